From an optimization exercise on the open Yosys and OpenROAD flow, aimed at a short achievable clock period and few clock cycles; shortcuts taken in it are not production practice.
RTL that was checked went through simulation tests only; none was proved equivalent to the original.
The runs stand in the order in which they began. Some may have run side by side, so a run need not build on the results above it, and the first need not be the original design.
Some runs may be left out. An edit can pass the tests and still lose a function that they never use.
No functional check of the RTL was part of runs 1 to 4 and 7.
Power and IR drop assume default switching activity.

[design/flow/config.mk]
export PLATFORM = sky130hd
export DESIGN_NAME = lc3_datapath
export DESIGN_NICKNAME = lc3_datapath
export VERILOG_FILES = /design/flow/design.v
export SDC_FILE = /design/flow/constraint.sdc
export NUM_CORES = 4
export LEC_CHECK = 0
export CAP_MARGIN = 20
export CORE_MARGIN = 2
export CORE_UTILIZATION = 40
export PLACE_DENSITY = 0.6
export SETUP_SLACK_MARGIN = 4.0
export SLEW_MARGIN = 20
[design/flow/constraint.sdc]
create_clock -name core_clock -period 7.5 [get_ports {clk}]
set_input_delay 1.5000 -clock core_clock [delete_from_list [all_inputs] [get_ports {clk}]]
set_output_delay 1.5000 -clock core_clock [all_outputs]
set_load 0.01 [all_outputs]
[design/flow/design.v]
module lc3_datapath
  (clk,
   rst,
   mem_en,
   mem_we,
   mem_addr,
   mem_wdata,
   mem_ready,
   mem_rdata
   );
  input         clk;
  input         rst;
  output        mem_en;
  output        mem_we;
  output [15:0] mem_addr;
  output [15:0] mem_wdata;
  input         mem_ready;
  input  [15:0] mem_rdata;
  localparam CL = 6;                  
  localparam CN = 1 << CL;
  localparam TW = 16 - CL;            
  localparam [2:0] K_FETCH = 3'd0,
                   K_LOAD  = 3'd1,
                   K_LDI   = 3'd2,
                   K_STI   = 3'd3,
                   K_STORE = 3'd4,
                   K_TRAP  = 3'd5,
                   K_ADDR  = 3'd6;    
  reg [15:0] r0, r1, r2, r3, r4, r5, r6, r7;
  reg        n, z, p;
  reg [15:0] pc;      
  reg [15:0] pc1;     
  reg [15:0] ir;
  reg [2:0]  kind;
  reg        en;      
  reg        we;
  reg [15:0] mar;
  reg [15:0] mdr;
  reg [15:0] sw;      
  reg        ex;
  reg [1:0]  aop;     
  reg [15:0] opa, opb;
  reg [15:0]   c_data  [0:CN-1];
  reg [TW-1:0] c_tag   [0:CN-1];
  reg [CN-1:0] c_valid;
  assign mem_en    = en;
  assign mem_we    = we;
  assign mem_addr  = mar;
  assign mem_wdata = mdr;
  function [15:0] rsel;
    input [2:0] s;
    input [15:0] a0, a1, a2, a3, a4, a5, a6, a7;
    case (s)
      3'd0: rsel = a0;
      3'd1: rsel = a1;
      3'd2: rsel = a2;
      3'd3: rsel = a3;
      3'd4: rsel = a4;
      3'd5: rsel = a5;
      3'd6: rsel = a6;
      default: rsel = a7;
    endcase
  endfunction
  function [15:0] ksadd;
    input [15:0] a, b;
    reg   [15:0] g, p, x;
    integer k, j;
    begin
      x = a ^ b;
      g = a & b;
      p = x;
      for (k = 0; k < 4; k = k + 1)
        for (j = 15; j >= (1 << k); j = j - 1)
          begin
            g[j] = g[j] | (p[j] & g[j - (1 << k)]);
            p[j] = p[j] & p[j - (1 << k)];
          end
      ksadd = x ^ {g[14:0], 1'b0};
    end
  endfunction
  wire [2:0] xdr = ir[11:9];          
  wire [3:0] sop = sw[15:12];
  reg        sdep;
  always @(*)
    case (sop)
      4'b0001, 4'b0101: sdep = (sw[8:6] == xdr) | (~sw[5] & (sw[2:0] == xdr));
      4'b1001:          sdep = (sw[8:6] == xdr);
      4'b0000, 4'b1111: sdep = 1'b1;
      default:          sdep = 1'b0;
    endcase
  wire       hold = ~en & ex & sdep;
  wire        step  = en ? mem_ready : ~hold;
  wire [15:0] d     = en ? mem_rdata : sw;
  wire [3:0]  op    = d[15:12];
  wire        taken = (d[11] & n) | (d[10] & z) | (d[9] & p);
  wire [15:0]   la    = (kind == K_FETCH) ? pc1 : pc;
  wire [CL-1:0] li    = la[CL-1:0];
  wire          lhit  = c_valid[li] & (c_tag[li] == la[15:CL]);
  wire [15:0]   lword = c_data[li];
  wire [15:0] ibase = rsel(ir[8:6], r0, r1, r2, r3, r4, r5, r6, r7);
  wire [15:0] isrc  = rsel(ir[11:9], r0, r1, r2, r3, r4, r5, r6, r7);
  wire [15:0] t9    = ksadd(pc, {{7{ir[8]}}, ir[8:0]});
  wire [15:0] t11   = ksadd(pc, {{5{ir[10]}}, ir[10:0]});
  wire [15:0] t6    = ksadd(ibase, {{10{ir[5]}}, ir[5:0]});
  wire [15:0] jsrt  = ir[11] ? t11 : ((ir[8:6] == 3'd7) ? pc : ibase);
  reg  [15:0] res;
  always @(*)
    case (aop)
      2'd0:    res = ksadd(opa, opb);
      2'd1:    res = opa & opb;
      default: res = ~opa;
    endcase
  wire        link  = step & (kind == K_FETCH) & (op == 4'b1111);
  wire        jlink = (kind == K_ADDR) & (ir[15:12] == 4'b0100);
  wire        ldw   = mem_ready & (kind == K_LOAD);
  wire [15:0] wval  = ex ? res : (ldw ? mem_rdata : (jlink ? pc : pc1));
  wire [2:0]  wsel  = (link | jlink) ? 3'd7 : ir[11:9];
  wire        wen   = ex | ldw | link | jlink;
  always @(posedge clk or negedge rst)
    begin
      if (rst == 1'b0)
        begin
          r0 <= 16'h0; r1 <= 16'h0; r2 <= 16'h0; r3 <= 16'h0;
          r4 <= 16'h0; r5 <= 16'h0; r6 <= 16'h0; r7 <= 16'h0;
        end
      else if (wen)
        case (wsel)
          3'd0: r0 <= wval;
          3'd1: r1 <= wval;
          3'd2: r2 <= wval;
          3'd3: r3 <= wval;
          3'd4: r4 <= wval;
          3'd5: r5 <= wval;
          3'd6: r6 <= wval;
          default: r7 <= wval;
        endcase
    end
  reg         zres;
  always @(*)
    case (aop)
      2'd0:    zres = ((opa ^ opb) == {opa[14:0] | opb[14:0], 1'b0});
      2'd1:    zres = ((opa & opb) == 16'h0);
      default: zres = (opa == 16'hffff);
    endcase
  wire        zv = ex ? zres : (mem_rdata == 16'h0);
  wire        nv = ex ? res[15] : mem_rdata[15];
  always @(posedge clk or negedge rst)
    begin
      if (rst == 1'b0)
        begin
          n <= 1'b0; z <= 1'b0; p <= 1'b0;
        end
      else if (ex | ldw)
        begin
          n <= nv;
          z <= zv;
          p <= ~nv & ~zv;
        end
    end
  wire fill = en & mem_ready & (kind == K_FETCH);
  always @(posedge clk)
    if (fill)
      begin
        c_data[pc[CL-1:0]] <= mem_rdata;
        c_tag[pc[CL-1:0]]  <= pc[15:CL];
      end
  integer i;
  always @(posedge clk or negedge rst)
    begin
      if (rst == 1'b0)
        c_valid <= {CN{1'b0}};
      else
        for (i = 0; i < CN; i = i + 1)
          if (fill & (pc[CL-1:0] == i))
            c_valid[i] <= 1'b1;
          else if ((kind == K_STORE) & (mar[CL-1:0] == i))
            c_valid[i] <= 1'b0;
    end
  always @(posedge clk or negedge rst)
    begin
      if (rst == 1'b0)
        begin
          pc   <= 16'h0200;
          pc1  <= 16'h0201;
          ir   <= 16'h0;
          mar  <= 16'h0200;
          mdr  <= 16'h0;
          en   <= 1'b1;
          we   <= 1'b0;
          sw   <= 16'h0;
          kind <= K_FETCH;
          ex   <= 1'b0;
          aop  <= 2'd0;
          opa  <= 16'h0;
          opb  <= 16'h0;
        end
      else
        begin
          ex  <= 1'b0;
          pc1 <= pc + 16'd1;
          case (kind)
            K_FETCH:
              if (step)
                begin
                  ir  <= d;
                  sw  <= lword;
                  pc  <= pc1;
                  pc1 <= pc1 + 16'd1;
                  opa <= (op == 4'b1110) ? pc1 : rsel(d[8:6], r0, r1, r2, r3, r4, r5, r6, r7);
                  opb <= (op == 4'b1110) ? {{7{d[8]}}, d[8:0]} :
                         (d[5] ? {{11{d[4]}}, d[4:0]} : rsel(d[2:0], r0, r1, r2, r3, r4, r5, r6, r7));
                  case (op)
                    4'b0101: aop <= 2'd1;
                    4'b1001: aop <= 2'd2;
                    default: aop <= 2'd0;
                  endcase
                  case (op)
                    4'b0000:  
                      if (taken)
                        begin
                          kind <= K_ADDR;
                          en   <= 1'b0;
                        end
                      else
                        begin
                          mar <= pc1;
                          en  <= ~lhit;
                        end
                    4'b0001, 4'b0101, 4'b1001, 4'b1110:  
                      begin
                        ex  <= 1'b1;
                        mar <= pc1;
                        en  <= ~lhit;
                      end
                    4'b1111:  
                      begin
                        kind <= K_TRAP;
                        mar  <= {8'h00, d[7:0]};
                        en   <= 1'b1;
                      end
                    4'b1000, 4'b1101:  
                      begin
                        mar <= pc1;
                        en  <= ~lhit;
                      end
                    default:  
                      begin
                        kind <= K_ADDR;
                        en   <= 1'b0;
                      end
                  endcase
                end
            K_ADDR:
              begin
                en  <= 1'b1;
                mdr <= isrc;
                case (ir[15:12])
                  4'b0010: begin kind <= K_LOAD;  mar <= t9; end
                  4'b0011: begin kind <= K_STORE; mar <= t9; we <= 1'b1; end
                  4'b0110: begin kind <= K_LOAD;  mar <= t6; end
                  4'b0111: begin kind <= K_STORE; mar <= t6; we <= 1'b1; end
                  4'b1010: begin kind <= K_LDI;   mar <= t9; end
                  4'b1011: begin kind <= K_STI;   mar <= t9; end
                  4'b0100: begin kind <= K_FETCH; mar <= jsrt; pc <= jsrt; end
                  4'b1100: begin kind <= K_FETCH; mar <= ibase; pc <= ibase; end
                  default: begin kind <= K_FETCH; mar <= t9; pc <= t9; end   
                endcase
              end
            K_LDI:
              if (mem_ready)
                begin
                  kind <= K_LOAD;
                  mar  <= mem_rdata;
                end
            K_STI:
              if (mem_ready)
                begin
                  kind <= K_STORE;
                  we   <= 1'b1;
                  mar  <= mem_rdata;
                end
            K_TRAP:
              if (mem_ready)
                begin
                  kind <= K_FETCH;
                  mar  <= mem_rdata;
                  pc   <= mem_rdata;
                end
            default:  
              if (mem_ready)
                begin
                  kind <= K_FETCH;
                  we   <= 1'b0;
                  mar  <= pc;
                  sw   <= lword;
                  en   <= ~lhit;
                end
          endcase
        end
    end
endmodule
[design/flow/run.sh]
#!/bin/bash
# synth_recipe.tcl (not shown) runs the flow's synth.tcl, then flattens the netlist and writes it again
# the make line also repeats each setting of config.mk as NAME=value (left out here)
make -C /OpenROAD-flow-scripts/flow DESIGN_CONFIG=/design/flow/config.mk WORK_HOME=/design/flow/orfs CLKGATE_MAP_FILE= SYNTH_SCRIPT=/design/flow/synth_recipe.tcl finish
==> results.yml, run 1 <==
sta:
  setup_ws_ns: 3.580
  hold_violations: 0
  finalSetupViolCount: 0
  fmax_ghz: 0.2551
  relSlewSlack_pct: 17.33
  fin_crit_ns: 3.920
  rsz0062_at_grt: "true"
  finClkSkew_ns: 0.08678
  fin_setup_tns_ns: 0
  slew_violations: 0
  tightestPinTransition_ns: 1.240
  fin_crit_sh_pct: 52.27
synth:
  synthesis.nets: 6690
  syn-mean-instance-area_um2: 13.45
  ys_seq_area_share_pct: 65.72
  synth-seq-cells: 1995
  synth_cells: 6592
  ys.warnings.count: 1
  ys.flop_type: "edfxtp_1"
  synth_edf_count: 1664
  syn_area_mm2: 0.08865
  ys_async_sr_fraction_pct: 16.59
  synth_cell_types: 84
worst_setup_path:
  crit_path_end_kind: "flop"
  path_buf_inv: 5
  cp.depth: 15
  required_ns: 8.29
  cp_top_family: "simple AND/OR/NAND/NOR gates"
  crit_top_cell: "buf_12"
  reg2reg_depth: 15
  cp_slowest_cell: "or4b_4"
  worstPathCellList: "buf_4 > or4b_4 > buf_12 > nand2_8 > buf_12 > buf_4 > buf_12 > mux2_2 > o311ai_0 > a211oi_1 > nor3_1 > xnor2_1 > o211ai_1 > nor4_1 > a31oi_1"
  worstPathArrival_ns: 4.71
  startpoint_type: "flop"
  ff2ff_setup_slack_ns: 3.58
  path_max_fanout: 26
  cpPeakStageDelay_ns: 0.53
  crit_type: "reg -> reg"
global_routing:
  antenna_found_initial: 26
  overflow: 0
  grt_pass1_wl_um: 455100
  first_global_vias: 60120
  grt_max_degree: 121
  gr-usage-all-layers_pct: 28.16
power:
  worst_ir_drop_vdd_mv: 0.3344
  leakage_nw: 36.99
  p_per_area_mw_per_mm2: 527.2
floorplanning:
  rows: 172
  core_mm2: 0.2199
  initial_core_util_pct: 40.30
  chipWidth_um: 474.8
  die_height_um: 474.8
  die_area_mm2: 0.2254
  ios: 53
clocking:
  hold_buffers: 0
  h-tree-depth: 4
  clkSlewWorstSetupHoldPaths_ns: 0.07
  cts_tree: "built"
  cts_inserted_buffers: 206
  clockBufferDepth: 3
  numClockSinks: 1995
  clockRootBuffer: "clkbuf_16"
  clock_latency_ns: 0.90
layout:
  ff_latch_area_mm2: 0.05830
  final_common_cell: "edfxtp_1"
  nFillCells: 18630
  fin_cells: 10110
  largest_reg_flops: 1024
  area_delta_synth_final_pct: 21.54
  final_cell_area_mm2: 0.1077
  final_cell_mix: "edfxtp_1 (1,664), nand2_1 (972), o21ai_0 (385)"
  fin_nets: 7065
  final_util_pct: 48.99
  drive_above_1_share_pct: 24.17
  multi_input_area_mm2: 0.03171
drt:
  firstDrtPassIters: 10
  routed_via_density: 6.312
  num_vias: 63840
  dr.first_iter.drc_count: 9687
  drc_errors: 0
  avgRoutedWirePerCell_um: 32.11
  ant_nets: 0
  drt-total-wl_um: 324700
place:
  dpl.hpwl_um: 181500
  io_buffers: 52
  placed_area_mm2: 0.09324
  placed_cells: 9328
  gp_congestion: 0.9505
  dp_slack_ns: 2.134
job:
  drv_cap: 0
worst_hold_path:
  holdCritPathClass: "reg -> reg"
  holdPathStages: 2
run_status:
  status: "timing/DRC/antenna clean"
[final timing paths]
path	from	end
setup reg to reg	kind[0]$_DFFE_PN0P_	en$_DFFE_PN1P_
max in group asynchronous	rst	opa[1]$_DFFE_PN0N_
min in group asynchronous	rst	mar[14]$_DFFE_PN0P_
hold reg to reg	mdr[13]$_DFFE_PN0P_	mdr[13]$_DFFE_PN0P_
setup / recovery	kind[0]$_DFFE_PN0P_	en$_DFFE_PN1P_
hold / removal	mdr[13]$_DFFE_PN0P_	mdr[13]$_DFFE_PN0P_
[power by group]
part	internal [mW]	total, mW	switching (mW)	leakage (nW)
registers	13.5	15.0	1.56	18.7
clock network	5.77	10.3	4.51	3.28
logic	12.2	31.5	19.3	15.0
total	31.5	56.8	25.3	37.0
[tightest hold or removal path: cells and delay by family (launching register included)]
family,cells,cell delay (ns)
compound gates,1,0.06
simple gates,1,0.05
flops,1,0.34
[cells by family after synthesis]
kind of cell,after synthesis,synth area share (%)
AND/OR/NAND/NOR,2054,10.16
flip-flops,1995,65.72
AO/OA/AOI/OAI,1318,9.571
buffers and inverters,542,2.478
multiplexers,501,9.908
XOR/XNOR,102,1.008
adder cells (fa/ha/maj),80,1.152
[layout make-up]
cell class / instances / share of cell area [%]
Multi-Input combinational cell: 4101 / 29.43
Timing Repair Buffer: 591 / 6.488
Tap cell: 2958 / 3.435
Clock buffer: 283 / 5.230
Clock inverter: 96 / 1.010
Sequential cell: 1995 / 54.11
Antenna cell: 18 / 0.04181
Inverter: 72 / 0.2543
[timing repair]
item / in CTS / in global routing
cloned: 69 / 15
pin swaps: 152 / 93
resized for setup: 490 / 212
setup buffers: 246 / 57
setup endpoints to repair: 1479 / 1110
[synthesized netlist by cell type (47+ instances only)]
| cell | n | area (µm²) |
|---|---|---|
| a21oi_1 | 252 | 1261 |
| nand2_1 | 1033 | 3877 |
| xor2_1 | 50 | 437.9 |
| mux2i_1 | 144 | 1441 |
| and3_1 | 130 | 813.3 |
| xnor2_1 | 52 | 455.4 |
| nor3_1 | 53 | 265.3 |
| a211oi_1 | 135 | 1013 |
| nor2_1 | 351 | 1318 |
| inv_1 | 72 | 270.3 |
| edfxtp_1 | 1664 | 49970 |
| mux2_2 | 62 | 698.2 |
| dfrtp_1 | 326 | 8158 |
| o21ai_0 | 404 | 2022 |
| nand4_1 | 47 | 294.0 |
| ha_1 | 76 | 950.9 |
| a31oi_1 | 93 | 581.8 |
| a311oi_1 | 89 | 779.5 |
| clkbuf_1 | 283 | 1062 |
| buf_2 | 103 | 515.5 |
| buf_1 | 76 | 285.3 |
| nand3_1 | 314 | 1572 |
| mux4_2 | 295 | 6644 |
[metrics by stage]
step                hold WS, ns  power, mW
floorplan                0.4538      29.71
global placement         0.4669      38.78
detailed placement       0.4737      39.02
CTS                      0.4900      54.63
global route             0.5194      58.62
finish                   0.4854      56.80
[routing by layer]
layer	GRT usage [%]	share of wire (%)	vias to the layer above
met5	0.4543	0.096	-
met1	39.68	39	32510
met4	11.15	4.7	20
met3	7.800	13	781
li1	-	-	26210
met2	41.19	43	4319
==> run 2: changes to the inputs <==
--- a/design/flow/design.v
+++ b/design/flow/design.v
@@ -97,3 +97,3 @@
   wire [CL-1:0] li    = la[CL-1:0];
-  wire          lhit  = c_valid[li] & (c_tag[li] == la[15:CL]);
+  wire          lhit  = 1'b0;
   wire [15:0]   lword = c_data[li];
--- a/design/flow/config.mk
+++ b/design/flow/config.mk
@@ -11,3 +11,3 @@
 export PLACE_DENSITY = 0.6
-export SETUP_SLACK_MARGIN = 4.0
+export SETUP_SLACK_MARGIN = 4.5
 export SLEW_MARGIN = 20
==> run 2 against run 1 <==
Effect of this change: highest routed layer unchanged; maximum frequency rose by 1.1%; critical path type unchanged; first-iteration DRC count fell by 22%; synthesized cell count fell by 16%; combinational power fell by 31%; clock skew fell by 0.030 ns; wire length fell by 23%; clock power fell by 33%; total power fell by 33%; cell count fell by 21%.
==> results.yml, run 2 <==
drt:
  num_vias: 51650
  drc_errors: 0
  dr.first_iter.drc_count: 7591
  routed_via_density: 6.443
  avgRoutedWirePerCell_um: 31.06
  ant_nets: 0
  firstDrtPassIters: 7
  drt-total-wl_um: 249000
worst_hold_path:
  holdCritPathClass: "reg -> reg"
  holdPathStages: 2
clocking:
  cts_tree: "built"
  numClockSinks: 1291
  cts_inserted_buffers: 139
  clkSlewWorstSetupHoldPaths_ns: 0.07
  clockBufferDepth: 3
  clock_latency_ns: 0.82
  h-tree-depth: 4
  clockRootBuffer: "clkbuf_16"
  hold_buffers: 0
place:
  dpl.hpwl_um: 126500
  placed_cells: 7288
  gp_congestion: 0.9787
  io_buffers: 52
  dp_slack_ns: 2.391
  placed_area_mm2: 0.06431
layout:
  multi_input_area_mm2: 0.02611
  nFillCells: 12740
  final_cell_mix: "nand2_1 (1,119), edfxtp_1 (1,024), buf_4 (277)"
  fin_nets: 5970
  ff_latch_area_mm2: 0.03748
  drive_above_1_share_pct: 26.16
  fin_cells: 8017
  final_common_cell: "nand2_1"
  area_delta_synth_final_pct: 30.16
  largest_reg_flops: 1024
  final_cell_area_mm2: 0.07937
sta:
  finClkSkew_ns: 0.05712
  hold_violations: 0
  fin_crit_sh_pct: 51.70
  relSlewSlack_pct: 34.34
  finalSetupViolCount: 0
  fmax_ghz: 0.2579
  rsz0062_at_grt: "true"
  fin_setup_tns_ns: 0
  setup_ws_ns: 3.622
  fin_crit_ns: 3.878
  slew_violations: 0
  tightestPinTransition_ns: 0.9849
global_routing:
  first_global_vias: 47320
  grt_pass1_wl_um: 340400
  gr-usage-all-layers_pct: 29.72
  overflow: 0
  grt_max_degree: 134
  antenna_found_initial: 13
worst_setup_path:
  ff2ff_setup_slack_ns: 3.62
  reg2reg_depth: 15
  cp_slowest_cell: "dfrtp_4"
  worstPathCellList: "buf_4 > mux2_2 > a221o_1 > a222oi_1 > buf_4 > nor2_1 > ha_1 > nand3b_1 > a211oi_4 > o31ai_4 > o211ai_1 > xor2_1 > o21ai_1 > a221oi_2 > a211o_1"
  startpoint_type: "flop"
  cpPeakStageDelay_ns: 0.55
  required_ns: 8.15
  crit_top_cell: "buf_4"
  path_max_fanout: 6
  crit_path_end_kind: "flop"
  crit_type: "reg -> reg"
  worstPathArrival_ns: 4.53
synth:
  synth_cells: 5510
  synthDominantCellAreaShare_pct: 50.43
  synth_cell_types: 79
  ys_async_sr_fraction_pct: 20.68
  synth_top_area_cell: "edfxtp_1"
  synth.most_common_cell: "nand2_1"
  ys.flop_type: "edfxtp_1"
  syn-mean-instance-area_um2: 11.07
  ys_top_cells_by_count: "nand2_1 (1,136), edfxtp_1 (1,024), nor2_1 (354)"
  ys_seq_area_share_pct: 61.39
  syn_area_mm2: 0.06098
  synth_edf_count: 1024
  synthesis.nets: 5603
  yosys-top-cells-area: "edfxtp_1 (50%), dfrtp_1 (11%), nand2_1 (7.0%)"
  ys.warnings.count: 1
  synth-seq-cells: 1291
floorplanning:
  core_mm2: 0.1517
  ios: 53
  chipWidth_um: 394.4
  die_area_mm2: 0.1556
  die_height_um: 394.4
  rows: 143
  initial_core_util_pct: 40.19
power:
  worst_ir_drop_vdd_mv: 0.3382
  leakage_nw: 28.71
  p_per_area_mw_per_mm2: 483.0
run_status:
  status: "timing/DRC/antenna clean"
job:
  drv_cap: 0
## run 2: cell types whose count changed after synthesis, sizes merged, moves of 44 or more
cell,previous run,this run
o21ai,407,216
nand3,314,222
and3,130,202
a311oi,89,180
edfxtp,1664,1024
mux2i,144,77
clkbuf,286,330
buf,184,98
dfrtp,326,262
mux4,295,19
a211oi,136,225
nand2,1033,1136
## run 2: path summary, 6_finish.rpt
check | start | endpoint
setup / recovery | ir[7]$_DFFE_PN0N_ | mar[14]$_DFFE_PN0P_
hold / removal | mdr[5]$_DFFE_PN0P_ | mdr[5]$_DFFE_PN0P_
setup reg to reg | ir[7]$_DFFE_PN0N_ | mar[14]$_DFFE_PN0P_
hold reg to reg | mdr[5]$_DFFE_PN0P_ | mdr[5]$_DFFE_PN0P_
max in group asynchronous | rst | pc1[1]$_DFF_PN0_
min in group asynchronous | rst | mdr[4]$_DFFE_PN0P_
## run 2: area by class of cell
cell class | count | share of cell area, %
flip-flops and latches | 1291 | 47.22
multi-input cells | 3744 | 32.89
repair buffers | 641 | 10.72
clock buffers | 187 | 4.753
well taps | 2030 | 3.200
clock inverters | 56 | 0.8969
inverters | 60 | 0.2932
diodes | 8 | 0.02522
## run 2: logic make-up (layout without fill, tap and decap cells)
kind of cell	count (synthesis)	in the layout	share of synthesized area [%]
other cells	0	8	0
flops	1291	1291	61.39
xor+xnor	90	90	1.315
mux	148	149	2.926
buf+inv	488	944	3.125
compound gates	1357	1359	15.10
simple gates	2061	2071	14.57
fa+ha+maj	75	75	1.572
## run 2: per-layer routing
layer  global-route usage (%)  share of wire, %
met1                    38.75                37
met2                    45.15                44
met3                    7.052                12
met4                    17.57               7.6
met5                        0             0.034
## run 2: worst max-delay path, delay by kind of cell (launching register included)
family / cells / cell delay [ns]
compound gates: 8 / 1.81
flops: 1 / 0.55
buf+inv: 2 / 0.37
fa+ha+maj: 1 / 0.32
mux: 1 / 0.29
simple gates: 2 / 0.26
xor+xnor: 1 / 0.11
## run 2: timing repair
action                      CTS  global route
resized for setup           649           461
pin swaps                   199           198
buffers inserted            237           147
cloned                       64            30
setup endpoints to repair  1272           698
## run 2: where the power goes
group	switching (mW)	total [mW]	internal [mW]
Sequential	1.44	9.92	8.48
Combinational	13.2	21.6	8.37
Clock	3.05	6.85	3.80
## run 2: stage by stage
stage          hold WS (ns)  power, mW  util [%]
2_1_floorplan        0.4428      19.04         -
3_5_place_dp         0.4596      24.44     42.39
4_1_cts              0.4684      35.54     49.62
3_3_place_gp         0.4511      24.32     42.38
6_report             0.4655      38.33     52.31
5_1_grt              0.4821      39.56     52.30
==> run 3: changes to the inputs <==
--- a/design/flow/design.v
+++ b/design/flow/design.v
@@ -18,5 +18,6 @@
   input  [15:0] mem_rdata;
-  localparam CL = 6;                  
-  localparam CN = 1 << CL;
-  localparam TW = 16 - CL;            
+  localparam STEP_BR  = 1;
+  localparam STEP_JMP = 1;
+  localparam STEP_PCR = 1;
+  localparam STEP_JSR = 1;
   localparam [2:0] K_FETCH = 3'd0,
@@ -32,2 +33,4 @@
   reg [15:0] pc1;     
+  reg [6:0]  h9p, h9m;
+  reg [4:0]  h11p, h11m;
   reg [15:0] ir;
@@ -38,3 +41,2 @@
   reg [15:0] mdr;
-  reg [15:0] sw;      
   reg        ex;
@@ -42,5 +44,2 @@
   reg [15:0] opa, opb;
-  reg [15:0]   c_data  [0:CN-1];
-  reg [TW-1:0] c_tag   [0:CN-1];
-  reg [CN-1:0] c_valid;
   assign mem_en    = en;
@@ -65,3 +64,3 @@
     input [15:0] a, b;
-    reg   [15:0] g, p, x;
+    reg   [15:0] g, q, x;
     integer k, j;
@@ -70,3 +69,3 @@
       g = a & b;
-      p = x;
+      q = x;
       for (k = 0; k < 4; k = k + 1)
@@ -74,4 +73,4 @@
           begin
-            g[j] = g[j] | (p[j] & g[j - (1 << k)]);
-            p[j] = p[j] & p[j - (1 << k)];
+            g[j] = g[j] | (q[j] & g[j - (1 << k)]);
+            q[j] = q[j] & q[j - (1 << k)];
           end
@@ -80,21 +79,12 @@
   endfunction
-  wire [2:0] xdr = ir[11:9];          
-  wire [3:0] sop = sw[15:12];
-  reg        sdep;
-  always @(*)
-    case (sop)
-      4'b0001, 4'b0101: sdep = (sw[8:6] == xdr) | (~sw[5] & (sw[2:0] == xdr));
-      4'b1001:          sdep = (sw[8:6] == xdr);
-      4'b0000, 4'b1111: sdep = 1'b1;
-      default:          sdep = 1'b0;
-    endcase
-  wire       hold = ~en & ex & sdep;
-  wire        step  = en ? mem_ready : ~hold;
-  wire [15:0] d     = en ? mem_rdata : sw;
+  wire [15:0] d     = mem_rdata;
   wire [3:0]  op    = d[15:12];
+  wire        fstep = mem_ready & (kind == K_FETCH);
   wire        taken = (d[11] & n) | (d[10] & z) | (d[9] & p);
-  wire [15:0]   la    = (kind == K_FETCH) ? pc1 : pc;
-  wire [CL-1:0] li    = la[CL-1:0];
-  wire          lhit  = 1'b0;
-  wire [15:0]   lword = c_data[li];
+  wire [9:0]  lo9  = {1'b0, pc1[8:0]} + {1'b0, d[8:0]};
+  wire [15:0] d9   = {(d[8] == lo9[9]) ? pc1[15:9] : (lo9[9] ? h9p : h9m), lo9[8:0]};
+  wire [11:0] lo11 = {1'b0, pc1[10:0]} + {1'b0, d[10:0]};
+  wire [15:0] d11  = {(d[10] == lo11[11]) ? pc1[15:11] : (lo11[11] ? h11p : h11m), lo11[10:0]};
+  wire [15:0] dbase = rsel(d[8:6], r0, r1, r2, r3, r4, r5, r6, r7);
+  wire [15:0] djsr  = d[11] ? d11 : ((d[8:6] == 3'd7) ? pc1 : dbase);
   wire [15:0] ibase = rsel(ir[8:6], r0, r1, r2, r3, r4, r5, r6, r7);
@@ -112,6 +102,6 @@
     endcase
-  wire        link  = step & (kind == K_FETCH) & (op == 4'b1111);
+  wire        link  = fstep & ((op == 4'b1111) | (STEP_JSR & (op == 4'b0100)));
   wire        jlink = (kind == K_ADDR) & (ir[15:12] == 4'b0100);
   wire        ldw   = mem_ready & (kind == K_LOAD);
-  wire [15:0] wval  = ex ? res : (ldw ? mem_rdata : (jlink ? pc : pc1));
+  wire [15:0] wval  = ex ? res : (ldw ? d : (jlink ? pc : pc1));
   wire [2:0]  wsel  = (link | jlink) ? 3'd7 : ir[11:9];
@@ -144,4 +134,4 @@
     endcase
-  wire        zv = ex ? zres : (mem_rdata == 16'h0);
-  wire        nv = ex ? res[15] : mem_rdata[15];
+  wire        zv = ex ? zres : (d == 16'h0);
+  wire        nv = ex ? res[15] : d[15];
   always @(posedge clk or negedge rst)
@@ -159,10 +149,2 @@
     end
-  wire fill = en & mem_ready & (kind == K_FETCH);
-  always @(posedge clk)
-    if (fill)
-      begin
-        c_data[pc[CL-1:0]] <= mem_rdata;
-        c_tag[pc[CL-1:0]]  <= pc[15:CL];
-      end
-  integer i;
   always @(posedge clk or negedge rst)
@@ -170,9 +152,17 @@
       if (rst == 1'b0)
-        c_valid <= {CN{1'b0}};
+        begin
+          pc1  <= 16'h0201;
+          h9p  <= 7'd2;
+          h9m  <= 7'd0;
+          h11p <= 5'd1;
+          h11m <= 5'd31;
+        end
       else
-        for (i = 0; i < CN; i = i + 1)
-          if (fill & (pc[CL-1:0] == i))
-            c_valid[i] <= 1'b1;
-          else if ((kind == K_STORE) & (mar[CL-1:0] == i))
-            c_valid[i] <= 1'b0;
+        begin
+          pc1  <= pc + 16'd1;
+          h9p  <= pc[15:9] + ((pc[8:0] == 9'h1ff) ? 7'd2 : 7'd1);
+          h9m  <= pc[15:9] + ((pc[8:0] == 9'h1ff) ? 7'd0 : 7'h7f);
+          h11p <= pc[15:11] + ((pc[10:0] == 11'h7ff) ? 5'd2 : 5'd1);
+          h11m <= pc[15:11] + ((pc[10:0] == 11'h7ff) ? 5'd0 : 5'h1f);
+        end
     end
@@ -183,3 +173,2 @@
           pc   <= 16'h0200;
-          pc1  <= 16'h0201;
           ir   <= 16'h0;
@@ -189,3 +178,2 @@
           we   <= 1'b0;
-          sw   <= 16'h0;
           kind <= K_FETCH;
@@ -198,13 +186,11 @@
         begin
-          ex  <= 1'b0;
-          pc1 <= pc + 16'd1;
+          ex <= 1'b0;
           case (kind)
             K_FETCH:
-              if (step)
+              if (mem_ready)
                 begin
                   ir  <= d;
-                  sw  <= lword;
                   pc  <= pc1;
-                  pc1 <= pc1 + 16'd1;
-                  opa <= (op == 4'b1110) ? pc1 : rsel(d[8:6], r0, r1, r2, r3, r4, r5, r6, r7);
+                  mdr <= rsel(d[11:9], r0, r1, r2, r3, r4, r5, r6, r7);
+                  opa <= (op == 4'b1110) ? pc1 : dbase;
                   opb <= (op == 4'b1110) ? {{7{d[8]}}, d[8:0]} :
@@ -217,13 +203,2 @@
                   case (op)
-                    4'b0000:  
-                      if (taken)
-                        begin
-                          kind <= K_ADDR;
-                          en   <= 1'b0;
-                        end
-                      else
-                        begin
-                          mar <= pc1;
-                          en  <= ~lhit;
-                        end
                     4'b0001, 4'b0101, 4'b1001, 4'b1110:  
@@ -232,3 +207,2 @@
                         mar <= pc1;
-                        en  <= ~lhit;
                       end
@@ -238,10 +212,84 @@
                         mar  <= {8'h00, d[7:0]};
-                        en   <= 1'b1;
                       end
-                    4'b1000, 4'b1101:  
-                      begin
+                    4'b0000:  
+                      if (~taken)
                         mar <= pc1;
-                        en  <= ~lhit;
-                      end
-                    default:  
+                      else if (STEP_BR)
+                        begin
+                          mar <= d9;
+                          pc  <= d9;
+                        end
+                      else
+                        begin
+                          kind <= K_ADDR;
+                          en   <= 1'b0;
+                        end
+                    4'b1100:  
+                      if (STEP_JMP)
+                        begin
+                          mar <= dbase;
+                          pc  <= dbase;
+                        end
+                      else
+                        begin
+                          kind <= K_ADDR;
+                          en   <= 1'b0;
+                        end
+                    4'b0100:  
+                      if (STEP_JSR)
+                        begin
+                          mar <= djsr;
+                          pc  <= djsr;
+                        end
+                      else
+                        begin
+                          kind <= K_ADDR;
+                          en   <= 1'b0;
+                        end
+                    4'b0010:  
+                      if (STEP_PCR)
+                        begin
+                          kind <= K_LOAD;
+                          mar  <= d9;
+                        end
+                      else
+                        begin
+                          kind <= K_ADDR;
+                          en   <= 1'b0;
+                        end
+                    4'b0011:  
+                      if (STEP_PCR)
+                        begin
+                          kind <= K_STORE;
+                          we   <= 1'b1;
+                          mar  <= d9;
+                        end
+                      else
+                        begin
+                          kind <= K_ADDR;
+                          en   <= 1'b0;
+                        end
+                    4'b1010:  
+                      if (STEP_PCR)
+                        begin
+                          kind <= K_LDI;
+                          mar  <= d9;
+                        end
+                      else
+                        begin
+                          kind <= K_ADDR;
+                          en   <= 1'b0;
+                        end
+                    4'b1011:  
+                      if (STEP_PCR)
+                        begin
+                          kind <= K_STI;
+                          mar  <= d9;
+                        end
+                      else
+                        begin
+                          kind <= K_ADDR;
+                          en   <= 1'b0;
+                        end
+                    4'b0110, 4'b0111:  
                       begin
@@ -250,2 +298,4 @@
                       end
+                    default:  
+                      mar <= pc1;
                   endcase
@@ -272,3 +322,3 @@
                   kind <= K_LOAD;
-                  mar  <= mem_rdata;
+                  mar  <= d;
                 end
@@ -279,3 +329,3 @@
                   we   <= 1'b1;
-                  mar  <= mem_rdata;
+                  mar  <= d;
                 end
@@ -285,4 +335,4 @@
                   kind <= K_FETCH;
-                  mar  <= mem_rdata;
-                  pc   <= mem_rdata;
+                  mar  <= d;
+                  pc   <= d;
                 end
@@ -294,4 +344,2 @@
                   mar  <= pc;
-                  sw   <= lword;
-                  en   <= ~lhit;
                 end
==> run 3 against run 2 <==
Effect of this change: synthesized cell count decreased by 48%; die area decreased by 62%; critical endpoint is now mar[10]$_DFFE_PN0P_; via count decreased by 49%; highest routed layer unchanged.
==> results.yml, run 3 <==
run_status:
  status: "timing/DRC/antenna clean"
sta:
  slew_violations: 0
  fin_setup_tns_ns: 0
  relSlewSlack_pct: 27.39
  tightestPinTransition_ns: 1.059
  fmax_ghz: 0.2631
  finalSetupViolCount: 0
  fin_crit_ns: 3.801
  finClkSkew_ns: 0.03144
  fin_crit_sh_pct: 50.68
  rsz0062_at_grt: "true"
  hold_violations: 0
clocking:
  cts_inserted_buffers: 36
  clockBufferDepth: 3
  clkSlewWorstSetupHoldPaths_ns: 0.06
  clockRootBuffer: "clkbuf_16"
  clock_latency_ns: 0.60
  numClockSinks: 273
  cts_tree: "built"
  h-tree-depth: 2
  hold_buffers: 0
layout:
  fin_nets: 3105
  multi_input_area_mm2: 0.01714
  fin_cells: 3777
  area_delta_synth_final_pct: 29.34
  final_cell_area_mm2: 0.02986
  ff_latch_area_mm2: 0.006864
  final_common_cell: "nor2_1"
  final_cell_mix: "nor2_1 (312), nand2_1 (305), dfrtp_1 (247)"
  nFillCells: 5333
  drive_above_1_share_pct: 24.19
  final_util_pct: 52.06
synth:
  synth-seq-cells: 273
  synthDominantCellAreaShare_pct: 28.39
  synth_top_area_cell: "dfrtp_1"
  ys.flop_type: "dfrtp_1"
  synth_cells: 2881
  syn_area_mm2: 0.02309
  yosys-top-cells-area: "dfrtp_1 (28%), o21ai_0 (6.1%), a21oi_1 (5.8%)"
  ys_top_cells_by_count: "nor2_1 (331), nand2_1 (319), o21ai_0 (281)"
  synth.most_common_cell: "nor2_1"
  synthesis.nets: 3002
  ys_seq_area_share_pct: 29.65
  ys.warnings.count: 1
  ys_async_sr_fraction_pct: 100.0
  synth_cell_types: 84
  syn-mean-instance-area_um2: 8.014
  synth_edf_count: 0
floorplanning:
  chipWidth_um: 244.3
  rows: 88
  initial_core_util_pct: 40.25
  core_mm2: 0.05737
  die_area_mm2: 0.05966
  die_height_um: 244.3
  ios: 53
place:
  dpl.hpwl_um: 74080
  gp_congestion: 1.002
  io_buffers: 52
  placed_area_mm2: 0.02444
  placed_cells: 3535
worst_setup_path:
  path_max_fanout: 2
  required_ns: 7.97
  crit_path_end_kind: "flop"
  startpoint_type: "input port"
  crit_type: "in -> reg"
  worstPathArrival_ns: 4.27
drt:
  ant_nets: 0
  drt-total-wl_um: 116200
  routed_via_density: 6.930
  drc_errors: 0
  firstDrtPassIters: 7
  avgRoutedWirePerCell_um: 30.77
  dr.first_iter.drc_count: 3796
  num_vias: 26180
power:
  worst_ir_drop_vdd_mv: 0.2504
  leakage_nw: 12.16
  p_total_mw: 16.02
  p_per_area_mw_per_mm2: 536.4
global_routing:
  gr-usage-all-layers_pct: 37.24
  grt_max_degree: 131
  first_global_vias: 24510
  antenna_found_initial: 2
  overflow: 0
  grt_pass1_wl_um: 165800
job:
  drv_cap: 0
worst_hold_path:
  holdCritPathClass: "reg -> reg"
## run 3: area by class of cell
type                       count  share of cell area (%)
multi-input combinational   2294                   57.38
sequential                   273                   22.98
timing repair buffer         290                   11.32
clock buffer                  53                   3.503
tap                          765                   3.205
inverter                      89                   1.202
clock inverter                11                  0.3855
antenna                        2                 0.01676
## run 3: power breakdown
group	internal [mW]	switching, mW
sequential	2.20	1.40
clock	1.01	0.752
combinational	4.45	6.22
total	7.66	8.36
## run 3: path summary, 6_finish.rpt
kind	start	endpoint	slack [ns]	cells past startpoint
max in group asynchronous	rst	ir[6]$_DFFE_PN0P_	5.12	2
hold reg to reg	en$_DFFE_PN1P_	en$_DFFE_PN1P_	0.48	2
setup reg to reg	ir[6]$_DFFE_PN0P_	mar[15]$_DFFE_PN0P_	3.80	12
hold / removal	en$_DFFE_PN1P_	en$_DFFE_PN1P_	0.48	2
min in group asynchronous	rst	h9m[3]$_DFF_PN0_	0.94	1
setup / recovery	mem_rdata[0]	mar[10]$_DFFE_PN0P_	3.70	14
## run 3: cells by family after synthesis
family	count (synthesis)	share of synthesized area, %
compound gates	1038	28.52
simple gates	846	15.63
buf+inv	317	5.251
flops	273	29.65
mux	206	11.41
fa+ha+maj	103	5.831
xor+xnor	98	3.717
## run 3: critical path, stage by stage
cell	delay, ns
buf_12	0.10
buf_12	0.13
ha_4	0.16
fa_2	0.37
a21oi_2	0.17
o211ai_1	0.15
or4_4	0.47
a41oi_2	0.17
xor2_1	0.26
o21ai_1	0.12
a31oi_2	0.21
buf_4	0.16
a31oi_4	0.10
o21a_1	0.19
## run 3: repair_timing
| item | 4_1_cts | 5_1_grt |
|---|---|---|
| hold endpoints to repair | 0 | 0 |
| pin swaps | 91 | 86 |
| endpoints found under the setup margin | 263 | 195 |
| cloned | 15 | 7 |
| buffers inserted | 97 | 57 |
| resized for setup | 410 | 168 |
## run 3: through the flow
stage                     hold WS, ns  setup WS (ns)
after floorplan                0.4722          3.569
after global placement         0.4781          2.291
after detailed placement       0.4758          2.320
after CTS                      0.4828          3.687
after global routing           0.4916          3.661
final                          0.4843          3.699
## run 3: layer usage
layer	part of all wire [%]	track usage [%]	up-vias
met5	0.013	0	-
met4	9.1	25.68	2
met3	13	10.63	679
met2	42	55.59	2033
met1	37	46.46	12620
li1	-	-	10840
==> run 4: changes to the inputs <==
==> design/flow/design.v (replaced) <==
module lc3_datapath
  (clk,
   rst,
   mem_en,
   mem_we,
   mem_addr,
   mem_wdata,
   mem_ready,
   mem_rdata
   );
  input         clk;
  input         rst;
  output        mem_en;
  output        mem_we;
  output [15:0] mem_addr;
  output [15:0] mem_wdata;
  input         mem_ready;
  input  [15:0] mem_rdata;
  localparam [2:0] K_FETCH = 3'd0,
                   K_LOAD  = 3'd1,
                   K_LDI   = 3'd2,
                   K_STI   = 3'd3,
                   K_STORE = 3'd4,
                   K_TRAP  = 3'd5,
                   K_ADDR  = 3'd6;    
  reg [15:0] r0, r1, r2, r3, r4, r5, r6, r7;
  reg        n, z, p;
  reg [15:0] pc;      
  reg [15:0] pc1;     
  reg [15:0] ir;
  reg [2:0]  kind;
  reg        en;      
  reg        we;
  reg [15:0] mar;
  reg [15:0] mdr;
  reg        ex;      
  reg [1:0]  aop;     
  reg [15:0] opa, opb;
  assign mem_en    = en;
  assign mem_we    = we;
  assign mem_addr  = mar;
  assign mem_wdata = mdr;
  function [15:0] rsel;
    input [2:0] s;
    input [15:0] a0, a1, a2, a3, a4, a5, a6, a7;
    case (s)
      3'd0: rsel = a0;
      3'd1: rsel = a1;
      3'd2: rsel = a2;
      3'd3: rsel = a3;
      3'd4: rsel = a4;
      3'd5: rsel = a5;
      3'd6: rsel = a6;
      default: rsel = a7;
    endcase
  endfunction
  function [15:0] ksadd;
    input [15:0] a, b;
    reg   [15:0] g, q, x;
    integer k, j;
    begin
      x = a ^ b;
      g = a & b;
      q = x;
      for (k = 0; k < 4; k = k + 1)
        for (j = 15; j >= (1 << k); j = j - 1)
          begin
            g[j] = g[j] | (q[j] & g[j - (1 << k)]);
            q[j] = q[j] & q[j - (1 << k)];
          end
      ksadd = x ^ {g[14:0], 1'b0};
    end
  endfunction
  wire [15:0] d     = mem_rdata;
  wire [3:0]  op    = d[15:12];
  wire        fstep = mem_ready & (kind == K_FETCH);
  wire        taken = (d[11] & n) | (d[10] & z) | (d[9] & p);
  wire [15:0] dbase = rsel(d[8:6], r0, r1, r2, r3, r4, r5, r6, r7);
  wire [15:0] djsrr = (d[8:6] == 3'd7) ? pc1 : dbase;
  wire [15:0] sum = ksadd(opa, opb);
  reg  [15:0] res;
  always @(*)
    case (aop)
      2'd0:    res = sum;
      2'd1:    res = opa & opb;
      default: res = ~opa;
    endcase
  wire        link  = fstep & ((op == 4'b1111) | (op == 4'b0100));
  wire        ldw   = mem_ready & (kind == K_LOAD);
  wire [15:0] wval  = ex ? res : (ldw ? d : pc1);
  wire [2:0]  wsel  = link ? 3'd7 : ir[11:9];
  wire        wen   = ex | ldw | link;
  always @(posedge clk or negedge rst)
    begin
      if (rst == 1'b0)
        begin
          r0 <= 16'h0; r1 <= 16'h0; r2 <= 16'h0; r3 <= 16'h0;
          r4 <= 16'h0; r5 <= 16'h0; r6 <= 16'h0; r7 <= 16'h0;
        end
      else if (wen)
        case (wsel)
          3'd0: r0 <= wval;
          3'd1: r1 <= wval;
          3'd2: r2 <= wval;
          3'd3: r3 <= wval;
          3'd4: r4 <= wval;
          3'd5: r5 <= wval;
          3'd6: r6 <= wval;
          default: r7 <= wval;
        endcase
    end
  reg         zres;
  always @(*)
    case (aop)
      2'd0:    zres = ((opa ^ opb) == {opa[14:0] | opb[14:0], 1'b0});
      2'd1:    zres = ((opa & opb) == 16'h0);
      default: zres = (opa == 16'hffff);
    endcase
  wire        zv = ex ? zres : (d == 16'h0);
  wire        nv = ex ? res[15] : d[15];
  always @(posedge clk or negedge rst)
    begin
      if (rst == 1'b0)
        begin
          n <= 1'b0; z <= 1'b0; p <= 1'b0;
        end
      else if (ex | ldw)
        begin
          n <= nv;
          z <= zv;
          p <= ~nv & ~zv;
        end
    end
  always @(posedge clk or negedge rst)
    begin
      if (rst == 1'b0)
        begin
          pc   <= 16'h0200;
          pc1  <= 16'h0201;
          ir   <= 16'h0;
          mar  <= 16'h0200;
          mdr  <= 16'h0;
          en   <= 1'b1;
          we   <= 1'b0;
          kind <= K_FETCH;
          ex   <= 1'b0;
          aop  <= 2'd0;
          opa  <= 16'h0;
          opb  <= 16'h0;
        end
      else
        begin
          ex  <= 1'b0;
          pc1 <= pc + 16'd1;
          case (kind)
            K_FETCH:
              if (mem_ready)
                begin
                  ir  <= d;
                  pc  <= pc1;
                  mdr <= rsel(d[11:9], r0, r1, r2, r3, r4, r5, r6, r7);
                  case (op)
                    4'b0000, 4'b0010, 4'b0011, 4'b1010, 4'b1011, 4'b1110:
                      begin
                        opa <= pc1;
                        opb <= {{7{d[8]}}, d[8:0]};
                      end
                    4'b0100:
                      begin
                        opa <= pc1;
                        opb <= {{5{d[10]}}, d[10:0]};
                      end
                    4'b0110, 4'b0111:
                      begin
                        opa <= dbase;
                        opb <= {{10{d[5]}}, d[5:0]};
                      end
                    default:
                      begin
                        opa <= dbase;
                        opb <= d[5] ? {{11{d[4]}}, d[4:0]} : rsel(d[2:0], r0, r1, r2, r3, r4, r5, r6, r7);
                      end
                  endcase
                  case (op)
                    4'b0101: aop <= 2'd1;
                    4'b1001: aop <= 2'd2;
                    default: aop <= 2'd0;
                  endcase
                  case (op)
                    4'b0001, 4'b0101, 4'b1001, 4'b1110:  
                      begin
                        ex  <= 1'b1;
                        mar <= pc1;
                      end
                    4'b1111:  
                      begin
                        kind <= K_TRAP;
                        mar  <= {8'h00, d[7:0]};
                      end
                    4'b1100:  
                      begin
                        mar <= dbase;
                        pc  <= dbase;
                      end
                    4'b0100:  
                      if (d[11])
                        begin
                          kind <= K_ADDR;
                          en   <= 1'b0;
                        end
                      else
                        begin
                          mar <= djsrr;
                          pc  <= djsrr;
                        end
                    4'b0000:  
                      if (taken)
                        begin
                          kind <= K_ADDR;
                          en   <= 1'b0;
                        end
                      else
                        mar <= pc1;
                    4'b0010, 4'b0011, 4'b0110, 4'b0111, 4'b1010, 4'b1011:
                      begin  
                        kind <= K_ADDR;
                        en   <= 1'b0;
                      end
                    default:  
                      mar <= pc1;
                  endcase
                end
            K_ADDR:
              begin
                en  <= 1'b1;
                mar <= sum;
                case (ir[15:12])
                  4'b0010, 4'b0110: kind <= K_LOAD;
                  4'b0011, 4'b0111: begin kind <= K_STORE; we <= 1'b1; end
                  4'b1010: kind <= K_LDI;
                  4'b1011: kind <= K_STI;
                  default: begin kind <= K_FETCH; pc <= sum; end   
                endcase
              end
            K_LDI:
              if (mem_ready)
                begin
                  kind <= K_LOAD;
                  mar  <= d;
                end
            K_STI:
              if (mem_ready)
                begin
                  kind <= K_STORE;
                  we   <= 1'b1;
                  mar  <= d;
                end
            K_TRAP:
              if (mem_ready)
                begin
                  kind <= K_FETCH;
                  mar  <= d;
                  pc   <= d;
                end
            default:  
              if (mem_ready)
                begin
                  kind <= K_FETCH;
                  we   <= 1'b0;
                  mar  <= pc;
                end
          endcase
        end
    end
endmodule
==> run 4 against run 3 <==
Effect of this change: still clean on timing, DRC and antenna; die area is 28% lower; combinational power down 56%; clock skew decreased by 0.016 ns; via count fell by 38%; maximum frequency is 24% higher; design area is 34% lower; worst setup slack gained 0.73 ns; critical path type unchanged; global-route usage is 5.5 points lower; cell count down 36%; critical endpoint is now opb[7]$_DFFE_PN0P_; flip-flop and latch count is 31 lower.
==> results.yml, run 4 <==
run_status:
  status: "timing/DRC/antenna clean"
place:
  io_buffers: 52
  dp_slack_ns: 2.662
  dpl.hpwl_um: 47630
  placed_cells: 2332
  gp_congestion: 0.9860
worst_setup_path:
  cp_top_family: "compound AO/OA/AOI/OAI gates"
  path_max_fanout: 44
  rr_endpoint: "r5[7]$_DFFE_PN0P_"
  ff2ff_setup_slack_ns: 4.57
  worstPathCellList: "buf_2 > buf_12 > inv_1 > nand2_1 > o221ai_1 > o211ai_1 > a221oi_2 > o21ai_0"
  cpPeakStageDelay_ns: 0.46
  path_buf_inv: 3
  crit_path_end_kind: "flop"
  r2r_start: "opa[6]$_DFFE_PN0P_"
  cp_slowest_cell: "a221oi_2"
  reg2reg_depth: 9
  startpoint_type: "input port"
  crit_type: "in -> reg"
  required_ns: 7.93
  worstPathArrival_ns: 3.50
synth:
  ys.warnings.count: 1
  synthDominantCellAreaShare_pct: 35.77
  syn-mean-instance-area_um2: 8.925
  ys_async_sr_fraction_pct: 100.0
  ys_top_cells_by_count: "dfrtp_1 (237), nand2_1 (223), o21ai_0 (165)"
  ys.flop_type: "dfrtp_1"
  synth_edf_count: 0
  synth_top_area_cell: "dfrtp_1"
  synth-seq-cells: 242
  synth_cells: 1858
  synth_cell_types: 91
  syn_area_mm2: 0.01658
  synth.most_common_cell: "dfrtp_1"
  synthesis.nets: 1910
  ys_seq_area_share_pct: 36.56
  yosys-top-cells-area: "dfrtp_1 (36%), mux2_2 (7.5%), nand2_1 (5.0%)"
drt:
  dr.first_iter.drc_count: 2238
  num_vias: 16350
  routed_via_density: 6.723
  dr_wl_met3_um: 7371
  highest_layer: "met5"
  avgRoutedWirePerCell_um: 28.85
  ant_nets: 0
  drt-total-wl_um: 70170
  drc_errors: 0
  wl_met2_um: 29870
  met1_length_um: 27660
  firstDrtPassIters: 8
worst_hold_path:
  min_to: "mdr[11]$_DFFE_PN0P_"
  holdCritStartpoint: "mdr[11]$_DFFE_PN0P_"
  holdPathStages: 2
  holdCritPathClass: "reg -> reg"
layout:
  area_delta_synth_final_pct: 19.73
  fin_cells: 2432
  final_util_pct: 48.62
  fin_nets: 1932
  final_cell_mix: "dfrtp_1 (232), nand2_1 (209), o21ai_0 (158)"
  final_common_cell: "dfrtp_1"
  drive_above_1_share_pct: 21.59
floorplanning:
  ios: 53
  initial_core_util_pct: 40.61
  chipWidth_um: 207.6
  core_mm2: 0.04083
  die_height_um: 207.6
  rows: 74
  die_area_mm2: 0.04310
sta:
  tightestPinTransition_ns: 1.187
  whs_ns: 0.4734
  fin_crit_ns: 3.070
  fin_crit_sh_pct: 40.94
  hold_violations: 0
  rsz0062_at_grt: "true"
  slew_violations: 0
  fin_setup_tns_ns: 0
  finClkSkew_ns: 0.01522
  finalSetupViolCount: 0
  setup_ws_ns: 4.430
  relSlewSlack_pct: 20.89
  fmax_ghz: 0.3257
clocking:
  clock_latency_ns: 0.60
  clkSlewWorstSetupHoldPaths_ns: 0.06
  clockBufferDepth: 3
  h-tree-depth: 1
  hold_buffers: 0
  cts_tree: "built"
  clockRootBuffer: "clkbuf_16"
  numClockSinks: 242
  cts_inserted_buffers: 29
global_routing:
  antenna_found_initial: 5
  gr-usage-all-layers_pct: 31.74
  grt_pass1_wl_um: 104000
  overflow: 0
  first_global_vias: 15550
  grt_max_degree: 175
power:
  leakage_nw: 8.249
  worst_ir_drop_vdd_mv: 0.2429
  p_per_area_mw_per_mm2: 452.8
job:
  drv_cap: 0
## run 4: cell count changes after synthesis, moves of 25 or more
cell,previous run,this run
o21ai_0,281,165
ha_1,94,32
buf_2,11,42
xnor2_1,56,13
a21oi_1,269,96
clkbuf_1,185,86
a211oi_1,62,14
mux2_2,46,111
mux2i_1,118,51
a21o_1,35,8
dfrtp_1,262,237
nor2_1,331,134
nand2_1,319,223
inv_1,86,52
## run 4: cells by family (layout without fill, tap and decap cells)
kind of cell / Yosys count / count (layout) / synth area share (%)
AO/OA/AOI/OAI: 607 / 608 / 24.85
multiplexers: 181 / 181 / 13.20
adder cells (fa/ha/maj): 33 / 33 / 2.535
buffers and inverters: 200 / 237 / 4.920
flip-flops: 242 / 242 / 36.56
AND/OR/NAND/NOR: 558 / 561 / 15.99
other: 0 / 1 / 0
XOR/XNOR: 37 / 37 / 1.954
## run 4: final cells by class
class                   count  area (µm²)
multi-input cells        1420       10540
flip-flops and latches    242        6068
inverters                  57       221.5
fillers                  3820       20980
clock inverters             9       135.1
repair buffers            130        1403
clock buffers              41       820.8
well taps                 532       665.6
diodes                      1       2.502
## run 4: tightest hold or removal path, delay by kind of cell, from the launching register on
family / cells / cell delay, ns
compound gates: 1 / 0.06
flops: 1 / 0.34
simple gates: 1 / 0.05
## run 4: power breakdown
part,total [mW],switching (mW),internal [mW]
Clock,1.46,0.600,0.860
Sequential,2.79,0.868,1.93
Combinational,4.74,2.85,1.89
Total,8.99,4.32,4.67
## run 4: stage by stage
stage               power (mW)  cell area (µm²)
floorplan                5.278            16920
global placement         6.902            17640
detailed placement       6.982            17650
CTS                      8.648            19400
global route             9.414            19850
finish                   8.990            19850
## run 4: repair_timing
| action | 4_1_cts | 5_1_grt |
|---|---|---|
| pin swaps | 17 | 16 |
| cloned | 5 | 3 |
| resized for setup | 149 | 75 |
| setup buffers | 26 | 15 |
| setup endpoints to repair | 223 | 158 |
## run 4: how the worst max path moves through the flow
| stage | start | end | slack (ns) | depth (start not counted) |
|---|---|---|---|---|
| final | mem_rdata[1] | opb[7]$_DFFE_PN0P_ | 4.43 | 8 |
| after global routing | mem_rdata[6] | mar[6]$_DFFE_PN0P_ | 4.38 | 7 |
| after CTS | opa[3]$_DFFE_PN0P_ | r7[13]$_DFFE_PN0P_ | 4.43 | 8 |
| after detailed placement | mem_rdata[15] | r1[12]$_DFFE_PN0P_ | 2.66 | 5 |
| after global placement | mem_rdata[15] | r2[2]$_DFFE_PN0P_ | 2.75 | 5 |
| after floorplan | mem_ready | r6[12]$_DFFE_PN0P_ | 4.44 | 7 |
## run 4: routing by layer
| layer | vias to the layer above | GRT usage, % |
|---|---|---|
| li1 | 7008 | - |
| met1 | 7980 | 42.46 |
| met2 | 1082 | 47.43 |
| met3 | 276 | 6.657 |
| met4 | 4 | 18.69 |
| met5 | - | 0 |
==> run 5: changes to the inputs <==
==> design/flow/design.v (replaced) <==
module lc3_datapath
  (clk,
   rst,
   mem_en,
   mem_we,
   mem_addr,
   mem_wdata,
   mem_ready,
   mem_rdata
   );
  input         clk;
  input         rst;
  output        mem_en;
  output        mem_we;
  output [15:0] mem_addr;
  output [15:0] mem_wdata;
  input         mem_ready;
  input  [15:0] mem_rdata;
  localparam [2:0] K_FETCH = 3'd0,
                   K_LOAD  = 3'd1,
                   K_LDI   = 3'd2,
                   K_STI   = 3'd3,
                   K_STORE = 3'd4,
                   K_TRAP  = 3'd5,
                   K_ADDR  = 3'd6,    
                   K_PF    = 3'd7;    
  reg [15:0] r0, r1, r2, r3, r4, r5, r6, r7;
  reg        n, z, p;
  reg [15:0] pc;      
  reg [15:0] pc1;     
  reg [15:0] ir;
  reg [2:0]  kind;
  reg        en;      
  reg        we;
  reg [15:0] mar;
  reg [15:0] mdr;
  reg [15:0] pf;      
  reg        pfv;
  reg        ex;      
  reg        lk;      
  reg [1:0]  aop;     
  reg [15:0] opa, opb;
  assign mem_en    = en;
  assign mem_we    = we;
  assign mem_addr  = mar;
  assign mem_wdata = mdr;
  function [15:0] rsel;
    input [2:0] s;
    input [15:0] a0, a1, a2, a3, a4, a5, a6, a7;
    case (s)
      3'd0: rsel = a0;
      3'd1: rsel = a1;
      3'd2: rsel = a2;
      3'd3: rsel = a3;
      3'd4: rsel = a4;
      3'd5: rsel = a5;
      3'd6: rsel = a6;
      default: rsel = a7;
    endcase
  endfunction
  function [15:0] ksadd;
    input [15:0] a, b;
    reg   [15:0] g, q, x;
    integer k, j;
    begin
      x = a ^ b;
      g = a & b;
      q = x;
      for (k = 0; k < 4; k = k + 1)
        for (j = 15; j >= (1 << k); j = j - 1)
          begin
            g[j] = g[j] | (q[j] & g[j - (1 << k)]);
            q[j] = q[j] & q[j - (1 << k)];
          end
      ksadd = x ^ {g[14:0], 1'b0};
    end
  endfunction
  wire [2:0] ldr  = ir[11:9];         
  wire       fw   = (kind == K_LOAD);
  wire       fwb  = fw & (pf[8:6] == ldr);
  wire       fws  = fw & (pf[11:9] == ldr);
  wire       fw2  = fw & (pf[2:0] == ldr);
  wire       pdep = (pf[15:12] == 4'b0000);
  reg step;
  always @(*)
    case (kind)
      K_FETCH: step = pfv | mem_ready;
      K_LOAD:  step = pfv & mem_ready & ~pdep;
      K_STORE: step = pfv & mem_ready;
      default: step = 1'b0;
    endcase
  wire [15:0] d     = pfv ? pf : mem_rdata;
  wire [3:0]  op    = d[15:12];
  wire        taken = (d[11] & n) | (d[10] & z) | (d[9] & p);
  wire [15:0] dbase = fwb ? mem_rdata : rsel(d[8:6], r0, r1, r2, r3, r4, r5, r6, r7);
  wire [15:0] dsrc  = fws ? mem_rdata : rsel(d[11:9], r0, r1, r2, r3, r4, r5, r6, r7);
  wire [15:0] dsr2  = fw2 ? mem_rdata : rsel(d[2:0], r0, r1, r2, r3, r4, r5, r6, r7);
  wire [15:0] djsrr = (d[8:6] == 3'd7) ? pc1 : dbase;
  wire [15:0] sum = ksadd(opa, opb);
  reg  [15:0] res;
  always @(*)
    case (aop)
      2'd0:    res = sum;
      2'd1:    res = opa & opb;
      default: res = ~opa;
    endcase
  wire        ldw   = mem_ready & (kind == K_LOAD);
  wire [15:0] wval  = ex ? res : (ldw ? mem_rdata : opa);
  wire [2:0]  wsel  = lk ? 3'd7 : ir[11:9];
  wire        wen   = ex | ldw | lk;
  always @(posedge clk or negedge rst)
    begin
      if (rst == 1'b0)
        begin
          r0 <= 16'h0; r1 <= 16'h0; r2 <= 16'h0; r3 <= 16'h0;
          r4 <= 16'h0; r5 <= 16'h0; r6 <= 16'h0; r7 <= 16'h0;
        end
      else if (wen)
        case (wsel)
          3'd0: r0 <= wval;
          3'd1: r1 <= wval;
          3'd2: r2 <= wval;
          3'd3: r3 <= wval;
          3'd4: r4 <= wval;
          3'd5: r5 <= wval;
          3'd6: r6 <= wval;
          default: r7 <= wval;
        endcase
    end
  reg         zres;
  always @(*)
    case (aop)
      2'd0:    zres = ((opa ^ opb) == {opa[14:0] | opb[14:0], 1'b0});
      2'd1:    zres = ((opa & opb) == 16'h0);
      default: zres = (opa == 16'hffff);
    endcase
  wire        zv = ex ? zres : (mem_rdata == 16'h0);
  wire        nv = ex ? res[15] : mem_rdata[15];
  always @(posedge clk or negedge rst)
    begin
      if (rst == 1'b0)
        begin
          n <= 1'b0; z <= 1'b0; p <= 1'b0;
        end
      else if (ex | ldw)
        begin
          n <= nv;
          z <= zv;
          p <= ~nv & ~zv;
        end
    end
  always @(posedge clk or negedge rst)
    begin
      if (rst == 1'b0)
        begin
          pc   <= 16'h0200;
          pc1  <= 16'h0201;
          ir   <= 16'h0;
          mar  <= 16'h0200;
          mdr  <= 16'h0;
          en   <= 1'b1;
          we   <= 1'b0;
          kind <= K_FETCH;
          pf   <= 16'h0;
          pfv  <= 1'b0;
          ex   <= 1'b0;
          lk   <= 1'b0;
          aop  <= 2'd0;
          opa  <= 16'h0;
          opb  <= 16'h0;
        end
      else
        begin
          ex  <= 1'b0;
          lk  <= 1'b0;
          pc1 <= pc + 16'd1;
          if (step)
            begin
              ir  <= d;
              pc  <= pc1;
              pfv <= 1'b0;
              we  <= 1'b0;
              en  <= 1'b1;
              mdr <= dsrc;
              case (op)
                4'b0000, 4'b0010, 4'b0011, 4'b1010, 4'b1011, 4'b1110:
                  begin
                    opa <= pc1;
                    opb <= {{7{d[8]}}, d[8:0]};
                  end
                4'b0100, 4'b1111:
                  begin
                    opa <= pc1;
                    opb <= {{5{d[10]}}, d[10:0]};
                  end
                4'b0110, 4'b0111:
                  begin
                    opa <= dbase;
                    opb <= {{10{d[5]}}, d[5:0]};
                  end
                default:
                  begin
                    opa <= dbase;
                    opb <= d[5] ? {{11{d[4]}}, d[4:0]} : dsr2;
                  end
              endcase
              case (op)
                4'b0101: aop <= 2'd1;
                4'b1001: aop <= 2'd2;
                default: aop <= 2'd0;
              endcase
              case (op)
                4'b0001, 4'b0101, 4'b1001, 4'b1110:  
                  begin
                    ex   <= 1'b1;
                    kind <= K_FETCH;
                    mar  <= pc1;
                  end
                4'b1111:  
                  begin
                    lk   <= 1'b1;
                    kind <= K_TRAP;
                    mar  <= {8'h00, d[7:0]};
                  end
                4'b1100:  
                  begin
                    kind <= K_FETCH;
                    mar  <= dbase;
                    pc   <= dbase;
                  end
                4'b0100:  
                  begin
                    lk <= 1'b1;
                    if (d[11])
                      begin
                        kind <= K_ADDR;
                        en   <= 1'b0;
                      end
                    else
                      begin
                        kind <= K_FETCH;
                        mar  <= djsrr;
                        pc   <= djsrr;
                      end
                  end
                4'b0000:  
                  if (taken)
                    begin
                      kind <= K_ADDR;
                      en   <= 1'b0;
                    end
                  else
                    begin
                      kind <= K_FETCH;
                      mar  <= pc1;
                    end
                4'b0010, 4'b0011, 4'b0110, 4'b0111, 4'b1010, 4'b1011:
                  begin  
                    kind <= K_PF;
                    mar  <= pc1;
                  end
                default:  
                  begin
                    kind <= K_FETCH;
                    mar  <= pc1;
                  end
              endcase
            end
          else
            case (kind)
              K_ADDR:  
                begin
                  en   <= 1'b1;
                  kind <= K_FETCH;
                  mar  <= sum;
                  pc   <= sum;
                end
              K_PF:
                if (mem_ready)
                  begin
                    pf  <= mem_rdata;
                    pfv <= 1'b1;
                    mar <= sum;
                    case (ir[15:12])
                      4'b0010, 4'b0110: kind <= K_LOAD;
                      4'b0011, 4'b0111: begin kind <= K_STORE; we <= 1'b1; end
                      4'b1010: kind <= K_LDI;
                      default: kind <= K_STI;
                    endcase
                  end
              K_LDI:
                if (mem_ready)
                  begin
                    kind <= K_LOAD;
                    mar  <= mem_rdata;
                  end
              K_STI:
                if (mem_ready)
                  begin
                    kind <= K_STORE;
                    we   <= 1'b1;
                    mar  <= mem_rdata;
                  end
              K_TRAP:
                if (mem_ready)
                  begin
                    kind <= K_FETCH;
                    mar  <= mem_rdata;
                    pc   <= mem_rdata;
                  end
              K_LOAD, K_STORE:  
                if (mem_ready)
                  begin
                    kind <= K_FETCH;
                    we   <= 1'b0;
                    en   <= 1'b0;
                  end
              default: ;
            endcase
        end
    end
endmodule
==> run 5 against run 4 <==
Effect of this change: worst setup slack worse by 0.063 ns; design area rose by 13%; die area grew 6.0%; wire length rose by 14%; maximum frequency decreased by 2.0%; area after synthesis up 6.1%; clock power is 9.6% higher; non-clock buffer count up 113; critical path depth increased by 5; worst hold slack lost 0.00098 ns; total power is 8.6% higher; largest cell class unchanged.
==> results.yml, run 5 <==
sta:
  finalSetupViolCount: 0
  tightestPinTransition_ns: 0.9784
  relSlewSlack_pct: 34.33
  hold_violations: 0
  slew_violations: 0
  setup_ws_ns: 4.367
  finClkSkew_ns: 0.02092
  fin_setup_tns_ns: 0
  rsz0062_at_grt: "true"
  fin_crit_sh_pct: 41.77
  fin_crit_ns: 3.133
  whs_ns: 0.4724
  fmax_ghz: 0.3192
power:
  p_total_mw: 9.765
  worst_ir_drop_vdd_mv: 0.2595
  leakage_nw: 9.363
  p_per_area_mw_per_mm2: 434.1
layout:
  area_delta_synth_final_pct: 27.81
  final_cell_mix: "nand2_1 (397), o21ai_0 (251), dfrtp_1 (251)"
  nFillCells: 4017
  num_antenna_cells: 0
  multi_input_area_mm2: 0.01149
  final_util_pct: 51.99
  ff_latch_area_mm2: 0.006518
  fin_cells: 2879
  final_common_cell: "nand2_1"
  final_cell_area_mm2: 0.02249
  drive_above_1_share_pct: 23.89
  fin_nets: 2322
floorplanning:
  core_mm2: 0.04327
  initial_core_util_pct: 40.68
  chipWidth_um: 213.8
  ios: 53
  rows: 76
  die_area_mm2: 0.04569
  die_height_um: 213.8
synth:
  syn-mean-instance-area_um2: 8.216
  ys_seq_area_share_pct: 37.00
  synth-seq-cells: 260
  ys.flop_type: "dfrtp_1"
  synth_top_area_cell: "dfrtp_1"
  ys_top_cells_by_count: "nand2_1 (408), o21ai_0 (272), dfrtp_1 (255)"
  ys_async_sr_fraction_pct: 100.0
  synthDominantCellAreaShare_pct: 36.26
  synth.most_common_cell: "nand2_1"
  yosys-top-cells-area: "dfrtp_1 (36%), nand2_1 (8.7%), o21ai_0 (7.7%)"
  synthesis.nets: 2194
  ys.warnings.count: 1
  synth_cell_types: 102
  syn_area_mm2: 0.01760
  synth_edf_count: 0
  synth_cells: 2142
worst_setup_path:
  rr_endpoint: "opb[1]$_DFFE_PN0N_"
  ff2ff_setup_slack_ns: 4.54
  cpPeakStageDelay_ns: 0.35
  crit_path_end_kind: "flop"
  endpoint: "opb[1]$_DFFE_PN0N_"
  critPathLaunch: "mem_rdata[0]"
  worstPathArrival_ns: 3.58
  worstPathCellList: "buf_6 > buf_8 > mux2i_4 > buf_4 > buf_6 > buf_4 > nand2_2 > nor2_1 > a31oi_1 > a211oi_2 > nor3_2 > a211oi_2 > o22ai_1"
  reg2reg_depth: 12
  startpoint_type: "input port"
  crit_type: "in -> reg"
  cp_slowest_cell: "a211oi_2"
  r2r_start: "pfv$_DFFE_PN0P_"
  path_max_fanout: 5
  required_ns: 7.95
drt:
  num_vias: 18700
  dr.first_iter.drc_count: 2880
  routed_via_density: 6.495
  firstDrtPassIters: 8
  drt-total-wl_um: 80020
  drc_errors: 0
  avgRoutedWirePerCell_um: 27.79
  ant_nets: 0
clocking:
  hold_buffers: 0
  numClockSinks: 260
  clockBufferDepth: 3
  clockRootBuffer: "clkbuf_16"
  cts_tree: "built"
  clkSlewWorstSetupHoldPaths_ns: 0.06
  cts_inserted_buffers: 31
  h-tree-depth: 1
  clock_latency_ns: 0.60
place:
  io_buffers: 52
  placed_cells: 2658
  dpl.hpwl_um: 51550
  gp_congestion: 1.016
  placed_area_mm2: 0.01866
  dp_slack_ns: 2.509
global_routing:
  first_global_vias: 17060
  grt_pass1_wl_um: 114600
  overflow: 0
  gr-usage-all-layers_pct: 34.01
  antenna_found_initial: 3
  grt_max_degree: 137
job:
  drv_cap: 0
run_status:
  status: "timing/DRC/antenna clean"
worst_hold_path:
  holdCritPathClass: "reg -> reg"
## run 5: what timing repair did
item	in CTS	in global routing
pin swaps	36	54
resized for setup	245	137
cloned	12	4
buffers inserted	93	54
endpoints found under the setup margin	268	158
## run 5: kinds of logic (layout without fill, tap and decap cells)
| logic type | Yosys count | count (layout) | share of synthesized area, % |
|---|---|---|---|
| DFF | 260 | 260 | 37.00 |
| xor gates and xnor gates | 49 | 49 | 2.438 |
| AOI/OAI and AO/OA | 713 | 718 | 25.14 |
| and+or+nand+nor | 757 | 757 | 18.26 |
| muxes | 124 | 133 | 9.292 |
| buffers and inverters | 206 | 344 | 5.481 |
| adders and majority gates | 33 | 33 | 2.389 |
## run 5: metal layers
| layer | GRT usage (%) | routed length (µm) | up-vias |
|---|---|---|---|
| li1 | - | - | 8040 |
| met1 | 46.32 | 31290 | 8940 |
| met2 | 50.77 | 34350 | 1357 |
| met3 | 6.957 | 8945 | 357 |
| met4 | 18.41 | 5358 | 4 |
| met5 | 0 | 74 | - |
## run 5: report_power, final
part           total, mW  leakage [nW]  internal (mW)  switching [mW]
clock               1.60         0.529          0.955           0.642
sequential          2.85          3.32           1.99           0.864
combinational       5.32          5.51           2.06            3.25
total               9.76          9.36           5.01            4.76
## run 5: critical path: cells and delay by family
kind | cells | cell delay, ns
compound gates | 4 | 0.82
simple gates | 3 | 0.40
mux | 1 | 0.26
buf+inv | 5 | 0.60
## run 5: cell type report
| class | count | share of cell area [%] |
|---|---|---|
| Clock buffer | 42 | 3.899 |
| Clock inverter | 15 | 0.8566 |
| Inverter | 44 | 0.7509 |
| Multi-Input combinational cell | 1690 | 51.08 |
| Sequential cell | 260 | 28.97 |
| Tap cell | 585 | 3.254 |
| Timing Repair Buffer | 243 | 11.19 |
## run 5: worst min path at each step
stage,slack [ns],endpoint,start,depth (start not counted)
finish,0.47,mdr[1]$_DFFE_PN0N_,mdr[1]$_DFFE_PN0N_,2
global route,0.50,mdr[5]$_DFFE_PN0N_,mdr[5]$_DFFE_PN0N_,2
CTS,0.48,mdr[1]$_DFFE_PN0N_,mdr[1]$_DFFE_PN0N_,2
detailed placement,0.47,mdr[1]$_DFFE_PN0N_,mdr[1]$_DFFE_PN0N_,2
global placement,0.47,mdr[8]$_DFFE_PN0N_,mdr[8]$_DFFE_PN0N_,2
floorplan,0.45,pc1[15]$_DFF_PN0_,pc[15]$_DFFE_PN0P_,1
Testbench counts for the RTL of run 5, summed over its fixed seeds: cycles 125,899.
==> run 6: changes to the inputs <==
--- a/design/flow/design.v
+++ b/design/flow/design.v
@@ -18,2 +18,5 @@
   input  [15:0] mem_rdata;
+  localparam CL = 5;                  
+  localparam CN = 1 << CL;
+  localparam TW = 16 - CL;            
   localparam [2:0] K_FETCH = 3'd0,
@@ -38,2 +41,7 @@
   reg        pfv;
+  reg [15:0]   c_data  [0:CN-1];
+  reg [TW-1:0] c_tag   [0:CN-1];
+  reg [CN-1:0] c_valid;
+  reg          fq;
+  reg [15:0]   fqa, fqd;
   reg        ex;      
@@ -77,2 +85,13 @@
   endfunction
+  function [15:0] inc16;
+    input [15:0] x;
+    reg   [15:0] c;
+    integer k;
+    begin
+      c[0] = 1'b1;
+      for (k = 1; k < 16; k = k + 1)
+        c[k] = c[k - 1] & x[k - 1];
+      inc16 = x ^ c;
+    end
+  endfunction
   wire [2:0] ldr  = ir[11:9];         
@@ -83,2 +102,19 @@
   wire       pdep = (pf[15:12] == 4'b0000);
+  wire [2:0] xdr = ir[11:9];          
+  wire       xb  = (pf[8:6] == xdr);
+  wire       xs  = (pf[11:9] == xdr);
+  reg        xdep;
+  always @(*)
+    case (pf[15:12])
+      4'b0001, 4'b0101: xdep = xb | (~pf[5] & (pf[2:0] == xdr));
+      4'b1001, 4'b0110, 4'b1100: xdep = xb;          
+      4'b0111:          xdep = xb | xs;              
+      4'b0011, 4'b1011: xdep = xs;                   
+      4'b0100:          xdep = ~pf[11] & xb;         
+      4'b0000:          xdep = 1'b1;                 
+      default:          xdep = 1'b0;                 
+    endcase
+  wire [CL-1:0] li    = pc1[CL-1:0];
+  wire          lhit  = c_valid[li] & (c_tag[li] == pc1[15:CL]);
+  wire [15:0]   lword = c_data[li];
   reg step;
@@ -86,3 +122,3 @@
     case (kind)
-      K_FETCH: step = pfv | mem_ready;
+      K_FETCH: step = pfv ? ~(ex & xdep) : mem_ready;
       K_LOAD:  step = pfv & mem_ready & ~pdep;
@@ -154,2 +190,31 @@
       if (rst == 1'b0)
+        fq <= 1'b0;
+      else
+        fq <= mem_ready & (((kind == K_FETCH) & ~pfv) | (kind == K_PF));
+    end
+  always @(posedge clk)
+    begin
+      fqa <= pc;
+      fqd <= mem_rdata;
+      if (fq)
+        begin
+          c_data[fqa[CL-1:0]] <= fqd;
+          c_tag[fqa[CL-1:0]]  <= fqa[15:CL];
+        end
+    end
+  integer i;
+  always @(posedge clk or negedge rst)
+    begin
+      if (rst == 1'b0)
+        c_valid <= {CN{1'b0}};
+      else
+        for (i = 0; i < CN; i = i + 1)
+          if ((kind == K_STORE) & (mar[CL-1:0] == i))
+            c_valid[i] <= 1'b0;
+          else if (fq & (fqa[CL-1:0] == i))
+            c_valid[i] <= 1'b1;
+    end
+  always @(posedge clk or negedge rst)
+    begin
+      if (rst == 1'b0)
         begin
@@ -175,3 +240,3 @@
           lk  <= 1'b0;
-          pc1 <= pc + 16'd1;
+          pc1 <= inc16(pc);
           if (step)
@@ -180,2 +245,4 @@
               pc  <= pc1;
+              pc1 <= inc16(pc1);
+              pf  <= lword;
               pfv <= 1'b0;
@@ -217,2 +284,4 @@
                     mar  <= pc1;
+                    pfv  <= lhit;
+                    en   <= ~lhit;
                   end
@@ -255,2 +324,4 @@
                       mar  <= pc1;
+                      pfv  <= lhit;
+                      en   <= ~lhit;
                     end
@@ -258,4 +329,6 @@
                   begin  
-                    kind <= K_PF;
+                    kind <= lhit ? K_ADDR : K_PF;
                     mar  <= pc1;
+                    pfv  <= lhit;
+                    en   <= ~lhit;
                   end
@@ -265,2 +338,4 @@
                     mar  <= pc1;
+                    pfv  <= lhit;
+                    en   <= ~lhit;
                   end
@@ -270,8 +345,13 @@
             case (kind)
-              K_ADDR:  
+              K_ADDR:
                 begin
-                  en   <= 1'b1;
-                  kind <= K_FETCH;
-                  mar  <= sum;
-                  pc   <= sum;
+                  en  <= 1'b1;
+                  mar <= sum;
+                  case (ir[15:12])
+                    4'b0010, 4'b0110: kind <= K_LOAD;
+                    4'b0011, 4'b0111: begin kind <= K_STORE; we <= 1'b1; end
+                    4'b1010: kind <= K_LDI;
+                    4'b1011: kind <= K_STI;
+                    default: begin kind <= K_FETCH; pc <= sum; end   
+                  endcase
                 end
==> run 6 against run 5 <==
Effect of this change: critical endpoint is now kind[0]$_DFFE_PN0P_; synthesized cell count is 74% higher; total power grew to 2.7 times the previous value; still clean on timing, DRC and antenna; count of clock-buffer cells in the layout is 114 higher; largest power group unchanged; non-clock buffer count is 120 higher; critical path type is now reg -> reg; combinational power is 100% higher; design area grew to 2.9 times the previous value.
==> results.yml, run 6 <==
worst_setup_path:
  required_ns: 8.08
  worstPathArrival_ns: 3.86
  startpoint_type: "flop"
  crit_path_end_kind: "flop"
  rr_endpoint: "kind[0]$_DFFE_PN0P_"
  crit_type: "reg -> reg"
  r2r_start: "pc1[0]$_DFF_PN1_"
  reg2reg_depth: 10
  ff2ff_setup_slack_ns: 4.22
  critPathLaunch: "pc1[0]$_DFF_PN1_"
  path_max_fanout: 5
sta:
  fmax_ghz: 0.3047
  finClkSkew_ns: 0.05972
  fin_crit_ns: 3.282
  hold_violations: 0
  slew_violations: 0
  relSlewSlack_pct: 30.09
  fin_setup_tns_ns: 0
  tightestPinTransition_ns: 1.049
  finalSetupViolCount: 0
  fin_crit_sh_pct: 43.76
  rsz0062_at_grt: "true"
place:
  gp_congestion: 0.9705
  dpl.hpwl_um: 100400
  placed_area_mm2: 0.05633
  io_buffers: 52
floorplanning:
  die_area_mm2: 0.1358
  rows: 133
  initial_core_util_pct: 40.38
  ios: 53
  core_mm2: 0.1316
  die_height_um: 368.5
  chipWidth_um: 368.5
synth:
  synth_cells: 3726
  synth.most_common_cell: "edfxtp_1"
  yosys-top-cells-area: "edfxtp_1 (49%), dfrtp_1 (14%), mux4_2 (11%)"
  ys.flop_type: "edfxtp_1"
  synth_mux_area_share_pct: 13.85
  synth_top_area_cell: "edfxtp_1"
  synth_xor_xnor_area_share_pct: 0.7580
  ys_top_cells_by_count: "edfxtp_1 (864), nand2_1 (474), dfrtp_1 (288)"
  synthDominantCellAreaShare_pct: 48.81
  synth_compound_area_share_pct: 10.12
  ys_async_sr_fraction_pct: 24.64
  synth-seq-cells: 1189
  syn-mean-instance-area_um2: 14.27
  synth_cell_types: 93
  synth-simple-area-share_pct: 7.405
  syn_area_mm2: 0.05315
  ys.warnings.count: 1
  ys_seq_area_share_pct: 63.82
  synth_edf_count: 864
  synth_top_family_by_area: "multiplexers"
  synthesis.nets: 3805
  synthAdderAreaFrac_pct: 1.426
drt:
  dr.first_iter.drc_count: 5579
  drt-total-wl_um: 175800
  firstDrtPassIters: 10
  avgRoutedWirePerCell_um: 30.14
  num_vias: 36340
  drc_errors: 0
  ant_nets: 0
  routed_via_density: 6.230
clocking:
  h-tree-depth: 3
  hold_buffers: 0
  cts_inserted_buffers: 118
  clockRootBuffer: "clkbuf_16"
  clock_latency_ns: 0.77
  cts_tree: "built"
  clockBufferDepth: 3
  numClockSinks: 1189
  clkSlewWorstSetupHoldPaths_ns: 0.06
power:
  switchingPower_mw: 10.28
  power.share.sequential_pct: 36.8
  leakage_nw: 22.48
  pwr-share-comb_pct: 40.3
  pwr-share-clk_pct: 22.8
  swShare_pct: 38.57
  p_per_area_mw_per_mm2: 412.7
  worst_ir_drop_vdd_mv: 0.2118
  internal_power_mw: 16.36
global_routing:
  antenna_found_initial: 6
  overflow: 0
  grt_pass1_wl_um: 252600
  grt_max_degree: 128
  gr-usage-all-layers_pct: 25.48
  first_global_vias: 35260
layout:
  final_common_cell: "edfxtp_1"
  ff_latch_area_mm2: 0.03401
  largest_reg_flops: 512
  nFillCells: 11030
  area_delta_synth_final_pct: 21.43
  fin_nets: 4052
  final_cell_mix: "edfxtp_1 (864), nand2_1 (461), mux4_2 (261)"
  drive_above_1_share_pct: 28.71
  final_cell_area_mm2: 0.06454
  multi_input_area_mm2: 0.02024
job:
  drv_cap: 0
worst_hold_path:
  holdCritStartpoint: "pc[1]$_DFFE_PN0P_"
  holdPathStages: 0
  min_to: "fqa[1]$_DFF_P_"
  holdCritPathClass: "reg -> reg"
run_status:
  status: "timing/DRC/antenna clean"
[run 6: cell count changes after synthesis, sizes merged, moves of 18 or more]
| cell | change |
|---|---|
| nand2 | +65 |
| ha | +27 |
| o22a | +19 |
| dfrtp | +33 |
| buf | +48 |
| a211oi | +18 |
| a31oi | +29 |
| dfxtp | +32 |
| mux4 | +243 |
| mux2i | +28 |
| nor2b | +26 |
| edfxtp | +864 |
| clkbuf | +44 |
[run 6: power by group through the flow]
stage	Sequential [mW]	Combinational [mW]	Clock (mW)
5_1_grt	9.88	11.3	6.42
6_report	9.82	10.7	6.08
4_1_cts	9.72	9.99	6.15
3_3_place_gp	9.99	8.36	0
3_5_place_dp	9.99	8.41	0
2_1_floorplan	9.02	6.22	0
[run 6: through the flow]
stage	worst slack, ns	cells	hold WS, ns	total power, mW	util (%)
finish	4.218	5833	0.4505	26.64	49.03
global route	4.180	5831	0.4453	27.61	49.03
CTS	4.249	5768	0.4259	25.87	48.11
detailed placement	2.407	5380	0.4468	18.40	42.80
global placement	2.492	5379	0.4438	18.35	42.78
floorplan	4.157	3726	0.3700	15.23	-
[run 6: kinds of logic (layout without fill, tap and decap cells)]
family,Yosys count,in the layout
other cells,0,3
flops,1189,1189
mux,398,413
simple gates,891,893
fa+ha+maj,60,60
buf+inv,301,632
xor+xnor,46,46
compound gates,841,842
[run 6: how the worst max path moves through the flow]
stage / end / cells after the start / slack [ns]
after detailed placement: mar[11]$_DFFE_PN0P_ / 10 / 2.41
after floorplan: mar[10]$_DFFE_PN0P_ / 9 / 4.16
after global routing: kind[0]$_DFFE_PN0P_ / 10 / 4.18
after CTS: kind[0]$_DFFE_PN0P_ / 10 / 4.25
final: kind[0]$_DFFE_PN0P_ / 10 / 4.22
after global placement: mar[11]$_DFFE_PN0P_ / 10 / 2.49
[run 6: cell type report]
type,instances,share of cell area [%]
Antenna cell,3,0.01163
Clock buffer,156,4.972
Clock inverter,66,1.150
Inverter,47,0.2753
Multi-Input combinational cell,2254,31.35
Sequential cell,1189,52.69
Tap cell,1755,3.402
Timing Repair Buffer,363,6.147
[run 6: per-layer routing]
metal	part of all wire, %	vias to the layer above	track usage, %
met5	0.056	-	0
met4	5.0	6	10.82
met3	10	582	6.642
met2	45	2185	38.85
met1	40	18530	34.58
li1	-	15040	-
[run 6: timing repair]
item	in CTS	in global routing
endpoints found under the hold margin	0	0
pin swaps	59	53
gates cloned	27	4
gates resized for setup	368	146
endpoints found under the setup margin	293	213
setup buffers	139	58
[run 6: worst max-delay path: stages, from the launching register on]
cell	delay (ns)
dfstp_4	0.67
buf_6	0.16
buf_6	0.15
buf_16	0.14
mux4_2	0.52
a22oi_2	0.32
nand4_1	0.36
xor2_2	0.28
nor4_4	0.22
buf_4	0.19
a41oi_1	0.12
Testbench counts for the RTL of run 6, summed over its fixed seeds: cycles 115,005.
==> run 7: changes to the inputs <==
==> design/flow/design.v (replaced) <==
module lc3_datapath
  (clk,
   rst,
   mem_en,
   mem_we,
   mem_addr,
   mem_wdata,
   mem_ready,
   mem_rdata
   );
  input         clk;
  input         rst;
  output        mem_en;
  output        mem_we;
  output [15:0] mem_addr;
  output [15:0] mem_wdata;
  input         mem_ready;
  input  [15:0] mem_rdata;
  localparam CL = 5;                  
  localparam CN = 1 << CL;
  localparam TW = 16 - CL;            
  localparam [2:0] K_FETCH = 3'd0,
                   K_LOAD  = 3'd1,
                   K_LDI   = 3'd2,
                   K_STI   = 3'd3,
                   K_STORE = 3'd4,
                   K_TRAP  = 3'd5,
                   K_ADDR  = 3'd6,    
                   K_PF    = 3'd7;    
  reg [15:0] r0, r1, r2, r3, r4, r5, r6, r7;
  reg        n, z, p;
  reg [15:0] pc;      
  reg [15:0] pc1;     
  reg [15:0] ir;
  reg [2:0]  kind;
  reg        en;      
  reg        we;
  reg [15:0] mar;
  reg [15:0] mdr;
  reg [15:0] pf;      
  reg        pfv;
  reg [15:0]   c_data  [0:CN-1];
  reg [TW-1:0] c_tag   [0:CN-1];
  reg [CN-1:0] c_valid;
  reg          fq;
  reg [15:0]   fqa, fqd;
  reg        ex;      
  reg        lk;      
  reg [1:0]  aop;     
  reg [15:0] opa, opb;
  assign mem_en    = en;
  assign mem_we    = we;
  assign mem_addr  = mar;
  assign mem_wdata = mdr;
  function [15:0] rsel;
    input [2:0] s;
    input [15:0] a0, a1, a2, a3, a4, a5, a6, a7;
    case (s)
      3'd0: rsel = a0;
      3'd1: rsel = a1;
      3'd2: rsel = a2;
      3'd3: rsel = a3;
      3'd4: rsel = a4;
      3'd5: rsel = a5;
      3'd6: rsel = a6;
      default: rsel = a7;
    endcase
  endfunction
  function [15:0] ksadd;
    input [15:0] a, b;
    reg   [15:0] g, q, x;
    integer k, j;
    begin
      x = a ^ b;
      g = a & b;
      q = x;
      for (k = 0; k < 4; k = k + 1)
        for (j = 15; j >= (1 << k); j = j - 1)
          begin
            g[j] = g[j] | (q[j] & g[j - (1 << k)]);
            q[j] = q[j] & q[j - (1 << k)];
          end
      ksadd = x ^ {g[14:0], 1'b0};
    end
  endfunction
  function [15:0] inc16;
    input [15:0] x;
    reg   [15:0] c;
    integer k;
    begin
      c[0] = 1'b1;
      for (k = 1; k < 16; k = k + 1)
        c[k] = c[k - 1] & x[k - 1];
      inc16 = x ^ c;
    end
  endfunction
  wire [2:0] ldr  = ir[11:9];         
  wire       fw   = (kind == K_LOAD);
  wire       fwb  = fw & (pf[8:6] == ldr);
  wire       fws  = fw & (pf[11:9] == ldr);
  wire       fw2  = fw & (pf[2:0] == ldr);
  wire       pdep = (pf[15:12] == 4'b0000);
  wire [2:0] xdr = ir[11:9];          
  wire       xb  = (pf[8:6] == xdr);
  wire       xs  = (pf[11:9] == xdr);
  reg        xdep;
  always @(*)
    case (pf[15:12])
      4'b0001, 4'b0101: xdep = xb | (~pf[5] & (pf[2:0] == xdr));
      4'b1001, 4'b0110, 4'b1100: xdep = xb;          
      4'b0111:          xdep = xb | xs;              
      4'b0011, 4'b1011: xdep = xs;                   
      4'b0100:          xdep = ~pf[11] & xb;         
      4'b0000:          xdep = 1'b1;                 
      default:          xdep = 1'b0;                 
    endcase
  wire [15:0]   la0   = inc16(pc);
  wire [15:0]   la1   = inc16(pc1);
  wire          hit0  = c_valid[la0[CL-1:0]] & (c_tag[la0[CL-1:0]] == la0[15:CL]);
  wire          hit1  = c_valid[la1[CL-1:0]] & (c_tag[la1[CL-1:0]] == la1[15:CL]);
  reg           lhit;
  reg  [15:0]   lword;
  reg step;
  always @(*)
    case (kind)
      K_FETCH: step = pfv ? ~(ex & xdep) : mem_ready;
      K_LOAD:  step = pfv & mem_ready & ~pdep;
      K_STORE: step = pfv & mem_ready;
      default: step = 1'b0;
    endcase
  wire [15:0] d     = pfv ? pf : mem_rdata;
  wire [3:0]  op    = d[15:12];
  wire        taken = (d[11] & n) | (d[10] & z) | (d[9] & p);
  wire [15:0] dbase = fwb ? mem_rdata : rsel(d[8:6], r0, r1, r2, r3, r4, r5, r6, r7);
  wire [15:0] dsrc  = fws ? mem_rdata : rsel(d[11:9], r0, r1, r2, r3, r4, r5, r6, r7);
  wire [15:0] dsr2  = fw2 ? mem_rdata : rsel(d[2:0], r0, r1, r2, r3, r4, r5, r6, r7);
  wire [15:0] djsrr = (d[8:6] == 3'd7) ? pc1 : dbase;
  wire [15:0] p9  = ksadd(pc1, {{7{pf[8]}}, pf[8:0]});
  wire [15:0] p11 = ksadd(pc1, {{5{pf[10]}}, pf[10:0]});
  wire [15:0] sum = ksadd(opa, opb);
  reg  [15:0] res;
  always @(*)
    case (aop)
      2'd0:    res = sum;
      2'd1:    res = opa & opb;
      default: res = ~opa;
    endcase
  wire        ldw   = mem_ready & (kind == K_LOAD);
  wire [15:0] wval  = ex ? res : (ldw ? mem_rdata : opa);
  wire [2:0]  wsel  = lk ? 3'd7 : ir[11:9];
  wire        wen   = ex | ldw | lk;
  always @(posedge clk or negedge rst)
    begin
      if (rst == 1'b0)
        begin
          r0 <= 16'h0; r1 <= 16'h0; r2 <= 16'h0; r3 <= 16'h0;
          r4 <= 16'h0; r5 <= 16'h0; r6 <= 16'h0; r7 <= 16'h0;
        end
      else if (wen)
        case (wsel)
          3'd0: r0 <= wval;
          3'd1: r1 <= wval;
          3'd2: r2 <= wval;
          3'd3: r3 <= wval;
          3'd4: r4 <= wval;
          3'd5: r5 <= wval;
          3'd6: r6 <= wval;
          default: r7 <= wval;
        endcase
    end
  reg         zres;
  always @(*)
    case (aop)
      2'd0:    zres = ((opa ^ opb) == {opa[14:0] | opb[14:0], 1'b0});
      2'd1:    zres = ((opa & opb) == 16'h0);
      default: zres = (opa == 16'hffff);
    endcase
  wire        zv = ex ? zres : (mem_rdata == 16'h0);
  wire        nv = ex ? res[15] : mem_rdata[15];
  always @(posedge clk or negedge rst)
    begin
      if (rst == 1'b0)
        begin
          n <= 1'b0; z <= 1'b0; p <= 1'b0;
        end
      else if (ex | ldw)
        begin
          n <= nv;
          z <= zv;
          p <= ~nv & ~zv;
        end
    end
  always @(posedge clk or negedge rst)
    begin
      if (rst == 1'b0)
        fq <= 1'b0;
      else
        fq <= mem_ready & (((kind == K_FETCH) & ~pfv) | (kind == K_PF));
    end
  always @(posedge clk)
    begin
      fqa <= pc;
      fqd <= mem_rdata;
      if (fq)
        begin
          c_data[fqa[CL-1:0]] <= fqd;
          c_tag[fqa[CL-1:0]]  <= fqa[15:CL];
        end
    end
  integer i;
  always @(posedge clk or negedge rst)
    begin
      if (rst == 1'b0)
        c_valid <= {CN{1'b0}};
      else
        for (i = 0; i < CN; i = i + 1)
          if ((kind == K_STORE) & (mar[CL-1:0] == i))
            c_valid[i] <= 1'b0;
          else if (fq & (fqa[CL-1:0] == i))
            c_valid[i] <= 1'b1;
    end
  reg [15:0] n_pc, n_pc1, n_ir, n_pf, n_mdr, n_opa, n_opb, n_mar;
  reg [2:0]  n_kind;
  reg [1:0]  n_aop;
  reg        n_pfv, n_we, n_en, n_ex, n_lk;
  always @(*)
    begin
      n_pc   = pc;
      n_ir   = ir;
      n_pf   = pf;
      n_pfv  = pfv;
      n_we   = we;
      n_en   = en;
      n_mdr  = mdr;
      n_opa  = opa;
      n_opb  = opb;
      n_aop  = aop;
      n_kind = kind;
      n_mar  = mar;
      n_ex   = 1'b0;
      n_lk   = 1'b0;
      n_pc1  = inc16(pc);
      if (step)
        begin
          n_ir  = d;
          n_pc  = pc1;
          n_pc1 = inc16(pc1);
          n_pf  = lword;
          n_pfv = 1'b0;
          n_we  = 1'b0;
          n_en  = 1'b1;
          n_mdr = dsrc;
          case (op)
            4'b0000, 4'b0010, 4'b0011, 4'b1010, 4'b1011, 4'b1110:
              begin
                n_opa = pc1;
                n_opb = {{7{d[8]}}, d[8:0]};
              end
            4'b0100, 4'b1111:
              begin
                n_opa = pc1;
                n_opb = {{5{d[10]}}, d[10:0]};
              end
            4'b0110, 4'b0111:
              begin
                n_opa = dbase;
                n_opb = {{10{d[5]}}, d[5:0]};
              end
            default:
              begin
                n_opa = dbase;
                n_opb = d[5] ? {{11{d[4]}}, d[4:0]} : dsr2;
              end
          endcase
          case (op)
            4'b0101: n_aop = 2'd1;
            4'b1001: n_aop = 2'd2;
            default: n_aop = 2'd0;
          endcase
          case (op)
            4'b0001, 4'b0101, 4'b1001, 4'b1110:  
              begin
                n_ex   = 1'b1;
                n_kind = K_FETCH;
                n_mar  = pc1;
                n_pfv  = lhit;
                n_en   = ~lhit;
              end
            4'b1111:  
              begin
                n_lk   = 1'b1;
                n_kind = K_TRAP;
                n_mar  = {8'h00, d[7:0]};
              end
            4'b1100:  
              begin
                n_kind = K_FETCH;
                n_mar  = dbase;
                n_pc   = dbase;
              end
            4'b0100:  
              begin
                n_lk = 1'b1;
                if (d[11] & pfv)
                  begin
                    n_kind = K_FETCH;
                    n_mar  = p11;
                    n_pc   = p11;
                  end
                else if (d[11])
                  begin
                    n_kind = K_ADDR;
                    n_en   = 1'b0;
                  end
                else
                  begin
                    n_kind = K_FETCH;
                    n_mar  = djsrr;
                    n_pc   = djsrr;
                  end
              end
            4'b0000:  
              if (taken & pfv)
                begin
                  n_kind = K_FETCH;
                  n_mar  = p9;
                  n_pc   = p9;
                end
              else if (taken)
                begin
                  n_kind = K_ADDR;
                  n_en   = 1'b0;
                end
              else
                begin
                  n_kind = K_FETCH;
                  n_mar  = pc1;
                  n_pfv  = lhit;
                  n_en   = ~lhit;
                end
            4'b0010, 4'b0011, 4'b0110, 4'b0111, 4'b1010, 4'b1011:
              begin  
                n_kind = lhit ? K_ADDR : K_PF;
                n_mar  = pc1;
                n_pfv  = lhit;
                n_en   = ~lhit;
              end
            default:  
              begin
                n_kind = K_FETCH;
                n_mar  = pc1;
                n_pfv  = lhit;
                n_en   = ~lhit;
              end
          endcase
        end
      else
        case (kind)
          K_ADDR:
            begin
              n_en  = 1'b1;
              n_mar = sum;
              case (ir[15:12])
                4'b0010, 4'b0110: n_kind = K_LOAD;
                4'b0011, 4'b0111: begin n_kind = K_STORE; n_we = 1'b1; end
                4'b1010: n_kind = K_LDI;
                4'b1011: n_kind = K_STI;
                default: begin n_kind = K_FETCH; n_pc = sum; end   
              endcase
            end
          K_PF:
            if (mem_ready)
              begin
                n_pf  = mem_rdata;
                n_pfv = 1'b1;
                n_mar = sum;
                case (ir[15:12])
                  4'b0010, 4'b0110: n_kind = K_LOAD;
                  4'b0011, 4'b0111: begin n_kind = K_STORE; n_we = 1'b1; end
                  4'b1010: n_kind = K_LDI;
                  default: n_kind = K_STI;
                endcase
              end
          K_LDI:
            if (mem_ready)
              begin
                n_kind = K_LOAD;
                n_mar  = mem_rdata;
              end
          K_STI:
            if (mem_ready)
              begin
                n_kind = K_STORE;
                n_we   = 1'b1;
                n_mar  = mem_rdata;
              end
          K_TRAP:
            if (mem_ready)
              begin
                n_kind = K_FETCH;
                n_mar  = mem_rdata;
                n_pc   = mem_rdata;
              end
          K_LOAD, K_STORE:  
            if (mem_ready)
              begin
                n_kind = K_FETCH;
                n_we   = 1'b0;
                n_en   = 1'b0;
              end
          default: ;
        endcase
      if ((kind == K_FETCH) & ~pfv & ~en)
        begin
          n_en  = 1'b1;
          n_we  = 1'b0;
          n_mar = pc;
        end
    end
  always @(posedge clk or negedge rst)
    begin
      if (rst == 1'b0)
        begin
          pc   <= 16'h0200;
          en   <= 1'b0;
          kind <= K_FETCH;
          pfv  <= 1'b0;
          ex   <= 1'b0;
          lk   <= 1'b0;
        end
      else
        begin
          pc   <= n_pc;
          en   <= n_en;
          kind <= n_kind;
          pfv  <= n_pfv;
          ex   <= n_ex;
          lk   <= n_lk;
        end
    end
  always @(posedge clk)
    begin
      pc1   <= n_pc1;
      ir    <= n_ir;
      pf    <= n_pf;
      we    <= n_we;
      mdr   <= n_mdr;
      opa   <= n_opa;
      opb   <= n_opb;
      aop   <= n_aop;
      mar   <= n_mar;
      lhit  <= step ? hit1 : hit0;
      lword <= step ? c_data[la1[CL-1:0]] : c_data[la0[CL-1:0]];
    end
endmodule
==> run 7 against run 6 <==
Effect of this change: maximum frequency decreased by 8.4%; non-clock buffer count grew 199; cell count is 21% higher; critical path depth is 1 lower; total power grew 59%; flip-flop and latch count grew 17; critical endpoint is now lhit$_DFF_P_; highest routed layer unchanged; worst setup slack got worse by 0.30 ns.
==> results.yml, run 7 <==
synth:
  synth_edf_count: 953
  synth_cells: 4530
  synthDominantCellAreaShare_pct: 45.96
  synth_top_area_cell: "edfxtp_1"
  ys_seq_area_share_pct: 55.59
  synth_cell_types: 86
  yosys-top-cells-area: "edfxtp_1 (46%), mux4_2 (18%), dfrtp_1 (7.5%)"
  ys.warnings.count: 1
  ys.flop_type: "edfxtp_1"
  synth-seq-cells: 1206
  syn-mean-instance-area_um2: 13.75
  syn_area_mm2: 0.06227
  synth.most_common_cell: "edfxtp_1"
  synthesis.nets: 4631
  ys_async_sr_fraction_pct: 15.51
  ys_top_cells_by_count: "edfxtp_1 (953), nand2_1 (620), mux4_2 (500)"
global_routing:
  grt_pass1_wl_um: 338600
  overflow: 0
  gr-usage-all-layers_pct: 30.10
  grt_max_degree: 97
  first_global_vias: 45250
  antenna_found_initial: 14
sta:
  finalSetupViolCount: 0
  fin_crit_sh_pct: 47.76
  whs_ns: 0.4913
  setup_ws_ns: 3.918
  fin_setup_tns_ns: 0
  tightestPinTransition_ns: 1.223
  rsz0062_at_grt: "true"
  fin_crit_ns: 3.582
  finClkSkew_ns: 0.05525
  relSlewSlack_pct: 18.30
  fmax_ghz: 0.2792
  slew_violations: 0
  hold_violations: 0
drt:
  drt-total-wl_um: 243200
  routed_via_density: 6.627
  num_vias: 46910
  ant_nets: 0
  drc_errors: 0
  avgRoutedWirePerCell_um: 34.35
  dr.first_iter.drc_count: 6665
  firstDrtPassIters: 13
floorplanning:
  die_area_mm2: 0.1589
  initial_core_util_pct: 40.33
  chipWidth_um: 398.6
  die_height_um: 398.6
  core_mm2: 0.1544
  rows: 144
  ios: 53
layout:
  drive_above_1_share_pct: 34.91
  multi_input_area_mm2: 0.02947
  final_common_cell: "edfxtp_1"
  fin_nets: 5014
  area_delta_synth_final_pct: 24.74
  final_cell_mix: "edfxtp_1 (953), nand2_1 (595), mux4_2 (501)"
  fin_cells: 7079
  nFillCells: 12780
  ff_latch_area_mm2: 0.03465
  largest_reg_flops: 512
worst_hold_path:
  min_to: "pf[5]$_DFFE_PP_"
  holdCritPathClass: "reg -> reg"
  holdPathStages: 2
  holdCritStartpoint: "lword[5]$_DFF_P_"
clocking:
  h-tree-depth: 4
  clkSlewWorstSetupHoldPaths_ns: 0.06
  clockBufferDepth: 3
  clock_latency_ns: 0.79
  hold_buffers: 0
  cts_inserted_buffers: 134
  cts_tree: "built"
  numClockSinks: 1206
  clockRootBuffer: "clkbuf_16"
worst_setup_path:
  worstPathCellList: "ha_4 > buf_6 > mux4_2 > mux4_2 > mux2i_2 > xor2_1 > nand2_1 > nor4_2 > a41o_1"
  crit_path_end_kind: "flop"
  path_max_fanout: 30
  crit_top_cell: "mux4_2"
  cp_slowest_cell: "ha_4"
  required_ns: 8.23
  worstPathArrival_ns: 4.31
  rr_endpoint: "lhit$_DFF_P_"
  ff2ff_setup_slack_ns: 3.92
  reg2reg_depth: 9
  path_buf_inv: 1
  r2r_start: "pc[0]$_DFFE_PN0P_"
  cp_top_family: "multiplexers"
  cpPeakStageDelay_ns: 0.58
  startpoint_type: "flop"
  crit_type: "reg -> reg"
run_status:
  status: "timing/DRC/antenna clean"
place:
  io_buffers: 52
  gp_congestion: 1.006
  placed_cells: 6418
  dp_slack_ns: 2.319
  dpl.hpwl_um: 137600
power:
  p_total_mw: 42.45
  worst_ir_drop_vdd_mv: 0.3468
  leakage_nw: 27.16
  p_per_area_mw_per_mm2: 546.5
job:
  drv_cap: 0
## run 7: changes by cell type in the layout (fill, tap and decap cells not counted), moves of 28 or more
cell and change:
dfxtp_1 +42, buf_4 +96, edfxtp_1 +89, nor2_1 +49, a21oi_1 +46, mux4_2 +240
mux2i_1 +97, nand2_1 +134, o21ai_0 -67, buf_6 +74, dfrtp_1 -78, o21ai_2 +28
## run 7: logic make-up (layout without fill, tap and decap cells)
logic type      Yosys count  count (layout)  share of synthesized area (%)
flops                  1206            1206                          55.59
mux                     710             719                          21.60
buf+inv                 388             870                          2.704
fa+ha+maj                82              82                          1.672
simple gates           1140            1146                          7.836
xor+xnor                 79              79                          1.111
compound gates          925             925                          9.486
other cells               0               8                              0
## run 7: repair_timing
item                       4_1_cts  5_1_grt
pin swaps                      138      145
setup endpoints to repair      390      242
setup buffers                  256      105
gates cloned                    31       10
resized for setup              633      255
## run 7: layer usage
| metal | global-route usage [%] | up-vias | routed length [µm] |
|---|---|---|---|
| li1 | - | 18750 | - |
| met5 | 0.2421 | - | 384 |
| met4 | 15.64 | 20 | 16510 |
| met1 | 38.82 | 23870 | 88230 |
| met2 | 45.59 | 3336 | 107600 |
| met3 | 9.494 | 929 | 30500 |
## run 7: area by class of cell
class | instances | area share (%)
flip-flops and latches | 1206 | 44.61
multi-input cells | 2951 | 37.94
repair buffers | 562 | 7.949
clock buffers | 177 | 4.695
well taps | 2044 | 3.292
clock inverters | 73 | 1.150
inverters | 56 | 0.3109
diodes | 8 | 0.02577
repair inverters | 2 | 0.02255
## run 7: worst max path at each step
| stage | slack (ns) | startpoint | depth (start not counted) | to |
|---|---|---|---|---|
| finish | 3.92 | pc[0]$_DFFE_PN0P_ | 9 | lhit$_DFF_P_ |
| detailed placement | 2.32 | mem_rdata[11] | 8 | mar[4]$_DFFE_PP_ |
| global route | 3.80 | pc1[0]$_DFF_P_ | 14 | mar[12]$_DFFE_PP_ |
| global placement | 2.35 | mem_rdata[11] | 8 | mar[0]$_DFFE_PP_ |
| CTS | 3.90 | pc[0]$_DFFE_PN0P_ | 19 | lhit$_DFF_P_ |
| floorplan | 3.89 | mem_rdata[7] | 10 | mar[10]$_DFFE_PP_ |
## run 7: power by group
part           internal, mW  total [mW]  switching, mW  leakage, nW
Sequential             8.71        10.4           1.64         11.6
Clock                  3.90        6.77           2.87         2.19
Combinational          11.1        25.3           14.2         13.4
## run 7: metrics by stage
step	instance area, µm²	util, %
global route	77660	50.29
finish	77680	50.31
detailed placement	65800	42.61
global placement	65790	42.61
CTS	75450	48.86
floorplan	63120	-
## run 7: worst min-delay path: stages, from the launching register on
cell and delay (ns):
dfxtp_1 0.30, nand2_1 0.04, nand2_1 0.04
==> run 8: changes to the inputs <==
==> design/flow/design.v: back to that of run 5 <==
--- a/design/flow/config.mk
+++ b/design/flow/config.mk
@@ -11,3 +11,3 @@
 export PLACE_DENSITY = 0.6
-export SETUP_SLACK_MARGIN = 4.5
+export SETUP_SLACK_MARGIN = 4.7
 export SLEW_MARGIN = 20
==> run 8 against run 7 <==
Effect of this change: critical path depth grew 3; wire length fell by 64%; design area down 67%; largest cell class is now multi-input gates.
==> results.yml, run 8 <==
run_status:
  status: "timing/DRC/antenna clean"
sta:
  fin_setup_tns_ns: 0
  whs_ns: 0.4820
  hold_violations: 0
  finClkSkew_ns: 0.01742
  fin_crit_ns: 3.059
  rsz0062_at_grt: "true"
  finalSetupViolCount: 0
  relSlewSlack_pct: 33.14
  slew_violations: 0
  setup_ws_ns: 4.441
  tightestPinTransition_ns: 1.000
  fmax_ghz: 0.3269
  fin_crit_sh_pct: 40.79
worst_setup_path:
  crit_path_end_kind: "flop"
  path_buf_inv: 4
  worstPathCellList: "buf_16 > mux2i_4 > buf_6 > buf_12 > buf_12 > nor2_4 > a221o_1 > a22oi_2 > nand2_1 > mux2_4 > mux2i_1 > a221oi_1"
  cpPeakStageDelay_ns: 0.33
  cp_slowest_cell: "a221o_1"
  worstPathArrival_ns: 3.47
  crit_type: "in -> reg"
  cp_top_family: "compound AO/OA/AOI/OAI gates"
  required_ns: 7.91
  path_max_fanout: 6
  startpoint_type: "input port"
  crit_top_cell: "buf_12"
clocking:
  clkSlewWorstSetupHoldPaths_ns: 0.06
  h-tree-depth: 2
  cts_tree: "built"
  clockRootBuffer: "clkbuf_16"
  numClockSinks: 260
  cts_inserted_buffers: 34
  clock_latency_ns: 0.57
  clockBufferDepth: 3
place:
  io_buffers: 52
  gp_congestion: 0.9743
  dpl.hpwl_um: 51240
  placed_cells: 2655
  dp_slack_ns: 2.266
layout:
  final_cell_mix: "nand2_1 (376), dfrtp_1 (245), buf_4 (213)"
  drive_above_1_share_pct: 36.17
  fin_nets: 2470
  fin_cells: 3029
  final_common_cell: "nand2_1"
  num_antenna_cells: 0
  area_delta_synth_final_pct: 46.54
drt:
  avgRoutedWirePerCell_um: 29.06
  ant_nets: 0
  dr.first_iter.drc_count: 3516
  routed_via_density: 6.725
  drt-total-wl_um: 88010
  firstDrtPassIters: 7
  num_vias: 20370
  drc_errors: 0
global_routing:
  grt_max_degree: 104
  grt_pass1_wl_um: 124200
  first_global_vias: 18450
  gr-usage-all-layers_pct: 37.10
  overflow: 0
  antenna_found_initial: 1
power:
  switchingPower_mw: 5.392
  power.share.sequential_pct: 25.7
  swShare_pct: 48.05
  pwr-share-clk_pct: 16.2
  pwr-share-comb_pct: 58.1
  worst_ir_drop_vdd_mv: 0.2209
  internal_power_mw: 5.829
  leakage_nw: 10.76
  p_per_area_mw_per_mm2: 435.1
floorplanning:
  core_mm2: 0.04327
  chipWidth_um: 213.8
  die_area_mm2: 0.04569
  die_height_um: 213.8
  ios: 53
  rows: 76
  initial_core_util_pct: 40.68
synth:
  ys.flop_type: "dfrtp_1"
  synth-seq-cells: 260
  synth_top_area_cell: "dfrtp_1"
  synth_cells: 2142
  synthesis.nets: 2194
  ys.warnings.count: 1
  synthDominantCellAreaShare_pct: 36.26
  syn-mean-instance-area_um2: 8.216
  ys_seq_area_share_pct: 37.00
  synth.most_common_cell: "nand2_1"
  yosys-top-cells-area: "dfrtp_1 (36%), nand2_1 (8.7%), o21ai_0 (7.7%)"
  ys_async_sr_fraction_pct: 100.0
  syn_area_mm2: 0.01760
  synth_edf_count: 0
  synth_cell_types: 102
  ys_top_cells_by_count: "nand2_1 (408), o21ai_0 (272), dfrtp_1 (255)"
worst_hold_path:
  holdCritPathClass: "reg -> reg"
job:
  drv_cap: 0
## run 8: changes by cell type after synthesis, sizes merged, moves of 55 or more
cell / delta
buf: -71
clkbuf: -99
dfrtp: +69
dfxtp: -66
edfxtp: -953
mux2i: -125
mux4: -483
nand2: -211
nor2: -55
## run 8: kinds of logic (layout without fill, tap and decap cells)
family / count (synthesis) / after routing / share of synthesized area [%]
flops: 260 / 260 / 37.00
xor+xnor: 49 / 49 / 2.438
simple gates: 757 / 758 / 18.26
mux: 124 / 132 / 9.292
fa+ha+maj: 33 / 33 / 2.389
buf+inv: 206 / 496 / 5.481
compound gates: 713 / 716 / 25.14
## run 8: final cells by class
| cell class | count | area [µm²] |
|---|---|---|
| Fill cell | 3621 | 17480 |
| Multi-Input combinational cell | 1688 | 12850 |
| Sequential cell | 260 | 6528 |
| Timing Repair Buffer | 390 | 4289 |
| Clock buffer | 45 | 1006 |
| Tap cell | 585 | 732.0 |
| Clock inverter | 17 | 224.0 |
| Inverter | 44 | 165.2 |
## run 8: power groups by stage
stage          logic (mW)  clock network [mW]  registers, mW
6_report             6.52                1.82           2.88
2_1_floorplan        3.22                   0           2.45
3_5_place_dp         4.50                   0           2.76
3_3_place_gp         4.44                   0           2.75
4_1_cts              5.59                1.82           2.79
5_1_grt              6.85                1.89           2.91
## run 8: tightest hold or removal path: cells and delay by family (launching register included)
family / cells / cell delay [ns]
DFF: 1 / 0.34
AOI/OAI and AO/OA: 1 / 0.06
and+or+nand+nor: 1 / 0.05
## run 8: metal layers
metal  track usage [%]  routed length, µm  vias to the layer above
met4             21.77               7550                        2
met5                 0                 12                        -
met1             48.42              32680                     9767
met2             55.94              36830                     1678
met3             9.139              10940                      541
li1                  -                  -                     8383
## run 8: worst paths after layout
check,slack (ns),to,startpoint,cells after the start
worst max-delay path,4.44,pc[13]$_DFFE_PN0P_,mem_rdata[6],12
worst min-delay path,0.48,mdr[11]$_DFFE_PN0N_,mdr[11]$_DFFE_PN0N_,2
worst max register to register,4.65,opb[5]$_DFFE_PN0N_,kind[0]$_DFFE_PN0P_,8
worst min register to register,0.48,mdr[11]$_DFFE_PN0N_,mdr[11]$_DFFE_PN0N_,2
max in group asynchronous,5.19,mdr[12]$_DFFE_PN0N_,rst,2
min in group asynchronous,0.94,ir[13]$_DFFE_PN0N_,rst,1
## run 8: per-stage QoR
step | power (mW) | area, µm² | utilization (%)
5_1_grt | 11.65 | 25790 | 59.61
2_1_floorplan | 5.662 | 18540 | -
3_5_place_dp | 7.255 | 18880 | 43.63
4_1_cts | 10.20 | 23770 | 54.93
3_3_place_gp | 7.191 | 18860 | 43.60
6_report | 11.22 | 25790 | 59.61
## run 8: timing repair
item / CTS / global route
setup buffers: 187 / 100
hold buffers: 0 / 0
gates resized for setup: 490 / 243
pin swaps: 129 / 168
endpoints found under the hold margin: 0 / 0
gates cloned: 21 / 4
endpoints found under the setup margin: 271 / 200
Testbench counts for the RTL of run 8, summed over its fixed seeds: cycles 125,899.
==> run 9: changes to the inputs <==
--- a/design/flow/design.v
+++ b/design/flow/design.v
@@ -18,2 +18,5 @@
   input  [15:0] mem_rdata;
+  localparam CL = 4;                  
+  localparam CN = 1 << CL;
+  localparam TW = 16 - CL;            
   localparam [2:0] K_FETCH = 3'd0,
@@ -38,2 +41,7 @@
   reg        pfv;
+  reg [15:0]   c_data  [0:CN-1];
+  reg [TW-1:0] c_tag   [0:CN-1];
+  reg [CN-1:0] c_valid;
+  reg          fq;
+  reg [15:0]   fqa, fqd;
   reg        ex;      
@@ -77,2 +85,13 @@
   endfunction
+  function [15:0] inc16;
+    input [15:0] x;
+    reg   [15:0] c;
+    integer k;
+    begin
+      c[0] = 1'b1;
+      for (k = 1; k < 16; k = k + 1)
+        c[k] = c[k - 1] & x[k - 1];
+      inc16 = x ^ c;
+    end
+  endfunction
   wire [2:0] ldr  = ir[11:9];         
@@ -83,2 +102,19 @@
   wire       pdep = (pf[15:12] == 4'b0000);
+  wire [2:0] xdr = ir[11:9];          
+  wire       xb  = (pf[8:6] == xdr);
+  wire       xs  = (pf[11:9] == xdr);
+  reg        xdep;
+  always @(*)
+    case (pf[15:12])
+      4'b0001, 4'b0101: xdep = xb | (~pf[5] & (pf[2:0] == xdr));
+      4'b1001, 4'b0110, 4'b1100: xdep = xb;          
+      4'b0111:          xdep = xb | xs;              
+      4'b0011, 4'b1011: xdep = xs;                   
+      4'b0100:          xdep = ~pf[11] & xb;         
+      4'b0000:          xdep = 1'b1;                 
+      default:          xdep = 1'b0;                 
+    endcase
+  wire [CL-1:0] li    = pc1[CL-1:0];
+  wire          lhit  = c_valid[li] & (c_tag[li] == pc1[15:CL]);
+  wire [15:0]   lword = c_data[li];
   reg step;
@@ -86,3 +122,3 @@
     case (kind)
-      K_FETCH: step = pfv | mem_ready;
+      K_FETCH: step = pfv ? ~(ex & xdep) : mem_ready;
       K_LOAD:  step = pfv & mem_ready & ~pdep;
@@ -154,2 +190,31 @@
       if (rst == 1'b0)
+        fq <= 1'b0;
+      else
+        fq <= mem_ready & (((kind == K_FETCH) & ~pfv) | (kind == K_PF));
+    end
+  always @(posedge clk)
+    begin
+      fqa <= pc;
+      fqd <= mem_rdata;
+      if (fq)
+        begin
+          c_data[fqa[CL-1:0]] <= fqd;
+          c_tag[fqa[CL-1:0]]  <= fqa[15:CL];
+        end
+    end
+  integer i;
+  always @(posedge clk or negedge rst)
+    begin
+      if (rst == 1'b0)
+        c_valid <= {CN{1'b0}};
+      else
+        for (i = 0; i < CN; i = i + 1)
+          if ((kind == K_STORE) & (mar[CL-1:0] == i))
+            c_valid[i] <= 1'b0;
+          else if (fq & (fqa[CL-1:0] == i))
+            c_valid[i] <= 1'b1;
+    end
+  always @(posedge clk or negedge rst)
+    begin
+      if (rst == 1'b0)
         begin
@@ -175,3 +240,3 @@
           lk  <= 1'b0;
-          pc1 <= pc + 16'd1;
+          pc1 <= inc16(pc);
           if (step)
@@ -180,2 +245,4 @@
               pc  <= pc1;
+              pc1 <= inc16(pc1);
+              pf  <= lword;
               pfv <= 1'b0;
@@ -217,2 +284,4 @@
                     mar  <= pc1;
+                    pfv  <= lhit;
+                    en   <= ~lhit;
                   end
@@ -255,2 +324,4 @@
                       mar  <= pc1;
+                      pfv  <= lhit;
+                      en   <= ~lhit;
                     end
@@ -258,4 +329,6 @@
                   begin  
-                    kind <= K_PF;
+                    kind <= lhit ? K_ADDR : K_PF;
                     mar  <= pc1;
+                    pfv  <= lhit;
+                    en   <= ~lhit;
                   end
@@ -265,2 +338,4 @@
                     mar  <= pc1;
+                    pfv  <= lhit;
+                    en   <= ~lhit;
                   end
@@ -270,8 +345,13 @@
             case (kind)
-              K_ADDR:  
+              K_ADDR:
                 begin
-                  en   <= 1'b1;
-                  kind <= K_FETCH;
-                  mar  <= sum;
-                  pc   <= sum;
+                  en  <= 1'b1;
+                  mar <= sum;
+                  case (ir[15:12])
+                    4'b0010, 4'b0110: kind <= K_LOAD;
+                    4'b0011, 4'b0111: begin kind <= K_STORE; we <= 1'b1; end
+                    4'b1010: kind <= K_LDI;
+                    4'b1011: kind <= K_STI;
+                    default: begin kind <= K_FETCH; pc <= sum; end   
+                  endcase
                 end
--- a/design/flow/config.mk
+++ b/design/flow/config.mk
@@ -11,3 +11,3 @@
 export PLACE_DENSITY = 0.6
-export SETUP_SLACK_MARGIN = 4.7
+export SETUP_SLACK_MARGIN = 4.5
 export SLEW_MARGIN = 20
==> run 9 against run 8 <==
Effect of this change: critical endpoint is now pc[8]$_DFFE_PN0P_; non-clock buffer count shrank 26; largest power group unchanged; clock power is 130% higher; sequential share of layout area grew 20 points; synthesized cell count is 44% higher; first-iteration DRC count up 39%; worst hold slack got worse by 0.010 ns; design area rose by 80%; via count up 46%; utilization down 8.8 points.
==> results.yml, run 9 <==
synth:
  ys.flop_type: "edfxtp_1"
  ys_top_cells_by_count: "nand2_1 (471), edfxtp_1 (448), dfrtp_1 (272)"
  yosys-top-cells-area: "edfxtp_1 (37%), dfrtp_1 (18%), mux4_2 (7.8%)"
  synthDominantCellAreaShare_pct: 36.54
  ys.warnings.count: 1
  syn_area_mm2: 0.03682
  synth.most_common_cell: "nand2_1"
  synth_top_area_cell: "edfxtp_1"
  synth-seq-cells: 757
  synth_cell_types: 89
  ys_seq_area_share_pct: 57.12
  syn-mean-instance-area_um2: 11.91
  synth_cells: 3092
  synthesis.nets: 3171
  ys_async_sr_fraction_pct: 36.59
  synth_edf_count: 448
drt:
  avgRoutedWirePerCell_um: 30.05
  drc_errors: 0
  drt-total-wl_um: 137600
  num_vias: 29710
  ant_nets: 0
  routed_via_density: 6.486
  firstDrtPassIters: 14
  dr.first_iter.drc_count: 4889
worst_setup_path:
  critPathLaunch: "mem_rdata[7]"
  r2r_start: "pc1[0]$_DFF_PN1_"
  rr_endpoint: "pfv$_DFFE_PN0P_"
  startpoint_type: "input port"
  required_ns: 8.06
  crit_path_end_kind: "flop"
  endpoint: "pc[8]$_DFFE_PN0P_"
  ff2ff_setup_slack_ns: 4.34
  crit_type: "in -> reg"
  reg2reg_depth: 11
  path_max_fanout: 4
  worstPathArrival_ns: 3.92
power:
  power.share.sequential_pct: 30.3
  swShare_pct: 44.00
  pwr-share-clk_pct: 18.3
  switchingPower_mw: 9.997
  p_per_area_mw_per_mm2: 489.1
  leakage_nw: 17.17
  internal_power_mw: 12.73
  pwr-share-comb_pct: 51.4
  worst_ir_drop_vdd_mv: 0.2586
global_routing:
  grt_pass1_wl_um: 196200
  gr-usage-all-layers_pct: 28.46
  antenna_found_initial: 7
  first_global_vias: 27770
  overflow: 0
  grt_max_degree: 117
sta:
  setup_ws_ns: 4.142
  finClkSkew_ns: 0.05481
  rsz0062_at_grt: "true"
  slew_violations: 0
  relSlewSlack_pct: 37.11
  fin_setup_tns_ns: 0
  finalSetupViolCount: 0
  fin_crit_ns: 3.358
  hold_violations: 0
  fin_crit_sh_pct: 44.77
  tightestPinTransition_ns: 0.9434
  fmax_ghz: 0.2978
layout:
  drive_above_1_share_pct: 28.47
  nFillCells: 7735
  final_util_pct: 50.84
  ff_latch_area_mm2: 0.02108
  fin_nets: 3403
  final_common_cell: "nand2_1"
  multi_input_area_mm2: 0.01707
  final_cell_mix: "nand2_1 (454), edfxtp_1 (448), dfrtp_1 (243)"
  largest_reg_flops: 256
  area_delta_synth_final_pct: 26.19
worst_hold_path:
  holdCritPathClass: "reg -> reg"
  holdPathStages: 2
  holdCritStartpoint: "mdr[0]$_DFFE_PN0N_"
floorplanning:
  ios: 53
  initial_core_util_pct: 40.29
  core_mm2: 0.09139
  rows: 111
  chipWidth_um: 307.4
  die_height_um: 307.4
  die_area_mm2: 0.09449
clocking:
  clockRootBuffer: "clkbuf_16"
  hold_buffers: 0
  cts_inserted_buffers: 80
  clockBufferDepth: 3
  cts_tree: "built"
  h-tree-depth: 3
  numClockSinks: 757
  clock_latency_ns: 0.69
  clkSlewWorstSetupHoldPaths_ns: 0.06
place:
  io_buffers: 52
  dp_slack_ns: 2.364
  dpl.hpwl_um: 79640
  gp_congestion: 0.9967
run_status:
  status: "timing/DRC/antenna clean"
job:
  drv_cap: 0
run 9: how the worst min path moves through the flow:
| stage | end | slack (ns) |
|---|---|---|
| after global routing | fqa[14]$_DFF_P_ | 0.49 |
| after floorplan | fqa[2]$_DFF_P_ | 0.37 |
| after CTS | fqa[15]$_DFF_P_ | 0.47 |
| after detailed placement | fqa[14]$_DFF_P_ | 0.42 |
| final | mdr[0]$_DFFE_PN0N_ | 0.47 |
| after global placement | fqa[14]$_DFF_P_ | 0.42 |
run 9: power by group through the flow:
stage / Sequential, mW / Clock [mW] / Combinational (mW)
global route: 6.92 / 4.38 / 12.2
floorplan: 6.10 / 0 / 6.29
finish: 6.88 / 4.16 / 11.7
detailed placement: 6.93 / 0 / 8.61
CTS: 6.76 / 4.20 / 10.6
global placement: 6.94 / 0 / 8.57
run 9: final cells by class:
type	instances	area share, %
flip-flops and latches	757	45.38
multi-input cells	2062	36.74
repair buffers	364	8.273
clock buffers	111	4.888
well taps	1186	3.194
clock inverters	37	1.029
inverters	59	0.4767
diodes	4	0.02154
run 9: critical path: stages:
cell	delay, ns
buf_12	0.11
mux2i_4	0.36
buf_12	0.18
buf_6	0.09
buf_6	0.09
buf_4	0.11
nor2_2	0.06
a22oi_1	0.36
o22ai_4	0.22
mux2_4	0.35
a22oi_2	0.16
o211a_1	0.22
o21ai_1	0.08
run 9: cells by family (layout without fill, tap and decap cells):
kind of cell               after synthesis  in the layout  synth area share, %
and+or+nand+nor                        852            853                9.926
AOI/OAI and AO/OA                      846            847                14.36
DFF                                    757            757                57.12
buffers and inverters                  285            571                3.589
muxes                                  242            252                11.75
adders and majority gates               60             60                2.059
xor gates and xnor gates                50             50                1.189
other                                    0              4                    0
run 9: repair_timing:
action | CTS | global route
resized for setup | 463 | 145
cloned | 20 | 3
setup endpoints to repair | 282 | 181
setup buffers | 167 | 52
pin swaps | 98 | 80
run 9: stage by stage:
step                hold slack, ns  power, mW  area, µm²  std cells
finish                      0.4717      22.72      46460       4580
global route                0.4862      23.52      46450       4576
CTS                         0.4707      21.58      45320       4520
detailed placement          0.4169      15.54      38880       4185
global placement            0.4159      15.51      38880       4185
floorplan                   0.3737      12.39      37410       3092
run 9: layer usage:
metal | vias to the layer above | global-route usage [%] | part of all wire, % | wire (µm)
met5 | - | 0 | 0.093 | 128
li1 | 12190 | - | - | -
met2 | 2149 | 42.26 | 43 | 58490
met3 | 727 | 9.001 | 12 | 16700
met1 | 14640 | 37.69 | 38 | 52730
met4 | 6 | 14.06 | 7.0 | 9568
Testbench counts for the RTL of run 9, summed over its fixed seeds: cycles 118,839.
==> run 10: changes to the inputs <==
==> design/flow/design.v (replaced) <==
module lc3_datapath
  (clk,
   rst,
   mem_en,
   mem_we,
   mem_addr,
   mem_wdata,
   mem_ready,
   mem_rdata
   );
  input         clk;
  input         rst;
  output        mem_en;
  output        mem_we;
  output [15:0] mem_addr;
  output [15:0] mem_wdata;
  input         mem_ready;
  input  [15:0] mem_rdata;
  localparam [2:0] K_FETCH = 3'd0,
                   K_LOAD  = 3'd1,
                   K_LDI   = 3'd2,
                   K_STI   = 3'd3,
                   K_STORE = 3'd4,
                   K_TRAP  = 3'd5,
                   K_ADDR  = 3'd6,    
                   K_PF    = 3'd7;    
  reg [15:0] r0, r1, r2, r3, r4, r5, r6, r7;
  reg        n, z, p;
  reg [15:0] pc;      
  reg [15:0] pc1;     
  reg [15:0] ir;
  reg [2:0]  kind;
  reg        en;      
  reg        we;
  reg [15:0] mar;
  reg [15:0] mdr;
  reg [15:0] pf;      
  reg        pfv;
  reg        ex;      
  reg        lk;      
  reg [1:0]  aop;     
  reg [15:0] opa, opb;
  assign mem_en    = en;
  assign mem_we    = we;
  assign mem_addr  = mar;
  assign mem_wdata = mdr;
  function [15:0] ksadd;
    input [15:0] a, b;
    reg   [15:0] g, q, x;
    integer k, j;
    begin
      x = a ^ b;
      g = a & b;
      q = x;
      for (k = 0; k < 4; k = k + 1)
        for (j = 15; j >= (1 << k); j = j - 1)
          begin
            g[j] = g[j] | (q[j] & g[j - (1 << k)]);
            q[j] = q[j] & q[j - (1 << k)];
          end
      ksadd = x ^ {g[14:0], 1'b0};
    end
  endfunction
  wire       fw   = (kind == K_LOAD);
  wire       pdep = (pf[15:12] == 4'b0000);
  reg step;
  always @(*)
    case (kind)
      K_FETCH: step = pfv | mem_ready;
      K_LOAD:  step = pfv & mem_ready & ~pdep;
      K_STORE: step = pfv & mem_ready;
      default: step = 1'b0;
    endcase
  wire [2:0]  b_kind, f_kind;
  wire        b_en, f_en, b_ex, f_ex, b_lk, f_lk;
  wire [15:0] b_mar, f_mar, b_pc, f_pc, b_mdr, f_mdr;
  wire [15:0] b_opa, f_opa, b_opb, f_opb;
  wire [1:0]  b_aop, f_aop;
  lc3_step #(.PF(0)) u_bus
    (.d(mem_rdata), .n(n), .z(z), .p(p),
     .r0(r0), .r1(r1), .r2(r2), .r3(r3), .r4(r4), .r5(r5), .r6(r6), .r7(r7),
     .pc1(pc1), .fw(1'b0), .fwd(mem_rdata), .ldr(ir[11:9]),
     .o_kind(b_kind), .o_en(b_en), .o_ex(b_ex), .o_lk(b_lk), .o_mar(b_mar),
     .o_pc(b_pc), .o_mdr(b_mdr), .o_opa(b_opa), .o_opb(b_opb), .o_aop(b_aop));
  lc3_step #(.PF(1)) u_pf
    (.d(pf), .n(n), .z(z), .p(p),
     .r0(r0), .r1(r1), .r2(r2), .r3(r3), .r4(r4), .r5(r5), .r6(r6), .r7(r7),
     .pc1(pc1), .fw(fw), .fwd(mem_rdata), .ldr(ir[11:9]),
     .o_kind(f_kind), .o_en(f_en), .o_ex(f_ex), .o_lk(f_lk), .o_mar(f_mar),
     .o_pc(f_pc), .o_mdr(f_mdr), .o_opa(f_opa), .o_opb(f_opb), .o_aop(f_aop));
  wire [15:0] sum = ksadd(opa, opb);
  reg  [15:0] res;
  always @(*)
    case (aop)
      2'd0:    res = sum;
      2'd1:    res = opa & opb;
      default: res = ~opa;
    endcase
  wire        ldw   = mem_ready & (kind == K_LOAD);
  wire [15:0] wval  = ex ? res : (ldw ? mem_rdata : opa);
  wire [2:0]  wsel  = lk ? 3'd7 : ir[11:9];
  wire        wen   = ex | ldw | lk;
  always @(posedge clk or negedge rst)
    begin
      if (rst == 1'b0)
        begin
          r0 <= 16'h0; r1 <= 16'h0; r2 <= 16'h0; r3 <= 16'h0;
          r4 <= 16'h0; r5 <= 16'h0; r6 <= 16'h0; r7 <= 16'h0;
        end
      else if (wen)
        case (wsel)
          3'd0: r0 <= wval;
          3'd1: r1 <= wval;
          3'd2: r2 <= wval;
          3'd3: r3 <= wval;
          3'd4: r4 <= wval;
          3'd5: r5 <= wval;
          3'd6: r6 <= wval;
          default: r7 <= wval;
        endcase
    end
  reg         zres;
  always @(*)
    case (aop)
      2'd0:    zres = ((opa ^ opb) == {opa[14:0] | opb[14:0], 1'b0});
      2'd1:    zres = ((opa & opb) == 16'h0);
      default: zres = (opa == 16'hffff);
    endcase
  wire        zv = ex ? zres : (mem_rdata == 16'h0);
  wire        nv = ex ? res[15] : mem_rdata[15];
  always @(posedge clk or negedge rst)
    begin
      if (rst == 1'b0)
        begin
          n <= 1'b0; z <= 1'b0; p <= 1'b0;
        end
      else if (ex | ldw)
        begin
          n <= nv;
          z <= zv;
          p <= ~nv & ~zv;
        end
    end
  always @(posedge clk or negedge rst)
    begin
      if (rst == 1'b0)
        begin
          pc   <= 16'h0200;
          pc1  <= 16'h0201;
          ir   <= 16'h0;
          mar  <= 16'h0200;
          mdr  <= 16'h0;
          en   <= 1'b1;
          we   <= 1'b0;
          kind <= K_FETCH;
          pf   <= 16'h0;
          pfv  <= 1'b0;
          ex   <= 1'b0;
          lk   <= 1'b0;
          aop  <= 2'd0;
          opa  <= 16'h0;
          opb  <= 16'h0;
        end
      else
        begin
          ex  <= 1'b0;
          lk  <= 1'b0;
          pc1 <= pc + 16'd1;
          if (step)
            begin
              ir   <= pfv ? pf : mem_rdata;
              pfv  <= 1'b0;
              we   <= 1'b0;
              pc   <= pfv ? f_pc   : b_pc;
              mar  <= pfv ? f_mar  : b_mar;
              mdr  <= pfv ? f_mdr  : b_mdr;
              opa  <= pfv ? f_opa  : b_opa;
              opb  <= pfv ? f_opb  : b_opb;
              aop  <= pfv ? f_aop  : b_aop;
              kind <= pfv ? f_kind : b_kind;
              en   <= pfv ? f_en   : b_en;
              ex   <= pfv ? f_ex   : b_ex;
              lk   <= pfv ? f_lk   : b_lk;
            end
          else
            case (kind)
              K_ADDR:  
                begin
                  en   <= 1'b1;
                  kind <= K_FETCH;
                  mar  <= sum;
                  pc   <= sum;
                end
              K_PF:
                if (mem_ready)
                  begin
                    pf  <= mem_rdata;
                    pfv <= 1'b1;
                    mar <= sum;
                    case (ir[15:12])
                      4'b0010, 4'b0110: kind <= K_LOAD;
                      4'b0011, 4'b0111: begin kind <= K_STORE; we <= 1'b1; end
                      4'b1010: kind <= K_LDI;
                      default: kind <= K_STI;
                    endcase
                  end
              K_LDI:
                if (mem_ready)
                  begin
                    kind <= K_LOAD;
                    mar  <= mem_rdata;
                  end
              K_STI:
                if (mem_ready)
                  begin
                    kind <= K_STORE;
                    we   <= 1'b1;
                    mar  <= mem_rdata;
                  end
              K_TRAP:
                if (mem_ready)
                  begin
                    kind <= K_FETCH;
                    mar  <= mem_rdata;
                    pc   <= mem_rdata;
                  end
              K_LOAD, K_STORE:  
                if (mem_ready)
                  begin
                    kind <= K_FETCH;
                    we   <= 1'b0;
                    en   <= 1'b0;
                  end
              default: ;
            endcase
        end
    end
endmodule
module lc3_step
  #(parameter PF = 0)
  (input      [15:0] d,
   input             n, z, p,
   input      [15:0] r0, r1, r2, r3, r4, r5, r6, r7,
   input      [15:0] pc1,
   input             fw,
   input      [15:0] fwd,
   input      [2:0]  ldr,
   output reg [2:0]  o_kind,
   output reg        o_en,
   output reg        o_ex,
   output reg        o_lk,
   output reg [15:0] o_mar,
   output reg [15:0] o_pc,
   output     [15:0] o_mdr,
   output reg [15:0] o_opa,
   output reg [15:0] o_opb,
   output reg [1:0]  o_aop);
  localparam [2:0] K_FETCH = 3'd0,
                   K_LOAD  = 3'd1,
                   K_LDI   = 3'd2,
                   K_STI   = 3'd3,
                   K_STORE = 3'd4,
                   K_TRAP  = 3'd5,
                   K_ADDR  = 3'd6,
                   K_PF    = 3'd7;
  function [15:0] rsel;
    input [2:0] s;
    input [15:0] a0, a1, a2, a3, a4, a5, a6, a7;
    case (s)
      3'd0: rsel = a0;
      3'd1: rsel = a1;
      3'd2: rsel = a2;
      3'd3: rsel = a3;
      3'd4: rsel = a4;
      3'd5: rsel = a5;
      3'd6: rsel = a6;
      default: rsel = a7;
    endcase
  endfunction
  function [15:0] ksadd;
    input [15:0] a, b;
    reg   [15:0] g, q, x;
    integer k, j;
    begin
      x = a ^ b;
      g = a & b;
      q = x;
      for (k = 0; k < 4; k = k + 1)
        for (j = 15; j >= (1 << k); j = j - 1)
          begin
            g[j] = g[j] | (q[j] & g[j - (1 << k)]);
            q[j] = q[j] & q[j - (1 << k)];
          end
      ksadd = x ^ {g[14:0], 1'b0};
    end
  endfunction
  wire [3:0]  op    = d[15:12];
  wire        taken = (d[11] & n) | (d[10] & z) | (d[9] & p);
  wire [15:0] dbase = (fw & (d[8:6] == ldr)) ? fwd : rsel(d[8:6], r0, r1, r2, r3, r4, r5, r6, r7);
  wire [15:0] dsr2  = (fw & (d[2:0] == ldr)) ? fwd : rsel(d[2:0], r0, r1, r2, r3, r4, r5, r6, r7);
  assign      o_mdr = (fw & (d[11:9] == ldr)) ? fwd : rsel(d[11:9], r0, r1, r2, r3, r4, r5, r6, r7);
  wire [15:0] djsrr = (d[8:6] == 3'd7) ? pc1 : dbase;
  wire [15:0] t9    = ksadd(pc1, {{7{d[8]}}, d[8:0]});
  wire [15:0] t11   = ksadd(pc1, {{5{d[10]}}, d[10:0]});
  always @(*)
    begin
      case (op)
        4'b0000, 4'b0010, 4'b0011, 4'b1010, 4'b1011, 4'b1110:
          begin
            o_opa = pc1;
            o_opb = {{7{d[8]}}, d[8:0]};
          end
        4'b0100, 4'b1111:
          begin
            o_opa = pc1;
            o_opb = {{5{d[10]}}, d[10:0]};
          end
        4'b0110, 4'b0111:
          begin
            o_opa = dbase;
            o_opb = {{10{d[5]}}, d[5:0]};
          end
        default:
          begin
            o_opa = dbase;
            o_opb = d[5] ? {{11{d[4]}}, d[4:0]} : dsr2;
          end
      endcase
      case (op)
        4'b0101: o_aop = 2'd1;
        4'b1001: o_aop = 2'd2;
        default: o_aop = 2'd0;
      endcase
      o_kind = K_FETCH;
      o_en   = 1'b1;
      o_ex   = 1'b0;
      o_lk   = 1'b0;
      o_mar  = pc1;
      o_pc   = pc1;
      case (op)
        4'b0001, 4'b0101, 4'b1001, 4'b1110:  
          o_ex = 1'b1;
        4'b1111:  
          begin
            o_lk   = 1'b1;
            o_kind = K_TRAP;
            o_mar  = {8'h00, d[7:0]};
          end
        4'b1100:  
          begin
            o_mar = dbase;
            o_pc  = dbase;
          end
        4'b0100:  
          begin
            o_lk = 1'b1;
            if (d[11] & (PF != 0))
              begin
                o_mar = t11;
                o_pc  = t11;
              end
            else if (d[11])
              begin
                o_kind = K_ADDR;
                o_en   = 1'b0;
              end
            else
              begin
                o_mar = djsrr;
                o_pc  = djsrr;
              end
          end
        4'b0000:  
          if (taken & (PF != 0))
            begin
              o_mar = t9;
              o_pc  = t9;
            end
          else if (taken)
            begin
              o_kind = K_ADDR;
              o_en   = 1'b0;
            end
        4'b0010, 4'b0011, 4'b0110, 4'b0111, 4'b1010, 4'b1011:
          o_kind = K_PF;    
        default: ;          
      endcase
    end
endmodule
--- a/design/flow/config.mk
+++ b/design/flow/config.mk
@@ -11,3 +11,3 @@
 export PLACE_DENSITY = 0.6
-export SETUP_SLACK_MARGIN = 4.5
+export SETUP_SLACK_MARGIN = 4.7
 export SLEW_MARGIN = 20
==> run 10 against run 9 <==
Effect of this change: maximum frequency rose by 5.9%; area after synthesis fell by 37%; clock power fell by 61%; critical path type is now reg -> reg; synthesized cell count fell by 4.3%; still clean; highest routed layer unchanged; sequential share of layout area fell by 25 points; largest cell class is now multi-input gates.
==> results.yml, run 10 <==
run_status:
  status: "timing/DRC/antenna clean"
synth:
  ys.flop_type: "dfrtp_1"
  syn_area_mm2: 0.02336
  synth.most_common_cell: "nand2_1"
  ys.warnings.count: 3
  synthDominantCellAreaShare_pct: 27.32
  ys_top_cells_by_count: "nand2_1 (419), o21ai_0 (358), dfrtp_1 (255)"
  synth-seq-cells: 260
  synth_top_area_cell: "dfrtp_1"
  ys_async_sr_fraction_pct: 100.0
  synthesis.nets: 3034
  yosys-top-cells-area: "dfrtp_1 (27%), o21ai_0 (7.7%), nand2_1 (6.7%)"
  synth_cell_types: 95
  synth_edf_count: 0
  syn-mean-instance-area_um2: 7.891
  ys_seq_area_share_pct: 27.88
  synth_cells: 2960
worst_hold_path:
  holdCritStartpoint: "ir[14]$_DFFE_PN0N_"
  holdPathStages: 2
  holdCritPathClass: "reg -> reg"
layout:
  fin_nets: 3199
  final_cell_area_mm2: 0.03162
  drive_above_1_share_pct: 32.12
  final_util_pct: 54.80
  final_cell_mix: "nand2_1 (399), o21ai_0 (252), dfrtp_1 (221)"
  area_delta_synth_final_pct: 35.37
  final_common_cell: "nand2_1"
  fin_cells: 3920
drt:
  firstDrtPassIters: 10
  ant_nets: 0
  dr.first_iter.drc_count: 4987
  drc_errors: 0
  avgRoutedWirePerCell_um: 35.26
  routed_via_density: 7.259
  num_vias: 28460
  drt-total-wl_um: 138200
clocking:
  cts_inserted_buffers: 31
  h-tree-depth: 1
  hold_buffers: 0
  clock_latency_ns: 0.63
  numClockSinks: 260
  cts_tree: "built"
  clkSlewWorstSetupHoldPaths_ns: 0.06
  clockBufferDepth: 3
  clockRootBuffer: "clkbuf_16"
floorplanning:
  chipWidth_um: 245.6
  initial_core_util_pct: 40.48
  core_mm2: 0.05770
  ios: 53
  die_height_um: 245.6
  rows: 88
  die_area_mm2: 0.06034
worst_setup_path:
  path_max_fanout: 5
  r2r_start: "pf[0]$_DFFE_PN0P_"
  reg2reg_depth: 10
  startpoint_type: "flop"
  cp_slowest_cell: "dfrtp_2"
  cpPeakStageDelay_ns: 0.70
  crit_path_end_kind: "flop"
  worstPathCellList: "ha_4 > buf_4 > a211oi_4 > o211ai_1 > nand2_2 > o311a_1 > a31o_2 > a21oi_2 > o21ai_0 > a221oi_1"
  crit_type: "reg -> reg"
  worstPathArrival_ns: 3.67
  required_ns: 8.00
  critPathLaunch: "pf[0]$_DFFE_PN0P_"
sta:
  finalSetupViolCount: 0
  whs_ns: 0.4785
  fin_crit_ns: 3.171
  rsz0062_at_grt: "true"
  finClkSkew_ns: 0.01683
  relSlewSlack_pct: 32.21
  hold_violations: 0
  tightestPinTransition_ns: 1.009
  slew_violations: 0
  fmax_ghz: 0.3154
  fin_setup_tns_ns: 0
  fin_crit_sh_pct: 42.27
power:
  leakage_nw: 12.42
  worst_ir_drop_vdd_mv: 0.3320
  p_per_area_mw_per_mm2: 437.3
global_routing:
  gr-usage-all-layers_pct: 43.36
  antenna_found_initial: 11
  first_global_vias: 25830
  grt_max_degree: 79
  grt_pass1_wl_um: 190100
  overflow: 0
job:
  drv_cap: 0
place:
  dpl.hpwl_um: 84300
  placed_area_mm2: 0.02456
  gp_congestion: 1.060
  io_buffers: 52
  placed_cells: 3588
run 10: cell count changes after synthesis, moves of 32 or more:
cell,before,now
o21ai_0,255,358
clkbuf_1,136,179
mux2_2,37,81
dfxtp_1,32,0
o221ai_1,13,46
nand2_1,471,419
nor2_1,187,242
edfxtp_1,448,0
mux4_2,128,63
run 10: final timing paths:
kind,endpoint,slack [ns]
worst min register to register,ir[14]$_DFFE_PN0N_,0.48
worst max register to register,mar[15]$_DFFE_PN0P_,4.33
worst min-delay path,ir[14]$_DFFE_PN0N_,0.48
max in group asynchronous,pf[8]$_DFFE_PN0P_,5.12
min in group asynchronous,pc1[4]$_DFF_PN0_,0.89
worst max-delay path,mar[15]$_DFFE_PN0P_,4.33
run 10: power breakdown:
part	internal, mW	switching, mW	leakage (nW)	total (mW)
clock	0.910	0.700	0.520	1.61
combinational	3.63	5.29	8.64	8.91
sequential	2.00	1.31	3.26	3.30
total	6.53	7.29	12.4	13.8
run 10: critical path, delay by kind of cell, from the launching register on:
kind	cells	cell delay [ns]
compound gates	7	1.87
simple gates	1	0.12
flops	1	0.70
buf+inv	1	0.12
fa+ha+maj	1	0.23
run 10: cell type report:
class,count,area [µm²]
fill,5197,26080
multi-input combinational,2363,18020
sequential,260,6571
timing repair buffer,391,4647
tap,765,957.2
clock buffer,43,900.9
inverter,78,346.6
clock inverter,13,151.4
antenna,7,17.52
run 10: kinds of logic after synthesis:
kind of cell,share of synthesized area (%)
xor gates and xnor gates,2.212
buffers and inverters,5.925
adders and majority gates,3.011
muxes,13.24
and+or+nand+nor,17.47
DFF,27.88
AOI/OAI and AO/OA,30.26
run 10: layer usage:
metal	part of all wire (%)	up-vias	wire [µm]	global-route usage, %
met4	10	14	13790	31.98
met3	15	859	20830	15.96
met5	0.11	-	154	0
met2	40	2529	54750	61.17
li1	-	11380	-	-
met1	35	13670	48710	53.89
run 10: per-stage QoR:
step	worst slack, ns	total power, mW
detailed placement	2.904	9.579
global placement	2.855	9.515
global route	3.886	14.22
finish	4.329	13.83
CTS	4.477	12.32
floorplan	4.174	6.911
run 10: repair_timing:
item,CTS,global route
pin swaps,105,162
buffers inserted,130,105
setup endpoints to repair,256,215
gates cloned,26,8
gates resized for setup,534,328
Testbench counts for the RTL of run 10, summed over its fixed seeds: cycles 125,368.
==> run 11: changes to the inputs <==
--- a/design/flow/design.v
+++ b/design/flow/design.v
@@ -18,2 +18,5 @@
   input  [15:0] mem_rdata;
+  localparam CL = 5;                  
+  localparam CN = 1 << CL;
+  localparam TW = 16 - CL;            
   localparam [2:0] K_FETCH = 3'd0,
@@ -42,2 +45,7 @@
   reg [15:0] opa, opb;
+  reg [15:0]   c_data  [0:CN-1];
+  reg [TW-1:0] c_tag   [0:CN-1];
+  reg [CN-1:0] c_valid;
+  reg          fq;
+  reg [15:0]   fqa, fqd;
   assign mem_en    = en;
@@ -65,2 +73,30 @@
   wire       pdep = (pf[15:12] == 4'b0000);
+  function [15:0] inc16;
+    input [15:0] x;
+    reg   [15:0] c;
+    integer k;
+    begin
+      c[0] = 1'b1;
+      for (k = 1; k < 16; k = k + 1)
+        c[k] = c[k - 1] & x[k - 1];
+      inc16 = x ^ c;
+    end
+  endfunction
+  wire [2:0] xdr = ir[11:9];          
+  wire       xb  = (pf[8:6] == xdr);
+  wire       xs  = (pf[11:9] == xdr);
+  reg        xdep;
+  always @(*)
+    case (pf[15:12])
+      4'b0001, 4'b0101: xdep = xb | (~pf[5] & (pf[2:0] == xdr));
+      4'b1001, 4'b0110, 4'b1100: xdep = xb;          
+      4'b0111:          xdep = xb | xs;              
+      4'b0011, 4'b1011: xdep = xs;                   
+      4'b0100:          xdep = ~pf[11] & xb;         
+      4'b0000:          xdep = 1'b1;                 
+      default:          xdep = 1'b0;                 
+    endcase
+  wire [CL-1:0] li    = pc1[CL-1:0];
+  wire          lhit  = c_valid[li] & (c_tag[li] == pc1[15:CL]);
+  wire [15:0]   lword = c_data[li];
   reg step;
@@ -68,3 +104,3 @@
     case (kind)
-      K_FETCH: step = pfv | mem_ready;
+      K_FETCH: step = pfv ? ~(ex & xdep) : mem_ready;
       K_LOAD:  step = pfv & mem_ready & ~pdep;
@@ -74,3 +110,3 @@
   wire [2:0]  b_kind, f_kind;
-  wire        b_en, f_en, b_ex, f_ex, b_lk, f_lk;
+  wire        b_en, f_en, b_ex, f_ex, b_lk, f_lk, b_seq, f_seq, b_dat, f_dat;
   wire [15:0] b_mar, f_mar, b_pc, f_pc, b_mdr, f_mdr;
@@ -83,3 +119,4 @@
      .o_kind(b_kind), .o_en(b_en), .o_ex(b_ex), .o_lk(b_lk), .o_mar(b_mar),
-     .o_pc(b_pc), .o_mdr(b_mdr), .o_opa(b_opa), .o_opb(b_opb), .o_aop(b_aop));
+     .o_pc(b_pc), .o_mdr(b_mdr), .o_opa(b_opa), .o_opb(b_opb), .o_aop(b_aop),
+     .o_seq(b_seq), .o_dat(b_dat));
   lc3_step #(.PF(1)) u_pf
@@ -89,3 +126,6 @@
      .o_kind(f_kind), .o_en(f_en), .o_ex(f_ex), .o_lk(f_lk), .o_mar(f_mar),
-     .o_pc(f_pc), .o_mdr(f_mdr), .o_opa(f_opa), .o_opb(f_opb), .o_aop(f_aop));
+     .o_pc(f_pc), .o_mdr(f_mdr), .o_opa(f_opa), .o_opb(f_opb), .o_aop(f_aop),
+     .o_seq(f_seq), .o_dat(f_dat));
+  wire s_seq = pfv ? f_seq : b_seq;
+  wire s_dat = pfv ? f_dat : b_dat;
   wire [15:0] sum = ksadd(opa, opb);
@@ -146,5 +186,35 @@
       if (rst == 1'b0)
+        fq <= 1'b0;
+      else
+        fq <= mem_ready & (((kind == K_FETCH) & ~pfv) | (kind == K_PF));
+    end
+  always @(posedge clk)
+    begin
+      fqa <= pc;
+      fqd <= mem_rdata;
+      if (fq)
+        begin
+          c_data[fqa[CL-1:0]] <= fqd;
+          c_tag[fqa[CL-1:0]]  <= fqa[15:CL];
+        end
+    end
+  integer i;
+  always @(posedge clk or negedge rst)
+    begin
+      if (rst == 1'b0)
+        c_valid <= {CN{1'b0}};
+      else
+        for (i = 0; i < CN; i = i + 1)
+          if ((kind == K_STORE) & (mar[CL-1:0] == i))
+            c_valid[i] <= 1'b0;
+          else if (fq & (fqa[CL-1:0] == i))
+            c_valid[i] <= 1'b1;
+    end
+  always @(posedge clk)
+    pc1 <= step ? inc16(pc1) : inc16(pc);
+  always @(posedge clk or negedge rst)
+    begin
+      if (rst == 1'b0)
         begin
           pc   <= 16'h0200;
-          pc1  <= 16'h0201;
           ir   <= 16'h0;
@@ -167,3 +237,2 @@
           lk  <= 1'b0;
-          pc1 <= pc + 16'd1;
           if (step)
@@ -171,3 +240,4 @@
               ir   <= pfv ? pf : mem_rdata;
-              pfv  <= 1'b0;
+              pf   <= lword;
+              pfv  <= (s_seq | s_dat) & lhit;
               we   <= 1'b0;
@@ -179,4 +249,4 @@
               aop  <= pfv ? f_aop  : b_aop;
-              kind <= pfv ? f_kind : b_kind;
-              en   <= pfv ? f_en   : b_en;
+              kind <= s_dat ? (lhit ? K_ADDR : K_PF) : (pfv ? f_kind : b_kind);
+              en   <= (s_seq | s_dat) ? ~lhit : (pfv ? f_en : b_en);
               ex   <= pfv ? f_ex   : b_ex;
@@ -186,8 +256,13 @@
             case (kind)
-              K_ADDR:  
+              K_ADDR:
                 begin
-                  en   <= 1'b1;
-                  kind <= K_FETCH;
-                  mar  <= sum;
-                  pc   <= sum;
+                  en  <= 1'b1;
+                  mar <= sum;
+                  case (ir[15:12])
+                    4'b0010, 4'b0110: kind <= K_LOAD;
+                    4'b0011, 4'b0111: begin kind <= K_STORE; we <= 1'b1; end
+                    4'b1010: kind <= K_LDI;
+                    4'b1011: kind <= K_STI;
+                    default: begin kind <= K_FETCH; pc <= sum; end   
+                  endcase
                 end
@@ -256,3 +331,5 @@
    output reg [15:0] o_opb,
-   output reg [1:0]  o_aop);
+   output reg [1:0]  o_aop,
+   output reg        o_seq,
+   output reg        o_dat);
   localparam [2:0] K_FETCH = 3'd0,
@@ -333,2 +410,4 @@
       endcase
+      o_seq  = 1'b0;
+      o_dat  = 1'b0;
       o_kind = K_FETCH;
@@ -341,3 +420,6 @@
         4'b0001, 4'b0101, 4'b1001, 4'b1110:  
-          o_ex = 1'b1;
+          begin
+            o_ex  = 1'b1;
+            o_seq = 1'b1;
+          end
         4'b1111:  
@@ -383,5 +465,11 @@
             end
+          else
+            o_seq = 1'b1;
         4'b0010, 4'b0011, 4'b0110, 4'b0111, 4'b1010, 4'b1011:
-          o_kind = K_PF;    
-        default: ;          
+          begin             
+            o_kind = K_PF;
+            o_dat  = 1'b1;
+          end
+        default:            
+          o_seq = 1'b1;
       endcase
==> run 11 against run 10 <==
Effect of this change: via count is 59% higher; worst setup slack improved by 0.040 ns; non-clock buffer count rose by 104; sequential power rose to 3.1 times the previous value; maximum frequency increased by 1.3%; wire length rose by 65%; sequential share of layout area increased by 25 points; design area increased by 130%; synthesized cell count grew 55%; total power up 140%; critical path type is now in -> reg; critical endpoint is now pc[14]$_DFFE_PN0P_; largest power group unchanged.
==> results.yml, run 11 <==
floorplanning:
  initial_core_util_pct: 40.37
  chipWidth_um: 388.0
  rows: 140
  ios: 53
  die_height_um: 388.0
  core_mm2: 0.1461
  die_area_mm2: 0.1505
synth:
  synth-simple-area-share_pct: 8.436
  syn_area_mm2: 0.05897
  synthesis.nets: 4687
  synthDominantCellAreaShare_pct: 44.00
  ys_async_sr_fraction_pct: 23.30
  yosys-top-cells-area: "edfxtp_1 (44%), mux4_2 (12%), dfrtp_1 (12%)"
  synth_cells: 4586
  ys_seq_area_share_pct: 57.39
  syn-mean-instance-area_um2: 12.86
  synth_compound_area_share_pct: 13.11
  synth_top_area_cell: "edfxtp_1"
  synth_edf_count: 864
  synth_top_family_by_area: "multiplexers"
  ys.warnings.count: 3
  synth_cell_types: 85
  ys_top_cells_by_count: "edfxtp_1 (864), nand2_1 (519), o21ai_0 (340)"
  synthAdderAreaFrac_pct: 1.765
  synth_xor_xnor_area_share_pct: 0.9208
  synth.most_common_cell: "edfxtp_1"
  ys.flop_type: "edfxtp_1"
  synth_mux_area_share_pct: 15.37
  synth-seq-cells: 1189
sta:
  relSlewSlack_pct: 25.79
  finClkSkew_ns: 0.07156
  rsz0062_at_grt: "true"
  setup_ws_ns: 4.370
  tightestPinTransition_ns: 1.113
  fin_crit_sh_pct: 41.74
  slew_violations: 0
  fin_setup_tns_ns: 0
  finalSetupViolCount: 0
  fin_crit_ns: 3.130
  fmax_ghz: 0.3195
  hold_violations: 0
place:
  dp_slack_ns: 2.434
  gp_congestion: 1.016
  placed_cells: 6333
  io_buffers: 52
  dpl.hpwl_um: 132500
drt:
  avgRoutedWirePerCell_um: 33.19
  drc_errors: 0
  drt-total-wl_um: 228100
  firstDrtPassIters: 9
  num_vias: 45320
  dr.first_iter.drc_count: 6433
  routed_via_density: 6.593
  ant_nets: 0
run_status:
  status: "timing/DRC/antenna clean"
worst_setup_path:
  required_ns: 8.13
  worstPathArrival_ns: 3.76
  ff2ff_setup_slack_ns: 4.37
  startpoint_type: "input port"
  path_max_fanout: 11
  reg2reg_depth: 9
  crit_path_end_kind: "flop"
  crit_type: "in -> reg"
layout:
  fin_cells: 6874
  drive_above_1_share_pct: 32.08
  final_common_cell: "edfxtp_1"
  final_util_pct: 50.35
  largest_reg_flops: 512
  area_delta_synth_final_pct: 24.72
  fin_nets: 4947
  nFillCells: 12480
  final_cell_mix: "edfxtp_1 (864), nand2_1 (501), mux4_2 (310)"
power:
  p_per_area_mw_per_mm2: 454.7
  leakage_nw: 25.97
  worst_ir_drop_vdd_mv: 0.2435
clocking:
  numClockSinks: 1189
  h-tree-depth: 3
  cts_tree: "built"
  clockRootBuffer: "clkbuf_16"
  clock_latency_ns: 0.80
  clkSlewWorstSetupHoldPaths_ns: 0.07
  clockBufferDepth: 3
  cts_inserted_buffers: 119
global_routing:
  grt_pass1_wl_um: 318500
  grt_max_degree: 119
  gr-usage-all-layers_pct: 29.21
  first_global_vias: 42820
  overflow: 0
  antenna_found_initial: 9
job:
  drv_cap: 0
worst_hold_path:
  holdPathStages: 0
  holdCritPathClass: "reg -> reg"
[run 11: cell count changes in the layout (fill, tap and decap cells not counted), sizes merged, moves of 71 or more]
cell	previous run	this run
clkbuf	51	171
mux2i	76	147
mux4	63	310
edfxtp	0	864
nand2	423	519
buf	332	458
[run 11: power breakdown]
group / switching [mW] / total, mW / leakage (nW) / internal (mW)
Clock: 2.69 / 6.23 / 1.99 / 3.54
Sequential: 1.83 / 10.1 / 11.7 / 8.22
Combinational: 9.76 / 17.2 / 12.3 / 7.40
[run 11: per-layer routing]
metal	up-vias	part of all wire, %	global-route usage, %	routed length (µm)
met5	-	0.028	0	65
met3	898	11	7.227	25340
met4	10	6.7	15.91	15360
met2	3130	45	44.88	103100
met1	22810	37	38.10	84300
li1	18470	-	-	-
[run 11: worst paths after layout]
path,from,end
max,mem_rdata[8],pc[14]$_DFFE_PN0P_
min,pc[1]$_DFFE_PN0P_,fqa[1]$_DFF_P_
max reg2reg,kind[1]$_DFFE_PN0P_,mar[14]$_DFFE_PN0P_
min reg2reg,pc[1]$_DFFE_PN0P_,fqa[1]$_DFF_P_
max in group asynchronous,rst,kind[1]$_DFFE_PN0P_
min in group asynchronous,rst,r6[11]$_DFFE_PN0P_
[run 11: final cells by class]
class	count	area, µm²	share of cell area, %
Sequential cell	1189	33950	46.16
Multi-Input combinational cell	2960	26770	36.40
Timing Repair Buffer	495	6015	8.177
Clock buffer	155	3276	4.454
Tap cell	1917	2399	3.261
Clock inverter	73	794.5	1.080
Inverter	81	335.3	0.4559
Antenna cell	4	10.01	0.01361
[run 11: cells by family (layout without fill, tap and decap cells)]
family | count (synthesis) | in the layout
flip-flops | 1189 | 1189
adder cells (fa/ha/maj) | 82 | 82
AO/OA/AOI/OAI | 1188 | 1190
multiplexers | 511 | 511
AND/OR/NAND/NOR | 1115 | 1115
buffers and inverters | 439 | 804
other | 0 | 4
XOR/XNOR | 62 | 62
[run 11: through the flow]
step | hold WS, ns | cell area [µm²] | power [mW]
floorplan | 0.3778 | 60030 | 17.80
global placement | 0.4482 | 62400 | 22.38
detailed placement | 0.4613 | 62400 | 22.47
CTS | 0.4337 | 71000 | 31.34
global route | 0.4535 | 73540 | 34.45
finish | 0.4512 | 73550 | 33.44
[run 11: worst max-delay path, cell delays in order]
cell,delay [ns]
buf_16,0.13
buf_12,0.17
mux2_2,0.40
a22oi_1,0.31
o21ai_4,0.19
a21oi_2,0.23
nor2_1,0.10
a2111oi_2,0.29
o31ai_1,0.11
a311o_1,0.31
[run 11: repair_timing]
action	4_1_cts	5_1_grt
gates cloned	30	19
endpoints found under the setup margin	297	249
buffers inserted	170	89
endpoints found under the hold margin	0	0
hold buffers	0	0
pin swaps	124	148
gates resized for setup	680	310
Testbench counts for the RTL of run 11, summed over its fixed seeds: cycles 113,250.
==> run 12: changes to the inputs <==
--- a/design/flow/design.v
+++ b/design/flow/design.v
@@ -379,4 +379,2 @@
   wire [15:0] djsrr = (d[8:6] == 3'd7) ? pc1 : dbase;
-  wire [15:0] t9    = ksadd(pc1, {{7{d[8]}}, d[8:0]});
-  wire [15:0] t11   = ksadd(pc1, {{5{d[10]}}, d[10:0]});
   always @(*)
@@ -438,8 +436,3 @@
             o_lk = 1'b1;
-            if (d[11] & (PF != 0))
-              begin
-                o_mar = t11;
-                o_pc  = t11;
-              end
-            else if (d[11])
+            if (d[11])
               begin
@@ -455,8 +448,3 @@
         4'b0000:  
-          if (taken & (PF != 0))
-            begin
-              o_mar = t9;
-              o_pc  = t9;
-            end
-          else if (taken)
+          if (taken)
             begin
==> run 12 against run 11 <==
Effect of this change: largest power group unchanged; non-clock buffer count fell by 46; wire length shrank 5.6%; die area shrank 1.6%; synthesized cell count down 4.0%; design area decreased by 4.0%; worst setup slack improved by 0.091 ns.
==> results.yml, run 12 <==
synth:
  synth_cell_types: 84
  syn_area_mm2: 0.05802
  synth_cells: 4403
  syn-mean-instance-area_um2: 13.18
  synth.most_common_cell: "edfxtp_1"
  ys_seq_area_share_pct: 58.32
  ys_async_sr_fraction_pct: 23.30
  synthesis.nets: 4482
  synth_edf_count: 864
  synthDominantCellAreaShare_pct: 44.71
  synth_top_area_cell: "edfxtp_1"
  ys.warnings.count: 3
  synth-seq-cells: 1189
  ys.flop_type: "edfxtp_1"
  ys_top_cells_by_count: "edfxtp_1 (864), nand2_1 (429), o21ai_0 (329)"
  yosys-top-cells-area: "edfxtp_1 (45%), mux4_2 (12%), dfrtp_1 (12%)"
worst_setup_path:
  required_ns: 8.15
  startpoint_type: "flop"
  worstPathCellList: "buf_12 > buf_8 > buf_12 > mux4_2 > a22o_1 > a221oi_2 > and4_1 > o22ai_4 > nor4_4 > nand3_2 > nor3b_2"
  cp_slowest_cell: "mux4_2"
  crit_type: "reg -> reg"
  path_max_fanout: 5
  crit_top_cell: "buf_12"
  cp_top_family: "simple AND/OR/NAND/NOR gates"
  crit_path_end_kind: "flop"
  worstPathArrival_ns: 3.69
  path_buf_inv: 3
  cpPeakStageDelay_ns: 0.51
power:
  worst_ir_drop_vdd_mv: 0.2575
  leakage_nw: 24.96
  p_per_area_mw_per_mm2: 439.7
floorplanning:
  ios: 53
  rows: 139
  initial_core_util_pct: 40.34
  die_height_um: 384.9
  core_mm2: 0.1438
  die_area_mm2: 0.1481
  chipWidth_um: 384.9
layout:
  area_delta_synth_final_pct: 21.63
  fin_nets: 4686
  largest_reg_flops: 512
  final_common_cell: "edfxtp_1"
  final_cell_mix: "edfxtp_1 (864), nand2_1 (421), mux4_2 (308)"
  final_util_pct: 49.07
  drive_above_1_share_pct: 30.41
place:
  io_buffers: 52
  dpl.hpwl_um: 121900
  gp_congestion: 1.039
job:
  drv_cap: 0
clocking:
  cts_inserted_buffers: 118
  clockRootBuffer: "clkbuf_16"
  clock_latency_ns: 0.78
  clkSlewWorstSetupHoldPaths_ns: 0.07
  clockBufferDepth: 3
  hold_buffers: 0
  cts_tree: "built"
  numClockSinks: 1189
  h-tree-depth: 3
drt:
  drt-total-wl_um: 215500
  avgRoutedWirePerCell_um: 32.56
  num_vias: 43290
  routed_via_density: 6.542
  dr.first_iter.drc_count: 6256
  ant_nets: 0
  firstDrtPassIters: 7
  drc_errors: 0
run_status:
  status: "timing/DRC/antenna clean"
sta:
  slew_violations: 0
  hold_violations: 0
  rsz0062_at_grt: "true"
  finalSetupViolCount: 0
  finClkSkew_ns: 0.05216
  tightestPinTransition_ns: 1.084
  fmax_ghz: 0.3290
  fin_crit_ns: 3.039
  fin_setup_tns_ns: 0
  fin_crit_sh_pct: 40.53
  relSlewSlack_pct: 27.64
global_routing:
  overflow: 0
  first_global_vias: 41220
  gr-usage-all-layers_pct: 28.39
  grt_max_degree: 124
  grt_pass1_wl_um: 303700
  antenna_found_initial: 5
worst_hold_path:
  holdCritPathClass: "reg -> reg"
## run 12: cell count changes after synthesis, sizes merged, moves of 18 or more
| cell | previous run | this run |
|---|---|---|
| nor3 | 36 | 54 |
| xnor2 | 44 | 16 |
| a31oi | 59 | 39 |
| a22oi | 68 | 50 |
| ha | 80 | 59 |
| buf | 107 | 143 |
| nand2 | 519 | 429 |
| nand3 | 74 | 54 |
| mux2 | 54 | 78 |
| clkbuf | 251 | 226 |
## run 12: through the flow
stage | total power, mW | setup slack, ns | area, µm² | hold slack, ns | instances
after CTS | 29.69 | 4.465 | 68690 | 0.4383 | 6516
after floorplan | 17.24 | 4.282 | 58870 | 0.3772 | 4403
after global routing | 32.04 | 4.372 | 70570 | 0.4401 | 6615
after detailed placement | 21.48 | 2.708 | 61020 | 0.4561 | 6113
after global placement | 21.38 | 2.818 | 61010 | 0.4619 | 6112
final | 31.03 | 4.461 | 70580 | 0.4653 | 6617
## run 12: cell type report
type | count | area [µm²]
Antenna cell | 2 | 5.005
Clock buffer | 162 | 3308
Clock inverter | 63 | 699.4
Fill cell | 12280 | 73250
Inverter | 63 | 265.3
Multi-Input combinational cell | 2786 | 24740
Sequential cell | 1189 | 33930
Tap cell | 1903 | 2381
Timing Repair Buffer | 449 | 5248
## run 12: what timing repair did
item,4_1_cts,5_1_grt
gates resized for setup,558,216
endpoints found under the setup margin,386,219
gates cloned,23,13
pin swaps,69,92
setup buffers,155,86
hold endpoints to repair,0,0
## run 12: final timing paths
kind / startpoint / end / slack [ns] / cells after the start
worst max-delay path: pc1[0]$_DFF_P_ / en$_DFFE_PN1P_ / 4.46 / 11
worst min register to register: pc[9]$_DFFE_PN1P_ / fqa[9]$_DFF_P_ / 0.47 / 0
worst max register to register: pc1[0]$_DFF_P_ / en$_DFFE_PN1P_ / 4.46 / 11
max in group asynchronous: rst / kind[2]$_DFFE_PN0P_ / 5.14 / 2
worst min-delay path: pc[9]$_DFFE_PN1P_ / fqa[9]$_DFF_P_ / 0.47 / 0
min in group asynchronous: rst / r6[0]$_DFFE_PN0P_ / 0.80 / 1
## run 12: kinds of logic after synthesis
logic type | count (synthesis) | synth area share, %
compound gates | 1127 | 12.54
xor+xnor | 43 | 0.6491
fa+ha+maj | 60 | 1.307
buf+inv | 432 | 3.226
flops | 1189 | 58.32
mux | 533 | 16.00
simple gates | 1019 | 7.950
## run 12: report_power, final
group	internal (mW)	total, mW	leakage (nW)	switching (mW)
clock	3.48	6.14	1.97	2.66
combinational	6.41	14.7	11.3	8.26
sequential	8.26	10.2	11.7	1.96
total	18.1	31.0	25.0	12.9
## run 12: metal layers
layer / vias up / part of all wire [%] / global-route usage [%]
met3: 784 / 11 / 6.908
met1: 21940 / 37 / 37.41
met5: - / 0.043 / 0
li1: 17600 / - / -
met4: 6 / 6.9 / 15.29
met2: 2966 / 45 / 43.35
Testbench counts for the RTL of run 12, summed over its fixed seeds: cycles 115,005.
==> run 13: changes to the inputs <==
--- a/design/flow/design.v
+++ b/design/flow/design.v
@@ -18,3 +18,3 @@
   input  [15:0] mem_rdata;
-  localparam CL = 5;                  
+  localparam CL = 6;                  
   localparam CN = 1 << CL;
@@ -220,5 +220,5 @@
           ir   <= 16'h0;
-          mar  <= 16'h0200;
+          mar  <= 16'h0;
           mdr  <= 16'h0;
-          en   <= 1'b1;
+          en   <= 1'b0;
           we   <= 1'b0;
@@ -308,3 +308,9 @@
                   end
-              default: ;
+              default:  
+                if (~pfv & ~en)
+                  begin
+                    en  <= 1'b1;
+                    we  <= 1'b0;
+                    mar <= pc;
+                  end
             endcase
@@ -379,2 +385,4 @@
   wire [15:0] djsrr = (d[8:6] == 3'd7) ? pc1 : dbase;
+  wire [15:0] t9    = ksadd(pc1, {{7{d[8]}}, d[8:0]});
+  wire [15:0] t11   = ksadd(pc1, {{5{d[10]}}, d[10:0]});
   always @(*)
@@ -436,3 +444,8 @@
             o_lk = 1'b1;
-            if (d[11])
+            if (d[11] & (PF != 0))
+              begin
+                o_mar = t11;
+                o_pc  = t11;
+              end
+            else if (d[11])
               begin
@@ -448,3 +461,8 @@
         4'b0000:  
-          if (taken)
+          if (taken & (PF != 0))
+            begin
+              o_mar = t9;
+              o_pc  = t9;
+            end
+          else if (taken)
             begin
==> run 13 against run 12 <==
Effect of this change: register-to-register slack got worse by 0.46 ns; wire length rose by 54%; synthesized cell count rose by 38%; total power rose by 62%; die area rose by 57%; critical path type unchanged; critical endpoint is now kind[0]$_DFFE_PN0P_; largest power group unchanged.
==> results.yml, run 13 <==
layout:
  drive_above_1_share_pct: 33.05
  final_cell_mix: "edfxtp_1 (1,664), mux4_2 (548), nand2_1 (527)"
  ff_latch_area_mm2: 0.05882
  area_delta_synth_final_pct: 22.42
  final_common_cell: "edfxtp_1"
  multi_input_area_mm2: 0.03418
  nFillCells: 18900
  fin_nets: 6584
  largest_reg_flops: 1024
  fin_cells: 9673
synth:
  synth.most_common_cell: "edfxtp_1"
  ys_seq_area_share_pct: 64.32
  synth-simple-area-share_pct: 5.992
  synth_top_area_cell: "edfxtp_1"
  ys_async_sr_fraction_pct: 15.29
  synth_cells: 6068
  yosys-top-cells-area: "edfxtp_1 (55%), mux4_2 (14%), dfrtp_1 (8.5%)"
  synth_edf_count: 1664
  ys.flop_type: "edfxtp_1"
  synth_cell_types: 88
  ys.warnings.count: 3
  synthesis.nets: 6169
  syn_area_mm2: 0.09121
  synth_mux_area_share_pct: 16.27
  synth_compound_area_share_pct: 9.037
  synth_top_family_by_area: "multiplexers"
  ys_top_cells_by_count: "edfxtp_1 (1,664), mux4_2 (547), nand2_1 (544)"
  synth_xor_xnor_area_share_pct: 0.8354
  syn-mean-instance-area_um2: 15.03
  synth-seq-cells: 2021
  synthDominantCellAreaShare_pct: 54.78
  synthAdderAreaFrac_pct: 1.141
clocking:
  numClockSinks: 2021
  cts_tree: "built"
  clock_latency_ns: 0.91
  hold_buffers: 0
  h-tree-depth: 4
  clockBufferDepth: 3
  cts_inserted_buffers: 207
  clkSlewWorstSetupHoldPaths_ns: 0.06
  clockRootBuffer: "clkbuf_16"
drt:
  drc_errors: 0
  avgRoutedWirePerCell_um: 34.33
  num_vias: 62380
  routed_via_density: 6.448
  drt-total-wl_um: 332100
  ant_nets: 0
  dr.first_iter.drc_count: 9351
  firstDrtPassIters: 8
sta:
  setup_ws_ns: 4.001
  finalSetupViolCount: 0
  fmax_ghz: 0.2858
  rsz0062_at_grt: "true"
  slew_violations: 0
  fin_crit_ns: 3.499
  hold_violations: 0
  finClkSkew_ns: 0.08612
  relSlewSlack_pct: 20.28
  whs_ns: 0.4581
  fin_crit_sh_pct: 46.66
  tightestPinTransition_ns: 1.187
  fin_setup_tns_ns: 0
floorplanning:
  rows: 175
  core_mm2: 0.2271
  die_height_um: 481.5
  ios: 53
  initial_core_util_pct: 40.17
  die_area_mm2: 0.2319
  chipWidth_um: 481.5
worst_setup_path:
  required_ns: 8.22
  rr_endpoint: "kind[0]$_DFFE_PN0P_"
  crit_path_end_kind: "flop"
  worstPathArrival_ns: 4.22
  r2r_start: "pc1[1]$_DFF_P_"
  endpoint: "kind[0]$_DFFE_PN0P_"
  startpoint_type: "flop"
  crit_type: "reg -> reg"
  path_max_fanout: 28
  reg2reg_depth: 11
  critPathLaunch: "pc1[1]$_DFF_P_"
  ff2ff_setup_slack_ns: 4.00
place:
  io_buffers: 52
  gp_congestion: 0.9777
  placed_cells: 8884
  dp_slack_ns: 2.539
  dpl.hpwl_um: 186600
job:
  drv_cap: 0
power:
  p_per_area_mw_per_mm2: 451.3
  p_total_mw: 50.40
  worst_ir_drop_vdd_mv: 0.2634
  leakage_nw: 38.22
global_routing:
  gr-usage-all-layers_pct: 27.76
  overflow: 0
  antenna_found_initial: 16
  grt_max_degree: 147
  grt_pass1_wl_um: 456400
  first_global_vias: 58850
worst_hold_path:
  holdCritPathClass: "reg -> reg"
run_status:
  status: "timing/DRC/antenna clean"
-- run 13: cell count changes after synthesis, moves of 83 or more --
cell	before	now
mux4_2	308	547
nor2_1	267	415
nand2_1	429	544
edfxtp_1	864	1664
a21oi_1	244	328
clkbuf_1	226	309
-- run 13: cell type report --
type	instances	area share, %
Timing Repair Buffer	636	6.823
Tap cell	3009	3.372
Sequential cell	2021	52.68
Multi-Input combinational cell	3543	30.61
Inverter	74	0.2902
Clock inverter	132	1.359
Antenna cell	4	0.008964
Clock buffer	254	4.860
-- run 13: how the worst min path moves through the flow --
stage	cells after the start	end	start	slack (ns)
3_3_place_gp	2	aop[0]$_DFFE_PN0N_	aop[0]$_DFFE_PN0N_	0.46
5_1_grt	0	fqa[9]$_DFF_P_	pc[9]$_DFFE_PN1P_	0.44
6_report	0	fqa[9]$_DFF_P_	pc[9]$_DFFE_PN1P_	0.46
3_5_place_dp	2	aop[0]$_DFFE_PN0N_	aop[0]$_DFFE_PN0N_	0.47
2_1_floorplan	0	fqa[1]$_DFF_P_	pc[1]$_DFFE_PN0P_	0.41
4_1_cts	0	fqa[9]$_DFF_P_	pc[9]$_DFFE_PN1P_	0.45
-- run 13: worst max-delay path: stages, from the launching register on --
cell,delay (ns)
dfxtp_4,0.40
buf_12,0.19
buf_8,0.28
mux4_2,0.42
a22o_1,0.28
or4_1,0.54
a22oi_2,0.35
nor3_2,0.09
nor4_4,0.28
buf_6,0.18
a21boi_1,0.07
o21a_1,0.18
-- run 13: where the power goes --
group | switching (mW) | internal, mW
registers | 2.06 | 13.6
logic | 13.9 | 10.4
clock network | 4.58 | 5.89
-- run 13: stage by stage --
| step | cell area, µm² | util [%] |
|---|---|---|
| floorplan | 92860 | - |
| global placement | 96350 | 42.43 |
| detailed placement | 96380 | 42.45 |
| CTS | 108500 | 47.80 |
| global route | 111700 | 49.17 |
| finish | 111700 | 49.18 |
-- run 13: kinds of logic after synthesis --
family	after synthesis
flops	2021
compound gates	1309
xor+xnor	87
mux	787
fa+ha+maj	82
buf+inv	508
simple gates	1274
-- run 13: per-layer routing --
metal	up-vias	wire length (µm)	global-route usage, %
met5	-	55	0
li1	24930	-	-
met2	4273	148800	42.00
met3	941	38500	6.862
met1	32230	126400	38.02
met4	8	18350	12.27
-- run 13: timing repair --
item / 4_1_cts / 5_1_grt
gates cloned: 39 / 22
pin swaps: 117 / 163
setup buffers: 222 / 115
resized for setup: 708 / 409
setup endpoints to repair: 544 / 335
Testbench counts for the RTL of run 13, summed over its fixed seeds: cycles 109,771.
==> run 14: changes to the inputs <==
--- a/design/flow/design.v
+++ b/design/flow/design.v
@@ -385,4 +385,2 @@
   wire [15:0] djsrr = (d[8:6] == 3'd7) ? pc1 : dbase;
-  wire [15:0] t9    = ksadd(pc1, {{7{d[8]}}, d[8:0]});
-  wire [15:0] t11   = ksadd(pc1, {{5{d[10]}}, d[10:0]});
   always @(*)
@@ -444,8 +442,3 @@
             o_lk = 1'b1;
-            if (d[11] & (PF != 0))
-              begin
-                o_mar = t11;
-                o_pc  = t11;
-              end
-            else if (d[11])
+            if (d[11])
               begin
@@ -461,8 +454,3 @@
         4'b0000:  
-          if (taken & (PF != 0))
-            begin
-              o_mar = t9;
-              o_pc  = t9;
-            end
-          else if (taken)
+          if (taken)
             begin
==> run 14 against run 13 <==
Effect of this change: worst setup slack got worse by 0.18 ns; register-to-register slack worse by 0.18 ns; utilization grew 0.087 points; non-clock buffer count decreased by 27; wire length down 3.8%; global-route usage down 0.79 points; highest routed layer unchanged; total power is 5.7% lower; largest power group unchanged; first-iteration DRC count is 4.9% higher; critical path type unchanged; critical endpoint unchanged; sequential power hardly changed.
==> results.yml, run 14 <==
run_status:
  status: "timing/DRC/antenna clean"
synth:
  ys.flop_type: "edfxtp_1"
  ys_seq_area_share_pct: 65.62
  synth_cell_types: 79
  ys_async_sr_fraction_pct: 15.29
  synthesis.nets: 5826
  ys_top_cells_by_count: "edfxtp_1 (1,664), mux4_2 (567), nand2_1 (495)"
  synth.most_common_cell: "edfxtp_1"
  syn_area_mm2: 0.08939
  ys.warnings.count: 3
  syn-mean-instance-area_um2: 15.55
  synth_cells: 5747
  synth-seq-cells: 2021
  synth_top_area_cell: "edfxtp_1"
  synth_edf_count: 1664
  synthDominantCellAreaShare_pct: 55.90
  yosys-top-cells-area: "edfxtp_1 (56%), mux4_2 (14%), dfrtp_1 (8.6%)"
power:
  worst_ir_drop_vdd_mv: 0.2389
  p_per_area_mw_per_mm2: 433.8
  switchingPower_mw: 18.71
  pwr-share-comb_pct: 45.3
  swShare_pct: 39.38
  power.share.sequential_pct: 32.7
  internal_power_mw: 28.80
  pwr-share-clk_pct: 22.1
  leakage_nw: 37.08
worst_setup_path:
  startpoint_type: "flop"
  worstPathArrival_ns: 4.38
  path_max_fanout: 24
  cp_slowest_cell: "or4_4"
  cp_top_family: "simple AND/OR/NAND/NOR gates"
  worstPathCellList: "buf_16 > buf_8 > mux4_2 > mux2i_1 > o22ai_1 > nor4_1 > o221ai_1 > and2_4 > or4_4 > o21ai_2 > a31oi_1"
  crit_type: "reg -> reg"
  required_ns: 8.21
  crit_path_end_kind: "flop"
  cpPeakStageDelay_ns: 0.56
  path_buf_inv: 2
sta:
  hold_violations: 0
  finalSetupViolCount: 0
  fin_setup_tns_ns: 0
  slew_violations: 0
  fmax_ghz: 0.2718
  rsz0062_at_grt: "true"
  tightestPinTransition_ns: 1.097
  relSlewSlack_pct: 26.17
  fin_crit_sh_pct: 49.06
  finClkSkew_ns: 0.08187
  fin_crit_ns: 3.679
floorplanning:
  core_mm2: 0.2223
  die_height_um: 476.7
  initial_core_util_pct: 40.21
  chipWidth_um: 476.7
  rows: 173
  ios: 53
  die_area_mm2: 0.2273
layout:
  nFillCells: 18410
  drive_above_1_share_pct: 33.69
  largest_reg_flops: 1024
  final_util_pct: 49.26
  final_common_cell: "edfxtp_1"
  area_delta_synth_final_pct: 22.51
  fin_nets: 6230
  final_cell_mix: "edfxtp_1 (1,664), mux4_2 (567), nand2_1 (474)"
global_routing:
  gr-usage-all-layers_pct: 26.97
  grt_pass1_wl_um: 439800
  antenna_found_initial: 14
  grt_max_degree: 111
  first_global_vias: 56910
  overflow: 0
job:
  drv_cap: 0
drt:
  drc_errors: 0
  drt-total-wl_um: 319600
  num_vias: 60430
  avgRoutedWirePerCell_um: 34.35
  ant_nets: 0
  dr.first_iter.drc_count: 9810
  routed_via_density: 6.495
  firstDrtPassIters: 9
place:
  dpl.hpwl_um: 181100
  io_buffers: 52
  gp_congestion: 0.9936
clocking:
  cts_inserted_buffers: 202
  cts_tree: "built"
  clockRootBuffer: "clkbuf_16"
  hold_buffers: 0
  clock_latency_ns: 0.89
  clockBufferDepth: 3
  clkSlewWorstSetupHoldPaths_ns: 0.06
  numClockSinks: 2021
  h-tree-depth: 4
worst_hold_path:
  holdCritPathClass: "reg -> reg"
==> run 14: cell types whose count changed in the layout (fill, tap and decap cells not counted), moves of 19 or more <==
cell / before / now
a21oi_1: 269 / 206
nand2_1: 527 / 474
nor2_1: 312 / 269
mux2i_1: 174 / 134
buf_4: 370 / 334
xnor2_1: 40 / 6
mux4_2: 548 / 567
nor3_1: 47 / 28
==> run 14: layer usage <==
layer,track usage (%),vias to the layer above,routed length (µm)
met1,37.20,31380,121800
met2,40.57,4205,141600
met4,11.55,14,17590
li1,-,23850,-
met5,0,-,92
met3,6.895,984,38510
==> run 14: what timing repair did <==
action | in CTS | in global routing
endpoints found under the setup margin | 511 | 472
pin swaps | 111 | 125
resized for setup | 772 | 329
setup buffers | 199 | 115
cloned | 42 | 21
==> run 14: kinds of logic after synthesis <==
group | count (synthesis) | synth area share (%)
AND/OR/NAND/NOR | 1161 | 5.660
XOR/XNOR | 39 | 0.3821
buffers and inverters | 487 | 2.255
adder cells (fa/ha/maj) | 60 | 0.8482
AO/OA/AOI/OAI | 1213 | 8.636
multiplexers | 766 | 16.60
flip-flops | 2021 | 65.62
==> run 14: power by group through the flow <==
stage	Clock, mW	Sequential [mW]	Combinational, mW
global placement	0	15.8	15.7
floorplan	0	14.7	11.2
CTS	10.6	15.4	19.3
global route	11.1	15.6	22.2
detailed placement	0	15.9	15.8
finish	10.5	15.5	21.5
==> run 14: per-stage QoR <==
step                      cells  setup WS (ns)  power [mW]  cell area [µm²]  hold WS (ns)
after floorplan            5747          4.069       25.91            91170        0.3977
after global placement     8545          2.665       31.47            94580        0.4320
after detailed placement   8545          2.650       31.62            94590        0.4311
after CTS                  9164          3.859       45.35           106600        0.4393
after global routing       9302          3.760       48.87           109500        0.4507
final                      9304          3.821       47.51           109500        0.4427
==> run 14: worst paths after layout <==
| check | from | to | slack [ns] | cells after the start |
|---|---|---|---|---|
| max reg2reg | pc1[1]$_DFF_P_ | kind[0]$_DFFE_PN0P_ | 3.82 | 11 |
| min in group asynchronous | rst | r0[11]$_DFFE_PN0P_ | 0.65 | 1 |
| max in group asynchronous | rst | ir[10]$_DFFE_PN0N_ | 5.25 | 2 |
| max | pc1[1]$_DFF_P_ | kind[0]$_DFFE_PN0P_ | 3.82 | 11 |
| min reg2reg | pc[9]$_DFFE_PN1P_ | fqa[9]$_DFF_P_ | 0.44 | 0 |
| min | pc[9]$_DFFE_PN1P_ | fqa[9]$_DFF_P_ | 0.44 | 0 |
==> run 14: area by class of cell <==
| cell class | instances | area [µm²] | area share (%) |
|---|---|---|---|
| diodes | 4 | 10.01 | 0.009140 |
| clock inverters | 126 | 1575 | 1.438 |
| multi-input cells | 3248 | 32260 | 29.46 |
| repair buffers | 609 | 7480 | 6.830 |
| flip-flops and latches | 2021 | 58820 | 53.71 |
| clock buffers | 252 | 5353 | 4.888 |
| inverters | 69 | 291.5 | 0.2662 |
| well taps | 2975 | 3722 | 3.399 |
Testbench counts for the RTL of run 14, summed over its fixed seeds: cycles 111,697.
==> run 15: changes to the inputs <==
--- a/design/flow/design.v
+++ b/design/flow/design.v
@@ -18,3 +18,3 @@
   input  [15:0] mem_rdata;
-  localparam CL = 6;                  
+  localparam CL = 5;                  
   localparam CN = 1 << CL;
==> run 15 against run 14 <==
Effect of this change: combinational power fell by 22%; flip-flop and latch count fell by 832; critical path depth did not move; clock power fell by 42%; first-iteration DRC count fell by 35%; area after synthesis fell by 35%; wire length fell by 30%; count of clock-buffer cells in the layout fell by 104; largest power group unchanged; highest routed layer unchanged.
==> results.yml, run 15 <==
run_status:
  status: "timing/DRC/antenna clean"
worst_setup_path:
  worstPathArrival_ns: 3.83
  cpPeakStageDelay_ns: 0.54
  path_buf_inv: 3
  worstPathCellList: "buf_12 > buf_8 > buf_16 > mux4_2 > nor2_1 > o22ai_1 > or3_4 > a22oi_2 > or4b_4 > o21a_1 > a31oi_1"
  startpoint_type: "flop"
  crit_path_end_kind: "flop"
  crit_type: "reg -> reg"
  cp_slowest_cell: "or4b_4"
  r2r_start: "pc1[0]$_DFF_P_"
  critPathLaunch: "pc1[0]$_DFF_P_"
  required_ns: 8.18
  path_max_fanout: 7
  cp_top_family: "simple AND/OR/NAND/NOR gates"
clocking:
  numClockSinks: 1189
  clock_latency_ns: 0.78
  cts_inserted_buffers: 117
  hold_buffers: 0
  cts_tree: "built"
  h-tree-depth: 3
  clkSlewWorstSetupHoldPaths_ns: 0.06
  clockRootBuffer: "clkbuf_16"
  clockBufferDepth: 3
synth:
  synth_edf_count: 864
  synth_cells: 4476
  syn-mean-instance-area_um2: 12.97
  synthDominantCellAreaShare_pct: 44.70
  ys.warnings.count: 3
  synth-seq-cells: 1189
  yosys-top-cells-area: "edfxtp_1 (45%), dfrtp_1 (12%), mux4_2 (12%)"
  synth.most_common_cell: "edfxtp_1"
  synth_top_area_cell: "edfxtp_1"
  ys_top_cells_by_count: "edfxtp_1 (864), nand2_1 (508), o21ai_0 (353)"
  ys_async_sr_fraction_pct: 23.30
  synth_cell_types: 85
  ys_seq_area_share_pct: 58.30
  ys.flop_type: "edfxtp_1"
  synthesis.nets: 4555
  syn_area_mm2: 0.05804
drt:
  num_vias: 44890
  drt-total-wl_um: 223600
  avgRoutedWirePerCell_um: 33.15
  routed_via_density: 6.654
  ant_nets: 0
  drc_errors: 0
  dr.first_iter.drc_count: 6354
  firstDrtPassIters: 9
floorplanning:
  initial_core_util_pct: 40.35
  chipWidth_um: 384.9
  die_area_mm2: 0.1482
  ios: 53
  rows: 139
  core_mm2: 0.1438
  die_height_um: 384.9
global_routing:
  first_global_vias: 41490
  grt_pass1_wl_um: 311700
  overflow: 0
  antenna_found_initial: 13
  grt_max_degree: 132
  gr-usage-all-layers_pct: 29.28
layout:
  final_cell_mix: "edfxtp_1 (864), nand2_1 (491), mux4_2 (306)"
  largest_reg_flops: 512
  final_common_cell: "edfxtp_1"
  drive_above_1_share_pct: 32.03
  final_cell_area_mm2: 0.07221
  area_delta_synth_final_pct: 24.41
  fin_nets: 4811
sta:
  tightestPinTransition_ns: 1.205
  rsz0062_at_grt: "true"
  fin_crit_ns: 3.151
  fin_setup_tns_ns: 0
  fin_crit_sh_pct: 42.01
  finalSetupViolCount: 0
  fmax_ghz: 0.3174
  relSlewSlack_pct: 19.69
  finClkSkew_ns: 0.04228
  hold_violations: 0
  slew_violations: 0
worst_hold_path:
  holdCritPathClass: "reg -> reg"
  holdCritStartpoint: "mdr[13]$_DFFE_PN0N_"
place:
  dpl.hpwl_um: 125000
  placed_area_mm2: 0.06106
  gp_congestion: 1.021
  io_buffers: 52
power:
  p_per_area_mw_per_mm2: 457.5
  leakage_nw: 25.49
  worst_ir_drop_vdd_mv: 0.2891
  p_total_mw: 33.04
job:
  drv_cap: 0
-- run 15: worst paths after layout --
kind                                       end  slack [ns]  cells past startpoint
setup / recovery               pfv$_DFFE_PN0P_        4.35                     11
hold / removal             mdr[13]$_DFFE_PN0N_        0.48                      2
setup reg to reg               pfv$_DFFE_PN0P_        4.35                     11
hold reg to reg            mdr[13]$_DFFE_PN0N_        0.48                      2
max in group asynchronous   pf[14]$_DFFE_PN0P_        5.22                      2
min in group asynchronous    r0[9]$_DFFE_PN0P_        0.77                      1
-- run 15: cell families (layout without fill, tap and decap cells) --
logic type	Yosys count	count (layout)	synth area share [%]
other	0	7	0
XOR/XNOR	40	40	0.6036
AO/OA/AOI/OAI	1168	1172	12.94
multiplexers	515	515	15.66
buffers and inverters	423	778	2.958
AND/OR/NAND/NOR	1081	1082	8.231
flip-flops	1189	1189	58.30
adder cells (fa/ha/maj)	60	60	1.306
-- run 15: through the flow --
stage               hold slack (ns)  worst slack (ns)  utilization [%]  cells
floorplan                    0.3975             4.082                -   4476
global placement             0.4663             2.673            42.44   6190
detailed placement           0.4710             2.579            42.46   6191
CTS                          0.4804             4.420            48.29   6617
global route                 0.5019             4.294            50.19   6739
finish                       0.4784             4.349            50.20   6746
-- run 15: report_power, final --
part / internal, mW / leakage [nW] / switching (mW) / total (mW)
Combinational: 7.30 / 11.9 / 9.46 / 16.8
Sequential: 8.26 / 11.7 / 1.97 / 10.2
Clock: 3.35 / 1.93 / 2.69 / 6.04
-- run 15: per-layer routing --
metal	up-vias	GRT usage (%)	routed length, µm
li1	18020	-	-
met2	3265	44.06	98010
met1	22670	38.36	82290
met5	-	0	96
met3	927	8.258	26960
met4	12	15.95	16250
-- run 15: layout make-up --
class                      count  area (µm²)
clock buffer                 148        3124
clock inverter                75       787.0
fill                       12080       71620
sequential                  1189       33920
inverter                      64       254.0
timing repair buffer         491        6117
tap                         1903        2381
multi-input combinational   2869       25600
antenna                        7       17.52
-- run 15: worst register-to-register path: stages, from the launching register on --
cell,delay [ns]
dfxtp_4,0.41
buf_12,0.14
buf_8,0.12
buf_16,0.14
mux4_2,0.49
nor2_1,0.09
o22ai_1,0.10
or3_4,0.39
a22oi_2,0.31
or4b_4,0.54
o21a_1,0.19
a31oi_1,0.14
-- run 15: repair_timing --
action	CTS	global route
endpoints found under the setup margin	420	278
resized for setup	610	353
pin swaps	75	177
buffers inserted	162	106
gates cloned	41	15
Testbench counts for the RTL of run 15, summed over its fixed seeds: cycles 115,085.
==> run 16: changes to the inputs <==
--- a/design/flow/design.v
+++ b/design/flow/design.v
@@ -220,5 +220,5 @@
           ir   <= 16'h0;
-          mar  <= 16'h0;
+          mar  <= 16'h0200;
           mdr  <= 16'h0;
-          en   <= 1'b0;
+          en   <= 1'b1;
           we   <= 1'b0;
@@ -308,9 +308,3 @@
                   end
-              default:  
-                if (~pfv & ~en)
-                  begin
-                    en  <= 1'b1;
-                    we  <= 1'b0;
-                    mar <= pc;
-                  end
+              default: ;
             endcase
--- a/design/flow/config.mk
+++ b/design/flow/config.mk
@@ -9,4 +9,4 @@
 export CORE_MARGIN = 2
-export CORE_UTILIZATION = 40
-export PLACE_DENSITY = 0.6
+export CORE_UTILIZATION = 55
+export PLACE_DENSITY = 0.7
 export SETUP_SLACK_MARGIN = 4.7
==> run 16 against run 15 <==
Effect of this change: maximum frequency up 2.8%; synthesized cell count is 1.6% lower; clock skew grew 0.023 ns; via count shrank 0.19%; total power is 2.8% lower; global-route usage up 11 points; combinational power decreased by 7%; sequential share of layout area rose by 0.76 points; largest power group unchanged.
==> results.yml, run 16 <==
floorplanning:
  core_mm2: 0.1050
  die_area_mm2: 0.1081
  chipWidth_um: 328.8
  rows: 119
  die_height_um: 328.8
  initial_core_util_pct: 55.28
  ios: 53
worst_setup_path:
  worstPathArrival_ns: 3.73
  crit_top_cell: "buf_16"
  cp_slowest_cell: "mux4_2"
  cpPeakStageDelay_ns: 0.75
  required_ns: 8.16
  crit_path_end_kind: "flop"
  path_max_fanout: 6
  startpoint_type: "input port"
  crit_type: "in -> reg"
  worstPathCellList: "buf_16 > buf_16 > buf_12 > mux2i_1 > mux4_2 > a21boi_4 > buf_4 > a211oi_4 > a211oi_2 > a21oi_1"
layout:
  area_delta_synth_final_pct: 22.38
  final_cell_mix: "edfxtp_1 (864), nand2_1 (416), mux4_2 (308)"
  final_common_cell: "edfxtp_1"
  multi_input_area_mm2: 0.02522
  largest_reg_flops: 512
  fin_nets: 4710
  nFillCells: 7106
  drive_above_1_share_pct: 32.00
  ff_latch_area_mm2: 0.03390
  fin_cells: 6130
  final_cell_area_mm2: 0.07101
job:
  drv_cap: 0
drt:
  drt-total-wl_um: 219900
  routed_via_density: 7.309
  dr.first_iter.drc_count: 7808
  firstDrtPassIters: 14
  num_vias: 44800
  avgRoutedWirePerCell_um: 35.88
  ant_nets: 0
  drc_errors: 0
global_routing:
  overflow: 0
  grt_max_degree: 108
  gr-usage-all-layers_pct: 40.02
  antenna_found_initial: 16
  grt_pass1_wl_um: 307200
  first_global_vias: 42080
synth:
  synth_xor_xnor_area_share_pct: 0.6491
  synth_edf_count: 864
  synth_mux_area_share_pct: 16.00
  yosys-top-cells-area: "edfxtp_1 (45%), mux4_2 (12%), dfrtp_1 (12%)"
  ys.flop_type: "edfxtp_1"
  syn_area_mm2: 0.05802
  synthAdderAreaFrac_pct: 1.307
  syn-mean-instance-area_um2: 13.18
  synth_cells: 4403
  synthesis.nets: 4482
  ys_async_sr_fraction_pct: 23.30
  synth_top_area_cell: "edfxtp_1"
  synthDominantCellAreaShare_pct: 44.71
  synth_cell_types: 84
  synth-simple-area-share_pct: 7.950
  ys_top_cells_by_count: "edfxtp_1 (864), nand2_1 (429), o21ai_0 (329)"
  synth.most_common_cell: "edfxtp_1"
  ys_seq_area_share_pct: 58.32
  ys.warnings.count: 3
  synth-seq-cells: 1189
  synth_top_family_by_area: "multiplexers"
  synth_compound_area_share_pct: 12.54
place:
  placed_area_mm2: 0.06042
  placed_cells: 5606
  gp_congestion: 1.064
  io_buffers: 52
  dpl.hpwl_um: 119000
clocking:
  clockBufferDepth: 3
  clkSlewWorstSetupHoldPaths_ns: 0.06
  cts_inserted_buffers: 117
  clockRootBuffer: "clkbuf_16"
  clock_latency_ns: 0.76
  cts_tree: "built"
  numClockSinks: 1189
  h-tree-depth: 3
run_status:
  status: "timing/DRC/antenna clean"
sta:
  fin_crit_sh_pct: 40.86
  slew_violations: 0
  hold_violations: 0
  rsz0062_at_grt: "true"
  finalSetupViolCount: 0
  fin_setup_tns_ns: 0
  finClkSkew_ns: 0.06484
  tightestPinTransition_ns: 1.328
  relSlewSlack_pct: 11.45
  fmax_ghz: 0.3263
  fin_crit_ns: 3.065
power:
  leakage_nw: 25.36
  p_per_area_mw_per_mm2: 452.4
  worst_ir_drop_vdd_mv: 0.5445
worst_hold_path:
  holdCritPathClass: "reg -> reg"
run 16: cell types whose count changed in the layout (fill, tap and decap cells not counted), moves of 15 or more:
| cell | delta |
|---|---|
| a21oi_1 | +45 |
| o22ai_1 | -30 |
| o21ai_0 | -39 |
| buf_6 | -25 |
| mux2i_1 | +27 |
| nand2_1 | -75 |
| clkinv_2 | -15 |
| clkbuf_8 | +15 |
run 16: critical path: cells and delay by family:
family          cells  cell delay, ns
mux                 2            0.86
compound gates      4            0.76
buf+inv             4            0.59
run 16: logic make-up after synthesis:
| family | count (synthesis) |
|---|---|
| AND/OR/NAND/NOR | 1019 |
| buffers and inverters | 432 |
| AO/OA/AOI/OAI | 1127 |
| adder cells (fa/ha/maj) | 60 |
| XOR/XNOR | 43 |
| multiplexers | 533 |
| flip-flops | 1189 |
run 16: layout make-up:
type | instances | share of cell area (%)
clock inverter | 57 | 1.235
tap | 1391 | 2.451
timing repair buffer | 473 | 7.906
clock buffer | 166 | 4.764
inverter | 63 | 0.3718
antenna | 4 | 0.01410
sequential | 1189 | 47.74
multi-input combinational | 2787 | 35.51
run 16: what timing repair did:
item / in CTS / in global routing
gates resized for setup: 571 / 287
cloned: 30 / 11
endpoints found under the setup margin: 354 / 261
pin swaps: 92 / 132
hold buffers: 0 / 0
setup buffers: 158 / 94
run 16: report_power, final:
| part | leakage (nW) | total [mW] | internal, mW | switching [mW] |
|---|---|---|---|---|
| clock | 2.06 | 6.45 | 3.78 | 2.68 |
| sequential | 11.7 | 10.1 | 8.25 | 1.86 |
| combinational | 11.6 | 15.6 | 6.66 | 8.89 |
run 16: worst paths after layout:
| kind | slack, ns | startpoint | cells after the start | end |
|---|---|---|---|---|
| min in group asynchronous | 0.84 | rst | 1 | pf[4]$_DFFE_PN0P_ |
| max reg2reg | 4.50 | pc1[0]$_DFF_P_ | 10 | en$_DFFE_PN1P_ |
| min | 0.45 | pc[9]$_DFFE_PN1P_ | 0 | fqa[9]$_DFF_P_ |
| max | 4.44 | mem_rdata[7] | 10 | opa[14]$_DFFE_PN0N_ |
| max in group asynchronous | 5.20 | rst | 2 | pfv$_DFFE_PN0P_ |
| min reg2reg | 0.45 | pc[9]$_DFFE_PN1P_ | 0 | fqa[9]$_DFF_P_ |
run 16: metal layers:
metal | global-route usage [%] | vias to the layer above | wire (µm)
met5 | 1.154 | - | 266
li1 | - | 17660 | -
met2 | 58.69 | 3752 | 96730
met3 | 14.99 | 1145 | 30640
met1 | 48.71 | 22220 | 72640
met4 | 28.75 | 24 | 19650
run 16: through the flow:
step | hold WS, ns | util, % | setup WS, ns | power [mW]
3_5_place_dp | 0.4165 | 57.56 | 2.815 | 21.36
2_1_floorplan | 0.3772 | - | 4.282 | 17.24
6_report | 0.4525 | 67.65 | 4.435 | 32.12
5_1_grt | 0.4497 | 67.64 | 4.451 | 32.90
4_1_cts | 0.4379 | 65.44 | 4.542 | 29.89
3_3_place_gp | 0.4191 | 57.55 | 2.861 | 21.22
Testbench counts for the RTL of run 16, summed over its fixed seeds: cycles 115,005.
==> run 17: changes to the inputs <==
--- a/design/flow/config.mk
+++ b/design/flow/config.mk
@@ -9,5 +9,5 @@
 export CORE_MARGIN = 2
-export CORE_UTILIZATION = 55
-export PLACE_DENSITY = 0.7
-export SETUP_SLACK_MARGIN = 4.7
+export CORE_UTILIZATION = 40
+export PLACE_DENSITY = 0.6
+export SETUP_SLACK_MARGIN = 4.6
 export SLEW_MARGIN = 20
==> run 17 against run 16 <==
Effect of this change: sequential power is essentially flat; still clean; highest routed layer unchanged; utilization shrank 20 points; via count shrank 5.3%; largest power group unchanged; design area shrank 3.2%.
==> results.yml, run 17 <==
drt:
  dr.first_iter.drc_count: 5524
  firstDrtPassIters: 8
  dr_wl_met3_um: 22820
  met1_length_um: 79290
  avgRoutedWirePerCell_um: 32.97
  highest_layer: "met5"
  routed_via_density: 6.523
  drc_errors: 0
  ant_nets: 0
  drt-total-wl_um: 214500
  num_vias: 42430
  wl_met2_um: 96100
floorplanning:
  die_height_um: 384.9
  core_mm2: 0.1438
  chipWidth_um: 384.9
  rows: 139
  initial_core_util_pct: 40.34
  die_area_mm2: 0.1481
  ios: 53
place:
  placed_area_mm2: 0.06075
  gp_congestion: 1.027
  io_buffers: 52
  dpl.hpwl_um: 123800
synth:
  synth_cell_types: 84
  synth.most_common_cell: "edfxtp_1"
  synth_top_area_cell: "edfxtp_1"
  ys_seq_area_share_pct: 58.32
  syn_area_mm2: 0.05802
  ys_async_sr_fraction_pct: 23.30
  ys_top_cells_by_count: "edfxtp_1 (864), nand2_1 (429), o21ai_0 (329)"
  synthDominantCellAreaShare_pct: 44.71
  synth_edf_count: 864
  syn-mean-instance-area_um2: 13.18
  synth_cells: 4403
  yosys-top-cells-area: "edfxtp_1 (45%), mux4_2 (12%), dfrtp_1 (12%)"
  synthesis.nets: 4482
  ys.warnings.count: 3
  ys.flop_type: "edfxtp_1"
  synth-seq-cells: 1189
sta:
  hold_violations: 0
  finClkSkew_ns: 0.09213
  tightestPinTransition_ns: 1.337
  fmax_ghz: 0.3164
  relSlewSlack_pct: 10.86
  fin_crit_ns: 3.160
  whs_ns: 0.4751
  finalSetupViolCount: 0
  fin_setup_tns_ns: 0
  rsz0062_at_grt: "true"
  slew_violations: 0
  fin_crit_sh_pct: 42.13
worst_setup_path:
  cp_slowest_cell: "o211ai_1"
  cpPeakStageDelay_ns: 0.62
  cp.depth: 7
  worstPathArrival_ns: 3.75
  path_buf_inv: 2
  crit_path_end_kind: "flop"
  required_ns: 8.09
  worstPathCellList: "buf_2 > buf_6 > nand3_4 > o221ai_1 > o21ai_1 > o211ai_1 > o21ai_0"
  reg2reg_depth: 16
  startpoint_type: "input port"
  path_max_fanout: 29
  crit_type: "in -> reg"
  cp_top_family: "compound AO/OA/AOI/OAI gates"
power:
  swShare_pct: 41.93
  pwr-share-clk_pct: 19.8
  internal_power_mw: 17.56
  p_per_area_mw_per_mm2: 439.8
  pwr-share-comb_pct: 45.9
  worst_ir_drop_vdd_mv: 0.2530
  power.share.sequential_pct: 34.3
  switchingPower_mw: 12.68
  p_total_mw: 30.25
  leakage_nw: 24.10
layout:
  largest_reg_flops: 512
  final_util_pct: 47.81
  drive_above_1_share_pct: 27.55
  final_common_cell: "edfxtp_1"
  final_cell_area_mm2: 0.06877
  fin_nets: 4578
  final_cell_mix: "edfxtp_1 (864), nand2_1 (421), mux4_2 (308)"
  nFillCells: 12370
  area_delta_synth_final_pct: 18.52
clocking:
  clockBufferDepth: 3
  hold_buffers: 0
  cts_inserted_buffers: 118
  numClockSinks: 1189
  clkSlewWorstSetupHoldPaths_ns: 0.06
  clock_latency_ns: 0.79
  clockRootBuffer: "clkbuf_16"
  cts_tree: "built"
  h-tree-depth: 3
job:
  drv_cap: 0
global_routing:
  first_global_vias: 40550
  gr-usage-all-layers_pct: 28.47
  grt_pass1_wl_um: 303100
  grt_max_degree: 141
  overflow: 0
  antenna_found_initial: 10
worst_hold_path:
  holdCritPathClass: "reg -> reg"
  holdPathStages: 2
run_status:
  status: "timing/DRC/antenna clean"
[run 17: changes by cell type in the layout (fill, tap and decap cells not counted), sizes merged, moves of 5 or more]
| cell | change |
|---|---|
| buf | -126 |
| bufinv | -10 |
| clkbuf | -5 |
| clkinv | +12 |
[run 17: repair_timing]
item	in CTS	in global routing
setup endpoints to repair	293	263
resized for setup	468	166
hold endpoints to repair	0	0
cloned	23	6
setup buffers	118	25
pin swaps	55	65
[run 17: path summary, 6_finish.rpt]
check | start | endpoint | slack, ns
worst min-delay path | mdr[6]$_DFFE_PN0N_ | mdr[6]$_DFFE_PN0N_ | 0.48
min in group asynchronous | rst | r6[8]$_DFFE_PN0P_ | 0.77
worst max-delay path | mem_rdata[1] | opb[3]$_DFFE_PN0N_ | 4.34
worst max register to register | pc[0]$_DFFE_PN0P_ | pc1[15]$_DFF_P_ | 4.42
worst min register to register | mdr[6]$_DFFE_PN0N_ | mdr[6]$_DFFE_PN0N_ | 0.48
max in group asynchronous | rst | pfv$_DFFE_PN0P_ | 5.20
[run 17: routing by layer]
layer / track usage (%) / up-vias
met2: 43.93 / 2681
met4: 16.91 / 4
met3: 7.061 / 771
met5: 0 / -
li1: - / 17390
met1: 36.39 / 21580
[run 17: cell type report]
class / count / area [µm²] / area share (%)
Antenna cell: 2 / 5.005 / 0.007278
Clock buffer: 163 / 3266 / 4.749
Clock inverter: 57 / 643.1 / 0.9352
Inverter: 63 / 271.5 / 0.3948
Multi-Input combinational cell: 2783 / 24350 / 35.42
Sequential cell: 1189 / 33930 / 49.34
Tap cell: 1903 / 2381 / 3.462
Timing Repair Buffer: 344 / 3914 / 5.691
[run 17: power by group through the flow]
stage | clock network, mW | registers [mW] | logic (mW)
2_1_floorplan | 0 | 9.14 | 8.03
3_3_place_gp | 0 | 10.4 | 10.9
3_5_place_dp | 0 | 10.4 | 11.0
4_1_cts | 6.08 | 10.2 | 12.9
5_1_grt | 6.35 | 10.4 | 14.6
6_report | 6.00 | 10.4 | 13.9
[run 17: cell families (layout without fill, tap and decap cells)]
family	count (synthesis)	count (layout)	share of synthesized area [%]
flops	1189	1189	58.32
xor+xnor	43	43	0.6491
compound gates	1127	1128	12.54
buf+inv	432	627	3.226
simple gates	1019	1019	7.950
other cells	0	2	0
mux	533	533	16.00
fa+ha+maj	60	60	1.307
[run 17: worst min-delay path, delay by kind of cell (launching register included)]
kind            cells  cell delay (ns)
flops               1             0.34
compound gates      1             0.06
simple gates        1             0.04
[run 17: through the flow]
stage	std cells	worst slack [ns]
after floorplan	4403	4.282
final	6504	4.340
after detailed placement	6110	2.798
after global placement	6109	2.885
after CTS	6471	4.463
after global routing	6502	4.400
==> run 18: changes to the inputs <==
--- a/design/flow/design.v
+++ b/design/flow/design.v
@@ -95,3 +95,2 @@
       4'b0100:          xdep = ~pf[11] & xb;         
-      4'b0000:          xdep = 1'b1;                 
       default:          xdep = 1'b0;                 
@@ -109,2 +108,20 @@
     endcase
+  wire [15:0] sum = ksadd(opa, opb);
+  reg  [15:0] res;
+  always @(*)
+    case (aop)
+      2'd0:    res = sum;
+      2'd1:    res = opa & opb;
+      default: res = ~opa;
+    endcase
+  reg         zres;
+  always @(*)
+    case (aop)
+      2'd0:    zres = ((opa ^ opb) == {opa[14:0] | opb[14:0], 1'b0});
+      2'd1:    zres = ((opa & opb) == 16'h0);
+      default: zres = (opa == 16'hffff);
+    endcase
+  wire        fn = ex ? res[15] : n;
+  wire        fz = ex ? zres : z;
+  wire        fp = ex ? (~res[15] & ~zres) : p;
   wire [2:0]  b_kind, f_kind;
@@ -122,3 +139,3 @@
   lc3_step #(.PF(1)) u_pf
-    (.d(pf), .n(n), .z(z), .p(p),
+    (.d(pf), .n(fn), .z(fz), .p(fp),
      .r0(r0), .r1(r1), .r2(r2), .r3(r3), .r4(r4), .r5(r5), .r6(r6), .r7(r7),
@@ -130,10 +147,2 @@
   wire s_dat = pfv ? f_dat : b_dat;
-  wire [15:0] sum = ksadd(opa, opb);
-  reg  [15:0] res;
-  always @(*)
-    case (aop)
-      2'd0:    res = sum;
-      2'd1:    res = opa & opb;
-      default: res = ~opa;
-    endcase
   wire        ldw   = mem_ready & (kind == K_LOAD);
@@ -161,9 +170,2 @@
     end
-  reg         zres;
-  always @(*)
-    case (aop)
-      2'd0:    zres = ((opa ^ opb) == {opa[14:0] | opb[14:0], 1'b0});
-      2'd1:    zres = ((opa & opb) == 16'h0);
-      default: zres = (opa == 16'hffff);
-    endcase
   wire        zv = ex ? zres : (mem_rdata == 16'h0);
--- a/design/flow/config.mk
+++ b/design/flow/config.mk
@@ -9,5 +9,5 @@
 export CORE_MARGIN = 2
-export CORE_UTILIZATION = 40
-export PLACE_DENSITY = 0.6
-export SETUP_SLACK_MARGIN = 4.6
+export CORE_UTILIZATION = 55
+export PLACE_DENSITY = 0.7
+export SETUP_SLACK_MARGIN = 4.7
 export SLEW_MARGIN = 20
==> run 18 against run 17 <==
Effect of this change: flip-flop and latch count unchanged; via count up 4.8%; highest routed layer unchanged; synthesized cell count shrank 0.14%; sequential power about the same; critical path type is now reg -> reg.
==> results.yml, run 18 <==
clocking:
  numClockSinks: 1189
  cts_inserted_buffers: 117
  clockRootBuffer: "clkbuf_16"
  clkSlewWorstSetupHoldPaths_ns: 0.07
  h-tree-depth: 3
  cts_tree: "built"
  hold_buffers: 0
  clock_latency_ns: 0.75
  clockBufferDepth: 3
worst_setup_path:
  ff2ff_setup_slack_ns: 4.37
  r2r_start: "opa[7]$_DFFE_PN0N_"
  reg2reg_depth: 10
  worstPathArrival_ns: 3.73
  required_ns: 8.09
  rr_endpoint: "r1[10]$_DFFE_PN0P_"
  crit_path_end_kind: "flop"
  crit_type: "reg -> reg"
  path_max_fanout: 8
  startpoint_type: "flop"
sta:
  finClkSkew_ns: 0.05816
  slew_violations: 0
  fin_setup_tns_ns: 0
  finalSetupViolCount: 0
  rsz0062_at_grt: "true"
  fin_crit_ns: 3.133
  relSlewSlack_pct: 25.38
  hold_violations: 0
  setup_ws_ns: 4.367
  whs_ns: 0.4702
  fin_crit_sh_pct: 41.77
  fmax_ghz: 0.3192
  tightestPinTransition_ns: 1.118
floorplanning:
  die_height_um: 326.9
  core_mm2: 0.1035
  ios: 53
  rows: 118
  die_area_mm2: 0.1069
  initial_core_util_pct: 55.42
  chipWidth_um: 326.9
global_routing:
  overflow: 0
  gr-usage-all-layers_pct: 40.41
  grt_max_degree: 128
  antenna_found_initial: 9
  grt_pass1_wl_um: 309400
  first_global_vias: 42230
layout:
  final_common_cell: "edfxtp_1"
  area_delta_synth_final_pct: 21.94
  fin_cells: 6068
  largest_reg_flops: 512
  nFillCells: 6998
  drive_above_1_share_pct: 31.41
  fin_nets: 4664
  final_cell_mix: "edfxtp_1 (864), nand2_1 (482), mux4_2 (312)"
  final_cell_area_mm2: 0.06994
  final_util_pct: 67.57
place:
  placed_area_mm2: 0.05982
  placed_cells: 5599
  io_buffers: 52
  dp_slack_ns: 2.896
  dpl.hpwl_um: 124100
  gp_congestion: 1.051
drt:
  firstDrtPassIters: 10
  drt-total-wl_um: 221200
  avgRoutedWirePerCell_um: 36.45
  num_vias: 44450
  ant_nets: 0
  drc_errors: 0
  routed_via_density: 7.325
  dr.first_iter.drc_count: 7501
job:
  drv_cap: 0
power:
  worst_ir_drop_vdd_mv: 0.3740
  p_per_area_mw_per_mm2: 459.8
  p_total_mw: 32.16
  leakage_nw: 24.78
synth:
  ys.flop_type: "edfxtp_1"
  syn_area_mm2: 0.05736
  ys.warnings.count: 3
  synth_cell_types: 90
  ys_async_sr_fraction_pct: 23.30
  ys_top_cells_by_count: "edfxtp_1 (864), nand2_1 (497), o21ai_0 (342)"
  synthDominantCellAreaShare_pct: 45.24
  synth-seq-cells: 1189
  syn-mean-instance-area_um2: 13.04
  ys_seq_area_share_pct: 59.00
  yosys-top-cells-area: "edfxtp_1 (45%), mux4_2 (12%), dfrtp_1 (12%)"
  synth_top_area_cell: "edfxtp_1"
  synthesis.nets: 4476
  synth_cells: 4397
  synth.most_common_cell: "edfxtp_1"
  synth_edf_count: 864
worst_hold_path:
  holdPathStages: 0
  holdCritStartpoint: "pc[9]$_DFFE_PN1P_"
  min_to: "fqa[9]$_DFF_P_"
  holdCritPathClass: "reg -> reg"
run_status:
  status: "timing/DRC/antenna clean"
## run 18: cell count changes after synthesis, moves of 15 or more
cell,change
mux2i_1,-27
nand2b_1,-17
nor2b_1,-15
o221ai_1,+17
inv_1,+17
nand2_1,+68
mux2_2,-26
## run 18: power breakdown
group | internal (mW) | switching (mW)
clock network | 3.41 | 2.67
logic | 6.68 | 9.18
registers | 8.22 | 2.00
## run 18: worst max-delay path by stage
stage / from / endpoint / cells after the start
after detailed placement: mem_rdata[7] / pc[1]$_DFFE_PN0P_ / 9
final: opa[7]$_DFFE_PN0N_ / r1[10]$_DFFE_PN0P_ / 10
after CTS: pc[1]$_DFFE_PN0P_ / pc1[15]$_DFF_P_ / 17
after floorplan: mem_rdata[7] / pc[5]$_DFFE_PN0P_ / 11
after global placement: mem_rdata[0] / opb[0]$_DFFE_PN0N_ / 11
after global routing: pc1[0]$_DFF_P_ / kind[0]$_DFFE_PN0P_ / 11
## run 18: kinds of logic (layout without fill, tap and decap cells)
logic type | after synthesis | count (layout) | share of synthesized area, %
AO/OA/AOI/OAI | 1138 | 1139 | 12.69
AND/OR/NAND/NOR | 1050 | 1053 | 7.962
other | 0 | 2 | 0
multiplexers | 484 | 484 | 15.37
adder cells (fa/ha/maj) | 60 | 60 | 1.322
buffers and inverters | 434 | 719 | 3.013
flip-flops | 1189 | 1189 | 59.00
XOR/XNOR | 42 | 42 | 0.6414
## run 18: layout make-up
cell class,instances,area [µm²],area share (%)
Timing Repair Buffer,418,4991,7.136
Inverter,81,370.4,0.5296
Clock buffer,167,3338,4.773
Sequential cell,1189,33920,48.50
Clock inverter,53,583.1,0.8337
Tap cell,1380,1727,2.469
Multi-Input combinational cell,2778,25000,35.75
Antenna cell,2,5.005,0.007156
## run 18: repair_timing
action | CTS | global route
gates cloned | 25 | 14
gates resized for setup | 680 | 288
setup buffers | 133 | 74
setup endpoints to repair | 297 | 271
pin swaps | 105 | 124
## run 18: per-layer routing
metal | vias to the layer above | global-route usage (%) | part of all wire, %
met1 | 21920 | 49.57 | 33
met4 | 4 | 26.50 | 8.9
met3 | 1176 | 13.00 | 13
met2 | 3853 | 61.91 | 45
met5 | - | 0 | 0.015
li1 | 17500 | - | -
## run 18: worst max-delay path: stages, from the launching register on
cell      delay, ns
dfrtp_1        0.48
ha_2           0.28
or4_4          0.55
o2111a_2       0.32
buf_6          0.12
or3_4          0.40
a311oi_4       0.37
a21oi_2        0.08
a21oi_4        0.19
buf_12         0.17
o21ai_2        0.06
Testbench counts for the RTL of run 18, summed over its fixed seeds: cycles 113,462.
==> run 19: changes to the inputs <==
--- a/design/flow/config.mk
+++ b/design/flow/config.mk
@@ -9,4 +9,4 @@
 export CORE_MARGIN = 2
-export CORE_UTILIZATION = 55
-export PLACE_DENSITY = 0.7
+export CORE_UTILIZATION = 40
+export PLACE_DENSITY = 0.6
 export SETUP_SLACK_MARGIN = 4.7
==> run 19 against run 18 <==
Effect of this change: via count decreased by 1.5%; utilization decreased by 17 points; sequential power about the same; still clean; clock skew increased by 0.028 ns; total power increased by 1.4%; worst hold slack got worse by 0.026 ns; global-route usage decreased by 11 points; combinational power increased by 3%; sequential share of layout area decreased by 0.83 points.
==> results.yml, run 19 <==
global_routing:
  gr-usage-all-layers_pct: 29.06
  grt_max_degree: 136
  grt_pass1_wl_um: 307400
  first_global_vias: 40690
  antenna_found_initial: 10
  overflow: 0
clocking:
  clockBufferDepth: 3
  clockRootBuffer: "clkbuf_16"
  clock_latency_ns: 0.81
  clkSlewWorstSetupHoldPaths_ns: 0.06
  numClockSinks: 1189
  cts_inserted_buffers: 121
  h-tree-depth: 3
  cts_tree: "built"
floorplanning:
  rows: 138
  chipWidth_um: 382.7
  ios: 53
  die_area_mm2: 0.1464
  initial_core_util_pct: 40.41
  core_mm2: 0.1419
  die_height_um: 382.7
synth:
  ys_async_sr_fraction_pct: 23.30
  syn-mean-instance-area_um2: 13.04
  synth-seq-cells: 1189
  synth.most_common_cell: "edfxtp_1"
  ys_seq_area_share_pct: 59.00
  synthDominantCellAreaShare_pct: 45.24
  ys.flop_type: "edfxtp_1"
  ys_top_cells_by_count: "edfxtp_1 (864), nand2_1 (497), o21ai_0 (342)"
  syn_area_mm2: 0.05736
  synth_cell_types: 90
  ys.warnings.count: 3
  yosys-top-cells-area: "edfxtp_1 (45%), mux4_2 (12%), dfrtp_1 (12%)"
  synth_top_area_cell: "edfxtp_1"
  synth_edf_count: 864
  synthesis.nets: 4476
  synth_cells: 4397
run_status:
  status: "timing/DRC/antenna clean"
layout:
  final_cell_mix: "edfxtp_1 (864), nand2_1 (480), mux4_2 (312)"
  fin_cells: 6609
  final_common_cell: "edfxtp_1"
  fin_nets: 4689
  area_delta_synth_final_pct: 24.08
  largest_reg_flops: 512
  drive_above_1_share_pct: 32.16
  final_util_pct: 50.14
sta:
  fin_crit_ns: 3.213
  setup_ws_ns: 4.287
  slew_violations: 0
  fin_setup_tns_ns: 0
  finalSetupViolCount: 0
  finClkSkew_ns: 0.08657
  fmax_ghz: 0.3112
  tightestPinTransition_ns: 1.110
  hold_violations: 0
  whs_ns: 0.4444
  rsz0062_at_grt: "true"
  fin_crit_sh_pct: 42.84
  relSlewSlack_pct: 25.38
worst_setup_path:
  ff2ff_setup_slack_ns: 4.29
  r2r_start: "opa[6]$_DFFE_PN0N_"
  rr_endpoint: "kind[2]$_DFFE_PN0P_"
  crit_type: "reg -> reg"
  worstPathArrival_ns: 3.83
  crit_path_end_kind: "flop"
  path_max_fanout: 7
  startpoint_type: "flop"
  reg2reg_depth: 12
  required_ns: 8.11
drt:
  avgRoutedWirePerCell_um: 33.63
  routed_via_density: 6.624
  firstDrtPassIters: 8
  num_vias: 43780
  drt-total-wl_um: 222300
  ant_nets: 0
  drc_errors: 0
  dr.first_iter.drc_count: 6843
power:
  power.share.sequential_pct: 31.2
  switchingPower_mw: 13.93
  pwr-share-comb_pct: 50.0
  internal_power_mw: 18.66
  p_per_area_mw_per_mm2: 458.0
  swShare_pct: 42.75
  worst_ir_drop_vdd_mv: 0.3287
  pwr-share-clk_pct: 18.8
  leakage_nw: 25.06
place:
  io_buffers: 52
  dpl.hpwl_um: 125300
  gp_congestion: 1.027
  dp_slack_ns: 2.708
  placed_cells: 6111
worst_hold_path:
  min_to: "fqa[4]$_DFF_P_"
  holdPathStages: 0
  holdCritPathClass: "reg -> reg"
  holdCritStartpoint: "pc[4]$_DFFE_PN0P_"
job:
  drv_cap: 0
-- run 19: how the worst max path moves through the flow --
stage	endpoint	from
floorplan	pc[5]$_DFFE_PN0P_	mem_rdata[7]
global placement	pc[5]$_DFFE_PN0P_	mem_rdata[6]
detailed placement	pc[5]$_DFFE_PN0P_	mem_rdata[6]
CTS	kind[0]$_DFFE_PN0P_	pc1[0]$_DFF_P_
global route	kind[0]$_DFFE_PN0P_	pc1[0]$_DFF_P_
finish	kind[2]$_DFFE_PN0P_	opa[6]$_DFFE_PN0N_
-- run 19: cells by family after synthesis --
| kind of cell | synth area share [%] |
|---|---|
| AOI/OAI and AO/OA | 12.69 |
| xor gates and xnor gates | 0.6414 |
| and+or+nand+nor | 7.962 |
| adders and majority gates | 1.322 |
| muxes | 15.37 |
| DFF | 59.00 |
| buffers and inverters | 3.013 |
-- run 19: final cells by class --
| cell class | count | area (µm²) |
|---|---|---|
| Sequential cell | 1189 | 33930 |
| Clock inverter | 60 | 589.3 |
| Multi-Input combinational cell | 2775 | 24890 |
| Antenna cell | 5 | 12.51 |
| Timing Repair Buffer | 442 | 5627 |
| Clock buffer | 167 | 3422 |
| Tap cell | 1890 | 2365 |
| Fill cell | 11980 | 70760 |
| Inverter | 81 | 342.8 |
-- run 19: power by group through the flow --
stage          combinational, mW  clock (mW)  sequential, mW
2_1_floorplan               8.13           0            9.11
3_3_place_gp                11.5           0            10.2
3_5_place_dp                11.6           0            10.2
4_1_cts                     14.4        6.18            10.0
5_1_grt                     16.9        6.43            10.2
6_report                    16.3        6.13            10.2
-- run 19: routing by layer --
layer  global-route usage [%]  vias to the layer above  wire length [µm]
met5                        0                        -                74
met4                    14.38                       12             14080
met3                    8.596                      834             28110
met2                    43.29                     3168             96950
met1                    38.77                    22180             83050
li1                         -                    17590                 -
-- run 19: worst max-delay path, cell delays in order, from the launching register on --
cell and delay, ns:
dfrtp_2 0.45, buf_6 0.13, inv_6 0.03, ha_4 0.34, xor2_1 0.17, nand4_1 0.25, nor4_4 0.37, nor3b_4 0.08
and2_4 0.18, a221oi_4 0.48, nor3_2 0.09, a311oi_2 0.33, a31oi_1 0.15
-- run 19: repair_timing --
action | CTS | global route
endpoints found under the setup margin | 297 | 269
resized for setup | 734 | 248
pin swaps | 148 | 116
gates cloned | 36 | 23
hold endpoints to repair | 0 | 0
buffers inserted | 136 | 71
hold buffers | 0 | 0
-- run 19: metrics by stage --
| stage | power, mW | instance area [µm²] |
|---|---|---|
| after floorplan | 17.24 | 58180 |
| after global placement | 21.68 | 60490 |
| after detailed placement | 21.74 | 60500 |
| after CTS | 30.63 | 69030 |
| after global routing | 33.55 | 71160 |
| final | 32.59 | 71170 |
==> run 20: changes to the inputs <==
--- a/design/flow/design.v
+++ b/design/flow/design.v
@@ -95,2 +95,3 @@
       4'b0100:          xdep = ~pf[11] & xb;         
+      4'b0000:          xdep = 1'b1;                 
       default:          xdep = 1'b0;                 
@@ -108,20 +109,2 @@
     endcase
-  wire [15:0] sum = ksadd(opa, opb);
-  reg  [15:0] res;
-  always @(*)
-    case (aop)
-      2'd0:    res = sum;
-      2'd1:    res = opa & opb;
-      default: res = ~opa;
-    endcase
-  reg         zres;
-  always @(*)
-    case (aop)
-      2'd0:    zres = ((opa ^ opb) == {opa[14:0] | opb[14:0], 1'b0});
-      2'd1:    zres = ((opa & opb) == 16'h0);
-      default: zres = (opa == 16'hffff);
-    endcase
-  wire        fn = ex ? res[15] : n;
-  wire        fz = ex ? zres : z;
-  wire        fp = ex ? (~res[15] & ~zres) : p;
   wire [2:0]  b_kind, f_kind;
@@ -139,3 +122,3 @@
   lc3_step #(.PF(1)) u_pf
-    (.d(pf), .n(fn), .z(fz), .p(fp),
+    (.d(pf), .n(n), .z(z), .p(p),
      .r0(r0), .r1(r1), .r2(r2), .r3(r3), .r4(r4), .r5(r5), .r6(r6), .r7(r7),
@@ -147,2 +130,10 @@
   wire s_dat = pfv ? f_dat : b_dat;
+  wire [15:0] sum = ksadd(opa, opb);
+  reg  [15:0] res;
+  always @(*)
+    case (aop)
+      2'd0:    res = sum;
+      2'd1:    res = opa & opb;
+      default: res = ~opa;
+    endcase
   wire        ldw   = mem_ready & (kind == K_LOAD);
@@ -170,2 +161,9 @@
     end
+  reg         zres;
+  always @(*)
+    case (aop)
+      2'd0:    zres = ((opa ^ opb) == {opa[14:0] | opb[14:0], 1'b0});
+      2'd1:    zres = ((opa & opb) == 16'h0);
+      default: zres = (opa == 16'hffff);
+    endcase
   wire        zv = ex ? zres : (mem_rdata == 16'h0);
--- a/design/flow/config.mk
+++ b/design/flow/config.mk
@@ -9,5 +9,5 @@
 export CORE_MARGIN = 2
-export CORE_UTILIZATION = 40
-export PLACE_DENSITY = 0.6
-export SETUP_SLACK_MARGIN = 4.7
+export CORE_UTILIZATION = 55
+export PLACE_DENSITY = 0.7
+export SETUP_SLACK_MARGIN = 4.8
 export SLEW_MARGIN = 20
==> run 20 against run 19 <==
Effect of this change: still clean; clock skew fell by 0.039 ns; synthesized cell count grew 0.14%; design area increased by 0.20%; sequential power about the same; area after synthesis increased by 1.2%; register-to-register slack better by 0.21 ns; total power down 1.9%; maximum frequency rose by 7.1%; worst hold slack improved by 0.035 ns; via count is 2.7% higher; utilization grew 18 points; largest power group unchanged.
==> results.yml, run 20 <==
sta:
  fmax_ghz: 0.3334
  fin_setup_tns_ns: 0
  tightestPinTransition_ns: 1.186
  fin_crit_ns: 2.999
  finClkSkew_ns: 0.04784
  rsz0062_at_grt: "true"
  fin_crit_sh_pct: 39.99
  finalSetupViolCount: 0
  slew_violations: 0
  relSlewSlack_pct: 20.90
  hold_violations: 0
layout:
  area_delta_synth_final_pct: 22.89
  final_common_cell: "edfxtp_1"
  largest_reg_flops: 512
  final_cell_mix: "edfxtp_1 (864), nand2_1 (419), mux4_2 (308)"
  final_cell_area_mm2: 0.07131
  drive_above_1_share_pct: 33.47
  fin_cells: 6145
  fin_nets: 4727
  nFillCells: 6971
clocking:
  numClockSinks: 1189
  clock_latency_ns: 0.77
  clkSlewWorstSetupHoldPaths_ns: 0.06
  clockRootBuffer: "clkbuf_16"
  cts_inserted_buffers: 118
  h-tree-depth: 3
  clockBufferDepth: 3
  hold_buffers: 0
  cts_tree: "built"
synth:
  synth_cells: 4403
  ys.flop_type: "edfxtp_1"
  synth.most_common_cell: "edfxtp_1"
  synthesis.nets: 4482
  ys_async_sr_fraction_pct: 23.30
  synthDominantCellAreaShare_pct: 44.71
  synth-seq-cells: 1189
  syn_area_mm2: 0.05802
  synth_edf_count: 864
  ys_top_cells_by_count: "edfxtp_1 (864), nand2_1 (429), o21ai_0 (329)"
  ys.warnings.count: 3
  syn-mean-instance-area_um2: 13.18
  yosys-top-cells-area: "edfxtp_1 (45%), mux4_2 (12%), dfrtp_1 (12%)"
  synth_top_area_cell: "edfxtp_1"
  synth_cell_types: 84
  ys_seq_area_share_pct: 58.32
floorplanning:
  ios: 53
  die_height_um: 328.8
  core_mm2: 0.1050
  chipWidth_um: 328.8
  rows: 119
  die_area_mm2: 0.1081
  initial_core_util_pct: 55.28
place:
  dpl.hpwl_um: 118200
  gp_congestion: 1.054
  placed_area_mm2: 0.06041
  io_buffers: 52
  placed_cells: 5598
drt:
  dr.first_iter.drc_count: 7254
  avgRoutedWirePerCell_um: 36.08
  num_vias: 44980
  ant_nets: 0
  routed_via_density: 7.320
  drc_errors: 0
  firstDrtPassIters: 12
  drt-total-wl_um: 221700
worst_hold_path:
  holdCritPathClass: "reg -> reg"
worst_setup_path:
  path_max_fanout: 7
  startpoint_type: "flop"
  crit_type: "reg -> reg"
  crit_path_end_kind: "flop"
  ff2ff_setup_slack_ns: 4.50
  required_ns: 8.10
  worstPathArrival_ns: 3.59
power:
  p_total_mw: 31.99
  leakage_nw: 25.44
  p_per_area_mw_per_mm2: 448.6
  worst_ir_drop_vdd_mv: 0.4357
global_routing:
  antenna_found_initial: 14
  grt_pass1_wl_um: 304600
  gr-usage-all-layers_pct: 39.47
  first_global_vias: 41780
  overflow: 0
  grt_max_degree: 107
run_status:
  status: "timing/DRC/antenna clean"
job:
  drv_cap: 0
run 20: cell count changes after synthesis, moves of 14 or more:
cell	before	now
nand2_1	497	429
mux2_2	52	78
mux2i_1	120	147
a22oi_1	35	49
o221ai_1	46	29
nand2b_1	22	39
inv_1	77	60
nor2b_1	35	50
run 20: metal layers:
layer / vias up / GRT usage, % / routed length, µm
met1: 22200 / 49.80 / 74110
met2: 3858 / 58.82 / 96830
met4: 6 / 26.70 / 20830
li1: 17720 / - / -
met3: 1202 / 12.05 / 29920
met5: - / 0.5768 / 46
run 20: per-stage QoR:
step,hold slack [ns],setup slack (ns),util [%]
CTS,0.4674,4.533,65.43
detailed placement,0.4320,3.000,57.55
finish,0.4792,4.501,67.93
global placement,0.4414,2.963,57.55
floorplan,0.3772,4.282,-
global route,0.4755,4.442,67.92
run 20: worst max-delay path: stages, from the launching register on:
cell,delay (ns)
dfxtp_4,0.39
ha_4,0.17
ha_4,0.15
ha_4,0.16
ha_4,0.16
ha_4,0.15
ha_4,0.16
ha_4,0.16
ha_4,0.16
ha_4,0.15
ha_4,0.15
ha_4,0.16
ha_4,0.16
ha_4,0.16
ha_4,0.15
xor2_1,0.13
nand2_1,0.09
o21ai_1,0.07
run 20: what timing repair did:
item | in CTS | in global routing
gates cloned | 28 | 18
endpoints found under the setup margin | 337 | 370
resized for setup | 651 | 351
setup buffers | 178 | 95
pin swaps | 114 | 181
run 20: layout make-up:
type | instances | area, µm² | share of cell area [%]
clock buffer | 156 | 3206 | 4.495
tap | 1391 | 1740 | 2.441
inverter | 63 | 262.8 | 0.3685
clock inverter | 67 | 693.2 | 0.9721
antenna | 3 | 7.507 | 0.01053
multi-input combinational | 2784 | 25520 | 35.79
timing repair buffer | 492 | 5958 | 8.356
sequential | 1189 | 33920 | 47.57
run 20: final timing paths:
| path | from | to | depth (start not counted) |
|---|---|---|---|
| worst min-delay path | pc[2]$_DFFE_PN0P_ | fqa[2]$_DFF_P_ | 0 |
| worst max register to register | pc1[0]$_DFF_P_ | pc1[15]$_DFF_P_ | 17 |
| max in group asynchronous | rst | opa[2]$_DFFE_PN0N_ | 2 |
| worst min register to register | pc[2]$_DFFE_PN0P_ | fqa[2]$_DFF_P_ | 0 |
| min in group asynchronous | rst | r3[8]$_DFFE_PN0P_ | 1 |
| worst max-delay path | pc1[0]$_DFF_P_ | pc1[15]$_DFF_P_ | 17 |
run 20: power breakdown:
| group | internal [mW] | switching, mW | leakage, nW | total (mW) |
|---|---|---|---|---|
| clock network | 3.33 | 2.69 | 1.88 | 6.02 |
| logic | 6.88 | 8.87 | 11.9 | 15.8 |
| registers | 8.26 | 1.96 | 11.7 | 10.2 |
| total | 18.5 | 13.5 | 25.4 | 32.0 |
run 20: logic make-up (layout without fill, tap and decap cells):
kind of cell | count (synthesis) | after routing | share of synthesized area (%)
DFF | 1189 | 1189 | 58.32
xor gates and xnor gates | 43 | 43 | 0.6491
muxes | 533 | 533 | 16.00
AOI/OAI and AO/OA | 1127 | 1128 | 12.54
and+or+nand+nor | 1019 | 1020 | 7.950
other | 0 | 3 | 0
adders and majority gates | 60 | 60 | 1.307
buffers and inverters | 432 | 778 | 3.226
Testbench counts for the RTL of run 20, summed over its fixed seeds: cycles 115,005.
==> run 21: changes to the inputs <==
--- a/design/flow/config.mk
+++ b/design/flow/config.mk
@@ -9,5 +9,5 @@
 export CORE_MARGIN = 2
-export CORE_UTILIZATION = 55
-export PLACE_DENSITY = 0.7
-export SETUP_SLACK_MARGIN = 4.8
+export CORE_UTILIZATION = 65
+export PLACE_DENSITY = 0.75
+export SETUP_SLACK_MARGIN = 4.7
 export SLEW_MARGIN = 20
==> run 21 against run 20 <==
Effect of this change: synthesized cell count did not move; wire length increased by 12%; critical endpoint is now pc[1]$_DFFE_PN0P_; worst hold slack got worse by 0.024 ns; cell count down 4.0%; global-route usage grew 13 points.
==> results.yml, run 21 <==
sta:
  finalSetupViolCount: 0
  fin_setup_tns_ns: 0
  slew_violations: 0
  rsz0062_at_grt: "true"
  fin_crit_ns: 3.285
  setup_ws_ns: 4.215
  fin_crit_sh_pct: 43.81
  relSlewSlack_pct: 19.47
  tightestPinTransition_ns: 1.206
  hold_violations: 0
  fmax_ghz: 0.3044
  whs_ns: 0.4552
  finClkSkew_ns: 0.07987
global_routing:
  first_global_vias: 44520
  overflow: 0
  grt_pass1_wl_um: 334400
  antenna_found_initial: 19
  grt_max_degree: 136
  gr-usage-all-layers_pct: 52.63
place:
  io_buffers: 52
  gp_congestion: 1.081
  dpl.hpwl_um: 117900
  dp_slack_ns: 2.712
drt:
  firstDrtPassIters: 22
  routed_via_density: 8.090
  drc_errors: 0
  num_vias: 47750
  dr.first_iter.drc_count: 9983
  drt-total-wl_um: 248100
  avgRoutedWirePerCell_um: 42.03
  ant_nets: 0
floorplanning:
  initial_core_util_pct: 65.66
  ios: 53
  die_height_um: 302.8
  chipWidth_um: 302.8
  die_area_mm2: 0.09168
  rows: 109
  core_mm2: 0.08837
synth:
  synth_cells: 4403
  synth-seq-cells: 1189
  synth_cell_types: 84
  ys.warnings.count: 3
  synthesis.nets: 4482
  ys_top_cells_by_count: "edfxtp_1 (864), nand2_1 (429), o21ai_0 (329)"
  ys.flop_type: "edfxtp_1"
  synthDominantCellAreaShare_pct: 44.71
  ys_seq_area_share_pct: 58.32
  synth_edf_count: 864
  yosys-top-cells-area: "edfxtp_1 (45%), mux4_2 (12%), dfrtp_1 (12%)"
  synth.most_common_cell: "edfxtp_1"
  synth_top_area_cell: "edfxtp_1"
  ys_async_sr_fraction_pct: 23.30
  syn-mean-instance-area_um2: 13.18
  syn_area_mm2: 0.05802
layout:
  nFillCells: 4631
  drive_above_1_share_pct: 32.27
  fin_nets: 4710
  largest_reg_flops: 512
  final_common_cell: "edfxtp_1"
  final_util_pct: 79.69
  area_delta_synth_final_pct: 21.37
  final_cell_mix: "edfxtp_1 (864), nand2_1 (419), mux4_2 (308)"
worst_setup_path:
  cpPeakStageDelay_ns: 0.67
  cp_top_family: "compound AO/OA/AOI/OAI gates"
  worstPathCellList: "buf_16 > buf_12 > buf_16 > buf_12 > mux2i_1 > mux4_2 > nand2_2 > a221oi_2 > nor2_2 > a21oi_2 > a221oi_2 > a311o_1"
  crit_path_end_kind: "flop"
  cp_slowest_cell: "mux4_2"
  worstPathArrival_ns: 3.91
  crit_type: "in -> reg"
  startpoint_type: "input port"
  path_max_fanout: 6
  path_buf_inv: 4
  required_ns: 8.12
power:
  p_per_area_mw_per_mm2: 459.4
  p_total_mw: 32.36
  swShare_pct: 44.12
  switchingPower_mw: 14.27
  leakage_nw: 25.23
  pwr-share-comb_pct: 49.5
  pwr-share-clk_pct: 18.6
  power.share.sequential_pct: 31.9
  internal_power_mw: 18.08
  worst_ir_drop_vdd_mv: 0.4152
clocking:
  hold_buffers: 0
  clockBufferDepth: 3
  numClockSinks: 1189
  clock_latency_ns: 0.80
  cts_inserted_buffers: 114
  cts_tree: "built"
  clkSlewWorstSetupHoldPaths_ns: 0.08
  h-tree-depth: 3
  clockRootBuffer: "clkbuf_16"
run_status:
  status: "timing/DRC/antenna clean"
worst_hold_path:
  holdCritPathClass: "reg -> reg"
job:
  drv_cap: 0
## run 21: cell counts after synthesis
Identical to the previous run, type by type.
## run 21: power by group through the flow
stage | clock network, mW | registers [mW] | logic [mW]
after CTS | 5.83 | 10.1 | 13.4
after global routing | 6.16 | 10.3 | 16.3
after global placement | 0 | 10.2 | 10.9
after detailed placement | 0 | 10.2 | 11.1
final | 6.01 | 10.3 | 16.0
after floorplan | 0 | 9.17 | 8.07
## run 21: through the flow
step	instances	area, µm²
detailed placement	5373	60110
finish	5902	70430
global placement	5372	60080
global route	5895	70410
floorplan	4403	58870
CTS	5771	67690
## run 21: area by class of cell
type / instances / area (µm²) / share of cell area [%]
clock inverters: 64 / 625.6 / 0.8883
inverters: 63 / 267.8 / 0.3802
repair buffers: 477 / 5816 / 8.258
flip-flops and latches: 1189 / 33930 / 48.17
well taps: 1165 / 1458 / 2.070
multi-input cells: 2786 / 25220 / 35.80
diodes: 8 / 20.02 / 0.02843
clock buffers: 150 / 3098 / 4.399
## run 21: final timing paths
kind,cells past startpoint,to,slack (ns),startpoint
max,12,pc[1]$_DFFE_PN0P_,4.21,mem_rdata[8]
min,0,fqa[9]$_DFF_P_,0.46,pc[9]$_DFFE_PN1P_
max reg2reg,13,en$_DFFE_PN1P_,4.32,pc1[0]$_DFF_P_
min reg2reg,0,fqa[9]$_DFF_P_,0.46,pc[9]$_DFFE_PN1P_
max in group asynchronous,2,pf[15]$_DFFE_PN0P_,5.23,rst
min in group asynchronous,1,r3[2]$_DFFE_PN0P_,0.72,rst
## run 21: metal layers
| layer | vias to the layer above | track usage (%) | part of all wire [%] | wire length (µm) |
|---|---|---|---|---|
| met4 | 10 | 42.29 | 11 | 28130 |
| li1 | 17630 | - | - | - |
| met2 | 5367 | 76.01 | 42 | 105000 |
| met1 | 22900 | 61.81 | 29 | 73060 |
| met5 | - | 1.242 | 0.076 | 189 |
| met3 | 1836 | 22.36 | 17 | 41670 |
## run 21: what timing repair did
action,CTS,global route
pin swaps,76,168
gates cloned,35,12
buffers inserted,149,105
resized for setup,552,341
setup endpoints to repair,313,295
## run 21: kinds of logic after synthesis
logic type,count (synthesis),share of synthesized area [%]
fa+ha+maj,60,1.307
compound gates,1127,12.54
flops,1189,58.32
xor+xnor,43,0.6491
simple gates,1019,7.950
mux,533,16.00
buf+inv,432,3.226
## run 21: worst register-to-register path, stage by stage, from the launching register on
cell and delay, ns:
dfxtp_4 0.39, buf_6 0.13, buf_12 0.14, buf_4 0.17, buf_4 0.16, buf_16 0.17
mux2i_1 0.16, a22oi_1 0.29, nand3_1 0.21, a31oi_2 0.36, o22ai_4 0.16, nor4_4 0.38
nand3_1 0.16, nor3b_2 0.18
==> run 22: changes to the inputs <==
--- a/design/flow/config.mk
+++ b/design/flow/config.mk
@@ -9,5 +9,5 @@
 export CORE_MARGIN = 2
-export CORE_UTILIZATION = 65
-export PLACE_DENSITY = 0.75
-export SETUP_SLACK_MARGIN = 4.7
+export CORE_UTILIZATION = 55
+export PLACE_DENSITY = 0.7
+export SETUP_SLACK_MARGIN = 4.9
 export SLEW_MARGIN = 20
==> run 22 against run 21 <==
Effect of this change: sequential power barely moved; die area rose by 18%; critical path depth fell by 2; worst setup slack improved by 0.15 ns; via count fell by 1.5%; first-iteration DRC count fell by 14%.
==> results.yml, run 22 <==
global_routing:
  antenna_found_initial: 17
  grt_pass1_wl_um: 318600
  overflow: 0
  first_global_vias: 43010
  gr-usage-all-layers_pct: 41.56
  grt_max_degree: 119
sta:
  whs_ns: 0.4594
  fmax_ghz: 0.3193
  rsz0062_at_grt: "true"
  slew_violations: 0
  finClkSkew_ns: 0.07658
  relSlewSlack_pct: 24.12
  fin_crit_sh_pct: 41.75
  fin_setup_tns_ns: 0
  fin_crit_ns: 3.132
  tightestPinTransition_ns: 1.138
  hold_violations: 0
  finalSetupViolCount: 0
drt:
  routed_via_density: 7.445
  num_vias: 47030
  wl_met2_um: 103200
  dr.first_iter.drc_count: 8562
  drc_errors: 0
  highest_layer: "met5"
  ant_nets: 0
  drt-total-wl_um: 237700
  dr_wl_met3_um: 33840
  firstDrtPassIters: 10
  avgRoutedWirePerCell_um: 37.62
  met1_length_um: 77340
power:
  pwr-share-comb_pct: 52.0
  power.share.sequential_pct: 30.2
  switchingPower_mw: 14.57
  internal_power_mw: 19.74
  worst_ir_drop_vdd_mv: 0.4568
  p_per_area_mw_per_mm2: 459.6
  swShare_pct: 42.47
  leakage_nw: 27.05
  pwr-share-clk_pct: 17.8
clocking:
  cts_tree: "built"
  h-tree-depth: 3
  clockBufferDepth: 3
  hold_buffers: 0
  numClockSinks: 1189
  clockRootBuffer: "clkbuf_16"
  clock_latency_ns: 0.77
  cts_inserted_buffers: 118
  clkSlewWorstSetupHoldPaths_ns: 0.06
synth:
  synthDominantCellAreaShare_pct: 44.71
  synth.most_common_cell: "edfxtp_1"
  ys_async_sr_fraction_pct: 23.30
  synth_cell_types: 84
  syn_area_mm2: 0.05802
  syn-mean-instance-area_um2: 13.18
  synthesis.nets: 4482
  synth_top_area_cell: "edfxtp_1"
  ys.flop_type: "edfxtp_1"
  synth_cells: 4403
  yosys-top-cells-area: "edfxtp_1 (45%), mux4_2 (12%), dfrtp_1 (12%)"
  ys_top_cells_by_count: "edfxtp_1 (864), nand2_1 (429), o21ai_0 (329)"
  synth-seq-cells: 1189
  ys_seq_area_share_pct: 58.32
  synth_edf_count: 864
  ys.warnings.count: 3
place:
  io_buffers: 52
  gp_congestion: 1.076
  dpl.hpwl_um: 120300
worst_setup_path:
  startpoint_type: "input port"
  r2r_start: "pc1[0]$_DFF_P_"
  path_max_fanout: 7
  required_ns: 8.12
  crit_path_end_kind: "flop"
  crit_type: "in -> reg"
  critPathLaunch: "mem_rdata[8]"
  worstPathArrival_ns: 3.75
floorplanning:
  die_height_um: 328.8
  initial_core_util_pct: 55.28
  ios: 53
  rows: 119
  core_mm2: 0.1050
  chipWidth_um: 328.8
  die_area_mm2: 0.1081
layout:
  fin_nets: 4894
  drive_above_1_share_pct: 38.45
  nFillCells: 6647
  final_cell_mix: "edfxtp_1 (864), nand2_1 (397), buf_4 (358)"
  area_delta_synth_final_pct: 28.69
  largest_reg_flops: 512
  final_common_cell: "edfxtp_1"
worst_hold_path:
  holdCritPathClass: "reg -> reg"
  holdCritStartpoint: "pc[9]$_DFFE_PN1P_"
job:
  drv_cap: 0
run_status:
  status: "timing/DRC/antenna clean"
## run 22: cell types whose count changed in the layout (fill, tap and decap cells not counted), moves of 22 or more
cell     previous run  this run
buf_4             259       358
o21ai_0           245       148
o21ai_2            33        87
buf_6              45        86
o21ai_1            49        89
buf_12             55        80
nand2_1           419       397
## run 22: final timing paths
path                            slack [ns]  cells past startpoint                  to
worst max-delay path                  4.37                     10   pc[8]$_DFFE_PN0P_
worst min-delay path                  0.46                      0      fqa[9]$_DFF_P_
worst max register to register        4.43                     11      en$_DFFE_PN1P_
worst min register to register        0.46                      0      fqa[9]$_DFF_P_
max in group asynchronous             5.18                      2  opa[2]$_DFFE_PN0N_
min in group asynchronous             0.84                      1  mdr[0]$_DFFE_PN0N_
## run 22: kinds of logic after synthesis
family / share of synthesized area, %
compound gates: 12.54
xor+xnor: 0.6491
fa+ha+maj: 1.307
buf+inv: 3.226
flops: 58.32
mux: 16.00
simple gates: 7.950
## run 22: area by class of cell
type	instances	area [µm²]	area share, %
inverters	63	276.5	0.3703
diodes	8	20.02	0.02681
repair buffers	656	8330	11.16
clock inverters	63	737.0	0.9869
multi-input cells	2787	26430	35.39
well taps	1391	1740	2.331
flip-flops and latches	1189	33950	45.47
clock buffers	160	3191	4.273
## run 22: power by group through the flow
stage | logic [mW] | registers (mW) | clock network, mW
global route | 18.2 | 10.4 | 6.36
global placement | 10.9 | 10.4 | 0
floorplan | 8.24 | 9.17 | 0
CTS | 14.9 | 10.1 | 6.08
detailed placement | 11.0 | 10.4 | 0
finish | 17.8 | 10.4 | 6.12
## run 22: what timing repair did
item / CTS / global route
cloned: 51 / 26
setup buffers: 249 / 170
pin swaps: 183 / 207
resized for setup: 843 / 437
setup endpoints to repair: 469 / 391
## run 22: worst max-delay path, cell delays in order
cell and delay, ns:
buf_16 0.14, buf_8 0.14, nand2b_1 0.13, mux4_2 0.79, a21oi_2 0.25, a211oi_2 0.09, o21ai_2 0.22, a21oi_1 0.06
a31o_2 0.25, o211ai_1 0.17
## run 22: routing by layer
layer,vias up,global-route usage [%]
met5,-,0
met4,20,28.42
met3,1458,12.77
met2,4409,61.80
met1,23090,52.47
li1,18060,-
## run 22: per-stage QoR
stage | utilization [%] | total power [mW] | cells | worst slack [ns] | cell area, µm²
3_5_place_dp | 57.65 | 21.47 | 5590 | 2.639 | 60510
2_1_floorplan | - | 17.41 | 4403 | 4.282 | 59330
6_report | 71.14 | 34.32 | 6317 | 4.368 | 74670
4_1_cts | 67.53 | 31.05 | 6113 | 4.509 | 70890
5_1_grt | 71.12 | 34.97 | 6310 | 4.404 | 74650
3_3_place_gp | 57.64 | 21.32 | 5589 | 2.666 | 60500

-- afterwards: timing with drivers on the ports --
In the flow no input, the clock included, has a driving cell. The finished layouts below were timed again as built, in two steps.
Step 1: set_driving_cell puts a clkbuf_16 on clk and a buf_2 on each other input, an assumption about the parent block.
Step 2 adds t to the input delays and takes it off the output delays; t is the mean of the earliest and latest rising clock arrival at the registers after step 1. Input paths then give back, and output paths get back, about the clock's delay inside the block.
Three values: ideal, step 1, step 2; two values: the first two.
| run | t, ns | slack for setup (ns) | worst hold slack (ns) | worst register clock-pin slew, ns |
|---|---|---|---|---|
| run 1 | 0.947 | 3.580 / 3.580 / 2.877 | 0.485 / 0.485 / 0.485 | 0.07 / 0.07 |
| run 2 | 0.867 | 3.622 / 3.622 / 3.212 | 0.465 / 0.465 / 0.465 | 0.07 / 0.07 |
| run 3 | 0.640 | 3.699 / 3.710 / 3.070 | 0.484 / 0.484 / 0.484 | 0.07 / 0.07 |
| run 4 | 0.645 | 4.430 / 4.465 / 3.820 | 0.473 / 0.473 / 0.473 | 0.07 / 0.07 |
| run 5 | 0.643 | 4.367 / 4.390 / 3.748 | 0.472 / 0.472 / 0.472 | 0.07 / 0.07 |
| run 6 | 0.816 | 4.218 / 4.218 / 3.641 | 0.451 / 0.451 / 0.451 | 0.07 / 0.07 |
| run 7 | 0.847 | 3.918 / 3.918 / 3.243 | 0.491 / 0.491 / 0.491 | 0.07 / 0.07 |
| run 8 | 0.611 | 4.441 / 4.431 / 3.819 | 0.482 / 0.482 / 0.482 | 0.07 / 0.07 |
| run 9 | 0.730 | 4.142 / 4.165 / 3.435 | 0.472 / 0.472 / 0.472 | 0.07 / 0.07 |
| run 10 | 0.690 | 4.329 / 4.277 / 3.587 | 0.479 / 0.479 / 0.479 | 0.07 / 0.07 |
| run 11 | 0.841 | 4.370 / 4.244 / 3.403 | 0.451 / 0.451 / 0.451 | 0.07 / 0.07 |
| run 12 | 0.825 | 4.461 / 4.393 / 3.568 | 0.465 / 0.465 / 0.465 | 0.08 / 0.08 |
| run 13 | 0.948 | 4.001 / 4.001 / 3.397 | 0.458 / 0.458 / 0.458 | 0.07 / 0.07 |
| run 14 | 0.935 | 3.821 / 3.821 / 3.526 | 0.443 / 0.443 / 0.443 | 0.07 / 0.07 |
| run 15 | 0.839 | 4.349 / 4.253 / 3.415 | 0.478 / 0.478 / 0.478 | 0.07 / 0.07 |
| run 16 | 0.802 | 4.435 / 4.302 / 3.500 | 0.452 / 0.452 / 0.452 | 0.08 / 0.08 |
| run 17 | 0.821 | 4.340 / 4.370 / 3.549 | 0.475 / 0.475 / 0.475 | 0.07 / 0.07 |
| run 18 | 0.802 | 4.367 / 4.298 / 3.496 | 0.470 / 0.470 / 0.470 | 0.08 / 0.08 |
| run 19 | 0.846 | 4.287 / 4.287 / 3.553 | 0.444 / 0.444 / 0.444 | 0.07 / 0.07 |
| run 20 | 0.814 | 4.501 / 4.449 / 3.635 | 0.479 / 0.479 / 0.479 | 0.07 / 0.07 |
| run 21 | 0.836 | 4.215 / 4.037 / 3.201 | 0.455 / 0.455 / 0.455 | 0.08 / 0.08 |
| run 22 | 0.810 | 4.368 / 4.207 / 3.396 | 0.459 / 0.459 / 0.459 | 0.08 / 0.08 |
After both steps setup and hold are still met in every run listed. For run 21, which loses most, drivers alone change the setup slack by -0.178 ns; drivers and shift together by -1.014 ns.
